This design comes from an exercise in tuning for small area and a short achievable clock period on the open sky130 flow, not from production work.
RTL that was checked went through simulation tests only; none was proved equivalent to the original.
The runs stand in the order in which they began. Some may have run side by side, so a run need not build on the results above it, and the first need not be the original design.
The series may have gaps, and a smaller design here may also do less where the tests do not look.
The RTL of runs 2 to 7 was laid out without a check of its function.
Power figures rest on the tool's default switching activity, not on a simulated workload.

File: flow/run.sh
#!/bin/bash
# synth_recipe.tcl (not shown) runs the flow's synth.tcl, then flattens the netlist and writes it again
# the make line also repeats each setting of config.mk as NAME=value (left out here)
make -C /OpenROAD-flow-scripts/flow DESIGN_CONFIG=/design/flow/config.mk WORK_HOME=/design/flow/orfs CLKGATE_MAP_FILE= SYNTH_SCRIPT=/design/flow/synth_recipe.tcl finish
File: flow/config.mk
export PLATFORM = sky130hd
export DESIGN_NAME = Q1S
export DESIGN_NICKNAME = Q1S
export VERILOG_FILES = /design/flow/design.v
export SDC_FILE = /design/flow/constraint.sdc
export NUM_CORES = 4
export LEC_CHECK = 0
export CAP_MARGIN = 20
export CORE_MARGIN = 2
export CORE_UTILIZATION = 40
export SLEW_MARGIN = 20
File: flow/constraint.sdc
create_clock -name core_clock -period 7.5 [get_ports {clk}]
set_input_delay 1.5000 -clock core_clock [delete_from_list [all_inputs] [get_ports {clk}]]
set_output_delay 1.5000 -clock core_clock [all_outputs]
set_load 0.01 [all_outputs]
File: flow/design.v
`timescale 1ns / 1ps
module Q1S(a,b,clk,res);
	input clk;
	input [31:0] a;
	input [31:0] b;
	output [63:0] res;
	reg [31:0] result1;
	reg [31:0] result2;
	reg [31:0] result3;
	reg [31:0] result4;
	reg [63:0] result5;
	reg [63:0] result6;
	reg [63:0] result7;
	reg [63:0] result8;
	reg [63:0] pipe1;
	reg [63:0] pipe2;
	reg [63:0] pipe3;
	reg [63:0] pipe4;
	reg [63:0] pipe5;
	reg [63:0] pipe6;
	reg [63:0] pipe7;
	reg [31:0] temp0a;
	reg [31:0] temp0b;
	reg [31:0] temp1a;
	reg [31:0] temp1b;
	reg [31:0] temp2a;
	reg [31:0] temp2b;
	reg [31:0] temp3a;
	reg [31:0] temp3b;
	reg [31:0] por32;
	reg [15:0] por16;
	always@(posedge clk)
		begin
		temp0a = a;
		temp0b = b;
		por32 = 0;
		por16 = 0;
		 result1[31:0]<=temp0b[15:0] * temp0a[15:0];
		 result5[63:0]<={por32,result1};
		 pipe1<=result5;
		 pipe2<=pipe1;
		 pipe3<=pipe2;
		 temp1a<=temp0a;
		 temp1b<=temp0b;
		 result2[31:0]<=temp1b[15:0] * temp1a[31:16];
		 result6[63:0]<={por16,result2,por16};
		 pipe4<=result6;
		 pipe5<=pipe4;
		 temp2a<=temp1a;
		 temp2b<=temp1b;
		 result3[31:0]<=temp2b[31:16] * temp2a[15:0];
		 result7[63:0]<={por16,result3,por16};
		 pipe6<=result7;
		 temp3a<=temp2a;
		 temp3b<=temp2b;
		 result4[31:0]<=temp3b[31:16] * temp3a[31:16];
		 result8[63:0]<={result4,por32};
	end
	assign res = pipe3 + pipe5 + pipe6 + result8 ;
endmodule
==> flow_metrics.py, run 1 <==
metrics = {
    "run_status": {
        "status": "no timing/DRC/antenna violations",
    },
    "clock_network": {
        "clk_latency_ns": 0.69,
        "clock_sinks": 592,
        "cts_resized": 0,
        "root_buffer": "clkbuf_16",
        "hold_buffers": 0,
        "ctsHtreeMaxLevel": 3,
        "clkTransAtPathRegs_ns": 0.07,
        "cts-buffers-inserted": 68,
        "postCtsSetupBuffers": 0,
        "cts_tree": "yes",
        "clk_path_buf_depth": 3,
    },
    "route": {
        "dr.pass1.iters": 5,
        "drc": 0,
        "drt_wl_total_um": 113000,
        "drtAntennaViolNets": 0,
        "route.detailed.wl_per_inst_um": 17.1,
        "viasPerCell": 4.73,
        "vias": 31400,
        "drtIter0Drc": 1793,
    },
    "global_route": {
        "grt-ovfl-total": 0,
        "track_usage": 0.192,
        "grt_start_max_net_pins": 18,
        "antenna_found_initial": 9,
        "grt_pass1_wl_um": 183000,
        "grt_pass1_vias": 33200,
    },
    "timing": {
        "fin_worst_skew_ns": 0.0534,
        "hold_viol_final": 0,
        "relSlewSlack": 0.324,
        "period_minus_slack_ns": 7.06,
        "tightest_slew_ns": 1.01,
        "setup_viol": 0,
        "max_freq_ghz": 0.142,
        "rsz0062_at_grt": "no",
        "drv_slew": 0,
        "timing.final.crit_share": 0.941,
    },
    "floorplan": {
        "coreArea_um2": 119000,
        "fp.dieH_um": 350,
        "dieArea_um2": 123000,
        "initial_core_util": 0.402,
        "fp-row-count": 127,
        "io_pins": 129,
        "dieWidth_um": 350,
    },
    "worst_setup_path": {
        "critical_path_arrival_ns": 7.67,
        "crit_type": "in -> reg",
        "crit_fanout": 5,
        "end_kind": "flop",
        "cp-start-kind": "input pin",
        "critPathRequiredTime_ns": 8.11,
        "r2r_cells": 20,
    },
    "hold_path": {
        "holdPathStages": 0,
        "holdCritPathClass": "reg -> reg",
    },
    "run": {
        "drv_cap": 0,
    },
    "final_layout": {
        "regArea_um2": 11900,
        "drive_above_1_share": 0.0573,
        "antenna_cells": 0,
        "fin_cells": 6625,
        "fill_cells": 11300,
        "finish.utilization": 0.454,
        "multi_input_area_um2": 31900,
        "areaGrowthSynthToFinish_pct": 13.1,
        "finish.net_count": 6281,
    },
    "placed_design": {
        "dp_cells": 6501,
        "port_buffers": 128,
        "dp_hpwl_um": 92500,
        "place.gp.congestion": 0.892,
    },
    "synth": {
        "yosys_warnings": 1,
        "synth_seq_area_share": 0.247,
        "yosys_register_bits": 592,
        "synth-edff-count": 0,
        "synth_cell_type_count": 69,
        "syn_avg_cell_area_um2": 10.1,
        "synthCells": 4758,
        "netlist_area_um2": 47900,
        "synth-main-ff-cell": "dfxtp_1",
        "syn_nets": 6080,
        "async_flop_share": 0,
    },
}
==> worst paths after layout <==
| kind | end | start | slack (ns) |
|---|---|---|---|
| setup reg to reg | result3[30] | temp2a[1] | 0.46 |
| hold / removal | temp2b[30] | temp1b[30] | 0.30 |
| setup / recovery | result1[30] | b[7] | 0.44 |
| hold reg to reg | temp2b[30] | temp1b[30] | 0.30 |
==> metal layers <==
layer | vias to the layer above | GRT usage | routed length, µm
met1 | 15600 | 0.270 | 52700
met3 | 153 | 0.0315 | 7220
met2 | 834 | 0.304 | 51100
met5 | - | 0 | 0
li1 | 14800 | - | -
met4 | 0 | 0.0535 | 2430
==> cells in the final DEF, fill, tap and decap left out, drive strengths merged, types with 67 or more instances in the layout <==
master	instances
clkbuf	87
nor2	69
inv	953
and2	475
dfxtp	592
o21ai	67
clkdlybuf4s50	128
buf	154
ha	448
xnor2	107
fa	809
nand2	617
a21oi	119
==> synthesized netlist by cell type (12+ instances only) <==
master,number,area share
and3_1,14,0.0018
o21ai_0,64,0.0067
nand2_1,617,0.048
a21oi_1,118,0.012
nand2b_1,18,0.0023
and2_1,474,0.062
a211oi_1,15,0.0023
nor2_1,69,0.0054
fa_1,809,0.34
inv_1,942,0.074
buf_4,16,0.0025
nor3_1,17,0.0018
a21o_1,57,0.0089
o21a_1,25,0.0039
nand3_1,19,0.0020
dfxtp_1,592,0.25
nor2b_1,16,0.0021
a31oi_1,12,0.0016
clkbuf_1,135,0.011
xor2_1,43,0.0079
xnor2_1,107,0.020
ha_1,448,0.12
==> logic make-up (layout without fill, tap and decap cells) <==
logic type	count (synthesis)	count (layout)	synth area share
flops	592	592	0.247
compound gates	382	382	0.0522
simple gates	1284	1284	0.132
xor+xnor	150	150	0.0274
buf+inv	1093	1348	0.0868
fa+ha+maj	1257	1257	0.455
==> stage by stage <==
stage | instance area, µm² | TNS [ns] | setup WS, ns | hold slack (ns)
2_1_floorplan | 47900 | 0 | 0.444 | 0.310
3_3_place_gp | 51900 | -0.991 | -0.225 | 0.310
3_5_place_dp | 51900 | -1.10 | -0.238 | 0.312
4_1_cts | 54200 | 0 | 0.237 | 0.300
5_1_grt | 54200 | 0 | 0.137 | 0.308
6_report | 54200 | 0 | 0.442 | 0.303
==> cell type report <==
type / count / share of cell area
Clock inverter: 37 / 0.00935
Clock buffer: 87 / 0.0340
Tap cell: 1612 / 0.0372
Timing Repair Buffer: 282 / 0.0468
Multi-Input combinational cell: 3073 / 0.589
Inverter: 942 / 0.0652
Sequential cell: 592 / 0.219
==> critical path, stage by stage <==
cell and delay [ns]:
clkdlybuf4s50_1 0.63, buf_4 0.20, nand2_1 0.07, fa_1 0.46, fa_1 0.47, fa_1 0.52
fa_1 0.54, inv_1 0.05, fa_1 0.47, inv_1 0.05, fa_1 0.47, inv_1 0.04
ha_1 0.31, a21oi_1 0.20, o211a_1 0.21, o31ai_1 0.09, or4_1 0.58, a21oi_1 0.21
a21oi_1 0.11, a21o_1 0.18, a21oi_1 0.17, xnor2_1 0.13
Power of run 1 is not shown: default switching activity piles up to over one toggle a cycle in this logic, so the estimate is an artifact.
--- run 2: outline of the changes from run 1 ---
flow/design.v: 60 -> 4593 lines; modules unchanged: 0
  Q1S: edited, 59 -> 4593 lines, shown in part
  code outside the modules changed too, not shown
==> module Q1S, changes in run 2, first 89 of 4652 lines <==
@@ -1,59 +1,4593 @@
-module Q1S(a,b,clk,res);
-	input clk;
-	input [31:0] a;
-	input [31:0] b;
-	output [63:0] res;
-	reg [31:0] result1;
-	reg [31:0] result2;
-	reg [31:0] result3;
-	reg [31:0] result4;
-	reg [63:0] result5;
-	reg [63:0] result6;
-	reg [63:0] result7;
-	reg [63:0] result8;
-	reg [63:0] pipe1;
-	reg [63:0] pipe2;
-	reg [63:0] pipe3;
-	reg [63:0] pipe4;
-	reg [63:0] pipe5;
-	reg [63:0] pipe6;
-	reg [63:0] pipe7;
-	reg [31:0] temp0a;
-	reg [31:0] temp0b;
-	reg [31:0] temp1a;
-	reg [31:0] temp1b;
-	reg [31:0] temp2a;
-	reg [31:0] temp2b;
-	reg [31:0] temp3a;
-	reg [31:0] temp3b;
-	reg [31:0] por32;
-	reg [15:0] por16;
-	always@(posedge clk)
-		begin
-		temp0a = a;
-		temp0b = b;
-		por32 = 0;
-		por16 = 0;
-		 result1[31:0]<=temp0b[15:0] * temp0a[15:0];
-		 result5[63:0]<={por32,result1};
-		 pipe1<=result5;
-		 pipe2<=pipe1;
-		 pipe3<=pipe2;
-		 temp1a<=temp0a;
-		 temp1b<=temp0b;
-		 result2[31:0]<=temp1b[15:0] * temp1a[31:16];
-		 result6[63:0]<={por16,result2,por16};
-		 pipe4<=result6;
-		 pipe5<=pipe4;
-		 temp2a<=temp1a;
-		 temp2b<=temp1b;
-		 result3[31:0]<=temp2b[31:16] * temp2a[15:0];
-		 result7[63:0]<={por16,result3,por16};
-		 pipe6<=result7;
-		 temp3a<=temp2a;
-		 temp3b<=temp2b;
-		 result4[31:0]<=temp3b[31:16] * temp3a[31:16];
-		 result8[63:0]<={result4,por32};
-	end
-	assign res = pipe3 + pipe5 + pipe6 + result8 ;
+module Q1S(a, b, clk, res);
+  input clk;
+  input [31:0] a;
+  input [31:0] b;
+  output [63:0] res;
+  wire n1;
+  reg r1_0;
+  wire n2;
+  reg r1_1;
+  wire n3;
+  reg r1_2;
+  wire n4;
+  reg r1_3;
+  wire n5;
+  reg r1_4;
+  wire n6;
+  reg r1_5;
+  wire n7;
+  reg r1_6;
+  wire n8;
+  reg r1_7;
+  wire n9;
+  reg r1_8;
+  wire n10;
+  reg r1_9;
+  wire n11;
+  reg r1_10;
+  wire n12;
+  reg r1_11;
+  wire n13;
==> run 2 against run 1 <==
  * Via count is 17% lower
  * Design area is 25% lower
  * Still clean
  * Area after synthesis is 23% lower
  * Global-route usage is 4.9 points higher
  * Die area is 23% lower
  * Clock skew is 0.029 ns lower
  * Sequential cell count is 43 lower
  * Register-to-register slack better by 3.1 ns
  * Critical endpoint is now r2_181
  * Wire length is 0.12% lower
  * Non-clock buffer count is 121 lower
==> flow_metrics.py, run 2 <==
metrics = {
    "final_layout": {
        "finish.net_count": 4063,
        "final_common_cell": "xnor2_1",
        "antenna_cells": 0,
        "final_cell_mix": "524 x xnor2_1, 497 x a22oi_1, 495 x dfxtp_1, 486 x inv_1, 474 x fa_1",
        "drive_above_1_share": 0.0656,
        "areaGrowthSynthToFinish_pct": 9.54,
        "fill_cells": 8649,
    },
    "synth": {
        "synth_top_area_share": 0.298,
        "synth_seq_area_share": 0.298,
        "yosys_warnings": 1,
        "synth_cell_type_count": 74,
        "netlist_area_um2": 36900,
        "syn_nets": 4211,
        "yosysTopAreaCell": "dfxtp_1",
        "syn_avg_cell_area_um2": 10.3,
        "synth_commonest_cells": "549 x dfxtp_1, 524 x xnor2_1, 497 x a22oi_1",
        "synth-main-ff-cell": "dfxtp_1",
        "synth-edff-count": 0,
        "async_flop_share": 0,
        "synthCells": 3571,
        "yosys_register_bits": 549,
        "synth_area_leaders": "dfxtp_1 30%, fa_1 26%, xnor2_1 12%",
        "synth_most_common_cell": "dfxtp_1",
    },
    "placed_design": {
        "dpl_worst_slack_ns": 3.64,
        "place.gp.congestion": 0.915,
        "port_buffers": 128,
        "dp_hpwl_um": 74000,
    },
    "global_route": {
        "grt-ovfl-total": 0,
        "grt_pass1_wl_um": 172000,
        "grt_start_max_net_pins": 47,
        "track_usage": 0.241,
        "antenna_found_initial": 1,
        "grt_pass1_vias": 27200,
    },
    "worst_setup_path": {
        "end_kind": "flop",
        "rrSetupSlack_ns": 3.51,
        "rr_endpoint": "r2_181",
        "cp-start-kind": "flop",
        "max_stage_delay_ns": 1.06,
        "path_buf_inv": 3,
        "cp_slowest_cell": "dfxtp_1",
        "r2r_cells": 7,
        "reg2reg_from": "r1_8",
        "critPathMostFrequentCell": "fa_1",
        "crit_family": "adder cells",
        "startpoint": "r1_8",
        "cp_cell_sequence": "inv_1 -> buf_4 -> xnor2_1 -> fa_1 -> fa_1 -> inv_1 -> fa_1",
        "crit_fanout": 16,
        "critical_path_arrival_ns": 4.52,
        "crit_type": "reg -> reg",
        "critPathRequiredTime_ns": 8.03,
    },
    "route": {
        "dr.pass1.iters": 6,
        "vias": 26000,
        "drtAntennaViolNets": 0,
        "drtIter0Drc": 3056,
        "drc": 0,
        "viasPerCell": 5.58,
        "route.detailed.wl_per_inst_um": 24.3,
        "drt_wl_total_um": 113000,
    },
    "timing": {
        "timing.final.crit_share": 0.532,
        "hold_viol_final": 0,
        "rsz0062_at_grt": "no",
        "whs_ns": 0.321,
        "setup_ws_ns": 3.51,
        "drv_slew": 0,
        "relSlewSlack": 0.243,
        "tns_ns": 0,
        "tightest_slew_ns": 1.14,
        "fin_worst_skew_ns": 0.0246,
        "setup_viol": 0,
        "max_freq_ghz": 0.251,
        "period_minus_slack_ns": 3.99,
    },
    "hold_path": {
        "whs_endpoint": "r5_512",
        "worstHoldStart": "r4_448",
        "holdPathStages": 0,
        "holdCritPathClass": "reg -> reg",
    },
    "clock_network": {
        "ctsHtreeMaxLevel": 2,
        "cts_resized": 0,
        "postCtsSetupBuffers": 0,
        "hold_buffers": 0,
        "clk_latency_ns": 0.67,
        "cts_tree": "yes",
        "root_buffer": "clkbuf_16",
        "clkTransAtPathRegs_ns": 0.06,
        "cts-buffers-inserted": 61,
        "clock_sinks": 549,
        "clk_path_buf_depth": 3,
    },
    "floorplan": {
        "dieWidth_um": 308,
        "io_pins": 129,
        "fp.dieH_um": 308,
        "fp-row-count": 111,
        "dieArea_um2": 94700,
        "initial_core_util": 0.403,
        "coreArea_um2": 91500,
    },
    "run": {
        "drv_cap": 0,
    },
    "power": {
        "ir_worst_vdd_v": 0.000216,
        "cellLeakagePower_nw": 16.7,
        "pwr_density_cell_nw_per_um2": 439,
    },
    "run_status": {
        "status": "no timing/DRC/antenna violations",
    },
}
## run 2: cell types whose count changed in the layout (fill, tap and decap cells not counted), moves of 23 or more
| cell | previous run | this run |
|---|---|---|
| inv_1 | 942 | 486 |
| a22oi_1 | 1 | 497 |
| dfxtp_1 | 592 | 495 |
| buf_4 | 146 | 33 |
| o21ai_0 | 64 | 41 |
| a21o_1 | 57 | 20 |
| ha_1 | 448 | 101 |
| and2_1 | 474 | 20 |
| nand2_1 | 617 | 130 |
| a21oi_1 | 118 | 60 |
| xnor2_1 | 107 | 524 |
| dfxtp_2 | 0 | 54 |
| fa_1 | 809 | 474 |
| xor2_1 | 43 | 75 |
## run 2: worst max-delay path by stage
stage             end  depth (start not counted)
4_1_cts        r2_151                          7
3_5_place_dp   r2_181                          7
3_3_place_gp   r2_170                          7
6_report       r2_181                          7
2_1_floorplan  r2_147                          8
5_1_grt        r2_151                          7
## run 2: cells by family (layout without fill, tap and decap cells)
logic type | count (synthesis) | in the layout | synth area share
buffers and inverters | 866 | 769 | 0.0952
AO/OA/AOI/OAI | 692 | 692 | 0.136
flip-flops | 549 | 549 | 0.298
XOR/XNOR | 599 | 599 | 0.142
multiplexers | 1 | 1 | 0.000271
adder cells (fa/ha/maj) | 575 | 575 | 0.291
AND/OR/NAND/NOR | 289 | 289 | 0.0372
## run 2: layer usage
metal	wire [µm]	up-vias	part of all wire	GRT usage
met5	0	-	0	0
met4	5500	0	0.049	0.107
met2	47100	1638	0.42	0.353
li1	-	11100	-	-
met1	45500	12800	0.40	0.315
met3	15200	381	0.13	0.0899
## run 2: cell type report
type | count | area, µm² | area share
clock buffers | 81 | 1720 | 0.0426
clock inverters | 33 | 373 | 0.00922
inverters | 494 | 1850 | 0.0459
multi-input cells | 2156 | 22400 | 0.554
flip-flops and latches | 549 | 11100 | 0.273
well taps | 1186 | 1480 | 0.0367
repair buffers | 161 | 1530 | 0.0378
## run 2: through the flow
stage / std cells / instance area, µm² / utilization / power (mW)
floorplan: 3571 / 36900 / - / 11.5
finish: 4660 / 40400 / 0.442 / 17.8
global placement: 4546 / 38300 / 0.419 / 14.4
detailed placement: 4546 / 38300 / 0.419 / 14.7
global route: 4660 / 40400 / 0.442 / 19.4
CTS: 4660 / 40400 / 0.442 / 17.9
## run 2: power breakdown
group | switching [mW] | internal, mW | total, mW
logic | 5.36 | 4.00 | 9.36
clock network | 1.29 | 1.80 | 3.10
registers | 0.822 | 4.49 | 5.31
--- run 3: outline of the changes from run 2 ---
flow/design.v: 4593 -> 4753 lines; modules unchanged: 0
  Q1S: edited, 4593 -> 4753 lines, shown in part
==> module Q1S, changes in run 3, first 119 of 2834 lines <==
@@ -1312,168 +1312,4 @@
   wire s1226;
   wire c1227;
-  wire s1228;
-  wire c1229;
-  wire s1230;
-  wire c1231;
-  wire s1232;
-  wire c1233;
-  wire s1234;
-  wire c1235;
-  wire s1236;
-  wire c1237;
-  wire s1238;
-  wire c1239;
-  wire s1240;
-  wire c1241;
-  wire s1242;
-  wire c1243;
-  wire s1244;
-  wire c1245;
-  wire s1246;
-  wire c1247;
-  wire s1248;
-  wire c1249;
-  wire s1250;
-  wire c1251;
-  wire s1252;
-  wire c1253;
-  wire s1254;
-  wire c1255;
-  wire s1256;
-  wire c1257;
-  wire s1258;
-  wire c1259;
-  wire s1260;
-  wire c1261;
-  wire s1262;
-  wire c1263;
-  wire s1264;
-  wire c1265;
-  wire s1266;
-  wire c1267;
-  wire s1268;
-  wire c1269;
-  wire s1270;
-  wire c1271;
-  wire s1272;
-  wire c1273;
-  wire s1274;
-  wire c1275;
-  wire s1276;
-  wire c1277;
-  wire s1278;
-  wire c1279;
-  wire s1280;
-  wire c1281;
-  wire s1282;
-  wire c1283;
-  wire s1284;
-  wire c1285;
-  wire s1286;
-  wire c1287;
-  wire s1288;
-  wire c1289;
-  wire s1290;
-  wire c1291;
-  wire s1292;
-  wire c1293;
-  wire s1294;
-  wire c1295;
-  wire s1296;
-  wire c1297;
-  wire s1298;
-  wire c1299;
-  wire s1300;
-  wire c1301;
-  wire s1302;
-  wire c1303;
-  wire s1304;
-  wire c1305;
-  wire s1306;
-  wire c1307;
-  wire s1308;
-  wire c1309;
-  wire s1310;
-  wire c1311;
-  wire s1312;
-  wire c1313;
-  wire s1314;
-  wire c1315;
-  wire s1316;
-  wire c1317;
-  wire s1318;
-  wire c1319;
-  wire s1320;
-  wire c1321;
-  wire s1322;
-  wire c1323;
-  wire s1324;
-  wire c1325;
-  wire s1326;
-  wire c1327;
-  wire s1328;
-  wire c1329;
-  wire s1330;
-  wire c1331;
-  wire s1332;
-  wire c1333;
-  wire s1334;
-  wire c1335;
-  wire s1336;
-  wire c1337;
-  wire s1338;
-  wire c1339;
-  wire s1340;
-  wire c1341;
-  wire s1342;
-  wire c1343;
--- a/flow/config.mk
+++ b/flow/config.mk
@@ -9,3 +9,4 @@
 export CORE_MARGIN = 2
 export CORE_UTILIZATION = 40
+export SETUP_SLACK_MARGIN = 4.6
 export SLEW_MARGIN = 20
==> run 3 against run 2 <==
  * Hold slack worse by 0.0040 ns
  * Still clean on timing, DRC and antenna
  * Sequential cell count grew 80
  * Power rose by 19%
  * Final cell count is 5.1% higher
  * Sequential power increased by 15%
  * Largest cell class unchanged
  * Critical path type unchanged
  * First-iteration DRC count grew 7.0%
  * Count of clock-buffer cells in the layout rose by 13
  * Synthesized cell count up 3.8%
  * Worst setup slack better by 1.0 ns
  * Sequential share of layout area increased by 2.3 points
  * Largest power group unchanged
==> flow_metrics.py, run 3 <==
metrics = {
    "run_status": {
        "status": "no timing/DRC/antenna violations",
    },
    "timing": {
        "setup_viol": 0,
        "rsz0062_at_grt": "yes",
        "relSlewSlack": 0.184,
        "period_minus_slack_ns": 2.95,
        "drv_slew": 0,
        "fin_worst_skew_ns": 0.0415,
        "whs_ns": 0.317,
        "max_freq_ghz": 0.339,
        "hold_viol_final": 0,
        "tightest_slew_ns": 1.22,
        "timing.final.crit_share": 0.393,
        "tns_ns": 0,
        "setup_ws_ns": 4.55,
    },
    "worst_setup_path": {
        "cp_slowest_cell": "dfxtp_2",
        "critPathMostFrequentCell": "fa_1",
        "crit_type": "reg -> reg",
        "critPathRequiredTime_ns": 8.01,
        "cp_cell_sequence": "a22oi_1 -> xnor2_1 -> fa_1 -> fa_1",
        "max_stage_delay_ns": 1.14,
        "cp-start-kind": "flop",
        "critical_path_arrival_ns": 3.46,
        "end_kind": "flop",
        "crit_fanout": 33,
    },
    "floorplan": {
        "fp.dieH_um": 315,
        "dieWidth_um": 315,
        "io_pins": 129,
        "coreArea_um2": 96400,
        "fp-row-count": 114,
        "dieArea_um2": 99400,
        "initial_core_util": 0.402,
    },
    "synth": {
        "synth-main-ff-cell": "dfxtp_1",
        "synth_area_leaders": "dfxtp_1 32%, fa_1 24%, a22oi_1 9.6%",
        "yosysTopAreaCell": "dfxtp_1",
        "syn_nets": 4347,
        "async_flop_share": 0,
        "yosys_register_bits": 629,
        "synthCells": 3707,
        "synth_commonest_cells": "629 x dfxtp_1, 533 x inv_1, 497 x a22oi_1",
        "synth_cell_type_count": 60,
        "synth_top_area_share": 0.325,
        "synth_seq_area_share": 0.325,
        "synth-edff-count": 0,
        "netlist_area_um2": 38800,
        "yosys_warnings": 1,
        "syn_avg_cell_area_um2": 10.5,
        "synth_most_common_cell": "dfxtp_1",
    },
    "global_route": {
        "grt-ovfl-total": 0,
        "grt_start_max_net_pins": 67,
        "track_usage": 0.246,
        "grt_pass1_wl_um": 182000,
        "grt_pass1_vias": 28400,
        "antenna_found_initial": 9,
    },
    "route": {
        "drt_wl_total_um": 122000,
        "vias": 26900,
        "drtIter0Drc": 3269,
        "dr.pass1.iters": 6,
        "drc": 0,
        "drtAntennaViolNets": 0,
        "viasPerCell": 5.48,
        "route.detailed.wl_per_inst_um": 25.0,
    },
    "clock_network": {
        "ctsHtreeMaxLevel": 3,
        "cts-buffers-inserted": 74,
        "hold_buffers": 0,
        "clkTransAtPathRegs_ns": 0.06,
        "root_buffer": "clkbuf_16",
        "clk_path_buf_depth": 3,
        "clk_latency_ns": 0.65,
        "clock_sinks": 629,
        "cts_tree": "yes",
    },
    "run": {
        "drv_cap": 0,
    },
    "hold_path": {
        "holdCritPathClass": "reg -> reg",
    },
    "placed_design": {
        "dp_cells": 4761,
        "placed_area_um2": 40200,
        "dp_hpwl_um": 75700,
        "port_buffers": 128,
        "place.gp.congestion": 0.874,
        "dpl_worst_slack_ns": 4.17,
    },
    "final_layout": {
        "finish.net_count": 4203,
        "drive_above_1_share": 0.0693,
        "final_cell_mix": "559 x dfxtp_1, 531 x inv_1, 497 x a22oi_1, 474 x fa_1, 421 x xnor2_1",
        "finish.utilization": 0.445,
        "areaGrowthSynthToFinish_pct": 10.6,
        "antenna_cells": 0,
        "final_common_cell": "dfxtp_1",
        "final_cell_area_um2": 42900,
        "fin_cells": 4898,
        "fill_cells": 9157,
    },
    "power": {
        "cellLeakagePower_nw": 18.2,
        "power_mw": 21.2,
        "pwr_density_cell_nw_per_um2": 494,
        "ir_worst_vdd_v": 0.000240,
    },
}
==> run 3: cell count changes in the layout (fill, tap and decap cells not counted), moves of 19 or more <==
cell             delta
nand2_1            -19
dfxtp_1            +64
dlygate4sd2_1      +64
xor2_1            +108
clkdlybuf4s50_1    -64
inv_1              +45
xnor2_1           -103
==> run 3: repair_timing <==
item	in CTS	in global routing
buffers inserted	0	2
gates cloned	0	0
resized for setup	74	29
pin swaps	0	2
endpoints found under the setup margin	166	33
==> run 3: worst paths after layout <==
path	start	endpoint	slack, ns	depth (start not counted)
max reg2reg	r1_57	r2_182	4.55	4
min reg2reg	r4_520	r5_584	0.32	0
max	r1_57	r2_182	4.55	4
min	r4_520	r5_584	0.32	0
==> run 3: area by class of cell <==
| cell class | instances | area, µm² | area share |
|---|---|---|---|
| clock inverters | 41 | 527 | 0.0123 |
| multi-input cells | 2165 | 22600 | 0.527 |
| repair buffers | 153 | 1390 | 0.0324 |
| clock buffers | 94 | 2040 | 0.0475 |
| well taps | 1276 | 1600 | 0.0372 |
| flip-flops and latches | 629 | 12700 | 0.296 |
| inverters | 540 | 2040 | 0.0475 |
==> run 3: critical path, delay by kind of cell (launching register included) <==
kind,cells,cell delay (ns)
flip-flops,1,1.14
adder cells (fa/ha/maj),2,1.18
AO/OA/AOI/OAI,1,0.26
XOR/XNOR,1,0.22
==> run 3: cells by family after synthesis <==
kind of cell             synth area share
multiplexers                     0.000290
adder cells (fa/ha/maj)             0.277
flip-flops                          0.325
AO/OA/AOI/OAI                       0.130
XOR/XNOR                            0.136
AND/OR/NAND/NOR                    0.0357
buffers and inverters              0.0948
==> run 3: routing by layer <==
layer | vias up | part of all wire | GRT usage
met5 | - | 0.00033 | 0
met4 | 6 | 0.042 | 0.104
met3 | 413 | 0.13 | 0.0829
met2 | 1816 | 0.41 | 0.358
met1 | 13100 | 0.41 | 0.334
li1 | 11500 | - | -
==> run 3: power breakdown <==
group	switching (mW)	leakage, nW	internal [mW]	total [mW]
logic	6.59	11.6	4.67	11.3
clock network	1.52	1.25	2.29	3.80
registers	1.05	5.31	5.08	6.13
==> run 4: changes to the inputs <==
--- a/flow/config.mk
+++ b/flow/config.mk
@@ -9,4 +9,6 @@
 export CORE_MARGIN = 2
 export CORE_UTILIZATION = 40
-export SETUP_SLACK_MARGIN = 4.6
+export CTS_CLUSTER_DIAMETER = 100
+export CTS_CLUSTER_SIZE = 20
+export SETUP_SLACK_MARGIN = 4.8
 export SLEW_MARGIN = 20
==> run 4 against run 3 <==
  * Still clean on timing, DRC and antenna
  * Sequential cell count did not move
  * Count of clock-buffer cells in the layout fell by 53
  * Register-to-register slack improved by 0.16 ns
  * Non-clock buffer count rose by 9
  * Highest routed layer unchanged
==> flow_metrics.py, run 4 <==
metrics = {
    "run_status": {
        "status": "no timing/DRC/antenna violations",
    },
    "synth": {
        "yosysTopAreaCell": "dfxtp_1",
        "synth_most_common_cell": "dfxtp_1",
        "synth-main-ff-cell": "dfxtp_1",
        "synth_top_area_share": 0.325,
        "syn_nets": 4347,
        "yosys_register_bits": 629,
        "synthXorXnorAreaFrac": 0.136,
        "synth-compound-area-share": 0.130,
        "async_flop_share": 0,
        "syn_avg_cell_area_um2": 10.5,
        "yosys_warnings": 1,
        "synth_mux_area_frac": 0.000291,
        "synth_cell_type_count": 60,
        "synth_area_leaders": "dfxtp_1 32%, fa_1 24%, a22oi_1 9.6%",
        "yosys.area_share.simple": 0.0357,
        "synthCells": 3707,
        "synth_top_family_by_area": "adder cells",
        "netlist_area_um2": 38800,
        "synth_adder_area_share": 0.277,
        "synth-edff-count": 0,
        "synth_seq_area_share": 0.325,
        "synth_commonest_cells": "629 x dfxtp_1, 533 x inv_1, 497 x a22oi_1",
    },
    "worst_setup_path": {
        "critPathMostFrequentCell": "fa_1",
        "max_stage_delay_ns": 1.06,
        "crit_fanout": 32,
        "end_kind": "flop",
        "r2r_cells": 4,
        "reg2reg_from": "r1_34",
        "rr_endpoint": "r2_242",
        "cp_cell_sequence": "a22oi_1 -> xnor2_1 -> fa_1 -> fa_1",
        "critical_path_arrival_ns": 3.26,
        "cp-start-kind": "flop",
        "cp_slowest_cell": "dfxtp_2",
        "critPathRequiredTime_ns": 7.97,
        "crit_type": "reg -> reg",
        "rrSetupSlack_ns": 4.71,
    },
    "power": {
        "power_frac_seq": 0.311,
        "cellLeakagePower_nw": 17.4,
        "p_clk_frac": 0.110,
        "ir_worst_vdd_v": 0.000222,
        "power_mw": 19.8,
        "switchingPower_mw": 8.91,
        "pwr_density_cell_nw_per_um2": 475,
        "switching_share": 0.449,
        "combPwrFrac": 0.580,
        "p_int_mw": 10.9,
    },
    "global_route": {
        "antenna_found_initial": 6,
        "track_usage": 0.245,
        "grt_pass1_wl_um": 181000,
        "grt_pass1_vias": 28000,
        "grt_start_max_net_pins": 67,
        "grt-ovfl-total": 0,
    },
    "hold_path": {
        "worstHoldStart": "r4_531",
        "holdPathStages": 0,
        "whs_endpoint": "r5_595",
        "holdCritPathClass": "reg -> reg",
    },
    "final_layout": {
        "finish.utilization": 0.433,
        "final_common_cell": "dfxtp_1",
        "areaGrowthSynthToFinish_pct": 7.71,
        "fin_cells": 4819,
        "final_cell_mix": "535 x dfxtp_1, 531 x inv_1, 497 x a22oi_1, 473 x fa_1, 421 x xnor2_1",
        "drive_above_1_share": 0.0824,
        "final_cell_area_um2": 41800,
        "finish.net_count": 4176,
    },
    "timing": {
        "tightest_slew_ns": 1.09,
        "timing.final.crit_share": 0.372,
        "period_minus_slack_ns": 2.79,
        "hold_viol_final": 0,
        "relSlewSlack": 0.274,
        "max_freq_ghz": 0.359,
        "tns_ns": 0,
        "rsz0062_at_grt": "yes",
        "setup_viol": 0,
        "drv_slew": 0,
        "fin_worst_skew_ns": 0.0429,
    },
    "clock_network": {
        "clk_latency_ns": 0.63,
        "clock_sinks": 629,
        "cts-buffers-inserted": 38,
        "clkTransAtPathRegs_ns": 0.09,
        "root_buffer": "clkbuf_16",
        "cts_tree": "yes",
        "ctsHtreeMaxLevel": 2,
        "hold_buffers": 0,
        "clk_path_buf_depth": 3,
    },
    "route": {
        "drtAntennaViolNets": 0,
        "route.detailed.wl_per_inst_um": 25.4,
        "vias": 26600,
        "drtIter0Drc": 3034,
        "viasPerCell": 5.52,
        "drc": 0,
        "drt_wl_total_um": 122000,
        "dr.pass1.iters": 6,
    },
    "floorplan": {
        "dieWidth_um": 315,
        "io_pins": 129,
        "fp.dieH_um": 315,
        "initial_core_util": 0.402,
        "dieArea_um2": 99400,
        "coreArea_um2": 96400,
        "fp-row-count": 114,
    },
    "placed_design": {
        "dp_hpwl_um": 75700,
        "dp_cells": 4761,
        "place.gp.congestion": 0.874,
        "port_buffers": 128,
        "placed_area_um2": 40200,
    },
    "run": {
        "drv_cap": 0,
    },
}
run 4: changes by cell type in the layout (fill, tap and decap cells not counted), sizes merged, moves of 9 or more:
cell and delta:
bufinv -9, buf +30, clkbuf -36, clkdlybuf4s15 +26, clkinv -15, dlygate4sd2 -64
run 4: layer usage:
metal	track usage	up-vias	wire (µm)
met1	0.331	13100	50000
met3	0.0901	378	16400
met5	0	-	41
li1	-	11400	-
met2	0.355	1733	50700
met4	0.0944	6	5100
run 4: power by group through the flow:
stage / clock network, mW / registers (mW) / logic (mW)
global placement: 0 / 6.17 / 11.0
finish: 2.18 / 6.16 / 11.5
floorplan: 0 / 5.58 / 7.64
CTS: 2.25 / 6.12 / 11.4
global route: 2.36 / 6.27 / 13.1
detailed placement: 0 / 6.18 / 11.2
run 4: critical path: cells and delay by family (launching register included):
kind | cells | cell delay, ns
flip-flops | 1 | 1.06
adder cells (fa/ha/maj) | 2 | 0.76
XOR/XNOR | 1 | 0.60
AO/OA/AOI/OAI | 1 | 0.22
run 4: what timing repair did:
action / 4_1_cts / 5_1_grt
buffers inserted: 8 / 3
endpoints found under the setup margin: 237 / 108
resized for setup: 256 / 106
pin swaps: 12 / 8
run 4: per-stage QoR:
stage	setup WS, ns	hold slack, ns
6_report	4.71	0.329
5_1_grt	4.75	0.326
4_1_cts	4.79	0.326
3_5_place_dp	4.17	0.312
3_3_place_gp	4.11	0.311
2_1_floorplan	4.88	0.310
run 4: final cells by class:
class                           instances  area, µm²
Clock inverter                          5       67.6
Multi-Input combinational cell       2165      22800
Fill cell                            9208      54700
Inverter                              540       2050
Clock buffer                           41        993
Antenna cell                            1       2.50
Tap cell                             1276       1600
Sequential cell                       629      12800
Timing Repair Buffer                  162       1390
run 4: logic make-up (layout without fill, tap and decap cells):
kind of cell,Yosys count,after routing
buffers and inverters,913,748
AO/OA/AOI/OAI,706,706
flip-flops,629,629
XOR/XNOR,604,604
adder cells (fa/ha/maj),575,575
AND/OR/NAND/NOR,279,279
multiplexers,1,1
other,0,1
run 4: worst max path at each step:
stage / endpoint / from / cells after the start
after floorplan: r2_196 / r1_32 / 7
after global placement: r4_563 / r3_398 / 9
after detailed placement: r4_563 / r3_398 / 9
after CTS: r4_562 / r3_406 / 9
after global routing: r4_551 / r3_443 / 9
final: r2_242 / r1_34 / 4
==> run 5: too many edits to list; what changed since run 4 <==
flow/design.v: 4753 -> 4139 lines; modules unchanged: 0
  Q1S: edited, 4753 -> 4139 lines, shown in part
==> module Q1S as of run 5, first 144 of 4139 lines <==
module Q1S(a, b, clk, res);
  input clk;
  input [31:0] a;
  input [31:0] b;
  output [63:0] res;
  reg r1_0;
  reg r1_1;
  reg r1_2;
  reg r1_3;
  reg r1_4;
  reg r1_5;
  reg r1_6;
  reg r1_7;
  reg r1_8;
  reg r1_9;
  reg r1_10;
  reg r1_11;
  reg r1_12;
  reg r1_13;
  reg r1_14;
  reg r1_15;
  reg r1_16;
  reg r1_17;
  reg r1_18;
  reg r1_19;
  reg r1_20;
  reg r1_21;
  reg r1_22;
  reg r1_23;
  reg r1_24;
  reg r1_25;
  reg r1_26;
  reg r1_27;
  reg r1_28;
  reg r1_29;
  reg r1_30;
  reg r1_31;
  wire g1;
  wire p2;
  wire g3;
  wire p4;
  wire g5;
  wire p6;
  wire g7;
  wire p8;
  wire g9;
  wire p10;
  wire g11;
  wire p12;
  wire g13;
  wire p14;
  wire g15;
  wire p16;
  wire g17;
  wire p18;
  wire g19;
  wire p20;
  wire g21;
  wire p22;
  wire g23;
  wire p24;
  wire g25;
  wire p26;
  wire g27;
  wire p28;
  wire g29;
  wire p30;
  wire g31;
  wire p32;
  wire g33;
  wire p34;
  wire g35;
  wire p36;
  wire g37;
  wire p38;
  wire g39;
  wire p40;
  wire g41;
  wire p42;
  wire g43;
  wire p44;
  wire g45;
  wire p46;
  wire g47;
  wire p48;
  wire g49;
  wire p50;
  wire g51;
  wire p52;
  wire g53;
  wire p54;
  wire g55;
  wire p56;
  wire g57;
  wire p58;
  wire g59;
  wire p60;
  wire g61;
  wire p62;
  wire G63;
  wire P64;
  wire G65;
  wire P66;
  wire G67;
  wire P68;
  wire G69;
  wire P70;
  wire G71;
  wire P72;
  wire G73;
  wire P74;
  wire G75;
  wire P76;
  wire G77;
  wire P78;
  wire G79;
  wire P80;
  wire G81;
  wire P82;
  wire G83;
  wire P84;
  wire G85;
  wire P86;
  wire G87;
  wire P88;
  wire G89;
  wire P90;
  wire G91;
  wire P92;
  wire G93;
  wire P94;
  wire G95;
  wire P96;
  wire G97;
  wire P98;
  wire G99;
  wire P100;
  wire G101;
  wire P102;
  wire G103;
  wire P104;
  wire G105;
  wire P106;
  wire G107;
--- a/flow/config.mk
+++ b/flow/config.mk
@@ -8,7 +8,7 @@
 export CAP_MARGIN = 20
 export CORE_MARGIN = 2
-export CORE_UTILIZATION = 40
+export CORE_UTILIZATION = 55
 export CTS_CLUSTER_DIAMETER = 100
 export CTS_CLUSTER_SIZE = 20
-export SETUP_SLACK_MARGIN = 4.8
+export SETUP_SLACK_MARGIN = 4.9
 export SLEW_MARGIN = 20
==> run 5 against run 4 <==
  * Die area is 32% lower
  * Design area is 6.3% lower
  * Non-clock buffer count grew 49
  * Sequential share of layout area is 1.1 points higher
  * Combinational power down 21%
  * Clock skew fell by 0.026 ns
  * Critical path type unchanged
  * Critical endpoint is now r5_606
  * Highest routed layer unchanged
==> flow_metrics.py, run 5 <==
metrics = {
    "run_status": {
        "status": "no timing/DRC/antenna violations",
    },
    "synth": {
        "yosys_warnings": 1,
        "synth_top_area_share": 0.339,
        "syn_avg_cell_area_um2": 10.4,
        "synth_cell_type_count": 79,
        "netlist_area_um2": 36100,
        "yosysTopAreaCell": "dfxtp_1",
        "async_flop_share": 0,
        "synth_commonest_cells": "611 x dfxtp_1, 414 x xnor2_1, 319 x inv_1",
        "syn_nets": 3976,
        "synth-main-ff-cell": "dfxtp_1",
        "synth_most_common_cell": "dfxtp_1",
        "synth_seq_area_share": 0.339,
        "yosys_register_bits": 611,
        "synthCells": 3478,
        "synth-edff-count": 0,
        "synth_area_leaders": "dfxtp_1 34%, fa_1 16%, xnor2_1 10%",
    },
    "route": {
        "drt_wl_total_um": 123000,
        "dr.pass1.iters": 13,
        "drtIter0Drc": 4218,
        "route.detailed.wl_per_inst_um": 29.5,
        "vias": 28300,
        "drc": 0,
        "viasPerCell": 6.75,
        "drtAntennaViolNets": 0,
    },
    "placed_design": {
        "placed_area_um2": 37000,
        "place.gp.congestion": 0.997,
        "port_buffers": 128,
        "dp_hpwl_um": 77500,
        "dpl_worst_slack_ns": 4.28,
    },
    "timing": {
        "period_minus_slack_ns": 2.69,
        "tns_ns": 0,
        "setup_viol": 0,
        "drv_slew": 0,
        "timing.final.crit_share": 0.358,
        "setup_ws_ns": 4.81,
        "max_freq_ghz": 0.372,
        "whs_ns": 0.322,
        "hold_viol_final": 0,
        "relSlewSlack": 0.407,
        "fin_worst_skew_ns": 0.0173,
        "tightest_slew_ns": 0.889,
        "rsz0062_at_grt": "yes",
    },
    "final_layout": {
        "drive_above_1_share": 0.127,
        "final_cell_area_um2": 39100,
        "finish.net_count": 3813,
        "areaGrowthSynthToFinish_pct": 8.46,
        "finish.utilization": 0.606,
        "final_common_cell": "dfxtp_1",
        "final_cell_mix": "522 x dfxtp_1, 414 x xnor2_1, 315 x inv_1, 306 x a22o_1, 293 x a221oi_1",
    },
    "global_route": {
        "antenna_found_initial": 12,
        "grt_pass1_wl_um": 180000,
        "track_usage": 0.356,
        "grt_pass1_vias": 28200,
        "grt-ovfl-total": 0,
        "grt_start_max_net_pins": 35,
    },
    "run": {
        "drv_cap": 0,
    },
    "worst_setup_path": {
        "crit_family": "compound AO/OA/AOI/OAI gates",
        "crit_fanout": 6,
        "critPathMostFrequentCell": "a21oi_4",
        "max_stage_delay_ns": 0.41,
        "cp-start-kind": "flop",
        "crit_type": "reg -> reg",
        "end_kind": "flop",
        "cp_slowest_cell": "a221o_2",
        "critPathRequiredTime_ns": 7.98,
        "critical_path_arrival_ns": 3.17,
        "path_buf_inv": 2,
        "cp_cell_sequence": "ha_4 -> a21oi_2 -> o21a_1 -> o211ai_2 -> a221o_2 -> buf_12 -> a21oi_4 -> a21oi_4 -> o21ai_2 -> buf_6 -> o221ai_4 -> xor2_1",
    },
    "clock_network": {
        "clkTransAtPathRegs_ns": 0.08,
        "cts_tree": "yes",
        "hold_buffers": 0,
        "cts-buffers-inserted": 38,
        "clk_latency_ns": 0.61,
        "clk_path_buf_depth": 3,
        "clock_sinks": 611,
        "root_buffer": "clkbuf_16",
        "ctsHtreeMaxLevel": 2,
    },
    "floorplan": {
        "dieWidth_um": 260,
        "fp-row-count": 93,
        "initial_core_util": 0.558,
        "io_pins": 129,
        "coreArea_um2": 64600,
        "fp.dieH_um": 260,
        "dieArea_um2": 67600,
    },
    "power": {
        "pwr_density_cell_nw_per_um2": 430,
        "cellLeakagePower_nw": 15.8,
        "ir_worst_vdd_v": 0.000203,
    },
    "hold_path": {
        "holdCritPathClass": "reg -> reg",
    },
}
## run 5: cell count changes after synthesis, moves of 17 or more
cell,delta
a22oi_1,-435
a22o_1,+306
a221oi_1,+305
inv_1,-214
fa_1,-184
xor2_1,-154
clkbuf_1,+48
ha_1,+42
a222oi_1,+22
and2_1,-20
dfxtp_1,-18
nor2b_1,+17
## run 5: what timing repair did
action	in CTS	in global routing
gates resized for setup	380	119
pin swaps	30	45
gates cloned	0	0
endpoints found under the setup margin	225	101
buffers inserted	27	17
## run 5: worst paths after layout
| path | startpoint | end | slack [ns] | cells after the start |
|---|---|---|---|---|
| worst max-delay path | r4_444 | r5_606 | 4.81 | 12 |
| worst min-delay path | r1_141 | r2_146 | 0.32 | 0 |
| worst max register to register | r4_444 | r5_606 | 4.81 | 12 |
| worst min register to register | r1_141 | r2_146 | 0.32 | 0 |
## run 5: power breakdown
part	internal, mW	switching, mW
Sequential	4.62	1.08
Clock	0.953	1.11
Combinational	3.91	5.14
## run 5: kinds of logic after synthesis
logic type / after synthesis / synth area share
compound gates: 939 / 0.213
buf+inv: 739 / 0.0837
flops: 611 / 0.339
xor+xnor: 443 / 0.108
fa+ha+maj: 433 / 0.211
simple gates: 311 / 0.0451
mux: 2 / 0.000590
## run 5: stage by stage
stage	cells	power (mW)
floorplan	3478	11.0
global placement	4086	13.8
detailed placement	4086	14.1
CTS	4161	16.3
global route	4180	18.1
finish	4184	16.8
## run 5: layout make-up
type	instances	area, µm²
fill	5366	25500
multi-input combinational	2128	21500
antenna	6	15.0
tap	855	1070
clock inverter	8	96.3
inverter	325	1250
clock buffer	40	980
sequential	611	12500
timing repair buffer	211	1740
## run 5: routing by layer
layer,wire [µm],GRT usage,part of all wire,up-vias
met1,49300,0.476,0.40,13600
met2,47800,0.484,0.39,2249
li1,-,-,-,11800
met5,306,0.0150,0.0025,-
met4,6390,0.150,0.052,14
met3,19500,0.174,0.16,580
==> run 6: changes to the inputs <==
--- a/flow/config.mk
+++ b/flow/config.mk
@@ -6,9 +6,9 @@
 export NUM_CORES = 4
 export LEC_CHECK = 0
-export CAP_MARGIN = 20
+export CAP_MARGIN = 50
 export CORE_MARGIN = 2
-export CORE_UTILIZATION = 55
+export CORE_UTILIZATION = 40
 export CTS_CLUSTER_DIAMETER = 100
 export CTS_CLUSTER_SIZE = 20
 export SETUP_SLACK_MARGIN = 4.9
-export SLEW_MARGIN = 20
+export SLEW_MARGIN = 70
==> run 6 against run 5 <==
  * Largest power group unchanged
  * Hold slack got worse by 0.0051 ns
  * Largest cell class unchanged
  * First-iteration DRC count fell by 24%
  * Wire length fell by 7.4%
  * Maximum frequency rose by 0.46%
  * Critical endpoint is now r5_601
  * Count of clock-buffer cells in the layout rose by 6
  * Final cell count rose by 9.4%
  * Critical path depth rose by 2
  * Sequential power fell by 4.0%
  * Still clean on timing, DRC and antenna
  * Die area rose by 37%
==> flow_metrics.py, run 6 <==
metrics = {
    "floorplan": {
        "dieArea_um2": 92500,
        "coreArea_um2": 89700,
        "dieWidth_um": 304,
        "initial_core_util": 0.402,
        "io_pins": 129,
        "fp-row-count": 110,
        "fp.dieH_um": 304,
    },
    "power": {
        "ir_worst_vdd_v": 0.000186,
        "pwr_density_cell_nw_per_um2": 411,
        "power_mw": 16.8,
        "cellLeakagePower_nw": 16.4,
    },
    "clock_network": {
        "cts_tree": "yes",
        "clock_sinks": 611,
        "clkTransAtPathRegs_ns": 0.08,
        "cts-buffers-inserted": 37,
        "clk_latency_ns": 0.59,
        "ctsHtreeMaxLevel": 2,
        "clk_path_buf_depth": 3,
        "root_buffer": "clkbuf_16",
    },
    "route": {
        "m1WireLength_um": 46600,
        "top_layer": "met5",
        "vias": 27400,
        "drtAntennaViolNets": 0,
        "viasPerCell": 5.99,
        "wl_met3_um": 16800,
        "drc": 0,
        "met2_length_um": 45400,
        "drtIter0Drc": 3210,
        "route.detailed.wl_per_inst_um": 25.0,
        "drt_wl_total_um": 114000,
        "dr.pass1.iters": 9,
    },
    "timing": {
        "tns_ns": 0,
        "period_minus_slack_ns": 2.67,
        "tightest_slew_ns": 0.520,
        "relSlewSlack": 0.653,
        "timing.final.crit_share": 0.357,
        "setup_ws_ns": 4.83,
        "drv_slew": 0,
        "max_freq_ghz": 0.374,
        "setup_viol": 0,
        "rsz0062_at_grt": "yes",
        "fin_worst_skew_ns": 0.0208,
        "hold_viol_final": 0,
    },
    "synth": {
        "yosys.area_share.simple": 0.0451,
        "yosys_register_bits": 611,
        "synth_seq_area_share": 0.339,
        "synth_most_common_cell": "dfxtp_1",
        "syn_nets": 3976,
        "synth_mux_area_frac": 0.000590,
        "synth_commonest_cells": "611 x dfxtp_1, 414 x xnor2_1, 319 x inv_1",
        "netlist_area_um2": 36100,
        "synth_cell_type_count": 79,
        "yosysTopAreaCell": "dfxtp_1",
        "synth_top_area_share": 0.339,
        "synth_top_family_by_area": "compound AO/OA/AOI/OAI gates",
        "synth-main-ff-cell": "dfxtp_1",
        "synth-compound-area-share": 0.213,
        "yosys_warnings": 1,
        "synthXorXnorAreaFrac": 0.108,
        "synth-edff-count": 0,
        "synth_area_leaders": "dfxtp_1 34%, fa_1 16%, xnor2_1 10%",
        "synth_adder_area_share": 0.211,
        "syn_avg_cell_area_um2": 10.4,
        "synthCells": 3478,
        "async_flop_share": 0,
    },
    "run_status": {
        "status": "no timing/DRC/antenna violations",
    },
    "placed_design": {
        "dp_hpwl_um": 78500,
        "place.gp.congestion": 0.910,
        "dpl_worst_slack_ns": 4.45,
        "port_buffers": 128,
        "dp_cells": 4470,
    },
    "worst_setup_path": {
        "crit_fanout": 5,
        "crit_type": "reg -> reg",
        "cp-start-kind": "flop",
        "end_kind": "flop",
        "reg2reg_from": "r4_431",
        "critPathRequiredTime_ns": 7.96,
        "critical_path_arrival_ns": 3.14,
        "rrSetupSlack_ns": 4.83,
        "startpoint": "r4_431",
        "endpoint": "r5_601",
        "r2r_cells": 14,
        "rr_endpoint": "r5_601",
    },
    "global_route": {
        "grt_start_max_net_pins": 35,
        "antenna_found_initial": 9,
        "grt_pass1_wl_um": 171000,
        "grt_pass1_vias": 27300,
        "track_usage": 0.238,
        "grt-ovfl-total": 0,
    },
    "run": {
        "drv_cap": 0,
    },
    "final_layout": {
        "fin_cells": 4577,
        "final_cell_mix": "527 x dfxtp_1, 406 x xnor2_1, 315 x inv_1, 306 x a22o_1, 286 x a221oi_1",
        "areaGrowthSynthToFinish_pct": 13.3,
        "drive_above_1_share": 0.146,
        "final_common_cell": "dfxtp_1",
        "finish.net_count": 3882,
    },
    "hold_path": {
        "holdCritPathClass": "reg -> reg",
        "holdPathStages": 0,
        "worstHoldStart": "r1_128",
    },
}
==> run 6: cell count changes in the layout (fill, tap and decap cells not counted), moves of 5 or more <==
cell	change
a221oi_1	-7
a221oi_2	+9
buf_1	+6
buf_16	+33
buf_2	-5
buf_6	+22
buf_8	+8
clkbuf_1	+8
dfxtp_1	+5
dfxtp_4	-9
xnor2_1	-8
xnor2_2	+8
==> run 6: through the flow <==
step / cell area [µm²] / utilization / hold slack (ns)
4_1_cts: 40100 / 0.447 / 0.319
2_1_floorplan: 36100 / - / 0.310
3_5_place_dp: 38700 / 0.432 / 0.312
5_1_grt: 40900 / 0.455 / 0.328
6_report: 40900 / 0.455 / 0.317
3_3_place_gp: 37500 / 0.418 / 0.310
==> run 6: report_power, final <==
group,leakage [nW],total [mW],switching (mW),internal (mW)
clock,0.502,2.03,1.08,0.947
combinational,10.8,9.31,5.24,4.07
sequential,5.16,5.47,0.836,4.63
==> run 6: worst min-delay path by stage <==
stage / endpoint / slack [ns]
3_5_place_dp: r2_134 / 0.31
4_1_cts: r2_133 / 0.32
5_1_grt: r4_433 / 0.33
6_report: r2_133 / 0.32
3_3_place_gp: r2_153 / 0.31
2_1_floorplan: r2_102 / 0.31
==> run 6: cell type report <==
cell class              count  area [µm²]
diodes                      2        5.00
fillers                  8344       48900
repair buffers            281        3060
clock inverters             8        81.3
inverters                 325        1240
clock buffers              46         960
multi-input cells        2128       21600
flip-flops and latches    611       12400
well taps                1176        1470
==> run 6: kinds of logic (layout without fill, tap and decap cells) <==
| logic type | Yosys count | after routing |
|---|---|---|
| AO/OA/AOI/OAI | 939 | 939 |
| XOR/XNOR | 443 | 443 |
| flip-flops | 611 | 611 |
| adder cells (fa/ha/maj) | 433 | 433 |
| multiplexers | 2 | 2 |
| other | 0 | 2 |
| buffers and inverters | 739 | 660 |
| AND/OR/NAND/NOR | 311 | 311 |
==> run 6: repair_timing <==
item | CTS | global route
resized for setup | 344 | 75
pin swaps | 36 | 32
hold buffers | 0 | 0
hold endpoints to repair | 0 | 0
buffers inserted | 22 | 17
setup endpoints to repair | 141 | 74
==> run 6: worst max-delay path: stages (launching register included) <==
cell,delay [ns]
dfxtp_2,0.33
ha_4,0.16
ha_4,0.16
nand3_4,0.10
nor4_4,0.04
buf_4,0.16
nor3_4,0.25
o41ai_4,0.11
buf_4,0.17
a211oi_4,0.31
nor2_2,0.10
a311oi_2,0.26
buf_4,0.16
o211ai_2,0.08
xor2_1,0.14
==> run 6: routing by layer <==
layer | GRT usage | up-vias
li1 | - | 12000
met2 | 0.336 | 1862
met3 | 0.105 | 482
met4 | 0.0901 | 12
met1 | 0.320 | 13100
met5 | 0.00465 | -
==> run 7: changes to the inputs <==
--- a/flow/design.v
+++ b/flow/design.v
@@ -1824,4 +1824,6 @@
   wire s1388;
   wire c1389;
+  wire g1390;
+  wire p1391;
   reg r4_431;
   reg r4_432;
@@ -1833,112 +1835,660 @@
   reg r4_438;
   reg r4_439;
+  wire g1392;
+  wire p1393;
   reg r4_440;
   reg r4_441;
+  wire g1394;
+  wire p1395;
   reg r4_442;
   reg r4_443;
+  wire g1396;
+  wire p1397;
   reg r4_444;
   reg r4_445;
+  wire g1398;
+  wire p1399;
   reg r4_446;
   reg r4_447;
+  wire g1400;
+  wire p1401;
   reg r4_448;
   reg r4_449;
+  wire g1402;
+  wire p1403;
   reg r4_450;
   reg r4_451;
+  wire g1404;
+  wire p1405;
   reg r4_452;
   reg r4_453;
+  wire g1406;
+  wire p1407;
   reg r4_454;
   reg r4_455;
+  wire g1408;
+  wire p1409;
   reg r4_456;
   reg r4_457;
+  wire g1410;
+  wire p1411;
   reg r4_458;
   reg r4_459;
+  wire g1412;
+  wire p1413;
   reg r4_460;
   reg r4_461;
+  wire g1414;
+  wire p1415;
   reg r4_462;
   reg r4_463;
+  wire g1416;
+  wire p1417;
   reg r4_464;
   reg r4_465;
+  wire g1418;
+  wire p1419;
   reg r4_466;
   reg r4_467;
+  wire g1420;
+  wire p1421;
   reg r4_468;
   reg r4_469;
+  wire g1422;
+  wire p1423;
   reg r4_470;
   reg r4_471;
+  wire g1424;
+  wire p1425;
   reg r4_472;
   reg r4_473;
+  wire g1426;
+  wire p1427;
   reg r4_474;
   reg r4_475;
+  wire g1428;
+  wire p1429;
   reg r4_476;
   reg r4_477;
+  wire g1430;
+  wire p1431;
   reg r4_478;
   reg r4_479;
+  wire g1432;
+  wire p1433;
   reg r4_480;
   reg r4_481;
+  wire g1434;
+  wire p1435;
   reg r4_482;
   reg r4_483;
+  wire g1436;
+  wire p1437;
   reg r4_484;
   reg r4_485;
+  wire g1438;
+  wire p1439;
   reg r4_486;
   reg r4_487;
+  wire g1440;
+  wire p1441;
   reg r4_488;
   reg r4_489;
+  wire g1442;
+  wire p1443;
   reg r4_490;
   reg r4_491;
+  wire g1444;
+  wire p1445;
   reg r4_492;
   reg r4_493;
+  wire g1446;
+  wire p1447;
   reg r4_494;
   reg r4_495;
+  wire g1448;
+  wire p1449;
   reg r4_496;
   reg r4_497;
+  wire g1450;
+  wire p1451;
   reg r4_498;
   reg r4_499;
+  wire g1452;
+  wire p1453;
   reg r4_500;
   reg r4_501;
+  wire g1454;
+  wire p1455;
   reg r4_502;
   reg r4_503;
+  wire g1456;
+  wire p1457;
   reg r4_504;
   reg r4_505;
+  wire g1458;
+  wire p1459;
   reg r4_506;
   reg r4_507;
+  wire g1460;
+  wire p1461;
   reg r4_508;
   reg r4_509;
+  wire g1462;
+  wire p1463;
   reg r4_510;
   reg r4_511;
+  wire g1464;
+  wire p1465;
   reg r4_512;
   reg r4_513;
+  wire g1466;
+  wire p1467;
   reg r4_514;
   reg r4_515;
+  wire g1468;
+  wire p1469;
   reg r4_516;
   reg r4_517;
+  wire g1470;
+  wire p1471;
   reg r4_518;
   reg r4_519;
+  wire g1472;
+  wire p1473;
   reg r4_520;
   reg r4_521;
+  wire g1474;
+  wire p1475;
   reg r4_522;
   reg r4_523;
+  wire g1476;
+  wire p1477;
   reg r4_524;
   reg r4_525;
+  wire g1478;
+  wire p1479;
   reg r4_526;
   reg r4_527;
+  wire g1480;
+  wire p1481;
   reg r4_528;
   reg r4_529;
+  wire g1482;
+  wire p1483;
   reg r4_530;
   reg r4_531;
   reg r4_532;
+  wire g1484;
+  wire p1485;
   reg r4_533;
   reg r4_534;
+  wire g1486;
+  wire p1487;
   reg r4_535;
   reg r4_536;
   reg r4_537;
+  wire g1488;
+  wire p1489;
   reg r4_538;
   reg r4_539;
+  wire g1490;
+  wire p1491;
   reg r4_540;
   reg r4_541;
   reg r4_542;
   reg r4_543;
+  wire g1492;
+  wire p1493;
   reg r4_544;
   reg r4_545;
   reg r4_546;
-  wire [63:0] cpx, cpy, cps;
+  wire G1494;
+  wire P1495;
+  wire G1496;
+  wire P1497;
+  wire G1498;
+  wire P1499;
+  wire G1500;
+  wire P1501;
+  wire G1502;
+  wire P1503;
+  wire G1504;
+  wire P1505;
+  wire G1506;
+  wire P1507;
+  wire G1508;
+  wire P1509;
+  wire G1510;
+  wire P1511;
+  wire G1512;
+  wire P1513;
+  wire G1514;
+  wire P1515;
+  wire G1516;
+  wire P1517;
+  wire G1518;
+  wire P1519;
+  wire G1520;
+  wire P1521;
+  wire G1522;
+  wire P1523;
+  wire G1524;
+  wire P1525;
+  wire G1526;
+  wire P1527;
+  wire G1528;
+  wire P1529;
+  wire G1530;
+  wire P1531;
+  wire G1532;
+  wire P1533;
+  wire G1534;
+  wire P1535;
+  wire G1536;
+  wire P1537;
+  wire G1538;
+  wire P1539;
+  wire G1540;
+  wire P1541;
+  wire G1542;
+  wire P1543;
+  wire G1544;
+  wire P1545;
+  wire G1546;
+  wire P1547;
+  wire G1548;
+  wire P1549;
+  wire G1550;
+  wire P1551;
+  wire G1552;
+  wire P1553;
+  wire G1554;
+  wire P1555;
+  wire G1556;
+  wire P1557;
+  wire G1558;
+  wire P1559;
+  wire G1560;
+  wire P1561;
+  wire G1562;
+  wire P1563;
+  wire G1564;
+  wire P1565;
+  wire G1566;
+  wire P1567;
+  wire G1568;
+  wire P1569;
+  wire G1570;
+  wire P1571;
+  wire G1572;
+  wire P1573;
+  wire G1574;
+  wire P1575;
+  wire G1576;
+  wire P1577;
+  wire G1578;
+  wire P1579;
+  wire G1580;
+  wire P1581;
+  wire G1582;
+  wire P1583;
+  wire G1584;
+  wire P1585;
+  wire G1586;
+  wire P1587;
+  wire G1588;
+  wire P1589;
+  wire G1590;
+  wire P1591;
+  wire G1592;
+  wire P1593;
+  wire G1594;
+  wire P1595;
+  wire G1596;
+  wire P1597;
+  wire G1598;
+  wire P1599;
+  wire G1600;
+  wire P1601;
+  wire G1602;
+  wire P1603;
+  wire G1604;
+  wire P1605;
+  wire G1606;
+  wire P1607;
+  wire G1608;
+  wire P1609;
+  wire G1610;
+  wire P1611;
+  wire G1612;
+  wire P1613;
+  wire G1614;
+  wire P1615;
+  wire G1616;
+  wire P1617;
+  wire G1618;
+  wire P1619;
+  wire G1620;
+  wire P1621;
+  wire G1622;
+  wire P1623;
+  wire G1624;
+  wire P1625;
+  wire G1626;
+  wire P1627;
+  wire G1628;
+  wire P1629;
+  wire G1630;
+  wire P1631;
+  wire G1632;
+  wire P1633;
+  wire G1634;
+  wire P1635;
+  wire G1636;
+  wire P1637;
+  wire G1638;
+  wire P1639;
+  wire G1640;
+  wire P1641;
+  wire G1642;
+  wire P1643;
+  wire G1644;
+  wire P1645;
+  wire G1646;
+  wire P1647;
+  wire G1648;
+  wire P1649;
+  wire G1650;
+  wire P1651;
+  wire G1652;
+  wire P1653;
+  wire G1654;
+  wire P1655;
+  wire G1656;
+  wire P1657;
+  wire G1658;
+  wire P1659;
+  wire G1660;
+  wire P1661;
+  wire G1662;
+  wire P1663;
+  wire G1664;
+  wire P1665;
+  wire G1666;
+  wire P1667;
+  wire G1668;
+  wire P1669;
+  wire G1670;
+  wire P1671;
+  wire G1672;
+  wire P1673;
+  wire G1674;
+  wire P1675;
+  wire G1676;
+  wire P1677;
+  wire G1678;
+  wire P1679;
+  wire G1680;
+  wire P1681;
+  wire G1682;
+  wire P1683;
+  wire G1684;
+  wire P1685;
+  wire G1686;
+  wire P1687;
+  wire G1688;
+  wire P1689;
+  wire G1690;
+  wire P1691;
+  wire G1692;
+  wire P1693;
+  wire G1694;
+  wire P1695;
+  wire G1696;
+  wire P1697;
+  wire G1698;
+  wire P1699;
+  wire G1700;
+  wire P1701;
+  wire G1702;
+  wire P1703;
+  wire G1704;
+  wire P1705;
+  wire G1706;
+  wire P1707;
+  wire G1708;
+  wire P1709;
+  wire G1710;
+  wire P1711;
+  wire G1712;
+  wire P1713;
+  wire G1714;
+  wire P1715;
+  wire G1716;
+  wire P1717;
+  wire G1718;
+  wire P1719;
+  wire G1720;
+  wire P1721;
+  wire G1722;
+  wire P1723;
+  wire G1724;
+  wire P1725;
+  wire G1726;
+  wire P1727;
+  wire G1728;
+  wire P1729;
+  wire G1730;
+  wire P1731;
+  wire G1732;
+  wire P1733;
+  wire G1734;
+  wire P1735;
+  wire G1736;
+  wire P1737;
+  wire G1738;
+  wire P1739;
+  wire G1740;
+  wire P1741;
+  wire G1742;
+  wire P1743;
+  wire G1744;
+  wire P1745;
+  wire G1746;
+  wire P1747;
+  wire G1748;
+  wire P1749;
+  wire G1750;
+  wire P1751;
+  wire G1752;
+  wire P1753;
+  wire G1754;
+  wire P1755;
+  wire G1756;
+  wire P1757;
+  wire G1758;
+  wire P1759;
+  wire G1760;
+  wire P1761;
+  wire G1762;
+  wire P1763;
+  wire G1764;
+  wire P1765;
+  wire G1766;
+  wire P1767;
+  wire G1768;
+  wire P1769;
+  wire G1770;
+  wire P1771;
+  wire G1772;
+  wire P1773;
+  wire G1774;
+  wire P1775;
+  wire G1776;
+  wire P1777;
+  wire G1778;
+  wire P1779;
+  wire G1780;
+  wire P1781;
+  wire G1782;
+  wire P1783;
+  wire G1784;
+  wire P1785;
+  wire G1786;
+  wire P1787;
+  wire G1788;
+  wire P1789;
+  wire G1790;
+  wire P1791;
+  wire G1792;
+  wire P1793;
+  wire G1794;
+  wire P1795;
+  wire G1796;
+  wire P1797;
+  wire G1798;
+  wire P1799;
+  wire G1800;
+  wire P1801;
+  wire G1802;
+  wire P1803;
+  wire G1804;
+  wire P1805;
+  wire G1806;
+  wire P1807;
+  wire G1808;
+  wire P1809;
+  wire G1810;
+  wire P1811;
+  wire G1812;
+  wire P1813;
+  wire G1814;
+  wire P1815;
+  wire G1816;
+  wire P1817;
+  wire G1818;
+  wire P1819;
+  wire G1820;
+  wire P1821;
+  wire G1822;
+  wire P1823;
+  wire G1824;
+  wire P1825;
+  wire G1826;
+  wire P1827;
+  wire G1828;
+  wire P1829;
+  wire G1830;
+  wire P1831;
+  wire G1832;
+  wire P1833;
+  wire G1834;
+  wire P1835;
+  wire G1836;
+  wire P1837;
+  wire G1838;
+  wire P1839;
+  wire G1840;
+  wire P1841;
+  wire G1842;
+  wire P1843;
+  wire G1844;
+  wire P1845;
+  wire G1846;
+  wire P1847;
+  wire G1848;
+  wire P1849;
+  wire G1850;
+  wire P1851;
+  wire G1852;
+  wire P1853;
+  wire G1854;
+  wire P1855;
+  wire G1856;
+  wire P1857;
+  wire G1858;
+  wire P1859;
+  wire G1860;
+  wire P1861;
+  wire G1862;
+  wire P1863;
+  wire G1864;
+  wire P1865;
+  wire G1866;
+  wire P1867;
+  wire G1868;
+  wire P1869;
+  wire G1870;
+  wire P1871;
+  wire G1872;
+  wire P1873;
+  wire G1874;
+  wire P1875;
+  wire G1876;
+  wire P1877;
+  wire q1878;
+  wire q1879;
+  wire q1880;
+  wire q1881;
+  wire q1882;
+  wire q1883;
+  wire q1884;
+  wire q1885;
+  wire q1886;
+  wire q1887;
+  wire q1888;
+  wire q1889;
+  wire q1890;
+  wire q1891;
+  wire q1892;
+  wire q1893;
+  wire q1894;
+  wire q1895;
+  wire q1896;
+  wire q1897;
+  wire q1898;
+  wire q1899;
+  wire q1900;
+  wire q1901;
+  wire q1902;
+  wire q1903;
+  wire q1904;
+  wire q1905;
+  wire q1906;
+  wire q1907;
+  wire q1908;
+  wire q1909;
+  wire q1910;
+  wire q1911;
+  wire q1912;
+  wire q1913;
+  wire q1914;
+  wire q1915;
+  wire q1916;
+  wire q1917;
+  wire q1918;
+  wire q1919;
+  wire q1920;
+  wire q1921;
+  wire q1922;
+  wire q1923;
+  wire q1924;
+  wire q1925;
+  wire q1926;
+  wire q1927;
+  wire q1928;
+  wire q1929;
+  wire q1930;
+  wire q1931;
+  wire q1932;
+  wire q1933;
+  wire q1934;
+  wire q1935;
+  wire q1936;
+  wire q1937;
+  wire q1938;
+  wire q1939;
+  wire q1940;
   reg r5_547;
   reg r5_548;
@@ -3394,133 +3944,555 @@
   assign s1388 = r3_426 ^ r3_427 ^ c1287;
   assign c1389 = (r3_426 & r3_427) | (r3_426 & c1287) | (r3_427 & c1287);
-  assign cpx[0] = r4_431;
-  assign cpy[0] = r4_432;
-  assign cpx[1] = r4_433;
-  assign cpy[1] = 1'b0;
-  assign cpx[2] = r4_434;
-  assign cpy[2] = 1'b0;
-  assign cpx[3] = r4_435;
-  assign cpy[3] = 1'b0;
-  assign cpx[4] = r4_436;
-  assign cpy[4] = 1'b0;
-  assign cpx[5] = r4_437;
-  assign cpy[5] = 1'b0;
-  assign cpx[6] = r4_438;
-  assign cpy[6] = 1'b0;
-  assign cpx[7] = r4_439;
-  assign cpy[7] = 1'b0;
-  assign cpx[8] = r4_440;
-  assign cpy[8] = r4_441;
-  assign cpx[9] = r4_442;
-  assign cpy[9] = r4_443;
-  assign cpx[10] = r4_444;
-  assign cpy[10] = r4_445;
-  assign cpx[11] = r4_446;
-  assign cpy[11] = r4_447;
-  assign cpx[12] = r4_448;
-  assign cpy[12] = r4_449;
-  assign cpx[13] = r4_450;
-  assign cpy[13] = r4_451;
-  assign cpx[14] = r4_452;
-  assign cpy[14] = r4_453;
-  assign cpx[15] = r4_454;
-  assign cpy[15] = r4_455;
-  assign cpx[16] = r4_456;
-  assign cpy[16] = r4_457;
-  assign cpx[17] = r4_458;
-  assign cpy[17] = r4_459;
-  assign cpx[18] = r4_460;
-  assign cpy[18] = r4_461;
-  assign cpx[19] = r4_462;
-  assign cpy[19] = r4_463;
-  assign cpx[20] = r4_464;
-  assign cpy[20] = r4_465;
-  assign cpx[21] = r4_466;
-  assign cpy[21] = r4_467;
-  assign cpx[22] = r4_468;
-  assign cpy[22] = r4_469;
-  assign cpx[23] = r4_470;
-  assign cpy[23] = r4_471;
-  assign cpx[24] = r4_472;
-  assign cpy[24] = r4_473;
-  assign cpx[25] = r4_474;
-  assign cpy[25] = r4_475;
-  assign cpx[26] = r4_476;
-  assign cpy[26] = r4_477;
-  assign cpx[27] = r4_478;
-  assign cpy[27] = r4_479;
-  assign cpx[28] = r4_480;
-  assign cpy[28] = r4_481;
-  assign cpx[29] = r4_482;
-  assign cpy[29] = r4_483;
-  assign cpx[30] = r4_484;
-  assign cpy[30] = r4_485;
-  assign cpx[31] = r4_486;
-  assign cpy[31] = r4_487;
-  assign cpx[32] = r4_488;
-  assign cpy[32] = r4_489;
-  assign cpx[33] = r4_490;
-  assign cpy[33] = r4_491;
-  assign cpx[34] = r4_492;
-  assign cpy[34] = r4_493;
-  assign cpx[35] = r4_494;
-  assign cpy[35] = r4_495;
-  assign cpx[36] = r4_496;
-  assign cpy[36] = r4_497;
-  assign cpx[37] = r4_498;
-  assign cpy[37] = r4_499;
-  assign cpx[38] = r4_500;
-  assign cpy[38] = r4_501;
-  assign cpx[39] = r4_502;
-  assign cpy[39] = r4_503;
-  assign cpx[40] = r4_504;
-  assign cpy[40] = r4_505;
-  assign cpx[41] = r4_506;
-  assign cpy[41] = r4_507;
-  assign cpx[42] = r4_508;
-  assign cpy[42] = r4_509;
-  assign cpx[43] = r4_510;
-  assign cpy[43] = r4_511;
-  assign cpx[44] = r4_512;
-  assign cpy[44] = r4_513;
-  assign cpx[45] = r4_514;
-  assign cpy[45] = r4_515;
-  assign cpx[46] = r4_516;
-  assign cpy[46] = r4_517;
-  assign cpx[47] = r4_518;
-  assign cpy[47] = r4_519;
-  assign cpx[48] = r4_520;
-  assign cpy[48] = r4_521;
-  assign cpx[49] = r4_522;
-  assign cpy[49] = r4_523;
-  assign cpx[50] = r4_524;
-  assign cpy[50] = r4_525;
-  assign cpx[51] = r4_526;
-  assign cpy[51] = r4_527;
-  assign cpx[52] = r4_528;
-  assign cpy[52] = r4_529;
-  assign cpx[53] = r4_530;
-  assign cpy[53] = r4_531;
-  assign cpx[54] = r4_532;
-  assign cpy[54] = 1'b0;
-  assign cpx[55] = r4_533;
-  assign cpy[55] = r4_534;
-  assign cpx[56] = r4_535;
-  assign cpy[56] = r4_536;
-  assign cpx[57] = r4_537;
-  assign cpy[57] = 1'b0;
-  assign cpx[58] = r4_538;
-  assign cpy[58] = r4_539;
-  assign cpx[59] = r4_540;
-  assign cpy[59] = r4_541;
-  assign cpx[60] = r4_542;
-  assign cpy[60] = 1'b0;
-  assign cpx[61] = r4_543;
-  assign cpy[61] = 1'b0;
-  assign cpx[62] = r4_544;
-  assign cpy[62] = r4_545;
-  assign cpx[63] = r4_546;
-  assign cpy[63] = 1'b0;
-  assign cps = cpx + cpy;
+  assign g1390 = r3_205 & r3_206;
+  assign p1391 = r3_205 ^ r3_206;
+  assign g1392 = c1289 & s1290;
+  assign p1393 = c1289 ^ s1290;
+  assign g1394 = c1291 & s1292;
+  assign p1395 = c1291 ^ s1292;
+  assign g1396 = c1293 & s1294;
+  assign p1397 = c1293 ^ s1294;
+  assign g1398 = c1295 & s1296;
+  assign p1399 = c1295 ^ s1296;
+  assign g1400 = c1297 & s1298;
+  assign p1401 = c1297 ^ s1298;
+  assign g1402 = c1299 & s1300;
+  assign p1403 = c1299 ^ s1300;
+  assign g1404 = c1301 & s1302;
+  assign p1405 = c1301 ^ s1302;
+  assign g1406 = c1303 & s1304;
+  assign p1407 = c1303 ^ s1304;
+  assign g1408 = c1305 & s1306;
+  assign p1409 = c1305 ^ s1306;
+  assign g1410 = c1307 & s1308;
+  assign p1411 = c1307 ^ s1308;
+  assign g1412 = c1309 & s1310;
+  assign p1413 = c1309 ^ s1310;
+  assign g1414 = c1311 & s1312;
+  assign p1415 = c1311 ^ s1312;
+  assign g1416 = c1313 & s1314;
+  assign p1417 = c1313 ^ s1314;
+  assign g1418 = c1315 & s1316;
+  assign p1419 = c1315 ^ s1316;
+  assign g1420 = c1317 & s1318;
+  assign p1421 = c1317 ^ s1318;
+  assign g1422 = c1319 & s1320;
+  assign p1423 = c1319 ^ s1320;
+  assign g1424 = c1321 & s1322;
+  assign p1425 = c1321 ^ s1322;
+  assign g1426 = c1323 & s1324;
+  assign p1427 = c1323 ^ s1324;
+  assign g1428 = c1325 & s1326;
+  assign p1429 = c1325 ^ s1326;
+  assign g1430 = c1327 & s1328;
+  assign p1431 = c1327 ^ s1328;
+  assign g1432 = c1329 & s1330;
+  assign p1433 = c1329 ^ s1330;
+  assign g1434 = c1331 & s1332;
+  assign p1435 = c1331 ^ s1332;
+  assign g1436 = c1333 & s1334;
+  assign p1437 = c1333 ^ s1334;
+  assign g1438 = c1335 & s1336;
+  assign p1439 = c1335 ^ s1336;
+  assign g1440 = c1337 & s1338;
+  assign p1441 = c1337 ^ s1338;
+  assign g1442 = c1339 & s1340;
+  assign p1443 = c1339 ^ s1340;
+  assign g1444 = c1341 & s1342;
+  assign p1445 = c1341 ^ s1342;
+  assign g1446 = c1343 & s1344;
+  assign p1447 = c1343 ^ s1344;
+  assign g1448 = c1345 & s1346;
+  assign p1449 = c1345 ^ s1346;
+  assign g1450 = c1347 & s1348;
+  assign p1451 = c1347 ^ s1348;
+  assign g1452 = c1349 & s1350;
+  assign p1453 = c1349 ^ s1350;
+  assign g1454 = c1351 & s1352;
+  assign p1455 = c1351 ^ s1352;
+  assign g1456 = c1353 & s1354;
+  assign p1457 = c1353 ^ s1354;
+  assign g1458 = c1355 & s1356;
+  assign p1459 = c1355 ^ s1356;
+  assign g1460 = c1357 & s1358;
+  assign p1461 = c1357 ^ s1358;
+  assign g1462 = c1359 & s1360;
+  assign p1463 = c1359 ^ s1360;
+  assign g1464 = c1361 & s1362;
+  assign p1465 = c1361 ^ s1362;
+  assign g1466 = c1363 & s1364;
+  assign p1467 = c1363 ^ s1364;
+  assign g1468 = c1365 & s1366;
+  assign p1469 = c1365 ^ s1366;
+  assign g1470 = c1367 & s1368;
+  assign p1471 = c1367 ^ s1368;
+  assign g1472 = c1369 & s1370;
+  assign p1473 = c1369 ^ s1370;
+  assign g1474 = c1371 & s1372;
+  assign p1475 = c1371 ^ s1372;
+  assign g1476 = c1373 & s1374;
+  assign p1477 = c1373 ^ s1374;
+  assign g1478 = c1375 & s1376;
+  assign p1479 = c1375 ^ s1376;
+  assign g1480 = c1377 & s1378;
+  assign p1481 = c1377 ^ s1378;
+  assign g1482 = c1379 & s1282;
+  assign p1483 = c1379 ^ s1282;
+  assign g1484 = c1381 & s1382;
+  assign p1485 = c1381 ^ s1382;
+  assign g1486 = c1383 & s1284;
+  assign p1487 = c1383 ^ s1284;
+  assign g1488 = c1385 & s1386;
+  assign p1489 = c1385 ^ s1386;
+  assign g1490 = c1387 & s1214;
+  assign p1491 = c1387 ^ s1214;
+  assign g1492 = c1389 & r3_428;
+  assign p1493 = c1389 ^ r3_428;
+  assign G1494 = 1'b0 | (r4_433 & r4_431);
+  assign P1495 = r4_433 & r4_432;
+  assign G1496 = 1'b0 | (r4_435 & 1'b0);
+  assign P1497 = r4_435 & r4_434;
+  assign G1498 = 1'b0 | (r4_437 & 1'b0);
+  assign P1499 = r4_437 & r4_436;
+  assign G1500 = 1'b0 | (r4_439 & 1'b0);
+  assign P1501 = r4_439 & r4_438;
+  assign G1502 = r4_442 | (r4_443 & r4_440);
+  assign P1503 = r4_443 & r4_441;
+  assign G1504 = r4_446 | (r4_447 & r4_444);
+  assign P1505 = r4_447 & r4_445;
+  assign G1506 = r4_450 | (r4_451 & r4_448);
+  assign P1507 = r4_451 & r4_449;
+  assign G1508 = r4_454 | (r4_455 & r4_452);
+  assign P1509 = r4_455 & r4_453;
+  assign G1510 = r4_458 | (r4_459 & r4_456);
+  assign P1511 = r4_459 & r4_457;
+  assign G1512 = r4_462 | (r4_463 & r4_460);
+  assign P1513 = r4_463 & r4_461;
+  assign G1514 = r4_466 | (r4_467 & r4_464);
+  assign P1515 = r4_467 & r4_465;
+  assign G1516 = r4_470 | (r4_471 & r4_468);
+  assign P1517 = r4_471 & r4_469;
+  assign G1518 = r4_474 | (r4_475 & r4_472);
+  assign P1519 = r4_475 & r4_473;
+  assign G1520 = r4_478 | (r4_479 & r4_476);
+  assign P1521 = r4_479 & r4_477;
+  assign G1522 = r4_482 | (r4_483 & r4_480);
+  assign P1523 = r4_483 & r4_481;
+  assign G1524 = r4_486 | (r4_487 & r4_484);
+  assign P1525 = r4_487 & r4_485;
+  assign G1526 = r4_490 | (r4_491 & r4_488);
+  assign P1527 = r4_491 & r4_489;
+  assign G1528 = r4_494 | (r4_495 & r4_492);
+  assign P1529 = r4_495 & r4_493;
+  assign G1530 = r4_498 | (r4_499 & r4_496);
+  assign P1531 = r4_499 & r4_497;
+  assign G1532 = r4_502 | (r4_503 & r4_500);
+  assign P1533 = r4_503 & r4_501;
+  assign G1534 = r4_506 | (r4_507 & r4_504);
+  assign P1535 = r4_507 & r4_505;
+  assign G1536 = r4_510 | (r4_511 & r4_508);
+  assign P1537 = r4_511 & r4_509;
+  assign G1538 = r4_514 | (r4_515 & r4_512);
+  assign P1539 = r4_515 & r4_513;
+  assign G1540 = r4_518 | (r4_519 & r4_516);
+  assign P1541 = r4_519 & r4_517;
+  assign G1542 = r4_522 | (r4_523 & r4_520);
+  assign P1543 = r4_523 & r4_521;
+  assign G1544 = r4_526 | (r4_527 & r4_524);
+  assign P1545 = r4_527 & r4_525;
+  assign G1546 = r4_530 | (r4_531 & r4_528);
+  assign P1547 = r4_531 & r4_529;
+  assign G1548 = r4_533 | (r4_534 & 1'b0);
+  assign P1549 = r4_534 & r4_532;
+  assign G1550 = 1'b0 | (r4_537 & r4_535);
+  assign P1551 = r4_537 & r4_536;
+  assign G1552 = r4_540 | (r4_541 & r4_538);
+  assign P1553 = r4_541 & r4_539;
+  assign G1554 = 1'b0 | (r4_543 & 1'b0);
+  assign P1555 = r4_543 & r4_542;
+  assign G1556 = 1'b0 | (r4_546 & r4_544);
+  assign P1557 = r4_546 & r4_545;
+  assign G1558 = 1'b0 | (r4_434 & G1494);
+  assign P1559 = r4_434 & P1495;
+  assign G1560 = G1496 | (P1497 & G1494);
+  assign P1561 = P1497 & P1495;
+  assign G1562 = 1'b0 | (r4_438 & G1498);
+  assign P1563 = r4_438 & P1499;
+  assign G1564 = G1500 | (P1501 & G1498);
+  assign P1565 = P1501 & P1499;
+  assign G1566 = r4_444 | (r4_445 & G1502);
+  assign P1567 = r4_445 & P1503;
+  assign G1568 = G1504 | (P1505 & G1502);
+  assign P1569 = P1505 & P1503;
+  assign G1570 = r4_452 | (r4_453 & G1506);
+  assign P1571 = r4_453 & P1507;
+  assign G1572 = G1508 | (P1509 & G1506);
+  assign P1573 = P1509 & P1507;
+  assign G1574 = r4_460 | (r4_461 & G1510);
+  assign P1575 = r4_461 & P1511;
+  assign G1576 = G1512 | (P1513 & G1510);
+  assign P1577 = P1513 & P1511;
+  assign G1578 = r4_468 | (r4_469 & G1514);
+  assign P1579 = r4_469 & P1515;
+  assign G1580 = G1516 | (P1517 & G1514);
+  assign P1581 = P1517 & P1515;
+  assign G1582 = r4_476 | (r4_477 & G1518);
+  assign P1583 = r4_477 & P1519;
+  assign G1584 = G1520 | (P1521 & G1518);
+  assign P1585 = P1521 & P1519;
+  assign G1586 = r4_484 | (r4_485 & G1522);
+  assign P1587 = r4_485 & P1523;
+  assign G1588 = G1524 | (P1525 & G1522);
+  assign P1589 = P1525 & P1523;
+  assign G1590 = r4_492 | (r4_493 & G1526);
+  assign P1591 = r4_493 & P1527;
+  assign G1592 = G1528 | (P1529 & G1526);
+  assign P1593 = P1529 & P1527;
+  assign G1594 = r4_500 | (r4_501 & G1530);
+  assign P1595 = r4_501 & P1531;
+  assign G1596 = G1532 | (P1533 & G1530);
+  assign P1597 = P1533 & P1531;
+  assign G1598 = r4_508 | (r4_509 & G1534);
+  assign P1599 = r4_509 & P1535;
+  assign G1600 = G1536 | (P1537 & G1534);
+  assign P1601 = P1537 & P1535;
+  assign G1602 = r4_516 | (r4_517 & G1538);
+  assign P1603 = r4_517 & P1539;
+  assign G1604 = G1540 | (P1541 & G1538);
+  assign P1605 = P1541 & P1539;
+  assign G1606 = r4_524 | (r4_525 & G1542);
+  assign P1607 = r4_525 & P1543;
+  assign G1608 = G1544 | (P1545 & G1542);
+  assign P1609 = P1545 & P1543;
+  assign G1610 = 1'b0 | (r4_532 & G1546);
+  assign P1611 = r4_532 & P1547;
+  assign G1612 = G1548 | (P1549 & G1546);
+  assign P1613 = P1549 & P1547;
+  assign G1614 = r4_538 | (r4_539 & G1550);
+  assign P1615 = r4_539 & P1551;
+  assign G1616 = G1552 | (P1553 & G1550);
+  assign P1617 = P1553 & P1551;
+  assign G1618 = r4_544 | (r4_545 & G1554);
+  assign P1619 = r4_545 & P1555;
+  assign G1620 = G1556 | (P1557 & G1554);
+  assign P1621 = P1557 & P1555;
+  assign G1622 = 1'b0 | (r4_436 & G1560);
+  assign P1623 = r4_436 & P1561;
+  assign G1624 = G1498 | (P1499 & G1560);
+  assign P1625 = P1499 & P1561;
+  assign G1626 = G1562 | (P1563 & G1560);
+  assign P1627 = P1563 & P1561;
+  assign G1628 = G1564 | (P1565 & G1560);
+  assign P1629 = P1565 & P1561;
+  assign G1630 = r4_448 | (r4_449 & G1568);
+  assign P1631 = r4_449 & P1569;
+  assign G1632 = G1506 | (P1507 & G1568);
+  assign P1633 = P1507 & P1569;
+  assign G1634 = G1570 | (P1571 & G1568);
+  assign P1635 = P1571 & P1569;
+  assign G1636 = G1572 | (P1573 & G1568);
+  assign P1637 = P1573 & P1569;
+  assign G1638 = r4_464 | (r4_465 & G1576);
+  assign P1639 = r4_465 & P1577;
+  assign G1640 = G1514 | (P1515 & G1576);
+  assign P1641 = P1515 & P1577;
+  assign G1642 = G1578 | (P1579 & G1576);
+  assign P1643 = P1579 & P1577;
+  assign G1644 = G1580 | (P1581 & G1576);
+  assign P1645 = P1581 & P1577;
+  assign G1646 = r4_480 | (r4_481 & G1584);
+  assign P1647 = r4_481 & P1585;
+  assign G1648 = G1522 | (P1523 & G1584);
+  assign P1649 = P1523 & P1585;
+  assign G1650 = G1586 | (P1587 & G1584);
+  assign P1651 = P1587 & P1585;
+  assign G1652 = G1588 | (P1589 & G1584);
+  assign P1653 = P1589 & P1585;
+  assign G1654 = r4_496 | (r4_497 & G1592);
+  assign P1655 = r4_497 & P1593;
+  assign G1656 = G1530 | (P1531 & G1592);
+  assign P1657 = P1531 & P1593;
+  assign G1658 = G1594 | (P1595 & G1592);
+  assign P1659 = P1595 & P1593;
+  assign G1660 = G1596 | (P1597 & G1592);
+  assign P1661 = P1597 & P1593;
+  assign G1662 = r4_512 | (r4_513 & G1600);
+  assign P1663 = r4_513 & P1601;
+  assign G1664 = G1538 | (P1539 & G1600);
+  assign P1665 = P1539 & P1601;
+  assign G1666 = G1602 | (P1603 & G1600);
+  assign P1667 = P1603 & P1601;
+  assign G1668 = G1604 | (P1605 & G1600);
+  assign P1669 = P1605 & P1601;
+  assign G1670 = r4_528 | (r4_529 & G1608);
+  assign P1671 = r4_529 & P1609;
+  assign G1672 = G1546 | (P1547 & G1608);
+  assign P1673 = P1547 & P1609;
+  assign G1674 = G1610 | (P1611 & G1608);
+  assign P1675 = P1611 & P1609;
+  assign G1676 = G1612 | (P1613 & G1608);
+  assign P1677 = P1613 & P1609;
+  assign G1678 = 1'b0 | (r4_542 & G1616);
+  assign P1679 = r4_542 & P1617;
+  assign G1680 = G1554 | (P1555 & G1616);
+  assign P1681 = P1555 & P1617;
+  assign G1682 = G1618 | (P1619 & G1616);
+  assign P1683 = P1619 & P1617;
+  assign G1684 = G1620 | (P1621 & G1616);
+  assign P1685 = P1621 & P1617;
+  assign G1686 = r4_440 | (r4_441 & G1628);
+  assign P1687 = r4_441 & P1629;
+  assign G1688 = G1502 | (P1503 & G1628);
+  assign P1689 = P1503 & P1629;
+  assign G1690 = G1566 | (P1567 & G1628);
+  assign P1691 = P1567 & P1629;
+  assign G1692 = G1568 | (P1569 & G1628);
+  assign P1693 = P1569 & P1629;
+  assign G1694 = G1630 | (P1631 & G1628);
+  assign P1695 = P1631 & P1629;
+  assign G1696 = G1632 | (P1633 & G1628);
+  assign P1697 = P1633 & P1629;
+  assign G1698 = G1634 | (P1635 & G1628);
+  assign P1699 = P1635 & P1629;
+  assign G1700 = G1636 | (P1637 & G1628);
+  assign P1701 = P1637 & P1629;
+  assign G1702 = r4_472 | (r4_473 & G1644);
+  assign P1703 = r4_473 & P1645;
+  assign G1704 = G1518 | (P1519 & G1644);
+  assign P1705 = P1519 & P1645;
+  assign G1706 = G1582 | (P1583 & G1644);
+  assign P1707 = P1583 & P1645;
+  assign G1708 = G1584 | (P1585 & G1644);
+  assign P1709 = P1585 & P1645;
+  assign G1710 = G1646 | (P1647 & G1644);
+  assign P1711 = P1647 & P1645;
+  assign G1712 = G1648 | (P1649 & G1644);
+  assign P1713 = P1649 & P1645;
+  assign G1714 = G1650 | (P1651 & G1644);
+  assign P1715 = P1651 & P1645;
+  assign G1716 = G1652 | (P1653 & G1644);
+  assign P1717 = P1653 & P1645;
+  assign G1718 = r4_504 | (r4_505 & G1660);
+  assign P1719 = r4_505 & P1661;
+  assign G1720 = G1534 | (P1535 & G1660);
+  assign P1721 = P1535 & P1661;
+  assign G1722 = G1598 | (P1599 & G1660);
+  assign P1723 = P1599 & P1661;
+  assign G1724 = G1600 | (P1601 & G1660);
+  assign P1725 = P1601 & P1661;
+  assign G1726 = G1662 | (P1663 & G1660);
+  assign P1727 = P1663 & P1661;
+  assign G1728 = G1664 | (P1665 & G1660);
+  assign P1729 = P1665 & P1661;
+  assign G1730 = G1666 | (P1667 & G1660);
+  assign P1731 = P1667 & P1661;
+  assign G1732 = G1668 | (P1669 & G1660);
+  assign P1733 = P1669 & P1661;
+  assign G1734 = r4_535 | (r4_536 & G1676);
+  assign P1735 = r4_536 & P1677;
+  assign G1736 = G1550 | (P1551 & G1676);
+  assign P1737 = P1551 & P1677;
+  assign G1738 = G1614 | (P1615 & G1676);
+  assign P1739 = P1615 & P1677;
+  assign G1740 = G1616 | (P1617 & G1676);
+  assign P1741 = P1617 & P1677;
+  assign G1742 = G1678 | (P1679 & G1676);
+  assign P1743 = P1679 & P1677;
+  assign G1744 = G1680 | (P1681 & G1676);
+  assign P1745 = P1681 & P1677;
+  assign G1746 = G1682 | (P1683 & G1676);
+  assign P1747 = P1683 & P1677;
+  assign G1748 = G1684 | (P1685 & G1676);
+  assign P1749 = P1685 & P1677;
+  assign G1750 = r4_456 | (r4_457 & G1700);
+  assign P1751 = r4_457 & P1701;
+  assign G1752 = G1510 | (P1511 & G1700);
+  assign P1753 = P1511 & P1701;
+  assign G1754 = G1574 | (P1575 & G1700);
+  assign P1755 = P1575 & P1701;
+  assign G1756 = G1576 | (P1577 & G1700);
+  assign P1757 = P1577 & P1701;
+  assign G1758 = G1638 | (P1639 & G1700);
+  assign P1759 = P1639 & P1701;
+  assign G1760 = G1640 | (P1641 & G1700);
+  assign P1761 = P1641 & P1701;
+  assign G1762 = G1642 | (P1643 & G1700);
+  assign P1763 = P1643 & P1701;
+  assign G1764 = G1644 | (P1645 & G1700);
+  assign P1765 = P1645 & P1701;
+  assign G1766 = G1702 | (P1703 & G1700);
+  assign P1767 = P1703 & P1701;
+  assign G1768 = G1704 | (P1705 & G1700);
+  assign P1769 = P1705 & P1701;
+  assign G1770 = G1706 | (P1707 & G1700);
+  assign P1771 = P1707 & P1701;
+  assign G1772 = G1708 | (P1709 & G1700);
+  assign P1773 = P1709 & P1701;
+  assign G1774 = G1710 | (P1711 & G1700);
+  assign P1775 = P1711 & P1701;
+  assign G1776 = G1712 | (P1713 & G1700);
+  assign P1777 = P1713 & P1701;
+  assign G1778 = G1714 | (P1715 & G1700);
+  assign P1779 = P1715 & P1701;
+  assign G1780 = G1716 | (P1717 & G1700);
+  assign P1781 = P1717 & P1701;
+  assign G1782 = r4_520 | (r4_521 & G1732);
+  assign P1783 = r4_521 & P1733;
+  assign G1784 = G1542 | (P1543 & G1732);
+  assign P1785 = P1543 & P1733;
+  assign G1786 = G1606 | (P1607 & G1732);
+  assign P1787 = P1607 & P1733;
+  assign G1788 = G1608 | (P1609 & G1732);
+  assign P1789 = P1609 & P1733;
+  assign G1790 = G1670 | (P1671 & G1732);
+  assign P1791 = P1671 & P1733;
+  assign G1792 = G1672 | (P1673 & G1732);
+  assign P1793 = P1673 & P1733;
+  assign G1794 = G1674 | (P1675 & G1732);
+  assign P1795 = P1675 & P1733;
+  assign G1796 = G1676 | (P1677 & G1732);
+  assign P1797 = P1677 & P1733;
+  assign G1798 = G1734 | (P1735 & G1732);
+  assign P1799 = P1735 & P1733;
+  assign G1800 = G1736 | (P1737 & G1732);
+  assign P1801 = P1737 & P1733;
+  assign G1802 = G1738 | (P1739 & G1732);
+  assign P1803 = P1739 & P1733;
+  assign G1804 = G1740 | (P1741 & G1732);
+  assign P1805 = P1741 & P1733;
+  assign G1806 = G1742 | (P1743 & G1732);
+  assign P1807 = P1743 & P1733;
+  assign G1808 = G1744 | (P1745 & G1732);
+  assign P1809 = P1745 & P1733;
+  assign G1810 = G1746 | (P1747 & G1732);
+  assign P1811 = P1747 & P1733;
+  assign G1812 = G1748 | (P1749 & G1732);
+  assign P1813 = P1749 & P1733;
+  assign G1814 = r4_488 | (r4_489 & G1780);
+  assign P1815 = r4_489 & P1781;
+  assign G1816 = G1526 | (P1527 & G1780);
+  assign P1817 = P1527 & P1781;
+  assign G1818 = G1590 | (P1591 & G1780);
+  assign P1819 = P1591 & P1781;
+  assign G1820 = G1592 | (P1593 & G1780);
+  assign P1821 = P1593 & P1781;
+  assign G1822 = G1654 | (P1655 & G1780);
+  assign P1823 = P1655 & P1781;
+  assign G1824 = G1656 | (P1657 & G1780);
+  assign P1825 = P1657 & P1781;
+  assign G1826 = G1658 | (P1659 & G1780);
+  assign P1827 = P1659 & P1781;
+  assign G1828 = G1660 | (P1661 & G1780);
+  assign P1829 = P1661 & P1781;
+  assign G1830 = G1718 | (P1719 & G1780);
+  assign P1831 = P1719 & P1781;
+  assign G1832 = G1720 | (P1721 & G1780);
+  assign P1833 = P1721 & P1781;
+  assign G1834 = G1722 | (P1723 & G1780);
+  assign P1835 = P1723 & P1781;
+  assign G1836 = G1724 | (P1725 & G1780);
+  assign P1837 = P1725 & P1781;
+  assign G1838 = G1726 | (P1727 & G1780);
+  assign P1839 = P1727 & P1781;
+  assign G1840 = G1728 | (P1729 & G1780);
+  assign P1841 = P1729 & P1781;
+  assign G1842 = G1730 | (P1731 & G1780);
+  assign P1843 = P1731 & P1781;
+  assign G1844 = G1732 | (P1733 & G1780);
+  assign P1845 = P1733 & P1781;
+  assign G1846 = G1782 | (P1783 & G1780);
+  assign P1847 = P1783 & P1781;
+  assign G1848 = G1784 | (P1785 & G1780);
+  assign P1849 = P1785 & P1781;
+  assign G1850 = G1786 | (P1787 & G1780);
+  assign P1851 = P1787 & P1781;
+  assign G1852 = G1788 | (P1789 & G1780);
+  assign P1853 = P1789 & P1781;
+  assign G1854 = G1790 | (P1791 & G1780);
+  assign P1855 = P1791 & P1781;
+  assign G1856 = G1792 | (P1793 & G1780);
+  assign P1857 = P1793 & P1781;
+  assign G1858 = G1794 | (P1795 & G1780);
+  assign P1859 = P1795 & P1781;
+  assign G1860 = G1796 | (P1797 & G1780);
+  assign P1861 = P1797 & P1781;
+  assign G1862 = G1798 | (P1799 & G1780);
+  assign P1863 = P1799 & P1781;
+  assign G1864 = G1800 | (P1801 & G1780);
+  assign P1865 = P1801 & P1781;
+  assign G1866 = G1802 | (P1803 & G1780);
+  assign P1867 = P1803 & P1781;
+  assign G1868 = G1804 | (P1805 & G1780);
+  assign P1869 = P1805 & P1781;
+  assign G1870 = G1806 | (P1807 & G1780);
+  assign P1871 = P1807 & P1781;
+  assign G1872 = G1808 | (P1809 & G1780);
+  assign P1873 = P1809 & P1781;
+  assign G1874 = G1810 | (P1811 & G1780);
+  assign P1875 = P1811 & P1781;
+  assign G1876 = G1812 | (P1813 & G1780);
+  assign P1877 = P1813 & P1781;
+  assign q1878 = r4_433 ^ r4_431;
+  assign q1879 = r4_434 ^ G1494;
+  assign q1880 = r4_435 ^ G1558;
+  assign q1881 = r4_436 ^ G1560;
+  assign q1882 = r4_437 ^ G1622;
+  assign q1883 = r4_438 ^ G1624;
+  assign q1884 = r4_439 ^ G1626;
+  assign q1885 = r4_441 ^ G1628;
+  assign q1886 = r4_443 ^ G1686;
+  assign q1887 = r4_445 ^ G1688;
+  assign q1888 = r4_447 ^ G1690;
+  assign q1889 = r4_449 ^ G1692;
+  assign q1890 = r4_451 ^ G1694;
+  assign q1891 = r4_453 ^ G1696;
+  assign q1892 = r4_455 ^ G1698;
+  assign q1893 = r4_457 ^ G1700;
+  assign q1894 = r4_459 ^ G1750;
+  assign q1895 = r4_461 ^ G1752;
+  assign q1896 = r4_463 ^ G1754;
+  assign q1897 = r4_465 ^ G1756;
+  assign q1898 = r4_467 ^ G1758;
+  assign q1899 = r4_469 ^ G1760;
+  assign q1900 = r4_471 ^ G1762;
+  assign q1901 = r4_473 ^ G1764;
+  assign q1902 = r4_475 ^ G1766;
+  assign q1903 = r4_477 ^ G1768;
+  assign q1904 = r4_479 ^ G1770;
+  assign q1905 = r4_481 ^ G1772;
+  assign q1906 = r4_483 ^ G1774;
+  assign q1907 = r4_485 ^ G1776;
+  assign q1908 = r4_487 ^ G1778;
+  assign q1909 = r4_489 ^ G1780;
+  assign q1910 = r4_491 ^ G1814;
+  assign q1911 = r4_493 ^ G1816;
+  assign q1912 = r4_495 ^ G1818;
+  assign q1913 = r4_497 ^ G1820;
+  assign q1914 = r4_499 ^ G1822;
+  assign q1915 = r4_501 ^ G1824;
+  assign q1916 = r4_503 ^ G1826;
+  assign q1917 = r4_505 ^ G1828;
+  assign q1918 = r4_507 ^ G1830;
+  assign q1919 = r4_509 ^ G1832;
+  assign q1920 = r4_511 ^ G1834;
+  assign q1921 = r4_513 ^ G1836;
+  assign q1922 = r4_515 ^ G1838;
+  assign q1923 = r4_517 ^ G1840;
+  assign q1924 = r4_519 ^ G1842;
+  assign q1925 = r4_521 ^ G1844;
+  assign q1926 = r4_523 ^ G1846;
+  assign q1927 = r4_525 ^ G1848;
+  assign q1928 = r4_527 ^ G1850;
+  assign q1929 = r4_529 ^ G1852;
+  assign q1930 = r4_531 ^ G1854;
+  assign q1931 = r4_532 ^ G1856;
+  assign q1932 = r4_534 ^ G1858;
+  assign q1933 = r4_536 ^ G1860;
+  assign q1934 = r4_537 ^ G1862;
+  assign q1935 = r4_539 ^ G1864;
+  assign q1936 = r4_541 ^ G1866;
+  assign q1937 = r4_542 ^ G1868;
+  assign q1938 = r4_543 ^ G1870;
+  assign q1939 = r4_545 ^ G1872;
+  assign q1940 = r4_546 ^ G1874;
   always @(posedge clk) begin
     r1_0 <= a[0];
@@ -3955,6 +4927,6 @@
     r3_429 <= c1097;
     r3_430 <= pp701;
-    r4_431 <= r3_205;
-    r4_432 <= r3_206;
+    r4_431 <= g1390;
+    r4_432 <= p1391;
     r4_433 <= r3_207;
     r4_434 <= r3_208;
@@ -3964,175 +4936,175 @@
     r4_438 <= s1218;
     r4_439 <= s1288;
-    r4_440 <= c1289;
-    r4_441 <= s1290;
-    r4_442 <= c1291;
-    r4_443 <= s1292;
-    r4_444 <= c1293;
-    r4_445 <= s1294;
-    r4_446 <= c1295;
-    r4_447 <= s1296;
-    r4_448 <= c1297;
-    r4_449 <= s1298;
-    r4_450 <= c1299;
-    r4_451 <= s1300;
-    r4_452 <= c1301;
-    r4_453 <= s1302;
-    r4_454 <= c1303;
-    r4_455 <= s1304;
-    r4_456 <= c1305;
-    r4_457 <= s1306;
-    r4_458 <= c1307;
-    r4_459 <= s1308;
-    r4_460 <= c1309;
-    r4_461 <= s1310;
-    r4_462 <= c1311;
-    r4_463 <= s1312;
-    r4_464 <= c1313;
-    r4_465 <= s1314;
-    r4_466 <= c1315;
-    r4_467 <= s1316;
-    r4_468 <= c1317;
-    r4_469 <= s1318;
-    r4_470 <= c1319;
-    r4_471 <= s1320;
-    r4_472 <= c1321;
-    r4_473 <= s1322;
-    r4_474 <= c1323;
-    r4_475 <= s1324;
-    r4_476 <= c1325;
-    r4_477 <= s1326;
-    r4_478 <= c1327;
-    r4_479 <= s1328;
-    r4_480 <= c1329;
-    r4_481 <= s1330;
-    r4_482 <= c1331;
-    r4_483 <= s1332;
-    r4_484 <= c1333;
-    r4_485 <= s1334;
-    r4_486 <= c1335;
-    r4_487 <= s1336;
-    r4_488 <= c1337;
-    r4_489 <= s1338;
-    r4_490 <= c1339;
-    r4_491 <= s1340;
-    r4_492 <= c1341;
-    r4_493 <= s1342;
-    r4_494 <= c1343;
-    r4_495 <= s1344;
-    r4_496 <= c1345;
-    r4_497 <= s1346;
-    r4_498 <= c1347;
-    r4_499 <= s1348;
-    r4_500 <= c1349;
-    r4_501 <= s1350;
-    r4_502 <= c1351;
-    r4_503 <= s1352;
-    r4_504 <= c1353;
-    r4_505 <= s1354;
-    r4_506 <= c1355;
-    r4_507 <= s1356;
-    r4_508 <= c1357;
-    r4_509 <= s1358;
-    r4_510 <= c1359;
-    r4_511 <= s1360;
-    r4_512 <= c1361;
-    r4_513 <= s1362;
-    r4_514 <= c1363;
-    r4_515 <= s1364;
-    r4_516 <= c1365;
-    r4_517 <= s1366;
-    r4_518 <= c1367;
-    r4_519 <= s1368;
-    r4_520 <= c1369;
-    r4_521 <= s1370;
-    r4_522 <= c1371;
-    r4_523 <= s1372;
-    r4_524 <= c1373;
-    r4_525 <= s1374;
-    r4_526 <= c1375;
-    r4_527 <= s1376;
-    r4_528 <= c1377;
-    r4_529 <= s1378;
-    r4_530 <= c1379;
-    r4_531 <= s1282;
+    r4_440 <= g1392;
+    r4_441 <= p1393;
+    r4_442 <= g1394;
+    r4_443 <= p1395;
+    r4_444 <= g1396;
+    r4_445 <= p1397;
+    r4_446 <= g1398;
+    r4_447 <= p1399;
+    r4_448 <= g1400;
+    r4_449 <= p1401;
+    r4_450 <= g1402;
+    r4_451 <= p1403;
+    r4_452 <= g1404;
+    r4_453 <= p1405;
+    r4_454 <= g1406;
+    r4_455 <= p1407;
+    r4_456 <= g1408;
+    r4_457 <= p1409;
+    r4_458 <= g1410;
+    r4_459 <= p1411;
+    r4_460 <= g1412;
+    r4_461 <= p1413;
+    r4_462 <= g1414;
+    r4_463 <= p1415;
+    r4_464 <= g1416;
+    r4_465 <= p1417;
+    r4_466 <= g1418;
+    r4_467 <= p1419;
+    r4_468 <= g1420;
+    r4_469 <= p1421;
+    r4_470 <= g1422;
+    r4_471 <= p1423;
+    r4_472 <= g1424;
+    r4_473 <= p1425;
+    r4_474 <= g1426;
+    r4_475 <= p1427;
+    r4_476 <= g1428;
+    r4_477 <= p1429;
+    r4_478 <= g1430;
+    r4_479 <= p1431;
+    r4_480 <= g1432;
+    r4_481 <= p1433;
+    r4_482 <= g1434;
+    r4_483 <= p1435;
+    r4_484 <= g1436;
+    r4_485 <= p1437;
+    r4_486 <= g1438;
+    r4_487 <= p1439;
+    r4_488 <= g1440;
+    r4_489 <= p1441;
+    r4_490 <= g1442;
+    r4_491 <= p1443;
+    r4_492 <= g1444;
+    r4_493 <= p1445;
+    r4_494 <= g1446;
+    r4_495 <= p1447;
+    r4_496 <= g1448;
+    r4_497 <= p1449;
+    r4_498 <= g1450;
+    r4_499 <= p1451;
+    r4_500 <= g1452;
+    r4_501 <= p1453;
+    r4_502 <= g1454;
+    r4_503 <= p1455;
+    r4_504 <= g1456;
+    r4_505 <= p1457;
+    r4_506 <= g1458;
+    r4_507 <= p1459;
+    r4_508 <= g1460;
+    r4_509 <= p1461;
+    r4_510 <= g1462;
+    r4_511 <= p1463;
+    r4_512 <= g1464;
+    r4_513 <= p1465;
+    r4_514 <= g1466;
+    r4_515 <= p1467;
+    r4_516 <= g1468;
+    r4_517 <= p1469;
+    r4_518 <= g1470;
+    r4_519 <= p1471;
+    r4_520 <= g1472;
+    r4_521 <= p1473;
+    r4_522 <= g1474;
+    r4_523 <= p1475;
+    r4_524 <= g1476;
+    r4_525 <= p1477;
+    r4_526 <= g1478;
+    r4_527 <= p1479;
+    r4_528 <= g1480;
+    r4_529 <= p1481;
+    r4_530 <= g1482;
+    r4_531 <= p1483;
     r4_532 <= s1380;
-    r4_533 <= c1381;
-    r4_534 <= s1382;
-    r4_535 <= c1383;
-    r4_536 <= s1284;
+    r4_533 <= g1484;
+    r4_534 <= p1485;
+    r4_535 <= g1486;
+    r4_536 <= p1487;
     r4_537 <= s1384;
-    r4_538 <= c1385;
-    r4_539 <= s1386;
-    r4_540 <= c1387;
-    r4_541 <= s1214;
+    r4_538 <= g1488;
+    r4_539 <= p1489;
+    r4_540 <= g1490;
+    r4_541 <= p1491;
     r4_542 <= s1286;
     r4_543 <= s1388;
-    r4_544 <= c1389;
-    r4_545 <= r3_428;
+    r4_544 <= g1492;
+    r4_545 <= p1493;
     r4_546 <= s1216;
-    r5_547 <= cps[0];
-    r5_548 <= cps[1];
-    r5_549 <= cps[2];
-    r5_550 <= cps[3];
-    r5_551 <= cps[4];
-    r5_552 <= cps[5];
-    r5_553 <= cps[6];
-    r5_554 <= cps[7];
-    r5_555 <= cps[8];
-    r5_556 <= cps[9];
-    r5_557 <= cps[10];
-    r5_558 <= cps[11];
-    r5_559 <= cps[12];
-    r5_560 <= cps[13];
-    r5_561 <= cps[14];
-    r5_562 <= cps[15];
-    r5_563 <= cps[16];
-    r5_564 <= cps[17];
-    r5_565 <= cps[18];
-    r5_566 <= cps[19];
-    r5_567 <= cps[20];
-    r5_568 <= cps[21];
-    r5_569 <= cps[22];
-    r5_570 <= cps[23];
-    r5_571 <= cps[24];
-    r5_572 <= cps[25];
-    r5_573 <= cps[26];
-    r5_574 <= cps[27];
-    r5_575 <= cps[28];
-    r5_576 <= cps[29];
-    r5_577 <= cps[30];
-    r5_578 <= cps[31];
-    r5_579 <= cps[32];
-    r5_580 <= cps[33];
-    r5_581 <= cps[34];
-    r5_582 <= cps[35];
-    r5_583 <= cps[36];
-    r5_584 <= cps[37];
-    r5_585 <= cps[38];
-    r5_586 <= cps[39];
-    r5_587 <= cps[40];
-    r5_588 <= cps[41];
-    r5_589 <= cps[42];
-    r5_590 <= cps[43];
-    r5_591 <= cps[44];
-    r5_592 <= cps[45];
-    r5_593 <= cps[46];
-    r5_594 <= cps[47];
-    r5_595 <= cps[48];
-    r5_596 <= cps[49];
-    r5_597 <= cps[50];
-    r5_598 <= cps[51];
-    r5_599 <= cps[52];
-    r5_600 <= cps[53];
-    r5_601 <= cps[54];
-    r5_602 <= cps[55];
-    r5_603 <= cps[56];
-    r5_604 <= cps[57];
-    r5_605 <= cps[58];
-    r5_606 <= cps[59];
-    r5_607 <= cps[60];
-    r5_608 <= cps[61];
-    r5_609 <= cps[62];
-    r5_610 <= cps[63];
+    r5_547 <= r4_432;
+    r5_548 <= q1878;
+    r5_549 <= q1879;
+    r5_550 <= q1880;
+    r5_551 <= q1881;
+    r5_552 <= q1882;
+    r5_553 <= q1883;
+    r5_554 <= q1884;
+    r5_555 <= q1885;
+    r5_556 <= q1886;
+    r5_557 <= q1887;
+    r5_558 <= q1888;
+    r5_559 <= q1889;
+    r5_560 <= q1890;
+    r5_561 <= q1891;
+    r5_562 <= q1892;
+    r5_563 <= q1893;
+    r5_564 <= q1894;
+    r5_565 <= q1895;
+    r5_566 <= q1896;
+    r5_567 <= q1897;
+    r5_568 <= q1898;
+    r5_569 <= q1899;
+    r5_570 <= q1900;
+    r5_571 <= q1901;
+    r5_572 <= q1902;
+    r5_573 <= q1903;
+    r5_574 <= q1904;
+    r5_575 <= q1905;
+    r5_576 <= q1906;
+    r5_577 <= q1907;
+    r5_578 <= q1908;
+    r5_579 <= q1909;
+    r5_580 <= q1910;
+    r5_581 <= q1911;
+    r5_582 <= q1912;
+    r5_583 <= q1913;
+    r5_584 <= q1914;
+    r5_585 <= q1915;
+    r5_586 <= q1916;
+    r5_587 <= q1917;
+    r5_588 <= q1918;
+    r5_589 <= q1919;
+    r5_590 <= q1920;
+    r5_591 <= q1921;
+    r5_592 <= q1922;
+    r5_593 <= q1923;
+    r5_594 <= q1924;
+    r5_595 <= q1925;
+    r5_596 <= q1926;
+    r5_597 <= q1927;
+    r5_598 <= q1928;
+    r5_599 <= q1929;
+    r5_600 <= q1930;
+    r5_601 <= q1931;
+    r5_602 <= q1932;
+    r5_603 <= q1933;
+    r5_604 <= q1934;
+    r5_605 <= q1935;
+    r5_606 <= q1936;
+    r5_607 <= q1937;
+    r5_608 <= q1938;
+    r5_609 <= q1939;
+    r5_610 <= q1940;
   end
   assign res = {r5_610, r5_609, r5_608, r5_607, r5_606, r5_605, r5_604, r5_603, r5_602, r5_601, r5_600, r5_599, r5_598, r5_597, r5_596, r5_595, r5_594, r5_593, r5_592, r5_591, r5_590, r5_589, r5_588, r5_587, r5_586, r5_585, r5_584, r5_583, r5_582, r5_581, r5_580, r5_579, r5_578, r5_577, r5_576, r5_575, r5_574, r5_573, r5_572, r5_571, r5_570, r5_569, r5_568, r5_567, r5_566, r5_565, r5_564, r5_563, r5_562, r5_561, r5_560, r5_559, r5_558, r5_557, r5_556, r5_555, r5_554, r5_553, r5_552, r5_551, r5_550, r5_549, r5_548, r5_547};
--- a/flow/config.mk
+++ b/flow/config.mk
@@ -6,9 +6,9 @@
 export NUM_CORES = 4
 export LEC_CHECK = 0
-export CAP_MARGIN = 50
+export CAP_MARGIN = 20
 export CORE_MARGIN = 2
-export CORE_UTILIZATION = 40
+export CORE_UTILIZATION = 55
 export CTS_CLUSTER_DIAMETER = 100
 export CTS_CLUSTER_SIZE = 20
 export SETUP_SLACK_MARGIN = 4.9
-export SLEW_MARGIN = 70
+export SLEW_MARGIN = 20
==> run 7 against run 6 <==
  * First-iteration DRC count increased by 12%
  * Wire length shrank 5.2%
  * Hold slack improved by 0.00093 ns
  * Sequential share of layout area increased by 2.3 points
  * Final cell count decreased by 12%
  * Sequential cell count did not move
  * Highest routed layer unchanged
==> flow_metrics.py, run 7 <==
metrics = {
    "clock_network": {
        "clk_path_buf_depth": 3,
        "hold_buffers": 0,
        "cts_tree": "yes",
        "cts-buffers-inserted": 38,
        "clock_sinks": 611,
        "ctsHtreeMaxLevel": 2,
        "root_buffer": "clkbuf_16",
        "clkTransAtPathRegs_ns": 0.09,
        "clk_latency_ns": 0.60,
    },
    "power": {
        "pwr_density_cell_nw_per_um2": 407,
        "switching_share": 0.411,
        "switchingPower_mw": 6.32,
        "p_clk_frac": 0.136,
        "power_frac_seq": 0.371,
        "ir_worst_vdd_v": 0.000202,
        "cellLeakagePower_nw": 15.4,
        "power_mw": 15.4,
        "p_int_mw": 9.07,
        "combPwrFrac": 0.493,
    },
    "worst_setup_path": {
        "cp_slowest_cell": "or4_4",
        "cp-start-kind": "flop",
        "end_kind": "flop",
        "crit_fanout": 4,
        "crit_type": "reg -> reg",
        "critPathMostFrequentCell": "o21ai_4",
        "max_stage_delay_ns": 0.44,
        "cp_cell_sequence": "ha_4 -> and3_4 -> a41oi_4 -> a211oi_4 -> buf_6 -> o21ai_4 -> buf_12 -> o21ai_4 -> buf_12 -> o21ai_4 -> buf_6 -> a21oi_4 -> or4_4 -> o311ai_2",
        "critPathRequiredTime_ns": 7.99,
        "critical_path_arrival_ns": 3.17,
    },
    "route": {
        "drtIter0Drc": 3589,
        "drtAntennaViolNets": 0,
        "drt_wl_total_um": 108000,
        "vias": 26000,
        "drc": 0,
        "dr.pass1.iters": 9,
        "viasPerCell": 6.50,
        "route.detailed.wl_per_inst_um": 27.0,
    },
    "final_layout": {
        "areaGrowthSynthToFinish_pct": 7.86,
        "final_cell_mix": "547 x dfxtp_1, 404 x xnor2_1, 306 x a22o_1, 300 x inv_1, 291 x a221oi_1",
        "fill_cells": 5257,
        "final_common_cell": "dfxtp_1",
        "regArea_um2": 12400,
        "multi_input_area_um2": 20300,
        "finish.net_count": 3655,
        "fin_cells": 4006,
        "drive_above_1_share": 0.117,
    },
    "timing": {
        "hold_viol_final": 0,
        "rsz0062_at_grt": "yes",
        "fin_worst_skew_ns": 0.0306,
        "period_minus_slack_ns": 2.67,
        "tns_ns": 0,
        "setup_ws_ns": 4.83,
        "drv_slew": 0,
        "max_freq_ghz": 0.374,
        "tightest_slew_ns": 0.942,
        "relSlewSlack": 0.371,
        "timing.final.crit_share": 0.356,
        "setup_viol": 0,
    },
    "placed_design": {
        "port_buffers": 128,
        "dp_cells": 3924,
        "place.gp.congestion": 0.919,
        "dp_hpwl_um": 70100,
        "dpl_worst_slack_ns": 4.22,
    },
    "global_route": {
        "grt_start_max_net_pins": 35,
        "track_usage": 0.327,
        "grt_pass1_wl_um": 165000,
        "grt-ovfl-total": 0,
        "grt_pass1_vias": 26200,
        "antenna_found_initial": 2,
    },
    "synth": {
        "synth_top_area_share": 0.349,
        "synthCells": 3288,
        "yosys_register_bits": 611,
        "synth_most_common_cell": "dfxtp_1",
        "syn_nets": 3791,
        "async_flop_share": 0,
        "yosys_warnings": 1,
        "synth_commonest_cells": "611 x dfxtp_1, 407 x xnor2_1, 306 x a221oi_1, 306 x a22o_1, 302 x inv_1",
        "syn_avg_cell_area_um2": 10.7,
        "synth_cell_type_count": 75,
        "netlist_area_um2": 35000,
        "synth_seq_area_share": 0.349,
        "synth-edff-count": 0,
        "synth_area_leaders": "dfxtp_1 35%, fa_1 17%, xnor2_1 10%",
        "synth-main-ff-cell": "dfxtp_1",
        "yosysTopAreaCell": "dfxtp_1",
    },
    "floorplan": {
        "coreArea_um2": 63000,
        "fp-row-count": 92,
        "fp.dieH_um": 256,
        "dieArea_um2": 65700,
        "io_pins": 129,
        "dieWidth_um": 256,
        "initial_core_util": 0.556,
    },
    "run_status": {
        "status": "no timing/DRC/antenna violations",
    },
    "run": {
        "drv_cap": 0,
    },
    "hold_path": {
        "holdCritPathClass": "reg -> reg",
    },
}
==> run 7: final timing paths <==
kind / from / end / slack [ns] / cells past startpoint
setup / recovery: r4_433 / r5_610 / 4.83 / 14
setup reg to reg: r4_433 / r5_610 / 4.83 / 14
hold / removal: r1_167 / r2_172 / 0.32 / 0
hold reg to reg: r1_167 / r2_172 / 0.32 / 0
==> run 7: stage by stage <==
| step | hold slack, ns | cell area (µm²) | util |
|---|---|---|---|
| 6_report | 0.318 | 37800 | 0.600 |
| 5_1_grt | 0.331 | 37800 | 0.600 |
| 4_1_cts | 0.322 | 37300 | 0.593 |
| 3_5_place_dp | 0.312 | 36100 | 0.574 |
| 3_3_place_gp | 0.310 | 36100 | 0.574 |
| 2_1_floorplan | 0.310 | 35000 | - |
==> run 7: critical path: cells and delay by family, from the launching register on <==
family          cells  cell delay (ns)
simple gates        2             0.60
fa+ha+maj           1             0.15
flops               1             0.33
compound gates      7             0.93
buf+inv             4             0.56
==> run 7: power groups by stage <==
| stage | Clock [mW] | Sequential (mW) | Combinational, mW |
|---|---|---|---|
| 6_report | 2.09 | 5.70 | 7.59 |
| 3_3_place_gp | 0 | 5.69 | 7.49 |
| 5_1_grt | 2.27 | 5.80 | 8.93 |
| 2_1_floorplan | 0 | 5.18 | 5.60 |
| 4_1_cts | 2.16 | 5.64 | 7.69 |
| 3_5_place_dp | 0 | 5.72 | 7.73 |
==> run 7: metal layers <==
metal | track usage | wire (µm) | part of all wire | up-vias
li1 | - | - | - | 11100
met1 | 0.435 | 43300 | 0.40 | 12600
met2 | 0.481 | 45400 | 0.42 | 1808
met3 | 0.113 | 14000 | 0.13 | 445
met4 | 0.146 | 5730 | 0.053 | 2
met5 | 0 | 13 | 0.00012 | -
==> run 7: cell families (layout without fill, tap and decap cells) <==
kind of cell / after synthesis / in the layout / synth area share
xor gates and xnor gates: 434 / 434 / 0.109
buffers and inverters: 707 / 578 / 0.0826
AOI/OAI and AO/OA: 854 / 854 / 0.204
and+or+nand+nor: 243 / 243 / 0.0363
DFF: 611 / 611 / 0.349
muxes: 1 / 1 / 0.000322
other: 0 / 1 / 0
adders and majority gates: 438 / 438 / 0.219
==> run 7: area by class of cell <==
cell class,count,share of cell area
Antenna cell,1,0.0000662
Sequential cell,611,0.328
Multi-Input combinational cell,1970,0.538
Clock buffer,40,0.0262
Tap cell,846,0.0280
Clock inverter,7,0.00245
Inverter,310,0.0315
Timing Repair Buffer,221,0.0458
==> run 7: repair_timing <==
item	CTS	global route
pin swaps	18	27
setup endpoints to repair	233	74
gates resized for setup	321	92
setup buffers	25	9
--- run 8: outline of the changes from run 7 ---
flow/design.v: 5111 -> 5047 lines; modules unchanged: 0
  Q1S: edited, 5111 -> 5047 lines, shown in part
==> module Q1S, changes in run 8, first 120 of 5214 lines <==
@@ -354,19 +354,46 @@
   reg r2_95;
   reg r2_96;
-  wire n254;
   reg r1_97;
-  wire n255;
   reg r1_98;
-  wire n256;
   reg r1_99;
-  wire n257;
   reg r1_100;
-  wire n258;
   reg r1_101;
-  reg r2_102;
-  reg r2_103;
-  reg r2_104;
-  reg r2_105;
-  reg r2_106;
+  reg r1_102;
+  reg r1_103;
+  reg r1_104;
+  reg r1_105;
+  reg r1_106;
+  reg r1_107;
+  reg r1_108;
+  reg r1_109;
+  reg r1_110;
+  reg r1_111;
+  reg r1_112;
+  reg r1_113;
+  reg r1_114;
+  reg r1_115;
+  reg r1_116;
+  reg r1_117;
+  reg r1_118;
+  reg r1_119;
+  reg r1_120;
+  reg r1_121;
+  reg r1_122;
+  reg r1_123;
+  reg r1_124;
+  reg r1_125;
+  reg r1_126;
+  reg r1_127;
+  reg r1_128;
+  wire n254;
+  reg r2_129;
+  wire n255;
+  reg r2_130;
+  wire n256;
+  reg r2_131;
+  wire n257;
+  reg r2_132;
+  reg r2_133;
+  wire pp258;
   wire pp259;
   wire pp260;
@@ -403,21 +430,16 @@
   wire pp291;
   wire pp292;
-  wire pp293;
+  wire n293;
   wire n294;
+  reg r2_134;
   wire n295;
-  reg r1_107;
+  reg r2_135;
   wire n296;
-  reg r1_108;
+  reg r2_136;
   wire n297;
-  reg r1_109;
-  wire n298;
-  reg r1_110;
-  wire n299;
-  reg r1_111;
-  reg r2_112;
-  reg r2_113;
-  reg r2_114;
-  reg r2_115;
-  reg r2_116;
+  reg r2_137;
+  reg r2_138;
+  wire pp298;
+  wire pp299;
   wire pp300;
   wire pp301;
@@ -453,22 +475,17 @@
   wire pp331;
   wire pp332;
-  wire pp333;
-  wire pp334;
+  wire n333;
+  wire n334;
+  reg r2_139;
   wire n335;
+  reg r2_140;
   wire n336;
-  reg r1_117;
+  reg r2_141;
   wire n337;
-  reg r1_118;
-  wire n338;
-  reg r1_119;
-  wire n339;
-  reg r1_120;
-  wire n340;
-  reg r1_121;
-  reg r2_122;
-  reg r2_123;
-  reg r2_124;
-  reg r2_125;
-  reg r2_126;
+  reg r2_142;
+  reg r2_143;
+  wire pp338;
+  wire pp339;
+  wire pp340;
   wire pp341;
   wire pp342;
==> run 8 against run 7 <==
  * Still clean
  * Global-route usage increased by 1.5 points
  * Sequential cell count decreased by 22
  * Utilization increased by 0.065 points
  * First-iteration DRC count decreased by 8.5%
  * Count of clock-buffer cells in the layout decreased by 1
  * Design area decreased by 1.5%
  * Area after synthesis decreased by 1.2%
  * Maximum frequency increased by 0.98%
  * Worst setup slack improved by 0.026 ns
  * Synthesized cell count decreased by 0.70%
  * Combinational power about the same
==> flow_metrics.py, run 8 <==
metrics = {
    "timing": {
        "drv_slew": 0,
        "setup_viol": 0,
        "tns_ns": 0,
        "tightest_slew_ns": 0.929,
        "rsz0062_at_grt": "yes",
        "timing.final.crit_share": 0.353,
        "period_minus_slack_ns": 2.65,
        "hold_viol_final": 0,
        "relSlewSlack": 0.374,
        "max_freq_ghz": 0.378,
        "fin_worst_skew_ns": 0.0226,
    },
    "synth": {
        "synth-main-ff-cell": "dfxtp_1",
        "netlist_area_um2": 34600,
        "synth_seq_area_share": 0.341,
        "synth_cell_type_count": 75,
        "synth_most_common_cell": "dfxtp_1",
        "yosys_register_bits": 589,
        "syn_nets": 3768,
        "synth_commonest_cells": "589 x dfxtp_1, 410 x xnor2_1, 306 x a221oi_1, 306 x a22o_1, 305 x inv_1",
        "async_flop_share": 0,
        "syn_avg_cell_area_um2": 10.6,
        "synth-edff-count": 0,
        "yosysTopAreaCell": "dfxtp_1",
        "synth_area_leaders": "dfxtp_1 34%, fa_1 17%, xnor2_1 10%",
        "synthCells": 3265,
        "synth_top_area_share": 0.341,
        "yosys_warnings": 1,
    },
    "floorplan": {
        "coreArea_um2": 61900,
        "fp.dieH_um": 255,
        "io_pins": 129,
        "dieArea_um2": 65000,
        "fp-row-count": 91,
        "initial_core_util": 0.559,
        "dieWidth_um": 255,
    },
    "worst_setup_path": {
        "cp_cell_sequence": "ha_4 -> and3_4 -> a41oi_4 -> a211oi_4 -> buf_6 -> o21ai_4 -> buf_12 -> o21ai_4 -> buf_12 -> o21ai_4 -> a21boi_2 -> or3b_1 -> o311ai_2",
        "critPathRequiredTime_ns": 8.00,
        "crit_family": "compound AO/OA/AOI/OAI gates",
        "reg2reg_from": "r4_411",
        "startpoint": "r4_411",
        "path_depth": 13,
        "rr_endpoint": "r5_584",
        "end_kind": "flop",
        "critical_path_arrival_ns": 3.15,
        "max_stage_delay_ns": 0.42,
        "cp_slowest_cell": "or3b_1",
        "endpoint": "r5_584",
        "crit_type": "reg -> reg",
        "rrSetupSlack_ns": 4.85,
        "cp-start-kind": "flop",
        "path_buf_inv": 3,
        "critPathMostFrequentCell": "o21ai_4",
        "crit_fanout": 4,
        "r2r_cells": 13,
    },
    "placed_design": {
        "place.gp.congestion": 0.944,
        "dp_hpwl_um": 70300,
        "port_buffers": 128,
    },
    "route": {
        "viasPerCell": 6.64,
        "drtAntennaViolNets": 0,
        "drc": 0,
        "drtIter0Drc": 3283,
        "route.detailed.wl_per_inst_um": 28.2,
        "dr.pass1.iters": 10,
        "vias": 26300,
        "drt_wl_total_um": 112000,
    },
    "final_layout": {
        "areaGrowthSynthToFinish_pct": 7.46,
        "finish.net_count": 3617,
        "drive_above_1_share": 0.113,
        "final_cell_mix": "516 x dfxtp_1, 410 x xnor2_1, 306 x a22o_1, 303 x inv_1, 294 x a221oi_1",
        "final_common_cell": "dfxtp_1",
    },
    "clock_network": {
        "cts-buffers-inserted": 38,
        "clk_latency_ns": 0.60,
        "hold_buffers": 0,
        "clk_path_buf_depth": 3,
        "cts_tree": "yes",
        "root_buffer": "clkbuf_16",
        "ctsHtreeMaxLevel": 2,
        "clock_sinks": 589,
        "clkTransAtPathRegs_ns": 0.08,
    },
    "global_route": {
        "antenna_found_initial": 6,
        "track_usage": 0.342,
        "grt_pass1_wl_um": 167000,
        "grt-ovfl-total": 0,
        "grt_pass1_vias": 26500,
        "grt_start_max_net_pins": 35,
    },
    "power": {
        "cellLeakagePower_nw": 15.1,
        "power_mw": 15.4,
        "pwr_density_cell_nw_per_um2": 414,
        "ir_worst_vdd_v": 0.000224,
    },
    "run_status": {
        "status": "no timing/DRC/antenna violations",
    },
    "run": {
        "drv_cap": 0,
    },
    "hold_path": {
        "holdCritPathClass": "reg -> reg",
    },
}
[run 8: through the flow]
stage                     std cells   util  setup slack [ns]  area [µm²]  hold slack, ns
after floorplan                3265      -              4.93       34600           0.310
after global placement         3885  0.576              4.15       35700           0.316
after detailed placement       3885  0.576              4.15       35700           0.316
after CTS                      3954  0.595              4.82       36900           0.332
after global routing           3961  0.600              4.76       37200           0.346
final                          3963  0.601              4.85       37200           0.329
[run 8: how the worst min path moves through the flow]
stage	startpoint	to	slack, ns	depth (start not counted)
6_report	r4_410	r5_525	0.33	0
5_1_grt	r3_188	r4_414	0.35	0
4_1_cts	r4_410	r5_525	0.33	0
3_5_place_dp	r3_188	r4_414	0.32	0
3_3_place_gp	r4_410	r5_525	0.32	0
2_1_floorplan	r3_185	r4_411	0.31	0
[run 8: final cells by class]
class                   instances  area [µm²]
diodes                          2        5.00
clock buffers                  39         965
clock inverters                11         148
fillers                      5199       24700
inverters                     313        1210
multi-input cells            1966       20200
flip-flops and latches        589       12000
well taps                     837        1050
repair buffers                206        1640
[run 8: power by group]
part | internal [mW] | switching, mW
Combinational | 3.46 | 4.17
Clock | 0.982 | 1.12
Sequential | 4.51 | 1.15
Total | 8.94 | 6.44
[run 8: worst reg2reg max path, delay by kind of cell, from the launching register on]
kind            cells  cell delay [ns]
buf+inv             3             0.41
compound gates      7             1.06
simple gates        2             0.58
fa+ha+maj           1             0.15
flops               1             0.33
[run 8: kinds of logic (layout without fill, tap and decap cells)]
group	Yosys count	after routing	synth area share
AOI/OAI and AO/OA	855	855	0.208
xor gates and xnor gates	434	434	0.110
adders and majority gates	438	438	0.221
buffers and inverters	710	569	0.0839
DFF	589	589	0.341
muxes	1	1	0.000325
other	0	2	0
and+or+nand+nor	238	238	0.0364
[run 8: routing by layer]
| metal | vias to the layer above | global-route usage | share of wire |
|---|---|---|---|
| li1 | 11000 | - | - |
| met1 | 12900 | 0.452 | 0.39 |
| met2 | 1957 | 0.513 | 0.42 |
| met3 | 453 | 0.116 | 0.13 |
| met4 | 2 | 0.146 | 0.050 |
| met5 | - | 0 | 0.00012 |
[run 8: what timing repair did]
| item | 4_1_cts | 5_1_grt |
|---|---|---|
| pin swaps | 22 | 24 |
| endpoints found under the setup margin | 218 | 99 |
| resized for setup | 332 | 76 |
| buffers inserted | 19 | 7 |
==> run 9: changes to the inputs <==
==> flow/flow/run.sh (new file) <==
#!/bin/bash
# The standard layout, with one extra step between synthesis and floorplan:
# flow/polarity.py picks the polarity of each full-adder cell so that fewer
# inverters are needed (FA(~a,~b,~c) = ~FA(a,b,c)); registers are untouched.
set -euo pipefail
cd "$(dirname "$0")/.."
R="$PWD/orfs/results/${FLOW_PLATFORM:-sky130hd}/Q1S/base"
bash standard.sh "$R/1_2_yosys.v" > synth.log 2>&1
cp "$R/1_2_yosys.v" synth_netlist_before_polarity.v
python3 flow/polarity.py "$R/1_2_yosys.v" > polarity.log 2>&1
bash standard.sh > layout.log 2>&1
==> flow/flow/polarity.py (new file) <==
#!/usr/bin/env python3
"""Remove inverters around full-adder cells in a flat sky130 netlist.

A full adder with all three inputs complemented gives both outputs
complemented: FA(~a, ~b, ~c) = (~sum, ~cout).  Each fa cell may therefore be
used in either polarity.  This script picks a polarity for every fa cell so
that fewer signals need an inverter, then rewrites the netlist: inverters
between cells are dropped and one inverter is added for each signal that some
load still needs in the other polarity.  Registers, ports and every other
cell keep their names and functions.

usage: polarity.py NETLIST.v   (rewrites the file in place; prints a summary)
"""
import re
import sys
from collections import defaultdict

path = sys.argv[1]
text = open(path).read()

m_mod = re.search(r'\bmodule\s+\w+\s*\(.*?\);', text, re.S)
end = text.rindex('endmodule')
body = text[m_mod.end():end]

inst_re = re.compile(r'^\s*(sky130_fd_sc_hd__\w+)\s+(\\\S+|\S+)\s*\((.*?)\);\s*$', re.S | re.M)
pin_re = re.compile(r'\.(\w+)\(\s*([^()]*?)\s*\)')

cells = []          # dict(type, name, pins{pin: net}, span)
for m in inst_re.finditer(body):
    pins = dict(pin_re.findall(m.group(3)))
    cells.append({'type': m.group(1), 'name': m.group(2), 'pins': pins,
                  'span': m.span()})

OUT_PINS = {'X', 'Y', 'Q', 'Q_N', 'SUM', 'COUT', 'HI', 'LO'}
port_nets = set()
for m in re.finditer(r'^\s*(input|output)\s+(\[\d+:\d+\]\s+)?(\w+)\s*;', body, re.M):
    rng, nm = m.group(2), m.group(3)
    if rng:
        hi, lo = map(int, re.findall(r'\d+', rng))
        for i in range(min(hi, lo), max(hi, lo) + 1):
            port_nets.add('%s[%d]' % (nm, i))
    port_nets.add(nm)


def is_inv(c):
    return re.match(r'sky130_fd_sc_hd__(clk)?inv_\d+$', c['type']) is not None


def is_fa(c):
    return re.match(r'sky130_fd_sc_hd__fa_\d+$', c['type']) is not None


# inverters that can be absorbed: output not a port
inv_out = {}        # out net -> in net
removable = set()
for i, c in enumerate(cells):
    if is_inv(c) and c['pins']['Y'] not in port_nets:
        inv_out[c['pins']['Y']] = c['pins']['A']
        removable.add(i)


def base(net):
    par = 0
    seen = 0
    while net in inv_out:
        net = inv_out[net]
        par ^= 1
        seen += 1
        if seen > 100:
            raise SystemExit('inverter loop')
    return net, par


driver_fa = {}      # base net -> fa cell index
for i, c in enumerate(cells):
    if is_fa(c):
        for p in ('SUM', 'COUT'):
            driver_fa[c['pins'][p]] = i

consumers = defaultdict(list)   # base net -> list of (cell idx, pin, parity)
for i, c in enumerate(cells):
    if i in removable:
        continue
    for p, n in c['pins'].items():
        if p in OUT_PINS or n == '':
            continue
        b, par = base(n)
        consumers[b].append((i, p, par))

fa_ids = [i for i, c in enumerate(cells) if is_fa(c)]
flip = defaultdict(int)


def provided(b):
    i = driver_fa.get(b)
    return flip[i] if i is not None else 0


def required(i, par):
    return par ^ flip[i] if is_fa(cells[i]) else par


def cost(b):
    pv = provided(b)
    return int(any(required(i, par) != pv for i, _, par in consumers[b]))


def touched(i):
    c = cells[i]
    s = set()
    for p in ('A', 'B', 'CIN'):
        s.add(base(c['pins'][p])[0])
    for p in ('SUM', 'COUT'):
        s.add(c['pins'][p])
    return s


before = sum(cost(b) for b in consumers)
improved = True
rounds = 0
while improved and rounds < 50:
    improved = False
    rounds += 1
    for i in fa_ids:
        sig = touched(i)
        c0 = sum(cost(b) for b in sig)
        flip[i] ^= 1
        c1 = sum(cost(b) for b in sig)
        if c1 < c0:
            improved = True
        else:
            flip[i] ^= 1
after = sum(cost(b) for b in consumers)

# rebuild
new_wires = []
new_cells = []
inv_net = {}


def comp_net(b):
    if b not in inv_net:
        k = len(inv_net)
        n = 'polinv_n%d' % k
        inv_net[b] = n
        new_wires.append(n)
        new_cells.append('  sky130_fd_sc_hd__inv_1 polinv_%d (\n    .A(%s),\n    .Y(%s)\n  );\n' % (k, b, n))
    return inv_net[b]


conn = {}           # (cell idx, pin) -> net
for b, lst in consumers.items():
    pv = provided(b)
    for i, p, par in lst:
        conn[(i, p)] = b if required(i, par) == pv else comp_net(b)

out = []
pos = 0
for i, c in enumerate(cells):
    s, e = c['span']
    out.append(body[pos:s])
    pos = e
    if i in removable:
        continue
    pins = []
    for p, n in c['pins'].items():
        pins.append('    .%s(%s)' % (p, conn.get((i, p), n)))
    out.append('\n  %s %s (\n%s\n  );' % (c['type'], c['name'], ',\n'.join(pins)))
out.append(body[pos:])
newbody = ''.join(out)
decl = ''.join('  wire %s;\n' % n for n in new_wires)
text2 = text[:m_mod.end()] + '\n' + decl + newbody + ''.join(new_cells) + text[end:]
open(path, 'w').write(text2)
print('fa cells %d, flipped %d, removable inverters %d, signals needing an inverter %d -> %d, new inverters %d'
      % (len(fa_ids), sum(flip[i] for i in fa_ids), len(removable), before, after, len(inv_net)))
==> flow/standard.sh (new file) <==
#!/bin/bash
# synth_recipe.tcl (not shown) runs the flow's synth.tcl, then flattens the netlist and writes it again
# the make line also repeats each setting of config.mk as NAME=value (left out here)
make -C /OpenROAD-flow-scripts/flow DESIGN_CONFIG=/design/flow/config.mk WORK_HOME=/design/flow/orfs CLKGATE_MAP_FILE= SYNTH_SCRIPT=/design/flow/synth_recipe.tcl "${@:-finish}"
removed: flow/run.sh
==> run 9 against run 8 <==
  * Still clean on timing, DRC and antenna
  * Final cell count down 4.9%
  * Critical path depth down 7
  * Clock skew up 0.0027 ns
  * Area after synthesis down 1.9%
  * Sequential power down 2%
  * Largest power group unchanged
  * Highest routed layer unchanged
==> flow_metrics.py, run 9 <==
metrics = {
    "final_layout": {
        "fin_cells": 3767,
        "final_cell_mix": "539 x dfxtp_1, 402 x xnor2_1, 306 x a22o_1, 286 x fa_1, 284 x a221oi_1",
        "finish.utilization": 0.599,
        "drive_above_1_share": 0.124,
        "fill_cells": 5193,
        "finish.net_count": 3473,
        "final_common_cell": "dfxtp_1",
        "areaGrowthSynthToFinish_pct": 8.22,
    },
    "route": {
        "vias": 25700,
        "drt_wl_total_um": 110000,
        "dr.pass1.iters": 7,
        "route.detailed.wl_per_inst_um": 29.2,
        "drtAntennaViolNets": 0,
        "drtIter0Drc": 3597,
        "drc": 0,
        "viasPerCell": 6.82,
    },
    "clock_network": {
        "ctsHtreeMaxLevel": 2,
        "clk_path_buf_depth": 3,
        "clock_sinks": 589,
        "root_buffer": "clkbuf_16",
        "clkTransAtPathRegs_ns": 0.08,
        "clk_latency_ns": 0.60,
        "hold_buffers": 0,
        "cts_tree": "yes",
        "cts-buffers-inserted": 37,
    },
    "power": {
        "pwr_density_cell_nw_per_um2": 406,
        "power_mw": 14.9,
        "ir_worst_vdd_v": 0.000247,
        "cellLeakagePower_nw": 14.4,
    },
    "floorplan": {
        "initial_core_util": 0.554,
        "fp-row-count": 91,
        "io_pins": 129,
        "coreArea_um2": 61400,
        "dieWidth_um": 253,
        "fp.dieH_um": 253,
        "dieArea_um2": 63800,
    },
    "worst_setup_path": {
        "rr_endpoint": "r3_289",
        "cp-start-kind": "flop",
        "critical_path_arrival_ns": 3.12,
        "end_kind": "flop",
        "critPathRequiredTime_ns": 7.96,
        "crit_fanout": 32,
        "r2r_cells": 6,
        "endpoint": "r3_289",
        "rrSetupSlack_ns": 4.84,
        "reg2reg_from": "r2_130",
        "crit_type": "reg -> reg",
        "startpoint": "r2_130",
    },
    "global_route": {
        "grt_start_max_net_pins": 35,
        "track_usage": 0.342,
        "antenna_found_initial": 5,
        "grt_pass1_vias": 25700,
        "grt_pass1_wl_um": 164000,
        "grt-ovfl-total": 0,
    },
    "timing": {
        "tns_ns": 0,
        "tightest_slew_ns": 0.940,
        "fin_worst_skew_ns": 0.0253,
        "setup_ws_ns": 4.84,
        "rsz0062_at_grt": "yes",
        "timing.final.crit_share": 0.355,
        "period_minus_slack_ns": 2.66,
        "drv_slew": 0,
        "setup_viol": 0,
        "relSlewSlack": 0.374,
        "max_freq_ghz": 0.376,
        "hold_viol_final": 0,
    },
    "run_status": {
        "status": "no timing/DRC/antenna violations",
    },
    "run": {
        "drv_cap": 0,
    },
    "synth": {
        "syn_nets": 3597,
        "syn_avg_cell_area_um2": 11.0,
        "synthCells": 3094,
        "netlist_area_um2": 34000,
        "yosys_warnings": 1,
    },
    "placed_design": {
        "dp_hpwl_um": 70600,
        "port_buffers": 128,
        "dpl_worst_slack_ns": 4.37,
        "dp_cells": 3684,
        "place.gp.congestion": 0.948,
    },
    "hold_path": {
        "holdCritPathClass": "reg -> reg",
    },
}
==> run 9: worst min path at each step <==
stage / start / endpoint / slack (ns) / cells after the start
2_1_floorplan: r3_185 / r4_411 / 0.31 / 0
3_3_place_gp: r3_188 / r4_414 / 0.32 / 0
3_5_place_dp: r3_186 / r4_412 / 0.32 / 0
4_1_cts: r3_186 / r4_412 / 0.33 / 0
5_1_grt: r3_186 / r4_412 / 0.34 / 0
6_report: r3_186 / r4_412 / 0.33 / 0
==> run 9: critical path: stages, from the launching register on <==
cell,delay [ns]
dfxtp_1,0.33
buf_12,0.17
a222oi_1,0.80
xnor2_1,0.19
fa_1,0.55
inv_1,0.05
fa_1,0.42
==> run 9: stage by stage <==
stage | hold WS [ns] | area, µm²
after floorplan | 0.310 | 34000
after global placement | 0.317 | 35100
after detailed placement | 0.316 | 35100
after CTS | 0.334 | 36300
after global routing | 0.345 | 36800
final | 0.332 | 36800
==> run 9: metal layers <==
metal,track usage,share of wire,vias up
li1,-,-,10800
met1,0.455,0.39,12600
met3,0.126,0.13,488
met2,0.497,0.41,1909
met4,0.154,0.056,6
met5,0,0.00065,-
==> run 9: final cells by class <==
type / count / area (µm²) / area share
Antenna cell: 1 / 2.50 / 0.0000681
Clock buffer: 37 / 926 / 0.0252
Clock inverter: 8 / 109 / 0.00296
Inverter: 142 / 558 / 0.0152
Multi-Input combinational cell: 1966 / 20400 / 0.554
Sequential cell: 589 / 11900 / 0.324
Tap cell: 790 / 988 / 0.0269
Timing Repair Buffer: 234 / 1920 / 0.0521
==> run 9: power breakdown <==
group	switching, mW	internal [mW]
combinational	3.93	3.45
sequential	1.05	4.50
clock	1.07	0.938
==> run 9: repair_timing <==
item                       CTS  global route
cloned                       0             1
setup buffers               24            12
pin swaps                   18            22
gates resized for setup    338            79
setup endpoints to repair  215            79
==> run 10: changes to the inputs <==
==> flow/run.sh (new file) <==
#!/bin/bash
# synth_recipe.tcl (not shown) runs the flow's synth.tcl, then flattens the netlist and writes it again
# the make line also repeats each setting of config.mk as NAME=value (left out here)
make -C /OpenROAD-flow-scripts/flow DESIGN_CONFIG=/design/flow/config.mk WORK_HOME=/design/flow/orfs CLKGATE_MAP_FILE= SYNTH_SCRIPT=/design/flow/synth_recipe.tcl finish
--- a/flow/config.mk
+++ b/flow/config.mk
@@ -8,7 +8,7 @@
 export CAP_MARGIN = 20
 export CORE_MARGIN = 2
-export CORE_UTILIZATION = 55
+export CORE_UTILIZATION = 65
 export CTS_CLUSTER_DIAMETER = 100
 export CTS_CLUSTER_SIZE = 20
-export SETUP_SLACK_MARGIN = 4.9
+export SETUP_SLACK_MARGIN = 5.0
 export SLEW_MARGIN = 20
removed: flow/flow/run.sh
removed: flow/flow/polarity.py
removed: flow/standard.sh
==> run 10 against run 9 <==
  * Sequential power rose by 1%
  * Maximum frequency rose by 1.7%
  * Via count rose by 6.9%
  * Clock power fell by 3%
  * Synthesized cell count rose by 5.5%
  * Final cell count rose by 2.6%
  * Worst setup slack improved by 0.044 ns
==> flow_metrics.py, run 10 <==
metrics = {
    "synth": {
        "synth_seq_area_share": 0.341,
        "yosys_register_bits": 589,
        "yosys_warnings": 1,
        "synth-compound-area-share": 0.208,
        "yosysTopAreaCell": "dfxtp_1",
        "yosys.area_share.simple": 0.0364,
        "async_flop_share": 0,
        "synth_top_family_by_area": "adder cells",
        "synth-main-ff-cell": "dfxtp_1",
        "synth-edff-count": 0,
        "synthCells": 3265,
        "synth_commonest_cells": "589 x dfxtp_1, 410 x xnor2_1, 306 x a221oi_1, 306 x a22o_1, 305 x inv_1",
        "netlist_area_um2": 34600,
        "syn_nets": 3768,
        "synth_cell_type_count": 75,
        "synth_most_common_cell": "dfxtp_1",
        "synthXorXnorAreaFrac": 0.110,
        "synth_mux_area_frac": 0.000325,
        "syn_avg_cell_area_um2": 10.6,
        "synth_top_area_share": 0.341,
        "synth_area_leaders": "dfxtp_1 34%, fa_1 17%, xnor2_1 10%",
        "synth_adder_area_share": 0.221,
    },
    "final_layout": {
        "final_common_cell": "dfxtp_1",
        "drive_above_1_share": 0.155,
        "final_cell_area_um2": 38400,
        "areaGrowthSynthToFinish_pct": 11.0,
        "finish.net_count": 3668,
        "final_cell_mix": "498 x dfxtp_1, 397 x xnor2_1, 306 x a22o_1, 301 x inv_1, 281 x fa_1",
        "finish.utilization": 0.729,
    },
    "global_route": {
        "grt-ovfl-total": 0,
        "grt_pass1_wl_um": 165000,
        "grt_pass1_vias": 27200,
        "antenna_found_initial": 4,
        "grt_start_max_net_pins": 35,
        "track_usage": 0.388,
    },
    "placed_design": {
        "dp_hpwl_um": 70400,
        "place.gp.congestion": 0.971,
        "port_buffers": 128,
        "placed_area_um2": 35600,
    },
    "worst_setup_path": {
        "crit_type": "reg -> reg",
        "critical_path_arrival_ns": 3.10,
        "end_kind": "flop",
        "r2r_cells": 12,
        "cp-start-kind": "flop",
        "path_buf_inv": 2,
        "reg2reg_from": "r4_409",
        "crit_family": "compound AO/OA/AOI/OAI gates",
        "cp_cell_sequence": "ha_4 -> and3_4 -> a41oi_4 -> a211oi_4 -> o21ai_4 -> buf_12 -> o21ai_4 -> buf_12 -> o21ai_4 -> a21oi_4 -> or4_1 -> o311ai_1",
        "rr_endpoint": "r5_588",
        "cp_slowest_cell": "or4_1",
        "critPathRequiredTime_ns": 7.99,
        "critPathMostFrequentCell": "o21ai_4",
        "crit_fanout": 4,
        "max_stage_delay_ns": 0.42,
        "rrSetupSlack_ns": 4.88,
    },
    "floorplan": {
        "fp.dieH_um": 235,
        "fp-row-count": 84,
        "dieArea_um2": 55100,
        "io_pins": 129,
        "dieWidth_um": 235,
        "initial_core_util": 0.657,
        "coreArea_um2": 52700,
    },
    "hold_path": {
        "whs_endpoint": "r4_413",
        "worstHoldStart": "r3_187",
        "holdCritPathClass": "reg -> reg",
        "holdPathStages": 0,
    },
    "timing": {
        "tns_ns": 0,
        "relSlewSlack": 0.422,
        "hold_viol_final": 0,
        "fin_worst_skew_ns": 0.0290,
        "timing.final.crit_share": 0.349,
        "period_minus_slack_ns": 2.62,
        "drv_slew": 0,
        "rsz0062_at_grt": "yes",
        "setup_viol": 0,
        "max_freq_ghz": 0.382,
        "tightest_slew_ns": 0.866,
        "whs_ns": 0.328,
    },
    "clock_network": {
        "clkTransAtPathRegs_ns": 0.08,
        "cts_tree": "yes",
        "ctsHtreeMaxLevel": 2,
        "root_buffer": "clkbuf_16",
        "hold_buffers": 0,
        "cts-buffers-inserted": 36,
        "clk_latency_ns": 0.60,
        "clk_path_buf_depth": 3,
        "clock_sinks": 589,
    },
    "route": {
        "drt_wl_total_um": 114000,
        "route.detailed.wl_per_inst_um": 29.5,
        "dr.pass1.iters": 11,
        "drtIter0Drc": 4058,
        "vias": 27500,
        "viasPerCell": 7.11,
        "drtAntennaViolNets": 0,
        "drc": 0,
    },
    "run_status": {
        "status": "no timing/DRC/antenna violations",
    },
    "power": {
        "p_int_mw": 9.06,
        "combPwrFrac": 0.515,
        "pwr_density_cell_nw_per_um2": 406,
        "p_clk_frac": 0.125,
        "switchingPower_mw": 6.51,
        "cellLeakagePower_nw": 15.7,
        "power_frac_seq": 0.360,
        "ir_worst_vdd_v": 0.000272,
        "switching_share": 0.418,
    },
    "run": {
        "drv_cap": 0,
    },
}
==> run 10: power by group through the flow <==
stage | Clock [mW] | Sequential [mW] | Combinational, mW
detailed placement | 0 | 5.57 | 7.80
global placement | 0 | 5.53 | 7.41
global route | 2.09 | 5.68 | 9.24
finish | 1.95 | 5.61 | 8.02
floorplan | 0 | 5.05 | 5.61
CTS | 1.97 | 5.52 | 7.84
==> run 10: layer usage <==
| metal | global-route usage | wire (µm) | up-vias |
|---|---|---|---|
| met5 | 0.0182 | 166 | - |
| met1 | 0.500 | 41100 | 13200 |
| met2 | 0.558 | 46600 | 2358 |
| li1 | - | - | 11200 |
| met3 | 0.160 | 18100 | 723 |
| met4 | 0.203 | 8250 | 10 |
==> run 10: worst max path at each step <==
stage / startpoint / end / slack, ns / depth (start not counted)
final: r4_409 / r5_588 / 4.88 / 12
after global placement: r2_148 / r3_339 / 4.37 / 6
after floorplan: r1_1 / r2_95 / 5.00 / 11
after global routing: r1_1 / r2_95 / 4.79 / 11
after CTS: r1_1 / r2_87 / 4.88 / 11
after detailed placement: r2_148 / r3_339 / 4.28 / 6
==> run 10: repair_timing <==
action | CTS | global route
gates cloned | 0 | 4
buffers inserted | 26 | 34
gates resized for setup | 389 | 211
pin swaps | 29 | 39
endpoints found under the setup margin | 247 | 176
==> run 10: cell type report <==
cell class,count,area (µm²)
diodes,5,12.5
clock buffers,38,930
clock inverters,6,55.1
fillers,3694,14200
inverters,313,1210
multi-input cells,1966,20700
flip-flops and latches,589,12000
well taps,688,861
repair buffers,259,2630
==> run 10: kinds of logic (layout without fill, tap and decap cells) <==
| family | after synthesis | count (layout) |
|---|---|---|
| buf+inv | 710 | 616 |
| flops | 589 | 589 |
| fa+ha+maj | 438 | 438 |
| mux | 1 | 1 |
| other cells | 0 | 5 |
| compound gates | 855 | 855 |
| simple gates | 238 | 238 |
| xor+xnor | 434 | 434 |
==> run 10: through the flow <==
stage / total power, mW / worst slack [ns] / std cells
after floorplan: 10.7 / 5.00 / 3265
after global placement: 12.9 / 4.37 / 3751
after detailed placement: 13.4 / 4.28 / 3751
after CTS: 15.3 / 4.88 / 3821
after global routing: 17.0 / 4.79 / 3859
final: 15.6 / 4.88 / 3864
==> run 11: changes to the inputs <==
==> flow/flow/run.sh (new file) <==
#!/bin/bash
# The standard layout, with one extra step between synthesis and floorplan:
# flow/polarity.py picks the polarity of each full-adder cell so that fewer
# inverters are needed (FA(~a,~b,~c) = ~FA(a,b,c); xor2 and xnor2 swap to absorb
# input or output inversions); registers are untouched.
set -euo pipefail
cd "$(dirname "$0")/.."
R="$PWD/orfs/results/${FLOW_PLATFORM:-sky130hd}/Q1S/base"
bash standard.sh "$R/1_2_yosys.v" > synth.log 2>&1
cp "$R/1_2_yosys.v" synth_netlist_before_polarity.v
python3 flow/polarity.py "$R/1_2_yosys.v" > polarity.log 2>&1
bash standard.sh > layout.log 2>&1
==> flow/flow/polarity.py (new file) <==
#!/usr/bin/env python3
"""Remove inverters around full-adder cells in a flat sky130 netlist.

A full adder with all three inputs complemented gives both outputs
complemented: FA(~a, ~b, ~c) = (~sum, ~cout).  Each fa cell may therefore be
used in either polarity.  This script picks a polarity for every fa cell so
that fewer signals need an inverter, then rewrites the netlist: inverters
between cells are dropped and one inverter is added for each signal that some
load still needs in the other polarity.  Registers, ports and every other
cell keep their names and functions.

usage: polarity.py NETLIST.v   (rewrites the file in place; prints a summary)
"""
import re
import sys
from collections import defaultdict

path = sys.argv[1]
text = open(path).read()

m_mod = re.search(r'\bmodule\s+\w+\s*\(.*?\);', text, re.S)
end = text.rindex('endmodule')
body = text[m_mod.end():end]

inst_re = re.compile(r'^\s*(sky130_fd_sc_hd__\w+)\s+(\\\S+|\S+)\s*\((.*?)\);\s*$', re.S | re.M)
pin_re = re.compile(r'\.(\w+)\(\s*([^()]*?)\s*\)')

cells = []          # dict(type, name, pins{pin: net}, span)
for m in inst_re.finditer(body):
    pins = dict(pin_re.findall(m.group(3)))
    cells.append({'type': m.group(1), 'name': m.group(2), 'pins': pins,
                  'span': m.span()})

OUT_PINS = {'X', 'Y', 'Q', 'Q_N', 'SUM', 'COUT', 'HI', 'LO'}
port_nets = set()
for m in re.finditer(r'^\s*(input|output)\s+(\[\d+:\d+\]\s+)?(\w+)\s*;', body, re.M):
    rng, nm = m.group(2), m.group(3)
    if rng:
        hi, lo = map(int, re.findall(r'\d+', rng))
        for i in range(min(hi, lo), max(hi, lo) + 1):
            port_nets.add('%s[%d]' % (nm, i))
    port_nets.add(nm)


def is_inv(c):
    return re.match(r'sky130_fd_sc_hd__(clk)?inv_\d+$', c['type']) is not None


def is_fa(c):
    return re.match(r'sky130_fd_sc_hd__fa_\d+$', c['type']) is not None


def is_x(c):
    return re.match(r'sky130_fd_sc_hd__x(n)?or2_\d+$', c['type']) is not None


def xout(c):
    # xor2 drives X, xnor2 drives Y
    return c['pins']['X'] if 'X' in c['pins'] else c['pins']['Y']


# inverters that can be absorbed: output not a port
inv_out = {}        # out net -> in net
removable = set()
for i, c in enumerate(cells):
    if is_inv(c) and c['pins']['Y'] not in port_nets:
        inv_out[c['pins']['Y']] = c['pins']['A']
        removable.add(i)


def base(net):
    par = 0
    seen = 0
    while net in inv_out:
        net = inv_out[net]
        par ^= 1
        seen += 1
        if seen > 100:
            raise SystemExit('inverter loop')
    return net, par


driver_fa = {}      # base net -> fa or xor cell index
for i, c in enumerate(cells):
    if is_fa(c):
        for p in ('SUM', 'COUT'):
            driver_fa[c['pins'][p]] = i
for i, c in enumerate(cells):
    if is_x(c):
        driver_fa[xout(c)] = i

consumers = defaultdict(list)   # base net -> list of (cell idx, pin, parity)
for i, c in enumerate(cells):
    if i in removable:
        continue
    for p, n in c['pins'].items():
        if p in OUT_PINS or n == '':
            continue
        b, par = base(n)
        consumers[b].append((i, p, par))

fa_ids = [i for i, c in enumerate(cells) if is_fa(c) or is_x(c)]
flip = defaultdict(int)


def provided(b):
    i = driver_fa.get(b)
    return flip[i] if i is not None else 0


def required(i, par):
    return par ^ flip[i] if is_fa(cells[i]) else par


def cost(b):
    pv = provided(b)
    return int(any(required(i, par) != pv for i, _, par in consumers[b]
                   if not is_x(cells[i])))


def touched(i):
    c = cells[i]
    s = set()
    if is_x(c):
        s.add(xout(c))
        return s
    for p in ('A', 'B', 'CIN'):
        s.add(base(c['pins'][p])[0])
    for p in ('SUM', 'COUT'):
        s.add(c['pins'][p])
    return s


before = sum(cost(b) for b in consumers)
import random
rng = random.Random(1)


def total():
    return sum(cost(b) for b in consumers)


def local_search(plateau):
    improved = True
    rounds = 0
    while improved and rounds < 60:
        improved = False
        rounds += 1
        order = list(fa_ids)
        rng.shuffle(order)
        for i in order:
            sig = touched(i)
            c0 = sum(cost(b) for b in sig)
            flip[i] ^= 1
            c1 = sum(cost(b) for b in sig)
            if c1 < c0:
                improved = True
            elif c1 == c0 and rng.random() < plateau:
                pass
            else:
                flip[i] ^= 1


local_search(0.0)
best = total()
best_flip = dict(flip)
for it in range(40):
    # perturb from the best solution, then descend
    flip.clear()
    flip.update(best_flip)
    for i in rng.sample(fa_ids, max(1, len(fa_ids) // 20)):
        flip[i] ^= 1
    local_search(0.3)
    local_search(0.0)
    t = total()
    if t < best:
        best = t
        best_flip = dict(flip)
flip.clear()
flip.update(best_flip)
after = sum(cost(b) for b in consumers)

# rebuild
new_wires = []
new_cells = []
inv_net = {}


def comp_net(b):
    if b not in inv_net:
        k = len(inv_net)
        n = 'polinv_n%d' % k
        inv_net[b] = n
        new_wires.append(n)
        new_cells.append('  sky130_fd_sc_hd__inv_1 polinv_%d (\n    .A(%s),\n    .Y(%s)\n  );\n' % (k, b, n))
    return inv_net[b]


conn = {}           # (cell idx, pin) -> net
xpar = defaultdict(int)     # xor cell -> parity of its physical inputs vs logical
for b, lst in consumers.items():
    pv = provided(b)
    for i, p, par in lst:
        if is_x(cells[i]):
            conn[(i, p)] = b
            xpar[i] ^= pv ^ par
        else:
            conn[(i, p)] = b if required(i, par) == pv else comp_net(b)
for i, c in enumerate(cells):
    if is_x(c):
        m = re.match(r'sky130_fd_sc_hd__(x(n)?or2)_(\d+)$', c['type'])
        inv = 1 if m.group(2) else 0
        newinv = inv ^ xpar[i] ^ flip[i]
        o = xout(c)
        c['type'] = 'sky130_fd_sc_hd__%s_%s' % ('xnor2' if newinv else 'xor2', m.group(3))
        c['pins'] = {k: v for k, v in c['pins'].items() if k not in ('X', 'Y')}
        c['pins']['Y' if newinv else 'X'] = o

out = []
pos = 0
for i, c in enumerate(cells):
    s, e = c['span']
    out.append(body[pos:s])
    pos = e
    if i in removable:
        continue
    pins = []
    for p, n in c['pins'].items():
        pins.append('    .%s(%s)' % (p, conn.get((i, p), n)))
    out.append('\n  %s %s (\n%s\n  );' % (c['type'], c['name'], ',\n'.join(pins)))
out.append(body[pos:])
newbody = ''.join(out)
decl = ''.join('  wire %s;\n' % n for n in new_wires)
text2 = text[:m_mod.end()] + '\n' + decl + newbody + ''.join(new_cells) + text[end:]
open(path, 'w').write(text2)
print('fa cells %d, flipped %d, removable inverters %d, signals needing an inverter %d -> %d, new inverters %d'
      % (len(fa_ids), sum(flip[i] for i in fa_ids), len(removable), before, after, len(inv_net)))
==> flow/standard.sh (new file) <==
#!/bin/bash
# synth_recipe.tcl (not shown) runs the flow's synth.tcl, then flattens the netlist and writes it again
# the make line also repeats each setting of config.mk as NAME=value (left out here)
make -C /OpenROAD-flow-scripts/flow DESIGN_CONFIG=/design/flow/config.mk WORK_HOME=/design/flow/orfs CLKGATE_MAP_FILE= SYNTH_SCRIPT=/design/flow/synth_recipe.tcl "${@:-finish}"
--- a/flow/config.mk
+++ b/flow/config.mk
@@ -8,7 +8,7 @@
 export CAP_MARGIN = 20
 export CORE_MARGIN = 2
-export CORE_UTILIZATION = 65
+export CORE_UTILIZATION = 55
 export CTS_CLUSTER_DIAMETER = 100
 export CTS_CLUSTER_SIZE = 20
-export SETUP_SLACK_MARGIN = 5.0
+export SETUP_SLACK_MARGIN = 4.9
 export SLEW_MARGIN = 20
removed: flow/run.sh
==> run 11 against run 10 <==
  * Design area shrank 5.2%
  * Wire length decreased by 5.5%
  * Highest routed layer unchanged
  * Largest cell class unchanged
  * Combinational power down 8.6%
  * Critical path depth shrank 1
  * First-iteration DRC count is 12% lower
  * Sequential cell count did not move
  * Die area rose by 15%
  * Worst setup slack got worse by 0.042 ns
  * Register-to-register slack worse by 0.04 ns
==> flow_metrics.py, run 11 <==
metrics = {
    "worst_setup_path": {
        "crit_fanout": 3,
        "r2r_cells": 11,
        "rr_endpoint": "r2_95",
        "reg2reg_from": "r1_1",
        "critical_path_arrival_ns": 3.16,
        "critPathRequiredTime_ns": 8.00,
        "cp-start-kind": "flop",
        "crit_type": "reg -> reg",
        "end_kind": "flop",
        "rrSetupSlack_ns": 4.84,
    },
    "clock_network": {
        "clkTransAtPathRegs_ns": 0.08,
        "clk_path_buf_depth": 3,
        "cts-buffers-inserted": 37,
        "cts_tree": "yes",
        "clk_latency_ns": 0.60,
        "ctsHtreeMaxLevel": 2,
        "clock_sinks": 589,
        "root_buffer": "clkbuf_16",
        "hold_buffers": 0,
    },
    "power": {
        "cellLeakagePower_nw": 14.2,
        "pwr_density_cell_nw_per_um2": 408,
        "power_mw": 14.9,
        "ir_worst_vdd_v": 0.000234,
    },
    "route": {
        "drc": 0,
        "drtIter0Drc": 3563,
        "dr.pass1.iters": 8,
        "vias": 25200,
        "drt_wl_total_um": 108000,
        "viasPerCell": 6.78,
        "drtAntennaViolNets": 0,
        "route.detailed.wl_per_inst_um": 29.1,
    },
    "floorplan": {
        "initial_core_util": 0.558,
        "fp-row-count": 90,
        "io_pins": 129,
        "coreArea_um2": 60500,
        "fp.dieH_um": 252,
        "dieWidth_um": 252,
        "dieArea_um2": 63400,
    },
    "timing": {
        "drv_slew": 0,
        "relSlewSlack": 0.409,
        "hold_viol_final": 0,
        "rsz0062_at_grt": "yes",
        "period_minus_slack_ns": 2.66,
        "setup_ws_ns": 4.84,
        "tns_ns": 0,
        "timing.final.crit_share": 0.354,
        "tightest_slew_ns": 0.885,
        "fin_worst_skew_ns": 0.0231,
        "setup_viol": 0,
        "whs_ns": 0.308,
        "max_freq_ghz": 0.376,
    },
    "final_layout": {
        "fin_cells": 3711,
        "drive_above_1_share": 0.124,
        "regArea_um2": 11900,
        "finish.utilization": 0.602,
        "multi_input_area_um2": 20200,
        "fill_cells": 4976,
        "final_cell_mix": "545 x dfxtp_1, 306 x a22o_1, 304 x xnor2_1, 292 x a221oi_1, 284 x fa_1",
        "areaGrowthSynthToFinish_pct": 7.94,
        "final_cell_area_um2": 36400,
        "final_common_cell": "dfxtp_1",
        "finish.net_count": 3421,
    },
    "synth": {
        "syn_nets": 3536,
        "syn_avg_cell_area_um2": 11.1,
        "yosys_warnings": 1,
        "netlist_area_um2": 33700,
        "synthCells": 3033,
    },
    "global_route": {
        "track_usage": 0.340,
        "grt_start_max_net_pins": 37,
        "grt_pass1_vias": 25200,
        "grt_pass1_wl_um": 162000,
        "grt-ovfl-total": 0,
        "antenna_found_initial": 1,
    },
    "placed_design": {
        "placed_area_um2": 34900,
        "dpl_worst_slack_ns": 4.36,
        "place.gp.congestion": 0.951,
        "dp_cells": 3622,
        "dp_hpwl_um": 69800,
        "port_buffers": 128,
    },
    "hold_path": {
        "whs_endpoint": "r4_413",
        "holdCritPathClass": "reg -> reg",
        "worstHoldStart": "r3_187",
        "holdPathStages": 0,
    },
    "run_status": {
        "status": "no timing/DRC/antenna violations",
    },
    "run": {
        "drv_cap": 0,
    },
}
## run 11: worst max path at each step
stage | from | endpoint | slack [ns] | cells past startpoint
after CTS | r4_409 | r5_588 | 4.84 | 11
after global placement | r4_409 | r5_588 | 4.48 | 10
after floorplan | r1_1 | r2_95 | 4.90 | 11
after global routing | r1_1 | r2_95 | 4.73 | 11
after detailed placement | r4_411 | r5_588 | 4.36 | 10
final | r1_1 | r2_95 | 4.84 | 11
## run 11: layout make-up
| class | instances | share of cell area |
|---|---|---|
| Antenna cell | 4 | 0.000275 |
| Clock buffer | 38 | 0.0258 |
| Clock inverter | 8 | 0.00261 |
| Inverter | 81 | 0.00927 |
| Multi-Input combinational cell | 1966 | 0.555 |
| Sequential cell | 589 | 0.326 |
| Tap cell | 782 | 0.0269 |
| Timing Repair Buffer | 243 | 0.0538 |
## run 11: layer usage
| metal | GRT usage | vias up | routed length, µm |
|---|---|---|---|
| met5 | 0 | - | 12 |
| met4 | 0.155 | 2 | 5520 |
| met3 | 0.119 | 412 | 13900 |
| met2 | 0.492 | 1740 | 45100 |
| met1 | 0.457 | 12400 | 43300 |
| li1 | - | 10600 | - |
## run 11: where the power goes
part / leakage (nW) / switching [mW] / internal, mW / total, mW
Clock: 0.508 / 1.08 / 0.920 / 2.00
Sequential: 4.96 / 1.01 / 4.51 / 5.51
Combinational: 8.74 / 3.91 / 3.43 / 7.33
Total: 14.2 / 6.00 / 8.85 / 14.9
## run 11: worst max-delay path, stage by stage, from the launching register on
cell,delay (ns)
dfxtp_4,0.37
ha_4,0.16
fa_2,0.35
a21o_1,0.16
a21o_1,0.19
a31oi_4,0.27
o21bai_4,0.12
o2111ai_2,0.20
nand2_2,0.07
o41a_1,0.37
a21oi_2,0.16
xnor2_1,0.14
## run 11: what timing repair did
| action | 4_1_cts | 5_1_grt |
|---|---|---|
| endpoints found under the setup margin | 197 | 105 |
| setup buffers | 32 | 7 |
| gates resized for setup | 312 | 78 |
| pin swaps | 13 | 20 |
| endpoints found under the hold margin | 0 | 0 |
==> run 12: changes to the inputs <==
==> flow/flow/run.sh (replaced) <==
#!/bin/bash
# The standard layout with two changes:
# - one extra step between synthesis and floorplan: flow/polarity.py picks the
#   polarity of each full-adder cell so that fewer inverters are needed
#   (FA(~a,~b,~c) = ~FA(a,b,c); xor2 and xnor2 swap to absorb input or output
#   inversions); registers are untouched.
# - the port buffers that placement inserts on every input and output are
#   buf_1 cells (timing repair still resizes them where needed).
set -euo pipefail
cd "$(dirname "$0")/.."
R="$PWD/orfs/results/${FLOW_PLATFORM:-sky130hd}/Q1S/base"
export BUFFER_PORTS_ARGS="-buffer_cell sky130_fd_sc_hd__buf_1"
bash standard.sh "$R/1_2_yosys.v" > synth.log 2>&1
cp "$R/1_2_yosys.v" synth_netlist_before_polarity.v
python3 flow/polarity.py "$R/1_2_yosys.v" > polarity.log 2>&1
bash standard.sh > layout.log 2>&1
==> run 12 against run 11 <==
  * Critical path depth decreased by 5
  * Sequential cell count unchanged
  * Sequential share of layout area increased by 0.29 points
  * Design area decreased by 1.1%
  * Die area unchanged
  * Critical path type unchanged
  * Critical endpoint is now r3_265
==> flow_metrics.py, run 12 <==
metrics = {
    "timing": {
        "hold_viol_final": 0,
        "tightest_slew_ns": 0.916,
        "rsz0062_at_grt": "yes",
        "drv_slew": 0,
        "fin_worst_skew_ns": 0.0263,
        "setup_ws_ns": 4.87,
        "period_minus_slack_ns": 2.63,
        "relSlewSlack": 0.389,
        "max_freq_ghz": 0.380,
        "tns_ns": 0,
        "timing.final.crit_share": 0.350,
        "setup_viol": 0,
    },
    "clock_network": {
        "clk_path_buf_depth": 3,
        "root_buffer": "clkbuf_16",
        "clk_latency_ns": 0.60,
        "clkTransAtPathRegs_ns": 0.08,
        "ctsHtreeMaxLevel": 2,
        "cts_tree": "yes",
        "clock_sinks": 589,
        "cts-buffers-inserted": 37,
        "hold_buffers": 0,
    },
    "global_route": {
        "grt-ovfl-total": 0,
        "antenna_found_initial": 2,
        "grt_start_max_net_pins": 37,
        "grt_pass1_vias": 25200,
        "track_usage": 0.338,
        "grt_pass1_wl_um": 162000,
    },
    "floorplan": {
        "initial_core_util": 0.558,
        "io_pins": 129,
        "dieWidth_um": 252,
        "fp.dieH_um": 252,
        "dieArea_um2": 63400,
        "coreArea_um2": 60500,
        "fp-row-count": 90,
    },
    "placed_design": {
        "port_buffers": 128,
        "dp_hpwl_um": 69700,
        "place.gp.congestion": 0.934,
        "placed_area_um2": 34100,
        "dpl_worst_slack_ns": 4.42,
    },
    "final_layout": {
        "drive_above_1_share": 0.107,
        "final_cell_mix": "552 x dfxtp_1, 306 x a22o_1, 305 x xnor2_1, 292 x a221oi_1, 282 x fa_1",
        "finish.utilization": 0.596,
        "final_cell_area_um2": 36000,
        "final_common_cell": "dfxtp_1",
        "fill_cells": 5077,
        "finish.net_count": 3430,
        "areaGrowthSynthToFinish_pct": 6.72,
    },
    "synth": {
        "yosys_warnings": 1,
        "syn_avg_cell_area_um2": 11.1,
        "synthCells": 3033,
        "netlist_area_um2": 33700,
        "syn_nets": 3536,
    },
    "route": {
        "dr.pass1.iters": 9,
        "vias": 25200,
        "drc": 0,
        "viasPerCell": 6.78,
        "drtAntennaViolNets": 0,
        "drt_wl_total_um": 107000,
        "route.detailed.wl_per_inst_um": 28.9,
        "drtIter0Drc": 3784,
    },
    "hold_path": {
        "holdCritPathClass": "reg -> reg",
        "holdPathStages": 0,
    },
    "power": {
        "cellLeakagePower_nw": 13.9,
        "ir_worst_vdd_v": 0.000203,
        "pwr_density_cell_nw_per_um2": 413,
        "power_mw": 14.9,
    },
    "run_status": {
        "status": "no timing/DRC/antenna violations",
    },
    "worst_setup_path": {
        "end_kind": "flop",
        "crit_type": "reg -> reg",
        "r2r_cells": 6,
        "critPathRequiredTime_ns": 7.94,
        "critical_path_arrival_ns": 3.07,
        "cp-start-kind": "flop",
        "rrSetupSlack_ns": 4.87,
        "crit_fanout": 33,
    },
    "run": {
        "drv_cap": 0,
    },
}
## run 12: layer usage
layer / global-route usage / routed length [µm] / up-vias
li1: - / - / 10700
met2: 0.491 / 45500 / 1803
met5: 0 / 0 / -
met3: 0.114 / 14000 / 383
met4: 0.149 / 4960 / 0
met1: 0.457 / 42900 / 12400
## run 12: report_power, final
| part | switching, mW | internal (mW) |
|---|---|---|
| Sequential | 0.978 | 4.51 |
| Clock | 1.08 | 0.981 |
| Combinational | 3.96 | 3.38 |
| Total | 6.02 | 8.87 |
## run 12: cell type report
| type | count | area (µm²) | share of cell area |
|---|---|---|---|
| Multi-Input combinational cell | 1966 | 20200 | 0.561 |
| Inverter | 81 | 338 | 0.00938 |
| Sequential cell | 589 | 11800 | 0.329 |
| Tap cell | 782 | 978 | 0.0272 |
| Clock buffer | 38 | 930 | 0.0258 |
| Timing Repair Buffer | 252 | 1550 | 0.0430 |
| Clock inverter | 9 | 154 | 0.00427 |
| Antenna cell | 2 | 5.00 | 0.000139 |
## run 12: final timing paths
kind	endpoint	startpoint
worst max-delay path	r3_265	r2_57
worst min-delay path	r4_411	r3_185
worst max register to register	r3_265	r2_57
worst min register to register	r4_411	r3_185
## run 12: per-stage QoR
step                instances  hold slack [ns]
floorplan                3033            0.310
global placement         3630            0.315
detailed placement       3630            0.313
CTS                      3708            0.325
global route             3717            0.335
finish                   3719            0.325
## run 12: critical path, cell delays in order (launching register included)
cell and delay [ns]:
dfxtp_1 0.31, buf_4 0.26, a22o_1 0.29, a221oi_1 0.32, xnor2_1 0.28, fa_1 0.54, fa_1 0.46
## run 12: timing repair
item,CTS,global route
pin swaps,21,29
buffers inserted,31,9
gates resized for setup,59,85
gates cloned,0,0
setup endpoints to repair,153,117
==> run 13: changes to the inputs <==
--- a/flow/config.mk
+++ b/flow/config.mk
@@ -9,6 +9,6 @@
 export CORE_MARGIN = 2
 export CORE_UTILIZATION = 55
-export CTS_CLUSTER_DIAMETER = 100
-export CTS_CLUSTER_SIZE = 20
+export CTS_CLUSTER_DIAMETER = 90
+export CTS_CLUSTER_SIZE = 24
 export SETUP_SLACK_MARGIN = 4.9
 export SLEW_MARGIN = 20
==> run 13 against run 12 <==
  * Still clean on timing, DRC and antenna
  * Area after synthesis is the same
  * Wire length grew 0.24%
  * Power shrank 0.18%
  * Critical path depth grew 6
  * Register-to-register slack lost 0.09 ns
  * Global-route usage shrank 0.31 points
  * Combinational power grew 2%
  * Clock skew grew 0.0029 ns
  * Critical endpoint is now r5_588
  * Largest cell class unchanged
  * Highest routed layer is now met5
==> flow_metrics.py, run 13 <==
metrics = {
    "run_status": {
        "status": "no timing/DRC/antenna violations",
    },
    "global_route": {
        "grt_start_max_net_pins": 37,
        "track_usage": 0.335,
        "grt_pass1_vias": 25100,
        "grt_pass1_wl_um": 161000,
        "antenna_found_initial": 3,
        "grt-ovfl-total": 0,
    },
    "hold_path": {
        "whs_endpoint": "r4_411",
        "holdPathStages": 0,
        "holdCritPathClass": "reg -> reg",
        "worstHoldStart": "r3_185",
    },
    "clock_network": {
        "ctsHtreeMaxLevel": 1,
        "clock_sinks": 589,
        "cts_tree": "yes",
        "clkTransAtPathRegs_ns": 0.09,
        "root_buffer": "clkbuf_16",
        "clk_latency_ns": 0.65,
        "clk_path_buf_depth": 3,
        "cts-buffers-inserted": 31,
    },
    "timing": {
        "tightest_slew_ns": 0.809,
        "whs_ns": 0.334,
        "tns_ns": 0,
        "max_freq_ghz": 0.368,
        "hold_viol_final": 0,
        "setup_viol": 0,
        "drv_slew": 0,
        "timing.final.crit_share": 0.362,
        "relSlewSlack": 0.460,
        "rsz0062_at_grt": "yes",
        "period_minus_slack_ns": 2.72,
        "fin_worst_skew_ns": 0.0291,
    },
    "worst_setup_path": {
        "end_kind": "flop",
        "rr_endpoint": "r5_588",
        "crit_fanout": 4,
        "path_buf_inv": 2,
        "critical_path_arrival_ns": 3.25,
        "cp-start-kind": "flop",
        "crit_type": "reg -> reg",
        "critPathMostFrequentCell": "o21ai_4",
        "critPathRequiredTime_ns": 8.03,
        "reg2reg_from": "r4_409",
        "rrSetupSlack_ns": 4.78,
        "max_stage_delay_ns": 0.53,
        "cp_slowest_cell": "or4_1",
        "crit_family": "compound AO/OA/AOI/OAI gates",
        "path_depth": 12,
        "r2r_cells": 12,
        "startpoint": "r4_409",
        "cp_cell_sequence": "ha_4 -> and3_4 -> a41oi_4 -> a211oi_4 -> buf_6 -> o21ai_4 -> o21ai_4 -> buf_12 -> o21ai_4 -> a21oi_4 -> or4_1 -> o311ai_1",
    },
    "synth": {
        "syn_avg_cell_area_um2": 11.1,
        "yosys_warnings": 1,
        "netlist_area_um2": 33700,
        "syn_nets": 3536,
        "synthCells": 3033,
    },
    "final_layout": {
        "antenna_cells": 0,
        "final_cell_mix": "518 x dfxtp_1, 306 x a22o_1, 303 x xnor2_1, 283 x a221oi_1, 281 x fa_1",
        "final_common_cell": "dfxtp_1",
        "fill_cells": 5057,
        "finish.net_count": 3428,
        "areaGrowthSynthToFinish_pct": 7.62,
        "finish.utilization": 0.601,
        "drive_above_1_share": 0.141,
    },
    "power": {
        "switching_share": 0.405,
        "ir_worst_vdd_v": 0.000221,
        "combPwrFrac": 0.504,
        "switchingPower_mw": 6.02,
        "power_frac_seq": 0.371,
        "pwr_density_cell_nw_per_um2": 409,
        "cellLeakagePower_nw": 14.1,
        "p_int_mw": 8.85,
        "p_clk_frac": 0.125,
    },
    "floorplan": {
        "fp-row-count": 90,
        "coreArea_um2": 60500,
        "fp.dieH_um": 252,
        "io_pins": 129,
        "dieWidth_um": 252,
        "dieArea_um2": 63400,
        "initial_core_util": 0.558,
    },
    "route": {
        "drt_wl_total_um": 108000,
        "drc": 0,
        "viasPerCell": 6.79,
        "dr.pass1.iters": 8,
        "route.detailed.wl_per_inst_um": 29.0,
        "drtAntennaViolNets": 0,
        "drtIter0Drc": 3626,
        "vias": 25200,
    },
    "placed_design": {
        "dp_hpwl_um": 69700,
        "place.gp.congestion": 0.934,
        "port_buffers": 128,
    },
    "run": {
        "drv_cap": 0,
    },
}
==> run 13: worst register-to-register path: cells and delay by family, from the launching register on <==
kind / cells / cell delay [ns]
buffers and inverters: 2 / 0.29
AOI/OAI and AO/OA: 7 / 1.14
adders and majority gates: 1 / 0.15
DFF: 1 / 0.34
and+or+nand+nor: 2 / 0.69
==> run 13: layout make-up <==
cell class | instances | area, µm² | area share
repair buffers | 256 | 1850 | 0.0509
well taps | 782 | 978 | 0.0269
clock inverters | 9 | 136 | 0.00376
flip-flops and latches | 589 | 11900 | 0.327
inverters | 81 | 338 | 0.00930
clock buffers | 31 | 776 | 0.0214
multi-input cells | 1966 | 20300 | 0.560
==> run 13: how the worst max path moves through the flow <==
stage / endpoint / slack [ns]
global route: r5_588 / 4.75
detailed placement: r5_584 / 4.42
global placement: r5_588 / 4.46
CTS: r2_95 / 4.86
floorplan: r2_95 / 4.90
finish: r5_588 / 4.78
==> run 13: through the flow <==
stage / power, mW / setup WS, ns / cell area, µm² / instances
global placement: 12.5 / 4.46 / 34100 / 3630
detailed placement: 12.7 / 4.42 / 34100 / 3630
global route: 16.2 / 4.75 / 36300 / 3714
finish: 14.9 / 4.78 / 36300 / 3714
floorplan: 10.3 / 4.90 / 33800 / 3033
CTS: 14.8 / 4.86 / 35600 / 3701
==> run 13: power by group through the flow <==
stage               Clock (mW)  Sequential [mW]  Combinational, mW
floorplan                    0             5.06               5.24
global placement             0             5.48               7.07
detailed placement           0             5.51               7.23
CTS                       1.90             5.45               7.42
global route              2.01             5.61               8.63
finish                    1.85             5.52               7.49
==> run 13: per-layer routing <==
layer	vias to the layer above	track usage	routed length, µm
met3	405	0.111	14500
li1	10700	-	-
met1	12300	0.451	42100
met2	1815	0.491	45400
met5	-	0	32
met4	6	0.146	5640
==> run 13: timing repair <==
action                                  in CTS  in global routing
cloned                                       0                  0
hold buffers                                 0                  0
setup buffers                               31                 13
pin swaps                                   15                 35
endpoints found under the setup margin     213                156
hold endpoints to repair                     0                  0
resized for setup                          139                145
==> run 14: changes to the inputs <==
--- a/flow/config.mk
+++ b/flow/config.mk
@@ -8,7 +8,7 @@
 export CAP_MARGIN = 20
 export CORE_MARGIN = 2
-export CORE_UTILIZATION = 55
-export CTS_CLUSTER_DIAMETER = 90
-export CTS_CLUSTER_SIZE = 24
+export CORE_UTILIZATION = 62
+export CTS_CLUSTER_DIAMETER = 100
+export CTS_CLUSTER_SIZE = 20
 export SETUP_SLACK_MARGIN = 4.9
 export SLEW_MARGIN = 20
==> run 14 against run 13 <==
  * First-iteration DRC count is 1.5% lower
  * Sequential cell count unchanged
  * Via count increased by 1.3%
  * Maximum frequency up 2.4%
  * Die area decreased by 11%
  * Worst setup slack improved by 0.064 ns
  * Critical path type unchanged
  * Sequential share of layout area increased by 0.42 points
  * Wire length fell by 2.3%
  * Utilization is 6.4 points higher
  * Combinational power shrank 2%
  * Synthesized cell count unchanged
  * Global-route usage increased by 3.4 points
==> flow_metrics.py, run 14 <==
metrics = {
    "timing": {
        "timing.final.crit_share": 0.354,
        "setup_viol": 0,
        "drv_slew": 0,
        "hold_viol_final": 0,
        "max_freq_ghz": 0.377,
        "tns_ns": 0,
        "fin_worst_skew_ns": 0.0231,
        "whs_ns": 0.329,
        "relSlewSlack": 0.401,
        "tightest_slew_ns": 0.898,
        "rsz0062_at_grt": "yes",
        "period_minus_slack_ns": 2.65,
    },
    "power": {
        "power_mw": 14.8,
        "cellLeakagePower_nw": 13.9,
        "ir_worst_vdd_v": 0.000263,
        "pwr_density_cell_nw_per_um2": 414,
    },
    "clock_network": {
        "clk_latency_ns": 0.61,
        "clock_sinks": 589,
        "cts_tree": "yes",
        "root_buffer": "clkbuf_16",
        "hold_buffers": 0,
        "clkTransAtPathRegs_ns": 0.09,
        "ctsHtreeMaxLevel": 2,
        "clk_path_buf_depth": 3,
        "cts-buffers-inserted": 36,
    },
    "global_route": {
        "grt_pass1_vias": 25100,
        "track_usage": 0.368,
        "antenna_found_initial": 1,
        "grt-ovfl-total": 0,
        "grt_start_max_net_pins": 37,
        "grt_pass1_wl_um": 157000,
    },
    "final_layout": {
        "regArea_um2": 11900,
        "areaGrowthSynthToFinish_pct": 5.92,
        "multi_input_area_um2": 20200,
        "drive_above_1_share": 0.102,
        "finish.net_count": 3422,
        "fill_cells": 4155,
        "final_cell_mix": "556 x dfxtp_1, 306 x a22o_1, 305 x xnor2_1, 285 x a221oi_1, 283 x fa_1",
        "final_common_cell": "dfxtp_1",
    },
    "route": {
        "drc": 0,
        "drtAntennaViolNets": 0,
        "route.detailed.wl_per_inst_um": 29.0,
        "dr.pass1.iters": 9,
        "viasPerCell": 7.05,
        "drtIter0Drc": 3573,
        "drt_wl_total_um": 105000,
        "vias": 25500,
    },
    "floorplan": {
        "dieWidth_um": 237,
        "coreArea_um2": 53800,
        "fp-row-count": 85,
        "dieArea_um2": 56300,
        "io_pins": 129,
        "initial_core_util": 0.627,
        "fp.dieH_um": 237,
    },
    "synth": {
        "yosys_warnings": 1,
        "netlist_area_um2": 33700,
        "synthCells": 3033,
        "syn_avg_cell_area_um2": 11.1,
        "syn_nets": 3536,
    },
    "run_status": {
        "status": "no timing/DRC/antenna violations",
    },
    "worst_setup_path": {
        "critical_path_arrival_ns": 3.12,
        "startpoint": "r2_87",
        "crit_type": "reg -> reg",
        "rrSetupSlack_ns": 4.85,
        "cp-start-kind": "flop",
        "crit_fanout": 11,
        "reg2reg_from": "r2_87",
        "critPathRequiredTime_ns": 7.97,
        "end_kind": "flop",
    },
    "placed_design": {
        "dp_hpwl_um": 67500,
        "place.gp.congestion": 0.970,
        "port_buffers": 128,
    },
    "hold_path": {
        "worstHoldStart": "r3_186",
        "holdCritPathClass": "reg -> reg",
    },
    "run": {
        "drv_cap": 0,
    },
}
-- run 14: path summary, 6_finish.rpt --
check	endpoint	depth (start not counted)
worst max-delay path	r3_261	5
worst min-delay path	r4_412	0
worst max register to register	r3_261	5
worst min register to register	r4_412	0
-- run 14: repair_timing --
item	in CTS	in global routing
gates resized for setup	45	84
pin swaps	18	21
buffers inserted	29	7
setup endpoints to repair	138	107
-- run 14: final cells by class --
type                       instances  share of cell area
tap                              696              0.0244
clock inverter                     6             0.00165
sequential                       589               0.332
timing repair buffer             245              0.0419
antenna                            1           0.0000700
clock buffer                      37              0.0259
inverter                          81             0.00945
multi-input combinational       1966               0.565
-- run 14: routing by layer --
layer  global-route usage  wire [µm]  part of all wire
met1                0.496      40600              0.39
met2                0.523      42900              0.41
met3                0.139      15200              0.14
met4                0.178       6440             0.061
met5              0.00260          0                 0
-- run 14: where the power goes --
group	total, mW	internal (mW)	switching [mW]
sequential	5.50	4.51	0.992
clock	1.96	0.896	1.06
combinational	7.32	3.38	3.95
total	14.8	8.78	6.01
-- run 14: metrics by stage --
step	area, µm²	worst slack (ns)	util	instances
3_5_place_dp	34000	4.47	0.631	3541
4_1_cts	35400	4.86	0.657	3613
6_report	35700	4.85	0.664	3621
2_1_floorplan	33800	4.90	-	3033
3_3_place_gp	34000	4.51	0.631	3541
5_1_grt	35700	4.78	0.664	3620
-- run 14: worst max-delay path, stage by stage, from the launching register on --
cell and delay (ns):
dfxtp_1 0.76, a22o_1 0.22, a221oi_1 0.05, xnor2_1 0.40
fa_1 0.57, fa_1 0.51
==> run 15: changes to the inputs <==
--- a/flow/config.mk
+++ b/flow/config.mk
@@ -8,7 +8,7 @@
 export CAP_MARGIN = 20
 export CORE_MARGIN = 2
-export CORE_UTILIZATION = 62
+export CORE_UTILIZATION = 55
 export CTS_CLUSTER_DIAMETER = 100
 export CTS_CLUSTER_SIZE = 20
-export SETUP_SLACK_MARGIN = 4.9
+export SETUP_SLACK_MARGIN = 4.8
 export SLEW_MARGIN = 20
==> run 15 against run 14 <==
  * Sequential share of layout area down 0.088 points
  * Worst setup slack got worse by 0.11 ns
  * Power is 0.35% lower
  * Via count fell by 1.3%
  * Final cell count grew 2.6%
  * Wire length grew 1.9%
  * Still clean
  * Clock skew shrank 0.0048 ns
  * Highest routed layer is now met5
  * Die area up 13%
==> flow_metrics.py, run 15 <==
metrics = {
    "floorplan": {
        "dieWidth_um": 252,
        "fp.dieH_um": 252,
        "dieArea_um2": 63400,
        "coreArea_um2": 60500,
        "initial_core_util": 0.558,
        "fp-row-count": 90,
        "io_pins": 129,
    },
    "global_route": {
        "grt_start_max_net_pins": 37,
        "antenna_found_initial": 4,
        "grt_pass1_wl_um": 162000,
        "grt_pass1_vias": 25300,
        "grt-ovfl-total": 0,
        "track_usage": 0.338,
    },
    "clock_network": {
        "cts_tree": "yes",
        "clock_sinks": 589,
        "root_buffer": "clkbuf_16",
        "clk_latency_ns": 0.59,
        "clk_path_buf_depth": 3,
        "cts-buffers-inserted": 36,
        "clkTransAtPathRegs_ns": 0.09,
        "ctsHtreeMaxLevel": 2,
    },
    "placed_design": {
        "place.gp.congestion": 0.941,
        "dpl_worst_slack_ns": 4.43,
        "port_buffers": 128,
        "dp_hpwl_um": 69700,
    },
    "worst_setup_path": {
        "cp_cell_sequence": "a22o_1 -> a221oi_1 -> xnor2_1 -> fa_1 -> fa_1",
        "crit_type": "reg -> reg",
        "reg2reg_from": "r2_82",
        "critPathMostFrequentCell": "fa_1",
        "cp_slowest_cell": "dfxtp_1",
        "critical_path_arrival_ns": 3.24,
        "cp-start-kind": "flop",
        "critPathRequiredTime_ns": 7.97,
        "r2r_cells": 5,
        "max_stage_delay_ns": 1.01,
        "rrSetupSlack_ns": 4.74,
        "crit_fanout": 11,
        "rr_endpoint": "r3_253",
        "end_kind": "flop",
    },
    "synth": {
        "netlist_area_um2": 33700,
        "synthCells": 3033,
        "yosys_warnings": 1,
        "syn_nets": 3536,
        "syn_avg_cell_area_um2": 11.1,
    },
    "power": {
        "pwr_density_cell_nw_per_um2": 412,
        "switchingPower_mw": 5.97,
        "cellLeakagePower_nw": 13.8,
        "power_frac_seq": 0.374,
        "combPwrFrac": 0.490,
        "p_int_mw": 8.76,
        "switching_share": 0.405,
        "p_clk_frac": 0.136,
        "power_mw": 14.7,
        "ir_worst_vdd_v": 0.000260,
    },
    "run_status": {
        "status": "no timing/DRC/antenna violations",
    },
    "timing": {
        "hold_viol_final": 0,
        "setup_viol": 0,
        "timing.final.crit_share": 0.369,
        "relSlewSlack": 0.311,
        "setup_ws_ns": 4.74,
        "tightest_slew_ns": 1.03,
        "period_minus_slack_ns": 2.76,
        "whs_ns": 0.329,
        "drv_slew": 0,
        "rsz0062_at_grt": "yes",
        "max_freq_ghz": 0.362,
        "fin_worst_skew_ns": 0.0184,
        "tns_ns": 0,
    },
    "hold_path": {
        "whs_endpoint": "r4_411",
        "holdPathStages": 0,
        "worstHoldStart": "r3_185",
        "holdCritPathClass": "reg -> reg",
    },
    "route": {
        "drtIter0Drc": 3433,
        "drc": 0,
        "route.detailed.wl_per_inst_um": 28.9,
        "drt_wl_total_um": 107000,
        "viasPerCell": 6.78,
        "vias": 25200,
        "dr.pass1.iters": 10,
        "drtAntennaViolNets": 0,
    },
    "final_layout": {
        "areaGrowthSynthToFinish_pct": 6.07,
        "finish.net_count": 3429,
        "final_common_cell": "dfxtp_1",
        "final_cell_mix": "564 x dfxtp_1, 306 x a22o_1, 305 x xnor2_1, 299 x a221oi_1, 288 x fa_1",
        "finish.utilization": 0.592,
        "drive_above_1_share": 0.0927,
    },
    "run": {
        "drv_cap": 0,
    },
}
run 15: timing repair:
item                       in CTS  in global routing
setup endpoints to repair      77                 56
buffers inserted               27                 17
hold buffers                    0                  0
pin swaps                      12                 24
resized for setup              30                 48
run 15: metal layers:
metal,global-route usage,share of wire
met5,0.00309,0.00061
met1,0.454,0.40
met2,0.487,0.42
met4,0.165,0.056
met3,0.116,0.13
run 15: worst max-delay path by stage:
stage	end	cells past startpoint	startpoint
finish	r3_253	5	r2_82
global route	r5_588	12	r4_409
CTS	r2_84	12	r1_0
detailed placement	r5_588	8	r4_485
global placement	r5_588	8	r4_485
floorplan	r3_203	5	r2_138
run 15: final cells by class:
type                       instances  area (µm²)
clock buffer                      37         926
tap                              782         978
fill                            5091       24700
timing repair buffer             252        1470
sequential                       589       11800
clock inverter                     8        86.3
inverter                          81         334
antenna                            1        2.50
multi-input combinational       1966       20200
run 15: worst max-delay path, delay by kind of cell (launching register included):
kind,cells,cell delay [ns]
adders and majority gates,2,1.15
xor gates and xnor gates,1,0.19
DFF,1,1.01
AOI/OAI and AO/OA,2,0.30
run 15: stage by stage:
step / instances / instance area, µm²
after floorplan: 3033 / 33700
after global placement: 3626 / 34100
final: 3716 / 35800
after detailed placement: 3626 / 34100
after global routing: 3715 / 35800
after CTS: 3698 / 35500
run 15: power groups by stage:
stage | Combinational, mW | Sequential [mW] | Clock (mW)
2_1_floorplan | 5.24 | 5.06 | 0
3_3_place_gp | 7.00 | 5.51 | 0
3_5_place_dp | 7.19 | 5.54 | 0
4_1_cts | 7.31 | 5.47 | 2.05
5_1_grt | 8.39 | 5.62 | 2.15
6_report | 7.22 | 5.52 | 2.00
==> run 16: changes to the inputs <==
--- a/flow/config.mk
+++ b/flow/config.mk
@@ -11,4 +11,4 @@
 export CTS_CLUSTER_DIAMETER = 100
 export CTS_CLUSTER_SIZE = 20
-export SETUP_SLACK_MARGIN = 4.8
+export SETUP_SLACK_MARGIN = 5.0
 export SLEW_MARGIN = 20
==> run 16 against run 15 <==
  * Clock power about the same
  * Critical endpoint is now r2_84
  * Largest cell class unchanged
  * Maximum frequency increased by 3.5%
  * Die area unchanged
  * Count of clock-buffer cells in the layout increased by 2
  * Wire length increased by 1.1%
==> flow_metrics.py, run 16 <==
metrics = {
    "route": {
        "drtAntennaViolNets": 0,
        "drt_wl_total_um": 108000,
        "drtIter0Drc": 3504,
        "drc": 0,
        "dr.pass1.iters": 6,
        "vias": 25300,
        "viasPerCell": 6.80,
        "route.detailed.wl_per_inst_um": 29.1,
    },
    "timing": {
        "hold_viol_final": 0,
        "setup_viol": 0,
        "tightest_slew_ns": 0.824,
        "period_minus_slack_ns": 2.67,
        "tns_ns": 0,
        "relSlewSlack": 0.450,
        "rsz0062_at_grt": "yes",
        "timing.final.crit_share": 0.356,
        "whs_ns": 0.322,
        "fin_worst_skew_ns": 0.0273,
        "max_freq_ghz": 0.375,
        "drv_slew": 0,
    },
    "power": {
        "combPwrFrac": 0.496,
        "switchingPower_mw": 6.03,
        "pwr_density_cell_nw_per_um2": 408,
        "cellLeakagePower_nw": 14.3,
        "p_clk_frac": 0.135,
        "power_mw": 15.0,
        "switching_share": 0.402,
        "ir_worst_vdd_v": 0.000201,
        "power_frac_seq": 0.370,
        "p_int_mw": 8.95,
    },
    "floorplan": {
        "io_pins": 129,
        "dieWidth_um": 252,
        "fp.dieH_um": 252,
        "fp-row-count": 90,
        "coreArea_um2": 60500,
        "initial_core_util": 0.558,
        "dieArea_um2": 63400,
    },
    "worst_setup_path": {
        "cp-start-kind": "flop",
        "crit_type": "reg -> reg",
        "critical_path_arrival_ns": 3.20,
        "crit_fanout": 4,
        "critPathRequiredTime_ns": 8.03,
        "end_kind": "flop",
    },
    "run_status": {
        "status": "no timing/DRC/antenna violations",
    },
    "global_route": {
        "grt_pass1_vias": 25500,
        "grt_start_max_net_pins": 37,
        "antenna_found_initial": 2,
        "track_usage": 0.338,
        "grt-ovfl-total": 0,
        "grt_pass1_wl_um": 162000,
    },
    "placed_design": {
        "place.gp.congestion": 0.934,
        "port_buffers": 128,
        "dp_hpwl_um": 69300,
        "dp_cells": 3622,
    },
    "final_layout": {
        "areaGrowthSynthToFinish_pct": 8.71,
        "finish.net_count": 3437,
        "finish.utilization": 0.607,
        "drive_above_1_share": 0.151,
        "final_common_cell": "dfxtp_1",
        "final_cell_mix": "518 x dfxtp_1, 306 x a22o_1, 305 x xnor2_1, 277 x fa_1, 270 x a221oi_1",
        "fin_cells": 3726,
    },
    "clock_network": {
        "clock_sinks": 589,
        "cts_tree": "yes",
        "clk_latency_ns": 0.60,
        "cts-buffers-inserted": 37,
        "hold_buffers": 0,
        "clkTransAtPathRegs_ns": 0.08,
        "root_buffer": "clkbuf_16",
        "ctsHtreeMaxLevel": 2,
        "clk_path_buf_depth": 3,
    },
    "run": {
        "drv_cap": 0,
    },
    "synth": {
        "syn_avg_cell_area_um2": 11.1,
        "synthCells": 3033,
        "netlist_area_um2": 33700,
        "syn_nets": 3536,
        "yosys_warnings": 1,
    },
    "hold_path": {
        "holdCritPathClass": "reg -> reg",
    },
}
==> run 16: worst paths after layout <==
kind	from	to	slack (ns)	depth (start not counted)
max	r1_1	r2_84	4.83	12
min reg2reg	r3_188	r4_414	0.32	0
max reg2reg	r1_1	r2_84	4.83	12
min	r3_188	r4_414	0.32	0
==> run 16: power groups by stage <==
stage | Clock [mW] | Combinational, mW | Sequential (mW)
CTS | 2.08 | 7.40 | 5.48
detailed placement | 0 | 7.18 | 5.54
global placement | 0 | 7.08 | 5.51
finish | 2.02 | 7.42 | 5.54
floorplan | 0 | 5.24 | 5.06
global route | 2.18 | 8.55 | 5.63
==> run 16: what timing repair did <==
item / in CTS / in global routing
buffers inserted: 41 / 14
pin swaps: 26 / 35
endpoints found under the setup margin: 239 / 184
gates resized for setup: 166 / 167
cloned: 0 / 0
==> run 16: stage by stage <==
stage | worst slack [ns] | area [µm²]
finish | 4.83 | 36700
global route | 4.75 | 36700
CTS | 4.80 | 35900
detailed placement | 4.39 | 34100
global placement | 4.42 | 34100
floorplan | 4.98 | 33800
==> run 16: layout make-up <==
type	count	area [µm²]
sequential	589	11900
antenna	1	2.50
fill	4900	23800
multi-input combinational	1966	20400
clock buffer	39	953
clock inverter	9	103
inverter	81	338
tap	782	978
timing repair buffer	259	1980
==> run 16: routing by layer <==
metal	global-route usage	routed length, µm
met1	0.451	42600
met2	0.498	45700
met3	0.114	14200
met4	0.149	5820
met5	0.00309	23
==> run 16: critical path, cell delays in order, from the launching register on <==
cell and delay (ns):
dfxtp_4 0.37, ha_4 0.16, fa_2 0.33, a21o_1 0.16, a21o_1 0.21, a31oi_4 0.26
buf_6 0.14, o2bb2ai_4 0.07, o311ai_4 0.26, a21boi_2 0.13, o21ai_4 0.20, nor2b_4 0.20
xnor2_2 0.11

-- separate check: timing with driven ports --
The flow's constraints put no driver on any port. The routed layouts listed below were extracted and timed again, unchanged, in two steps.
Step 1: set_driving_cell puts a clkbuf_16 on clk and a buf_2 on each other input, an assumption about the parent block.
Step 2 adds t to the input delays and takes it off the output delays; t is the mean of the earliest and latest rising clock arrival at the registers after step 1. Input paths then give back, and output paths get back, about the clock's delay inside the block.
a / b / c = no drivers / after step 1 / after step 2; a / b = the first two.
run | t, ns | setup WS [ns] | hold WS [ns]
run 1 | 0.731 | 0.442 / 0.460 / -0.239 | 0.303 / 0.303 / 0.303
run 2 | 0.732 | 3.513 / 3.513 / 3.513 | 0.321 / 0.321 / 0.321
run 3 | 0.696 | 4.550 / 4.550 / 4.550 | 0.317 / 0.317 / 0.317
run 4 | 0.678 | 4.712 / 4.712 / 4.712 | 0.329 / 0.329 / 0.329
run 5 | 0.665 | 4.814 / 4.814 / 4.523 | 0.322 / 0.322 / 0.322
run 6 | 0.648 | 4.826 / 4.803 / 4.534 | 0.317 / 0.317 / 0.317
run 7 | 0.647 | 4.827 / 4.827 / 4.536 | 0.318 / 0.318 / 0.318
run 8 | 0.657 | 4.853 / 4.853 / 4.853 | 0.329 / 0.329 / 0.329
run 9 | 0.647 | 4.840 / 4.840 / 4.840 | 0.332 / 0.332 / 0.332
run 10 | 0.645 | 4.884 / 4.884 / 4.884 | 0.328 / 0.328 / 0.328
run 11 | 0.649 | 4.842 / 4.842 / 4.842 | 0.308 / 0.308 / 0.308
run 12 | 0.649 | 4.871 / 4.871 / 4.871 | 0.325 / 0.325 / 0.325
run 13 | 0.695 | 4.782 / 4.782 / 4.782 | 0.334 / 0.334 / 0.334
run 14 | 0.660 | 4.847 / 4.842 / 4.847 | 0.329 / 0.329 / 0.329
run 15 | 0.648 | 4.736 / 4.736 / 4.736 | 0.329 / 0.329 / 0.329
run 16 | 0.645 | 4.830 / 4.830 / 4.830 | 0.322 / 0.322 / 0.322
With both steps, setup timing fails in run 1, where it was met with ideal ports. The setup slack of run 1, which loses most, moves by +0.018 ns with the drivers and by -0.681 ns with both steps.
